Context: an optimization exercise on an open-source flow, tuned for small area. The choices shown serve that exercise and are no tape-out recipe.
RTL that was checked went through simulation tests only; none was proved equivalent to the original.
Order is by start time. A run may have started before the one above it ended, and the first run may already hold edits.
The series may have gaps, and a smaller design here may also do less where the tests do not look.
The RTL of runs 8 and 9 was laid out without a check of its function.

==> flow/design.v <==
module decoder(
    input [1:0] pix_data,
    input [2:0] sel,
    output reg [7:0] decoded_pix_data
    );
always @(*) begin
    if (sel == 3'b111) begin                     
        if (pix_data == 2'b00) 
            decoded_pix_data = 8'b00000000;
        else if (pix_data == 2'b11)
            decoded_pix_data = 8'b11111111;
        else 
            decoded_pix_data = 8'b01100100;    
    end else if (sel == 3'b110) begin                  
        if (pix_data == 2'b00) 
            decoded_pix_data = 8'b00000000;
        else if (pix_data == 2'b11)
            decoded_pix_data = 8'b10010110;
        else 
            decoded_pix_data = 8'b00110010; 
    end else if (sel == 3'b001) begin                  
        if (pix_data == 2'b00) 
            decoded_pix_data = 8'b00000000;
        else if (pix_data == 2'b11)
            decoded_pix_data = 8'b10010110;
        else 
            decoded_pix_data = 8'b00110010;
    end else 
        decoded_pix_data = 8'b00000000;        
end   
endmodule
module pixel_memory_cubes (
    input  [9:0] width,
    input  [8:0] height,
    output reg [1:0] pix_value
);
    wire [9:0] x = width;
    wire [8:0] y = height;
    wire [5:0] a = x[9:4];
    wire [4:0] b = y[8:4];
    wire [2:0] bm5 = b % 5;
    wire       par = (b / 5) & 1'b1;
    wire [3:0] l = x[3:0];
    wire [2:0] am5 = (a + (par ? (3'd2 + l[3]) : 3'd0)) % 5;
    wire [6:0] u = {am5, l[3] ^ par, l[2:0]};
    wire [6:0] v = {bm5, y[3:0]};
    wire [7:0] s = u + v;
    always @(*) begin
        if (v == 7'd0 || v == 7'd79)
            pix_value = 2'd0;
        else if (v < 7'd40)
            pix_value = (u < v) ? 2'd1 : (s >= 8'd80) ? 2'd3 : 2'd0;
        else if (u <= 7'd39)
            pix_value = (u + 7'd39 >= v) ? 2'd1 : 2'd0;
        else
            pix_value = (s <= 8'd118) ? 2'd3 : 2'd0;
    end
endmodule
module pixel_memory_logo (
    input  [9:0] width,
    input  [8:0] height,
    output reg [1:0] pix_value
);
    wire [9:0] x = width;
    wire [8:0] y = height;
    reg [3:0] rc; reg [5:0] cc;
    always @(*) begin
        rc = 4'd0;
        if (y >= 9'd361) rc = 4'd0;
        else if (y >= 9'd345) rc = 4'd14;
        else if (y >= 9'd329) rc = 4'd13;
        else if (y >= 9'd313) rc = 4'd12;
        else if (y >= 9'd297) rc = 4'd11;
        else if (y >= 9'd281) rc = 4'd10;
        else if (y >= 9'd249) rc = 4'd9;
        else if (y >= 9'd233) rc = 4'd8;
        else if (y >= 9'd217) rc = 4'd7;
        else if (y >= 9'd201) rc = 4'd6;
        else if (y >= 9'd185) rc = 4'd5;
        else if (y >= 9'd169) rc = 4'd4;
        else if (y >= 9'd153) rc = 4'd3;
        else if (y >= 9'd137) rc = 4'd2;
        else if (y >= 9'd120) rc = 4'd1;
        cc = 6'd0;
        if (x >= 10'd577) cc = 6'd43;
        else if (x >= 10'd560) cc = 6'd42;
        else if (x >= 10'd545) cc = 6'd41;
        else if (x >= 10'd528) cc = 6'd40;
        else if (x >= 10'd513) cc = 6'd39;
        else if (x >= 10'd496) cc = 6'd38;
        else if (x >= 10'd481) cc = 6'd37;
        else if (x >= 10'd465) cc = 6'd36;
        else if (x >= 10'd464) cc = 6'd35;
        else if (x >= 10'd449) cc = 6'd34;
        else if (x >= 10'd448) cc = 6'd33;
        else if (x >= 10'd433) cc = 6'd32;
        else if (x >= 10'd417) cc = 6'd31;
        else if (x >= 10'd416) cc = 6'd30;
        else if (x >= 10'd401) cc = 6'd29;
        else if (x >= 10'd400) cc = 6'd28;
        else if (x >= 10'd385) cc = 6'd27;
        else if (x >= 10'd384) cc = 6'd26;
        else if (x >= 10'd369) cc = 6'd25;
        else if (x >= 10'd368) cc = 6'd24;
        else if (x >= 10'd353) cc = 6'd23;
        else if (x >= 10'd352) cc = 6'd22;
        else if (x >= 10'd337) cc = 6'd21;
        else if (x >= 10'd336) cc = 6'd20;
        else if (x >= 10'd321) cc = 6'd19;
        else if (x >= 10'd320) cc = 6'd18;
        else if (x >= 10'd305) cc = 6'd17;
        else if (x >= 10'd288) cc = 6'd16;
        else if (x >= 10'd273) cc = 6'd15;
        else if (x >= 10'd256) cc = 6'd14;
        else if (x >= 10'd241) cc = 6'd13;
        else if (x >= 10'd224) cc = 6'd12;
        else if (x >= 10'd209) cc = 6'd11;
        else if (x >= 10'd193) cc = 6'd10;
        else if (x >= 10'd192) cc = 6'd9;
        else if (x >= 10'd176) cc = 6'd8;
        else if (x >= 10'd169) cc = 6'd7;
        else if (x >= 10'd152) cc = 6'd6;
        else if (x >= 10'd145) cc = 6'd5;
        else if (x >= 10'd128) cc = 6'd4;
        else if (x >= 10'd112) cc = 6'd3;
        else if (x >= 10'd97) cc = 6'd2;
        else if (x >= 10'd80) cc = 6'd1;
        case ({rc, cc})
            {4'd1, 6'd1}: pix_value = 2'd1;
            {4'd1, 6'd2}: pix_value = 2'd1;
            {4'd1, 6'd3}: pix_value = 2'd1;
            {4'd1, 6'd4}: pix_value = 2'd1;
            {4'd1, 6'd8}: pix_value = 2'd1;
            {4'd1, 6'd9}: pix_value = 2'd1;
            {4'd1, 6'd10}: pix_value = 2'd1;
            {4'd1, 6'd11}: pix_value = 2'd1;
            {4'd1, 6'd12}: pix_value = 2'd1;
            {4'd2, 6'd1}: pix_value = 2'd1;
            {4'd2, 6'd4}: pix_value = 2'd1;
            {4'd2, 6'd8}: pix_value = 2'd1;
            {4'd2, 6'd9}: pix_value = 2'd1;
            {4'd2, 6'd12}: pix_value = 2'd1;
            {4'd3, 6'd1}: pix_value = 2'd1;
            {4'd3, 6'd4}: pix_value = 2'd1;
            {4'd3, 6'd8}: pix_value = 2'd1;
            {4'd3, 6'd9}: pix_value = 2'd1;
            {4'd3, 6'd12}: pix_value = 2'd1;
            {4'd3, 6'd14}: pix_value = 2'd1;
            {4'd3, 6'd16}: pix_value = 2'd1;
            {4'd4, 6'd1}: pix_value = 2'd1;
            {4'd4, 6'd4}: pix_value = 2'd1;
            {4'd4, 6'd8}: pix_value = 2'd1;
            {4'd4, 6'd9}: pix_value = 2'd1;
            {4'd4, 6'd12}: pix_value = 2'd1;
            {4'd4, 6'd16}: pix_value = 2'd1;
            {4'd4, 6'd20}: pix_value = 2'd1;
            {4'd4, 6'd21}: pix_value = 2'd1;
            {4'd4, 6'd22}: pix_value = 2'd1;
            {4'd4, 6'd24}: pix_value = 2'd1;
            {4'd4, 6'd25}: pix_value = 2'd1;
            {4'd4, 6'd26}: pix_value = 2'd1;
            {4'd4, 6'd28}: pix_value = 2'd1;
            {4'd4, 6'd29}: pix_value = 2'd1;
            {4'd4, 6'd30}: pix_value = 2'd1;
            {4'd4, 6'd31}: pix_value = 2'd1;
            {4'd4, 6'd33}: pix_value = 2'd1;
            {4'd4, 6'd34}: pix_value = 2'd1;
            {4'd4, 6'd35}: pix_value = 2'd1;
            {4'd4, 6'd36}: pix_value = 2'd1;
            {4'd4, 6'd37}: pix_value = 2'd1;
            {4'd4, 6'd38}: pix_value = 2'd1;
            {4'd5, 6'd1}: pix_value = 2'd1;
            {4'd5, 6'd4}: pix_value = 2'd1;
            {4'd5, 6'd5}: pix_value = 2'd1;
            {4'd5, 6'd6}: pix_value = 2'd1;
            {4'd5, 6'd7}: pix_value = 2'd1;
            {4'd5, 6'd8}: pix_value = 2'd1;
            {4'd5, 6'd9}: pix_value = 2'd1;
            {4'd5, 6'd12}: pix_value = 2'd1;
            {4'd5, 6'd14}: pix_value = 2'd1;
            {4'd5, 6'd16}: pix_value = 2'd1;
            {4'd5, 6'd18}: pix_value = 2'd1;
            {4'd5, 6'd19}: pix_value = 2'd1;
            {4'd5, 6'd20}: pix_value = 2'd1;
            {4'd5, 6'd24}: pix_value = 2'd1;
            {4'd5, 6'd25}: pix_value = 2'd1;
            {4'd5, 6'd26}: pix_value = 2'd1;
            {4'd5, 6'd27}: pix_value = 2'd1;
            {4'd5, 6'd28}: pix_value = 2'd1;
            {4'd5, 6'd33}: pix_value = 2'd1;
            {4'd5, 6'd34}: pix_value = 2'd1;
            {4'd5, 6'd35}: pix_value = 2'd1;
            {4'd5, 6'd38}: pix_value = 2'd1;
            {4'd6, 6'd1}: pix_value = 2'd1;
            {4'd6, 6'd12}: pix_value = 2'd1;
            {4'd6, 6'd14}: pix_value = 2'd1;
            {4'd6, 6'd16}: pix_value = 2'd1;
            {4'd6, 6'd17}: pix_value = 2'd1;
            {4'd6, 6'd18}: pix_value = 2'd1;
            {4'd6, 6'd24}: pix_value = 2'd1;
            {4'd6, 6'd25}: pix_value = 2'd1;
            {4'd6, 6'd26}: pix_value = 2'd1;
            {4'd6, 6'd33}: pix_value = 2'd1;
            {4'd6, 6'd34}: pix_value = 2'd1;
            {4'd6, 6'd35}: pix_value = 2'd1;
            {4'd6, 6'd38}: pix_value = 2'd1;
            {4'd7, 6'd1}: pix_value = 2'd1;
            {4'd7, 6'd3}: pix_value = 2'd0;
            {4'd7, 6'd4}: pix_value = 2'd0;
            {4'd7, 6'd5}: pix_value = 2'd0;
            {4'd7, 6'd6}: pix_value = 2'd0;
            {4'd7, 6'd7}: pix_value = 2'd0;
            {4'd7, 6'd8}: pix_value = 2'd0;
            {4'd7, 6'd9}: pix_value = 2'd0;
            {4'd7, 6'd10}: pix_value = 2'd0;
            {4'd7, 6'd12}: pix_value = 2'd1;
            {4'd7, 6'd14}: pix_value = 2'd1;
            {4'd7, 6'd16}: pix_value = 2'd1;
            {4'd7, 6'd18}: pix_value = 2'd1;
            {4'd7, 6'd19}: pix_value = 2'd1;
            {4'd7, 6'd20}: pix_value = 2'd1;
            {4'd7, 6'd24}: pix_value = 2'd1;
            {4'd7, 6'd25}: pix_value = 2'd1;
            {4'd7, 6'd26}: pix_value = 2'd1;
            {4'd7, 6'd33}: pix_value = 2'd1;
            {4'd7, 6'd34}: pix_value = 2'd1;
            {4'd7, 6'd35}: pix_value = 2'd1;
            {4'd7, 6'd38}: pix_value = 2'd1;
            {4'd8, 6'd1}: pix_value = 2'd1;
            {4'd8, 6'd6}: pix_value = 2'd0;
            {4'd8, 6'd12}: pix_value = 2'd1;
            {4'd8, 6'd14}: pix_value = 2'd1;
            {4'd8, 6'd16}: pix_value = 2'd1;
            {4'd8, 6'd20}: pix_value = 2'd1;
            {4'd8, 6'd21}: pix_value = 2'd1;
            {4'd8, 6'd22}: pix_value = 2'd1;
            {4'd8, 6'd24}: pix_value = 2'd1;
            {4'd8, 6'd25}: pix_value = 2'd1;
            {4'd8, 6'd26}: pix_value = 2'd1;
            {4'd8, 6'd33}: pix_value = 2'd1;
            {4'd8, 6'd34}: pix_value = 2'd1;
            {4'd8, 6'd35}: pix_value = 2'd1;
            {4'd8, 6'd36}: pix_value = 2'd1;
            {4'd8, 6'd37}: pix_value = 2'd1;
            {4'd8, 6'd38}: pix_value = 2'd1;
            {4'd9, 6'd1}: pix_value = 2'd1;
            {4'd9, 6'd6}: pix_value = 2'd0;
            {4'd10, 6'd1}: pix_value = 2'd1;
            {4'd10, 6'd6}: pix_value = 2'd0;
            {4'd10, 6'd9}: pix_value = 2'd0;
            {4'd10, 6'd10}: pix_value = 2'd0;
            {4'd10, 6'd11}: pix_value = 2'd0;
            {4'd10, 6'd12}: pix_value = 2'd0;
            {4'd10, 6'd14}: pix_value = 2'd0;
            {4'd10, 6'd15}: pix_value = 2'd0;
            {4'd10, 6'd16}: pix_value = 2'd0;
            {4'd10, 6'd18}: pix_value = 2'd0;
            {4'd10, 6'd19}: pix_value = 2'd0;
            {4'd10, 6'd20}: pix_value = 2'd0;
            {4'd10, 6'd21}: pix_value = 2'd0;
            {4'd10, 6'd22}: pix_value = 2'd0;
            {4'd10, 6'd23}: pix_value = 2'd0;
            {4'd10, 6'd24}: pix_value = 2'd0;
            {4'd10, 6'd26}: pix_value = 2'd0;
            {4'd10, 6'd27}: pix_value = 2'd0;
            {4'd10, 6'd28}: pix_value = 2'd0;
            {4'd10, 6'd30}: pix_value = 2'd0;
            {4'd10, 6'd31}: pix_value = 2'd0;
            {4'd10, 6'd32}: pix_value = 2'd0;
            {4'd10, 6'd33}: pix_value = 2'd0;
            {4'd10, 6'd35}: pix_value = 2'd0;
            {4'd10, 6'd36}: pix_value = 2'd0;
            {4'd10, 6'd38}: pix_value = 2'd0;
            {4'd11, 6'd1}: pix_value = 2'd1;
            {4'd11, 6'd6}: pix_value = 2'd0;
            {4'd11, 6'd12}: pix_value = 2'd0;
            {4'd11, 6'd14}: pix_value = 2'd0;
            {4'd11, 6'd22}: pix_value = 2'd0;
            {4'd11, 6'd23}: pix_value = 2'd0;
            {4'd11, 6'd24}: pix_value = 2'd0;
            {4'd11, 6'd26}: pix_value = 2'd0;
            {4'd11, 6'd27}: pix_value = 2'd0;
            {4'd11, 6'd28}: pix_value = 2'd0;
            {4'd11, 6'd29}: pix_value = 2'd0;
            {4'd11, 6'd30}: pix_value = 2'd0;
            {4'd11, 6'd35}: pix_value = 2'd0;
            {4'd11, 6'd36}: pix_value = 2'd0;
            {4'd11, 6'd38}: pix_value = 2'd0;
            {4'd11, 6'd39}: pix_value = 2'd0;
            {4'd11, 6'd40}: pix_value = 2'd0;
            {4'd11, 6'd41}: pix_value = 2'd0;
            {4'd11, 6'd42}: pix_value = 2'd0;
            {4'd12, 6'd1}: pix_value = 2'd1;
            {4'd12, 6'd6}: pix_value = 2'd0;
            {4'd12, 6'd9}: pix_value = 2'd0;
            {4'd12, 6'd10}: pix_value = 2'd0;
            {4'd12, 6'd11}: pix_value = 2'd0;
            {4'd12, 6'd12}: pix_value = 2'd0;
            {4'd12, 6'd14}: pix_value = 2'd0;
            {4'd12, 6'd15}: pix_value = 2'd0;
            {4'd12, 6'd16}: pix_value = 2'd0;
            {4'd12, 6'd18}: pix_value = 2'd0;
            {4'd12, 6'd19}: pix_value = 2'd0;
            {4'd12, 6'd20}: pix_value = 2'd0;
            {4'd12, 6'd21}: pix_value = 2'd0;
            {4'd12, 6'd22}: pix_value = 2'd0;
            {4'd12, 6'd23}: pix_value = 2'd0;
            {4'd12, 6'd24}: pix_value = 2'd0;
            {4'd12, 6'd26}: pix_value = 2'd0;
            {4'd12, 6'd27}: pix_value = 2'd0;
            {4'd12, 6'd28}: pix_value = 2'd0;
            {4'd12, 6'd35}: pix_value = 2'd0;
            {4'd12, 6'd36}: pix_value = 2'd0;
            {4'd12, 6'd38}: pix_value = 2'd0;
            {4'd12, 6'd40}: pix_value = 2'd0;
            {4'd12, 6'd42}: pix_value = 2'd0;
            {4'd13, 6'd1}: pix_value = 2'd1;
            {4'd13, 6'd6}: pix_value = 2'd0;
            {4'd13, 6'd9}: pix_value = 2'd0;
            {4'd13, 6'd10}: pix_value = 2'd0;
            {4'd13, 6'd12}: pix_value = 2'd0;
            {4'd13, 6'd16}: pix_value = 2'd0;
            {4'd13, 6'd18}: pix_value = 2'd0;
            {4'd13, 6'd19}: pix_value = 2'd0;
            {4'd13, 6'd20}: pix_value = 2'd0;
            {4'd13, 6'd22}: pix_value = 2'd0;
            {4'd13, 6'd23}: pix_value = 2'd0;
            {4'd13, 6'd24}: pix_value = 2'd0;
            {4'd13, 6'd26}: pix_value = 2'd0;
            {4'd13, 6'd27}: pix_value = 2'd0;
            {4'd13, 6'd28}: pix_value = 2'd0;
            {4'd13, 6'd35}: pix_value = 2'd0;
            {4'd13, 6'd36}: pix_value = 2'd0;
            {4'd13, 6'd38}: pix_value = 2'd0;
            {4'd13, 6'd42}: pix_value = 2'd0;
            {4'd14, 6'd1}: pix_value = 2'd1;
            {4'd14, 6'd6}: pix_value = 2'd0;
            {4'd14, 6'd9}: pix_value = 2'd0;
            {4'd14, 6'd10}: pix_value = 2'd0;
            {4'd14, 6'd11}: pix_value = 2'd0;
            {4'd14, 6'd12}: pix_value = 2'd0;
            {4'd14, 6'd14}: pix_value = 2'd0;
            {4'd14, 6'd15}: pix_value = 2'd0;
            {4'd14, 6'd16}: pix_value = 2'd0;
            {4'd14, 6'd18}: pix_value = 2'd0;
            {4'd14, 6'd19}: pix_value = 2'd0;
            {4'd14, 6'd20}: pix_value = 2'd0;
            {4'd14, 6'd21}: pix_value = 2'd0;
            {4'd14, 6'd22}: pix_value = 2'd0;
            {4'd14, 6'd23}: pix_value = 2'd0;
            {4'd14, 6'd24}: pix_value = 2'd0;
            {4'd14, 6'd26}: pix_value = 2'd0;
            {4'd14, 6'd27}: pix_value = 2'd0;
            {4'd14, 6'd28}: pix_value = 2'd0;
            {4'd14, 6'd35}: pix_value = 2'd0;
            {4'd14, 6'd36}: pix_value = 2'd0;
            {4'd14, 6'd38}: pix_value = 2'd0;
            {4'd14, 6'd42}: pix_value = 2'd0;
            default: pix_value = 2'd3;
        endcase
    end
endmodule
module pixel_memory_choco_bar (
    input  [9:0] width,
    input  [8:0] height,
    output reg [1:0] pix_value
);
    wire [9:0] x = width;
    wire [8:0] y = height;
    wire [7:0] xa = x[9:2] - 8'd5;
    wire [6:0] yb = y[8:2] - 7'd10;
    wire [4:0] xm = xa % 8'd25;
    wire [4:0] ym = yb % 7'd25;
    wire [6:0] u = {xm, x[1:0]};
    wire [6:0] v = {ym, y[1:0]};
    wire [7:0] s = u + v;
    wire in_y = (y >= 9'd41) && (y <= 9'd439);
    wire in_x = (x >= 10'd19) && (x <= 10'd619);
    reg t;
    always @(*) begin
        if (v >= 7'd25 && v <= 7'd74)
            t = (u <= 7'd23) || (s >= 8'd100 && u <= 7'd74);
        else
            t = (s <= 8'd98);
        if (!(in_x && in_y))
            pix_value = 2'd0;
        else if (x == 10'd19 || t)
            pix_value = 2'd3;
        else
            pix_value = 2'd1;
    end
endmodule
module frame_timing_gen #(
    parameter FPS               = 30,
    parameter CLK_FREQ_HZ       = 100_000_000,
    parameter FVAL2LVAL         = 50,
    parameter LVAL2DVAL         = 80,
    parameter DVAL_HIGH         = 640,
    parameter ROW_COUNT         = 480,
    parameter LVAL_HIGH         = 800,
    parameter LVAL_LOW          = 100
)(
    input clk,
    input rst,
    input en,
    output reg fval,
    output reg dval,
    output reg lval,
    output lval_negedge_out,
    output fval_posedge_out
    );
localparam FRAME_CYCLES = CLK_FREQ_HZ / FPS;
reg [18:0] counter_fval;
reg [9:0]  counter_lval;
reg [9:0]  counter_dval;
reg [5:0]  counter_fval2lval;
reg [6:0]  counter_lval2dval;
reg [8:0]  line_counter;
reg fval_samp;
reg lval_samp;
reg en_samp; 
wire fval_posedge; 
wire lval_negedge;
wire en_posedge;
assign lval_negedge_out = lval_negedge;
assign fval_posedge_out = fval_posedge;
assign fval_posedge = fval && !fval_samp; 
assign lval_negedge = !lval && lval_samp; 
assign en_posedge = en && !en_samp; 
always @(posedge clk or posedge rst) begin
    if (rst == 1) begin
      counter_fval <= 0;
      counter_lval <= 0;
      counter_dval <= 0;
      counter_fval2lval <= 1;
      counter_lval2dval <= 1;
      line_counter <= 0;
      fval <= 1'b0;
      lval <= 1'b0;
      dval <= 1'b0;
      fval_samp <= 1'b0;
      lval_samp <= 1'b0;
      en_samp <= 1'b0;
    end else begin
        if (en_posedge) begin
            fval <= 1'b1; 
            counter_fval <= 1;
        end    
        en_samp <= en;
        if (lval_negedge) begin
            if (line_counter >= (ROW_COUNT - 1)) begin        
                lval <= 1'b0;
                dval <= 1'b0;
                fval <= 1'b0;            
            end else begin
                line_counter <= line_counter + 1;
                lval <= 1'b1;
                counter_dval <= 0;
                counter_lval <= 0;
            end              
        end    
        lval_samp <= lval;  
        if (fval_posedge) begin
            line_counter <= 0;
            counter_fval <= 1;
            counter_lval <= 0;
            counter_dval <= 0;
            counter_fval2lval <= 1;
            counter_lval2dval <= 1;
        end
        fval_samp <= fval; 
        if (en == 1) begin
            if (counter_fval == FRAME_CYCLES) begin   
                fval <= 1'b1;
                counter_fval <= 1;
            end else
                counter_fval <= counter_fval + 1;
        end
        if (fval == 1) begin
            if (counter_fval2lval >= FVAL2LVAL) begin
                counter_lval <= counter_lval + 1;  
                if (counter_lval == (LVAL_HIGH + LVAL_LOW)) begin 
                    lval <= 1'b1;
                    counter_lval <= 1;
                end else if (counter_lval >= LVAL_HIGH) begin
                    lval <= 1'b0; 
                end else
                    lval <= 1'b1;       
            end else begin
                lval <= 1'b0;   
                counter_fval2lval <= counter_fval2lval + 1;      
            end
        end else begin
            lval <= 1'b0;
            counter_fval2lval <= 1; 
        end 
        if (lval == 1) begin
            if (counter_lval2dval >= LVAL2DVAL) begin
                if (counter_dval == DVAL_HIGH) begin
                    dval <= 1'b0;
                end else begin
                    counter_dval <= counter_dval + 1;
                    dval <= 1'b1;
                end      
            end else begin
                dval <= 1'b0;
                counter_lval2dval <= counter_lval2dval + 1;    
            end        
        end else begin
            dval <= 1'b0;
            counter_lval2dval <= 1;
        end
    end
end
endmodule
module frame_pattern_gen #(
    parameter DVAL_HIGH = 640,
    parameter ROW_COUNT = 480
)(
    input clk,
    input rst,
    input [2:0] sel,
    input dval,
    input lval_negedge,
    input fval_posedge,
    output reg [7:0] pix_value
    );
reg [9:0] line_counter; 
reg [9:0] counter_dval;
reg [1:0] repeat1;
reg [7:0] reg_pix_value;
reg [1:0] pix_logo;
reg [1:0] pix_cubes;
reg [1:0] pix_choco_bar;
wire [1:0] new_logo;
wire [1:0] new_cubes;
wire [1:0] new_choco_bar;
wire [7:0] decoded_pix_value_logo;
wire [7:0] decoded_pix_value_cubes;
wire [7:0] decoded_pix_value_choco_bar;
wire image_sel = (sel == 3'b001) || (sel == 3'b110) || (sel == 3'b111);
pixel_memory_logo PIX_MEM_LOGO (
    .width(counter_dval), 
    .height(line_counter[8:0]),
    .pix_value(new_logo)
);
pixel_memory_cubes PIX_MEM_CUBES (
    .width(counter_dval), 
    .height(line_counter[8:0]), 
    .pix_value(new_cubes)
);
pixel_memory_choco_bar PIX_MEM_CHOCO_BAR (
    .width(counter_dval), 
    .height(line_counter[8:0]), 
    .pix_value(new_choco_bar)
);
decoder DECODER_LOGO (
    .pix_data(pix_logo),
    .sel(sel),
    .decoded_pix_data(decoded_pix_value_logo)
);
decoder DECODER_CUBES (
    .pix_data(pix_cubes),
    .sel(sel),
    .decoded_pix_data(decoded_pix_value_cubes)    
);
decoder DECODER_CHOCO_BAR (
    .pix_data(pix_choco_bar),
    .sel(sel),
    .decoded_pix_data(decoded_pix_value_choco_bar)    
);
always @(posedge clk or posedge rst) begin
    if (rst == 1) begin
      repeat1 <= 1;
      reg_pix_value <= 0;
      line_counter <= 0;
      counter_dval <= 0;
      pix_logo <= 2'b11;
      pix_cubes <= 2'b00;
      pix_choco_bar <= 2'b00;
      pix_value <= 0;
    end else begin
        if (lval_negedge) begin
            line_counter <= line_counter + 1;
            counter_dval <= 0;
            pix_value <= 0;                 
            reg_pix_value <= 0;
        end            
        if (fval_posedge) begin
            line_counter <= 0;
            repeat1 <= 1;
            pix_value <= 0;          
            reg_pix_value <= 0;
            counter_dval <= 0;
            pix_logo <= 2'b11;
            pix_cubes <= 2'b00;
            pix_choco_bar <= 2'b00;
        end
        if (dval) begin
            counter_dval <= counter_dval + 1;
        end else 
            pix_value <= 0;
        if (dval && image_sel) begin
            pix_logo <= new_logo;
            pix_cubes <= new_cubes;
            pix_choco_bar <= new_choco_bar;
        end
        if (sel == 3'b000) begin
            if (line_counter < (ROW_COUNT / 16) ||
            (line_counter >= (ROW_COUNT * 4 / 16) && line_counter < (ROW_COUNT * 5 / 16)) ||
            (line_counter >= (ROW_COUNT * 8 / 16) && line_counter < (ROW_COUNT * 9 / 16)) ||
            (line_counter >= (ROW_COUNT * 12 / 16) && line_counter < (ROW_COUNT * 13 / 16)) ) begin
                if (dval)
                    pix_value <= 8'b00000000; 
            end else if (line_counter < (ROW_COUNT * 2 / 16) ||
            (line_counter >= (ROW_COUNT * 5 / 16) && line_counter < (ROW_COUNT * 6 / 16)) ||
            (line_counter >= (ROW_COUNT * 9 / 16) && line_counter < (ROW_COUNT * 10 / 16)) ||
            (line_counter >= (ROW_COUNT * 13 / 16) && line_counter < (ROW_COUNT * 14 / 16)) ) begin
                if (dval)
                    pix_value <= 8'b01010101;
            end else if (line_counter < (ROW_COUNT * 3 / 16) ||
            (line_counter >= (ROW_COUNT * 6 / 16) && line_counter < (ROW_COUNT * 7 / 16)) ||
            (line_counter >= (ROW_COUNT * 10 / 16) && line_counter < (ROW_COUNT * 11 / 16)) ||
            (line_counter >= (ROW_COUNT * 14 / 16) && line_counter < (ROW_COUNT * 15 / 16)) ) begin
                if (dval)
                    pix_value <= 8'b10101010;
            end else if (line_counter < (ROW_COUNT * 4 / 16) ||
            (line_counter >= (ROW_COUNT * 7 / 16) && line_counter < (ROW_COUNT * 8 / 16)) ||
            (line_counter >= (ROW_COUNT * 11 / 16) && line_counter < (ROW_COUNT * 12 / 16)) ||
            (line_counter >= (ROW_COUNT * 15 / 16) && line_counter < ROW_COUNT) ) begin
                if (dval)
                    pix_value <= 8'b11111111;
            end
        end
        if (sel == 3'b001) begin
            if (dval == 1)
                pix_value <= decoded_pix_value_choco_bar;    
        end
        if (sel == 3'b010) begin
            if (repeat1 == 2'd3) begin 
                if (dval) begin
                    pix_value <= reg_pix_value;
                    if (counter_dval % 3 == 0)
                        reg_pix_value <= reg_pix_value + 1;                   
                end
            end else
                repeat1 <= repeat1 + 1;    
        end
        if (sel == 3'b011) begin
            if (line_counter < (ROW_COUNT / 8) || 
            (line_counter >= (ROW_COUNT / 8 * 2) && line_counter < (ROW_COUNT / 8 * 3)) || 
            (line_counter >= (ROW_COUNT / 8 * 4) && line_counter < (ROW_COUNT / 8 * 5)) || 
            (line_counter >= (ROW_COUNT / 8 * 6) && line_counter < (ROW_COUNT / 8 * 7)) ) begin
                if (counter_dval <=  DVAL_HIGH / 8) begin
                    pix_value <= 8'b00000000;   
                end else if (counter_dval <= DVAL_HIGH / 8 * 2) begin
                    pix_value <= 8'b11111111; 
                end else if (counter_dval <= DVAL_HIGH / 8 * 3) begin
                    pix_value <= 8'b00000000; 
                end else if (counter_dval <= DVAL_HIGH / 8 * 4) begin
                    pix_value <= 8'b11111111; 
                end else if (counter_dval <= DVAL_HIGH / 8 * 5) begin
                    pix_value <= 8'b00000000; 
                end else if (counter_dval <= DVAL_HIGH / 8 * 6) begin
                    pix_value <= 8'b11111111; 
                end else if (counter_dval <= DVAL_HIGH / 8 * 7) begin
                    pix_value <= 8'b00000000; 
                end else
                    pix_value <= 8'b11111111; 
            end else if ((line_counter >= (ROW_COUNT / 8) && line_counter < (ROW_COUNT / 8 * 2)) || 
            (line_counter >= (ROW_COUNT / 8 * 3) && line_counter < (ROW_COUNT / 8 * 4)) ||
            (line_counter >= (ROW_COUNT / 8 * 5) && line_counter < (ROW_COUNT / 8 * 6)) || 
            (line_counter >= (ROW_COUNT / 8 * 7) && line_counter < ROW_COUNT)) begin
                if (counter_dval <=  DVAL_HIGH / 8) begin
                    pix_value <= 8'b11111111;   
                end else if (counter_dval <= DVAL_HIGH / 8 * 2) begin
                    pix_value <= 8'b00000000; 
                end else if (counter_dval <= DVAL_HIGH / 8 * 3) begin
                    pix_value <= 8'b11111111; 
                end else if (counter_dval <= DVAL_HIGH / 8 * 4) begin
                    pix_value <= 8'b00000000; 
                end else if (counter_dval <= DVAL_HIGH / 8 * 5) begin
                    pix_value <= 8'b11111111; 
                end else if (counter_dval <= DVAL_HIGH / 8 * 6) begin
                    pix_value <= 8'b00000000; 
                end else if (counter_dval <= DVAL_HIGH / 8 * 7) begin
                    pix_value <= 8'b11111111; 
                end else
                    pix_value <= 8'b00000000; 
            end else begin
                    pix_value <= 8'b11111111;
            end
        end
        if (sel == 3'b110) begin
            if (dval == 1)
                pix_value <= decoded_pix_value_cubes;    
        end
        if (sel == 3'b111) begin
            if (dval == 1)
                pix_value <= decoded_pix_value_logo;    
        end  
    end
end
endmodule
module frame_gen #(
    parameter FPS               = 30,
    parameter CLK_FREQ_HZ       = 13200000,
    parameter FVAL2LVAL         = 50,
    parameter LVAL2DVAL         = 80,
    parameter WIDTH             = 640,
    parameter HEIGHT            = 480,
    parameter LVAL_HIGH         = 800,
    parameter LVAL_LOW          = 100,
    parameter BPP               = 8
)(
    input clk,
    input rst,
    input en,                
    input [2:0] sel,         
    output fval,
    output lval,
    output dval,
    output [BPP-1:0] pix_data
    );
wire lval_negedge_out;
wire fval_posedge_out;
wire fval_out;
wire lval_out;
wire dval_out;
wire [7:0] pix_value; 
assign fval = fval_out;
assign lval = lval_out;
assign dval = dval_out;
assign pix_data = pix_value;
frame_timing_gen #(.FPS(FPS),.CLK_FREQ_HZ(CLK_FREQ_HZ),.FVAL2LVAL(FVAL2LVAL),.LVAL2DVAL(LVAL2DVAL),
.DVAL_HIGH(WIDTH),.ROW_COUNT(HEIGHT),.LVAL_HIGH(LVAL_HIGH),.LVAL_LOW(LVAL_LOW)) 
FRAME_TIME_GEN (
    .clk(clk),
    .rst(rst),
    .en(en),
    .fval(fval_out),
    .lval(lval_out),
    .dval(dval_out),
    .lval_negedge_out(lval_negedge_out),
    .fval_posedge_out(fval_posedge_out)
);  
frame_pattern_gen #(.DVAL_HIGH(WIDTH),.ROW_COUNT(HEIGHT))
FRAME_PAT_GEN(
    .clk(clk),
    .rst(rst),
    .sel(sel),
    .dval(dval_out),
    .lval_negedge(lval_negedge_out),
    .fval_posedge(fval_posedge_out),
    .pix_value(pix_value)
);    
endmodule
==> flow/run.sh <==
#!/bin/bash
# synth_recipe.tcl (not shown) runs the flow's synth.tcl, then flattens the netlist and writes it again
# the make line also repeats each setting of config.mk as NAME=value (left out here)
make -C /OpenROAD-flow-scripts/flow DESIGN_CONFIG=/design/flow/config.mk WORK_HOME=/design/flow/orfs CLKGATE_MAP_FILE= SYNTH_SCRIPT=/design/flow/synth_recipe.tcl finish
==> flow/config.mk <==
export PLATFORM = sky130hd
export DESIGN_NAME = frame_gen
export DESIGN_NICKNAME = frame_gen
export VERILOG_FILES = /design/flow/design.v
export SDC_FILE = /design/flow/constraint.sdc
export NUM_CORES = 4
export LEC_CHECK = 0
export CAP_MARGIN = 20
export CORE_MARGIN = 2
export CORE_UTILIZATION = 40
export SLEW_MARGIN = 20
export SYNTH_MEMORY_MAX_BITS = 1048576
==> flow/constraint.sdc <==
create_clock -name core_clock -period 100.0 [get_ports {clk}]
set_input_delay 20.0000 -clock core_clock [delete_from_list [all_inputs] [get_ports {clk}]]
set_output_delay 20.0000 -clock core_clock [all_outputs]
set_load 0.01 [all_outputs]
==> key figures, run 1 <==
Run status
  – Run status: timing/DRC/antenna clean

Route
  – Number of nets still failing antenna checks after routing: 0
  – Number of detailed-routing iterations run before antenna repair: 6
  – Top routing layer in use: met4
  – Met2 WL post-DR: 18,460 um
  – DRC marker count from the first detailed-route iteration: 1,421
  – DRC violations left: 0
  – Vias: 14,415
  – Detailed-route wire length per cell: 17.95 um
  – Vias per inst: 6.232
  – Met3 layer wire length in the routed design: 2941 um
  – Wire length reported by the detailed router: 41,510 um
  – Post-Route M1 WL: 19,320 um

Timing
  – Slew margin rel.: 31.95%
  – Number of failing setup endpoints in the final timing report: 0
  – Worst-Margin Slew: 1013 ps
  – Achievable Freq: 0.04418 GHz
  – Share of the cycle needed by the critical path after routing: 22.64%
  – Layout Skew: 13.54 ps
  – Total count of hold-check failures in the final report: 0
  – Setup Total Neg Slack: 0 ps
  – Max Slew Vio Count: 0
  – Final critical path time including I/O delays and setup: 22,640 ps
  – RSZ-0062 raised after global routing: no

Worst setup path
  – WP depth: 7
  – Worst reg-to-reg path cell count: 47
  – CP Buf/Inv Count: 1
  – Reg2reg end: FRAME_PAT_GEN.pix_cubes[0]$_DFFE_PP0P_
  – Critical path origin: sel[0]
  – Critical path start-end classification: input port to flop
  – Startpoint of the lowest-slack register-to-register path: FRAME_PAT_GEN.line_counter[6]$_DFFE_PP0P_
  – Startpoint kind of the worst setup timing path: input port
  – CP endpoint kind: flop
  – Critical path destination: FRAME_PAT_GEN.reg_pix_value[6]$_DFF_PP0_
  – Required time at the endpoint of the critical path: 100,250 ps
  – CP top delay family: compound AO/OA/AOI/OAI gates
  – Endpoint arrival time on the critical path: 22,880 ps
  – CP cell instances: clkdlybuf4s50_1, nor3b_1, and3_1, o21a_1, o311ai_0, a211o_1, a311o_1
  – Worst-path cell with the longest stage delay: sky130_fd_sc_hd__and3_1
  – Flop-to-flop setup slack: 88,980 ps
  – Worst-path fanout max: 19
  – Highest cell delay on the worst timing path: 590 ps

Synthesis
  – Fraction of synthesized cell area taken by the top area cell type: 19.20%
  – Fraction of synthesized cell area in xor and xnor cells: 5.046%
  – Library cell occupying the most area in the post-synthesis netlist: sky130_fd_sc_hd__dfrtp_1
  – Area of the mapped netlist: 13,810 um^2
  – Synth Area in Simple Gates: 25.14%
  – Largest cells by area after synthesis: sky130_fd_sc_hd__dfrtp_1, sky130_fd_sc_hd__ha_1, sky130_fd_sc_hd__o21ai_0
  – Number of nets produced by synthesis: 2,014
  – Main flop type after synthesis: sky130_fd_sc_hd__dfrtp_1
  – Number of enable flip-flop cells after synthesis: 0
  – Combinational family with the most area after synthesis: compound AO/OA/AOI/OAI gates
  – Synth Area per Inst: 7.228 um^2
  – FFs w/ async S/R, synth: 100.0%
  – Area fraction in compound gates after synthesis: 32.52%
  – Ys Warns: 6
  – Register bit total from synthesis: 111
  – Sequential element share of the synthesized area: 20.16%
  – Cell count after synthesis: 1,911
  – Share of synthesized cell area in full adder, half adder and majority cells: 9.041%
  – Multiplexer area fraction after synthesis: 2.464%
  – Most frequent cells after synthesis: sky130_fd_sc_hd__nand2_1, sky130_fd_sc_hd__o21ai_0, sky130_fd_sc_hd__nor2_1, sky130_fd_sc_hd__a21oi_1, sky130_fd_sc_hd__dfrtp_1
  – Netlist cell types: 106
  – Most repeated cell in the gate-level netlist after synthesis: sky130_fd_sc_hd__nand2_1

Layout
  – Area growth from synthesis to layout: 5.336%
  – Share of cells above drive strength 1: 5.221%
  – Number of fillers in the final layout: 3,483
  – Total number of nets in the final design: 1,956
  – Antenna Cells: 0

Clock network
  – Sink Count: 111
  – Clock tree root driver cell: sky130_fd_sc_hd__clkbuf_16
  – Post-CTS setup-driven buffer insertion count: 0
  – Clock tree from TritonCTS: built
  – Latest clock arrival within the worst-skew pair: 370 ps
  – Clock tree buffer depth: 2
  – Count of instances resized after the clock tree is built: 0
  – Number of hold-repair buffers added at the cts stage: 0
  – Clock-pin slew on the worst setup and hold paths: 80 ps
  – Maximum level of the CTS H-tree: 3
  – Number of buffers added by the clock tree synthesis step: 9

Hold path
  – Worst hold path startpoint: FRAME_TIME_GEN.counter_fval[10]$_DFFE_PP0P_
  – Kind of path behind the tightest hold check: flop to flop

Global routing
  – Number of antenna violations at the first check in global routing: 0
  – Total global-route track usage: 22.54%
  – Vias in the first global route: 13,346
  – Global-route wire length before repair: 67,870 um
  – Grt ovf: 0
  – Maximum number of pins on one net before global-route repair: 73

Floorplanning
  – Initial core utilization: 40.28%
  – Standard cell core area: 34,290 um^2
  – Width of the die: 189.8 um
  – Overall die area: 36,030 um^2
  – Top-level port count: 17
  – Standard-cell rows: 68
  – Vertical die dimension: 189.8 um

Placement
  – Routability-driven placement congestion ratio: 0.9440
  – Buffers on Ports: 16
  – HPWL Detailed: 29,840 um

Run
  – Max-capacitance violation count: 0
==> registers in the layout, indices dropped and copies added (netlist names) <==
register and flops:
FRAME_PAT_GEN.reg_pix_value 8, FRAME_TIME_GEN.fval_samp 1, FRAME_TIME_GEN.line_counter 9, FRAME_TIME_GEN.lval 1, FRAME_PAT_GEN.line_counter 10, FRAME_TIME_GEN.counter_fval2lval 6, FRAME_TIME_GEN.counter_dval 10, FRAME_TIME_GEN.lval_samp 1
FRAME_TIME_GEN.counter_lval 10, FRAME_PAT_GEN.counter_dval 10, FRAME_TIME_GEN.counter_fval 19, FRAME_TIME_GEN.counter_lval2dval 7, FRAME_TIME_GEN.fval 1, FRAME_PAT_GEN.pix_cubes 2, FRAME_PAT_GEN.pix_value 8, FRAME_TIME_GEN.dval 1
FRAME_TIME_GEN.en_samp 1, FRAME_PAT_GEN.pix_choco_bar 2, FRAME_PAT_GEN.pix_logo 2, FRAME_PAT_GEN.repeat1 2
==> metrics by stage <==
| step | worst slack [ps] | cell area [um^2] | cells | hold WS, ps | utilization (%) |
|---|---|---|---|---|---|
| floorplan | 77080 | 13810 | 1911 | 445.4 | - |
| global placement | 77080 | 14260 | 2297 | 466.7 | 41.59 |
| detailed placement | 76990 | 14260 | 2297 | 468.4 | 41.59 |
| CTS | 77370 | 14550 | 2313 | 484.2 | 42.42 |
| global route | 77130 | 14550 | 2313 | 508.7 | 42.43 |
| finish | 77360 | 14550 | 2313 | 481.3 | 42.43 |
==> layer usage <==
layer  global-route usage, %  vias up
met3                   2.638       70
li1                        -     6943
met1                   32.38     6833
met5                       0        -
met2                   35.50      569
met4                   6.530        0
==> worst min path at each step <==
stage | end | cells after the start | slack [ps]
floorplan | FRAME_TIME_GEN.counter_fval[10]$_DFFE_PP0P_ | 1 | 450
global placement | FRAME_TIME_GEN.counter_fval[10]$_DFFE_PP0P_ | 1 | 470
detailed placement | FRAME_TIME_GEN.counter_fval[10]$_DFFE_PP0P_ | 1 | 470
CTS | FRAME_TIME_GEN.counter_fval[10]$_DFFE_PP0P_ | 1 | 480
global route | FRAME_TIME_GEN.counter_fval[10]$_DFFE_PP0P_ | 1 | 510
finish | FRAME_TIME_GEN.counter_fval[10]$_DFFE_PP0P_ | 1 | 480
==> cell families after synthesis <==
logic type               count (synthesis)
adder cells (fa/ha/maj)                 99
multiplexers                            33
AO/OA/AOI/OAI                          682
XOR/XNOR                                78
buffers and inverters                  195
flip-flops                             111
AND/OR/NAND/NOR                        713
==> placed cells by master (no fill, tap or decap), types with 22 or more instances in the layout <==
cell type / synthesis / final
sky130_fd_sc_hd__xnor2_1: 54 / 54
sky130_fd_sc_hd__nand3_1: 72 / 72
sky130_fd_sc_hd__nand4_1: 22 / 22
sky130_fd_sc_hd__a21oi_1: 152 / 152
sky130_fd_sc_hd__and3_1: 31 / 31
sky130_fd_sc_hd__nor2b_1: 25 / 25
sky130_fd_sc_hd__nor2_1: 179 / 177
sky130_fd_sc_hd__ha_1: 95 / 95
sky130_fd_sc_hd__xor2_1: 23 / 23
sky130_fd_sc_hd__nor3_1: 55 / 55
sky130_fd_sc_hd__nand2b_1: 27 / 27
sky130_fd_sc_hd__o21ai_0: 193 / 193
sky130_fd_sc_hd__mux2i_1: 25 / 25
sky130_fd_sc_hd__dfrtp_1: 106 / 106
sky130_fd_sc_hd__nand2_1: 205 / 205
sky130_fd_sc_hd__a31oi_1: 34 / 34
sky130_fd_sc_hd__inv_1: 79 / 78
sky130_fd_sc_hd__o31ai_1: 24 / 24
==> final cells by class <==
class | instances | area [um^2] | share of cell area [%]
Clock buffer | 10 | 229.0 | 1.574
Clock inverter | 6 | 57.56 | 0.3956
Inverter | 89 | 336.6 | 2.313
Multi-Input combinational cell | 1605 | 10250 | 70.48
Sequential cell | 111 | 2784 | 19.13
Tap cell | 455 | 569.3 | 3.913
Timing Repair Buffer | 37 | 317.8 | 2.184
==> worst reg2reg max path, delay by kind of cell, from the launching register on <==
family                   cells  cell delay [ps]
AND/OR/NAND/NOR             10             1760
flip-flops                   1              360
multiplexers                 2              580
adder cells (fa/ha/maj)      9             2540
buffers and inverters        7             1290
AO/OA/AOI/OAI               17             4020
XOR/XNOR                     2              400
Power of run 1 is not shown: the default activity estimate is doubtful for this run.
==> inputs of run 2 (changes only) <==
--- a/flow/design.v
+++ b/flow/design.v
@@ -30,20 +30,17 @@
 end   
 endmodule
 module pixel_memory_cubes (
-    input  [9:0] width,
+    input  [9:0] pos,
     input  [8:0] height,
     output reg [1:0] pix_value
 );
-    wire [9:0] x = width;
-    wire [8:0] y = height;
-    wire [5:0] a = x[9:4];
-    wire [4:0] b = y[8:4];
+    wire       l3  = pos[3];
+    wire [4:0] b   = height[8:4];
     wire [2:0] bm5 = b % 5;
     wire       par = (b / 5) & 1'b1;
-    wire [3:0] l = x[3:0];
-    wire [2:0] am5 = (a + (par ? (3'd2 + l[3]) : 3'd0)) % 5;
-    wire [6:0] u = {am5, l[3] ^ par, l[2:0]};
-    wire [6:0] v = {bm5, y[3:0]};
+    wire [2:0] am5 = (pos[9:4] + 6'd1 + (par ? {4'd0, 1'b1, l3} : 6'd0)) % 5;
+    wire [6:0] u = {am5, l3 ^ par, pos[2:0]};
+    wire [6:0] v = {bm5, height[3:0]};
     wire [7:0] s = u + v;
     always @(*) begin
         if (v == 7'd0 || v == 7'd79)
@@ -57,74 +54,73 @@
     end
 endmodule
 module pixel_memory_logo (
-    input  [9:0] width,
+    input  [9:0] pos,
     input  [8:0] height,
     output reg [1:0] pix_value
 );
-    wire [9:0] x = width;
-    wire [8:0] y = height;
-    reg [3:0] rc; reg [5:0] cc;
+    reg [3:0] rc;
+    reg [5:0] cc;
     always @(*) begin
         rc = 4'd0;
-        if (y >= 9'd361) rc = 4'd0;
-        else if (y >= 9'd345) rc = 4'd14;
-        else if (y >= 9'd329) rc = 4'd13;
-        else if (y >= 9'd313) rc = 4'd12;
-        else if (y >= 9'd297) rc = 4'd11;
-        else if (y >= 9'd281) rc = 4'd10;
-        else if (y >= 9'd249) rc = 4'd9;
-        else if (y >= 9'd233) rc = 4'd8;
-        else if (y >= 9'd217) rc = 4'd7;
-        else if (y >= 9'd201) rc = 4'd6;
-        else if (y >= 9'd185) rc = 4'd5;
-        else if (y >= 9'd169) rc = 4'd4;
-        else if (y >= 9'd153) rc = 4'd3;
-        else if (y >= 9'd137) rc = 4'd2;
-        else if (y >= 9'd120) rc = 4'd1;
+        if (height >= 9'd361) rc = 4'd0;
+        else if (height >= 9'd345) rc = 4'd14;
+        else if (height >= 9'd329) rc = 4'd13;
+        else if (height >= 9'd313) rc = 4'd12;
+        else if (height >= 9'd297) rc = 4'd11;
+        else if (height >= 9'd281) rc = 4'd10;
+        else if (height >= 9'd249) rc = 4'd9;
+        else if (height >= 9'd233) rc = 4'd8;
+        else if (height >= 9'd217) rc = 4'd7;
+        else if (height >= 9'd201) rc = 4'd6;
+        else if (height >= 9'd185) rc = 4'd5;
+        else if (height >= 9'd169) rc = 4'd4;
+        else if (height >= 9'd153) rc = 4'd3;
+        else if (height >= 9'd137) rc = 4'd2;
+        else if (height >= 9'd120) rc = 4'd1;
         cc = 6'd0;
-        if (x >= 10'd577) cc = 6'd43;
-        else if (x >= 10'd560) cc = 6'd42;
-        else if (x >= 10'd545) cc = 6'd41;
-        else if (x >= 10'd528) cc = 6'd40;
-        else if (x >= 10'd513) cc = 6'd39;
-        else if (x >= 10'd496) cc = 6'd38;
-        else if (x >= 10'd481) cc = 6'd37;
-        else if (x >= 10'd465) cc = 6'd36;
-        else if (x >= 10'd464) cc = 6'd35;
-        else if (x >= 10'd449) cc = 6'd34;
-        else if (x >= 10'd448) cc = 6'd33;
-        else if (x >= 10'd433) cc = 6'd32;
-        else if (x >= 10'd417) cc = 6'd31;
-        else if (x >= 10'd416) cc = 6'd30;
-        else if (x >= 10'd401) cc = 6'd29;
-        else if (x >= 10'd400) cc = 6'd28;
-        else if (x >= 10'd385) cc = 6'd27;
-        else if (x >= 10'd384) cc = 6'd26;
-        else if (x >= 10'd369) cc = 6'd25;
-        else if (x >= 10'd368) cc = 6'd24;
-        else if (x >= 10'd353) cc = 6'd23;
-        else if (x >= 10'd352) cc = 6'd22;
-        else if (x >= 10'd337) cc = 6'd21;
-        else if (x >= 10'd336) cc = 6'd20;
-        else if (x >= 10'd321) cc = 6'd19;
-        else if (x >= 10'd320) cc = 6'd18;
-        else if (x >= 10'd305) cc = 6'd17;
-        else if (x >= 10'd288) cc = 6'd16;
-        else if (x >= 10'd273) cc = 6'd15;
-        else if (x >= 10'd256) cc = 6'd14;
-        else if (x >= 10'd241) cc = 6'd13;
-        else if (x >= 10'd224) cc = 6'd12;
-        else if (x >= 10'd209) cc = 6'd11;
-        else if (x >= 10'd193) cc = 6'd10;
-        else if (x >= 10'd192) cc = 6'd9;
-        else if (x >= 10'd176) cc = 6'd8;
-        else if (x >= 10'd169) cc = 6'd7;
-        else if (x >= 10'd152) cc = 6'd6;
-        else if (x >= 10'd145) cc = 6'd5;
-        else if (x >= 10'd128) cc = 6'd4;
-        else if (x >= 10'd112) cc = 6'd3;
-        else if (x >= 10'd97) cc = 6'd2;
-        else if (x >= 10'd80) cc = 6'd1;
+        if (pos >= 10'd721) cc = 6'd43;
+        else if (pos >= 10'd704) cc = 6'd42;
+        else if (pos >= 10'd689) cc = 6'd41;
+        else if (pos >= 10'd672) cc = 6'd40;
+        else if (pos >= 10'd657) cc = 6'd39;
+        else if (pos >= 10'd640) cc = 6'd38;
+        else if (pos >= 10'd625) cc = 6'd37;
+        else if (pos >= 10'd609) cc = 6'd36;
+        else if (pos >= 10'd608) cc = 6'd35;
+        else if (pos >= 10'd593) cc = 6'd34;
+        else if (pos >= 10'd592) cc = 6'd33;
+        else if (pos >= 10'd577) cc = 6'd32;
+        else if (pos >= 10'd561) cc = 6'd31;
+        else if (pos >= 10'd560) cc = 6'd30;
+        else if (pos >= 10'd545) cc = 6'd29;
+        else if (pos >= 10'd544) cc = 6'd28;
+        else if (pos >= 10'd529) cc = 6'd27;
+        else if (pos >= 10'd528) cc = 6'd26;
+        else if (pos >= 10'd513) cc = 6'd25;
+        else if (pos >= 10'd512) cc = 6'd24;
+        else if (pos >= 10'd497) cc = 6'd23;
+        else if (pos >= 10'd496) cc = 6'd22;
+        else if (pos >= 10'd481) cc = 6'd21;
+        else if (pos >= 10'd480) cc = 6'd20;
+        else if (pos >= 10'd465) cc = 6'd19;
+        else if (pos >= 10'd464) cc = 6'd18;
+        else if (pos >= 10'd449) cc = 6'd17;
+        else if (pos >= 10'd432) cc = 6'd16;
+        else if (pos >= 10'd417) cc = 6'd15;
+        else if (pos >= 10'd400) cc = 6'd14;
+        else if (pos >= 10'd385) cc = 6'd13;
+        else if (pos >= 10'd368) cc = 6'd12;
+        else if (pos >= 10'd353) cc = 6'd11;
+        else if (pos >= 10'd337) cc = 6'd10;
+        else if (pos >= 10'd336) cc = 6'd9;
+        else if (pos >= 10'd320) cc = 6'd8;
+        else if (pos >= 10'd313) cc = 6'd7;
+        else if (pos >= 10'd296) cc = 6'd6;
+        else if (pos >= 10'd289) cc = 6'd5;
+        else if (pos >= 10'd272) cc = 6'd4;
+        else if (pos >= 10'd256) cc = 6'd3;
+        else if (pos >= 10'd241) cc = 6'd2;
+        else if (pos >= 10'd224) cc = 6'd1;
         case ({rc, cc})
             {4'd1, 6'd1}: pix_value = 2'd1;
             {4'd1, 6'd2}: pix_value = 2'd1;
@@ -361,21 +357,19 @@
     end
 endmodule
 module pixel_memory_choco_bar (
-    input  [9:0] width,
+    input  [9:0] pos,
     input  [8:0] height,
     output reg [1:0] pix_value
 );
-    wire [9:0] x = width;
-    wire [8:0] y = height;
-    wire [7:0] xa = x[9:2] - 8'd5;
-    wire [6:0] yb = y[8:2] - 7'd10;
+    wire [7:0] xa = pos[9:2] - 8'd41;
+    wire [6:0] yb = height[8:2] - 7'd10;
     wire [4:0] xm = xa % 8'd25;
     wire [4:0] ym = yb % 7'd25;
-    wire [6:0] u = {xm, x[1:0]};
-    wire [6:0] v = {ym, y[1:0]};
+    wire [6:0] u = {xm, pos[1:0]};                
+    wire [6:0] v = {ym, height[1:0]};             
     wire [7:0] s = u + v;
-    wire in_y = (y >= 9'd41) && (y <= 9'd439);
-    wire in_x = (x >= 10'd19) && (x <= 10'd619);
+    wire in_y = (height >= 9'd41) && (height <= 9'd439);
+    wire in_x = (pos >= 10'd163) && (pos <= 10'd763);
     reg t;
     always @(*) begin
         if (v >= 7'd25 && v <= 7'd74)
@@ -384,22 +378,13 @@
             t = (s <= 8'd98);
         if (!(in_x && in_y))
             pix_value = 2'd0;
-        else if (x == 10'd19 || t)
+        else if (pos == 10'd163 || t)
             pix_value = 2'd3;
         else
             pix_value = 2'd1;
     end
 endmodule
-module frame_timing_gen #(
-    parameter FPS               = 30,
-    parameter CLK_FREQ_HZ       = 100_000_000,
-    parameter FVAL2LVAL         = 50,
-    parameter LVAL2DVAL         = 80,
-    parameter DVAL_HIGH         = 640,
-    parameter ROW_COUNT         = 480,
-    parameter LVAL_HIGH         = 800,
-    parameter LVAL_LOW          = 100
-)(
+module frame_timing_gen (
     input clk,
     input rst,
     input en,
@@ -407,126 +392,81 @@
     output reg dval,
     output reg lval,
     output lval_negedge_out,
-    output fval_posedge_out
+    output fval_posedge_out,
+    output reg [9:0] line_pos,
+    output reg [8:0] line_counter
     );
-localparam FRAME_CYCLES = CLK_FREQ_HZ / FPS;
+localparam POS0 = 63;                   
+localparam [18:0] FVAL_CNT_0    = 19'h00001;
+localparam [18:0] FVAL_CNT_1    = 19'h00002;
+localparam [18:0] FVAL_CNT_LAST = 19'h501b7;    
 reg [18:0] counter_fval;
-reg [9:0]  counter_lval;
-reg [9:0]  counter_dval;
-reg [5:0]  counter_fval2lval;
-reg [6:0]  counter_lval2dval;
-reg [8:0]  line_counter;
 reg fval_samp;
 reg lval_samp;
 reg en_samp; 
-wire fval_posedge; 
-wire lval_negedge;
-wire en_posedge;
+wire fval_posedge = fval && !fval_samp; 
+wire lval_negedge = !lval && lval_samp; 
+wire en_posedge = en && !en_samp; 
 assign lval_negedge_out = lval_negedge;
 assign fval_posedge_out = fval_posedge;
-assign fval_posedge = fval && !fval_samp; 
-assign lval_negedge = !lval && lval_samp; 
-assign en_posedge = en && !en_samp; 
+wire last_line   = (line_counter >= 9'd479);
+wire fval_wrap   = (counter_fval == FVAL_CNT_LAST);
+wire [18:0] fval_step = {counter_fval[17:0],
+                         counter_fval[18] ^ counter_fval[17] ^ counter_fval[16] ^ counter_fval[13]};
+wire in_lines    = (line_pos >= POS0);                  
+wire line_end    = (line_pos == POS0 + 900);            
 always @(posedge clk or posedge rst) begin
     if (rst == 1) begin
-      counter_fval <= 0;
-      counter_lval <= 0;
-      counter_dval <= 0;
-      counter_fval2lval <= 1;
-      counter_lval2dval <= 1;
-      line_counter <= 0;
-      fval <= 1'b0;
-      lval <= 1'b0;
-      dval <= 1'b0;
-      fval_samp <= 1'b0;
-      lval_samp <= 1'b0;
-      en_samp <= 1'b0;
+        counter_fval <= FVAL_CNT_0;
+        line_pos <= POS0 - 49;
+        line_counter <= 0;
+        fval <= 1'b0;
+        lval <= 1'b0;
+        dval <= 1'b0;
+        fval_samp <= 1'b0;
+        lval_samp <= 1'b0;
+        en_samp <= 1'b0;
     end else begin
-        if (en_posedge) begin
-            fval <= 1'b1; 
-            counter_fval <= 1;
-        end    
         en_samp <= en;
-        if (lval_negedge) begin
-            if (line_counter >= (ROW_COUNT - 1)) begin        
-                lval <= 1'b0;
-                dval <= 1'b0;
-                fval <= 1'b0;            
-            end else begin
-                line_counter <= line_counter + 1;
-                lval <= 1'b1;
-                counter_dval <= 0;
-                counter_lval <= 0;
-            end              
-        end    
-        lval_samp <= lval;  
-        if (fval_posedge) begin
+        fval_samp <= fval;
+        lval_samp <= lval;
+        if (en && fval_wrap)
+            fval <= 1'b1;
+        else if (lval_negedge && last_line)
+            fval <= 1'b0;
+        else if (en_posedge)
+            fval <= 1'b1;
+        if (en)
+            counter_fval <= fval_wrap ? FVAL_CNT_1 : fval_step;
+        else if (fval_posedge)
+            counter_fval <= FVAL_CNT_1;
+        if (!fval)
+            line_pos <= POS0 - 49;
+        else if (line_end)
+            line_pos <= POS0 + 1;
+        else
+            line_pos <= line_pos + 1;
+        if (fval_posedge)
             line_counter <= 0;
-            counter_fval <= 1;
-            counter_lval <= 0;
-            counter_dval <= 0;
-            counter_fval2lval <= 1;
-            counter_lval2dval <= 1;
-        end
-        fval_samp <= fval; 
-        if (en == 1) begin
-            if (counter_fval == FRAME_CYCLES) begin   
-                fval <= 1'b1;
-                counter_fval <= 1;
-            end else
-                counter_fval <= counter_fval + 1;
-        end
-        if (fval == 1) begin
-            if (counter_fval2lval >= FVAL2LVAL) begin
-                counter_lval <= counter_lval + 1;  
-                if (counter_lval == (LVAL_HIGH + LVAL_LOW)) begin 
-                    lval <= 1'b1;
-                    counter_lval <= 1;
-                end else if (counter_lval >= LVAL_HIGH) begin
-                    lval <= 1'b0; 
-                end else
-                    lval <= 1'b1;       
-            end else begin
-                lval <= 1'b0;   
-                counter_fval2lval <= counter_fval2lval + 1;      
-            end
-        end else begin
-            lval <= 1'b0;
-            counter_fval2lval <= 1; 
-        end 
-        if (lval == 1) begin
-            if (counter_lval2dval >= LVAL2DVAL) begin
-                if (counter_dval == DVAL_HIGH) begin
-                    dval <= 1'b0;
-                end else begin
-                    counter_dval <= counter_dval + 1;
-                    dval <= 1'b1;
-                end      
-            end else begin
-                dval <= 1'b0;
-                counter_lval2dval <= counter_lval2dval + 1;    
-            end        
-        end else begin
-            dval <= 1'b0;
-            counter_lval2dval <= 1;
-        end
+        else if (lval_negedge)
+            line_counter <= line_counter + 1;
+        lval <= fval && in_lines && (line_pos < POS0 + 800 || line_end);
+        dval <= lval && (line_pos >= POS0 + 80) && (line_pos < POS0 + 720) && (line_counter < 9'd480);
     end
 end
 endmodule
-module frame_pattern_gen #(
-    parameter DVAL_HIGH = 640,
-    parameter ROW_COUNT = 480
-)(
+module frame_pattern_gen (
     input clk,
     input rst,
     input [2:0] sel,
     input dval,
     input lval_negedge,
     input fval_posedge,
+    input [9:0] line_pos,
+    input [8:0] line_counter,
     output reg [7:0] pix_value
     );
-reg [9:0] line_counter; 
-reg [9:0] counter_dval;
+localparam COL0 = 144;                  
 reg [1:0] repeat1;
 reg [7:0] reg_pix_value;
 reg [1:0] pix_logo;
@@ -540,18 +480,18 @@
 wire [7:0] decoded_pix_value_choco_bar;
 wire image_sel = (sel == 3'b001) || (sel == 3'b110) || (sel == 3'b111);
 pixel_memory_logo PIX_MEM_LOGO (
-    .width(counter_dval), 
-    .height(line_counter[8:0]),
+    .pos(line_pos), 
+    .height(line_counter),
     .pix_value(new_logo)
 );
 pixel_memory_cubes PIX_MEM_CUBES (
-    .width(counter_dval), 
-    .height(line_counter[8:0]), 
+    .pos(line_pos), 
+    .height(line_counter), 
     .pix_value(new_cubes)
 );
 pixel_memory_choco_bar PIX_MEM_CHOCO_BAR (
-    .width(counter_dval), 
-    .height(line_counter[8:0]), 
+    .pos(line_pos), 
+    .height(line_counter), 
     .pix_value(new_choco_bar)
 );
 decoder DECODER_LOGO (
@@ -569,36 +509,38 @@
     .sel(sel),
     .decoded_pix_data(decoded_pix_value_choco_bar)    
 );
+wire col_zero = (line_pos < COL0 - 81) || (line_pos > COL0 + 720);
+wire [7:0] col_le;
+genvar j;
+generate
+    for (j = 1; j <= 7; j = j + 1) begin : COL_LE
+        assign col_le[j] = col_zero || (line_pos <= COL0 + 80 * j);
+    end
+endgenerate
+assign col_le[0] = 1'b0;
+wire col_mod3_zero = (line_pos % 3 == 0);
 always @(posedge clk or posedge rst) begin
     if (rst == 1) begin
       repeat1 <= 1;
       reg_pix_value <= 0;
-      line_counter <= 0;
-      counter_dval <= 0;
       pix_logo <= 2'b11;
       pix_cubes <= 2'b00;
       pix_choco_bar <= 2'b00;
       pix_value <= 0;
     end else begin
         if (lval_negedge) begin
-            line_counter <= line_counter + 1;
-            counter_dval <= 0;
             pix_value <= 0;                 
             reg_pix_value <= 0;
         end            
         if (fval_posedge) begin
-            line_counter <= 0;
             repeat1 <= 1;
             pix_value <= 0;          
             reg_pix_value <= 0;
-            counter_dval <= 0;
             pix_logo <= 2'b11;
             pix_cubes <= 2'b00;
             pix_choco_bar <= 2'b00;
         end
-        if (dval) begin
-            counter_dval <= counter_dval + 1;
-        end else 
+        if (!dval)
             pix_value <= 0;
         if (dval && image_sel) begin
             pix_logo <= new_logo;
@@ -606,28 +548,28 @@
             pix_choco_bar <= new_choco_bar;
         end
         if (sel == 3'b000) begin
-            if (line_counter < (ROW_COUNT / 16) ||
-            (line_counter >= (ROW_COUNT * 4 / 16) && line_counter < (ROW_COUNT * 5 / 16)) ||
-            (line_counter >= (ROW_COUNT * 8 / 16) && line_counter < (ROW_COUNT * 9 / 16)) ||
-            (line_counter >= (ROW_COUNT * 12 / 16) && line_counter < (ROW_COUNT * 13 / 16)) ) begin
+            if (line_counter < 30 ||
+            (line_counter >= 120 && line_counter < 150) ||
+            (line_counter >= 240 && line_counter < 270) ||
+            (line_counter >= 360 && line_counter < 390) ) begin
                 if (dval)
                     pix_value <= 8'b00000000; 
-            end else if (line_counter < (ROW_COUNT * 2 / 16) ||
-            (line_counter >= (ROW_COUNT * 5 / 16) && line_counter < (ROW_COUNT * 6 / 16)) ||
-            (line_counter >= (ROW_COUNT * 9 / 16) && line_counter < (ROW_COUNT * 10 / 16)) ||
-            (line_counter >= (ROW_COUNT * 13 / 16) && line_counter < (ROW_COUNT * 14 / 16)) ) begin
+            end else if (line_counter < 60 ||
+            (line_counter >= 150 && line_counter < 180) ||
+            (line_counter >= 270 && line_counter < 300) ||
+            (line_counter >= 390 && line_counter < 420) ) begin
                 if (dval)
                     pix_value <= 8'b01010101;
-            end else if (line_counter < (ROW_COUNT * 3 / 16) ||
-            (line_counter >= (ROW_COUNT * 6 / 16) && line_counter < (ROW_COUNT * 7 / 16)) ||
-            (line_counter >= (ROW_COUNT * 10 / 16) && line_counter < (ROW_COUNT * 11 / 16)) ||
-            (line_counter >= (ROW_COUNT * 14 / 16) && line_counter < (ROW_COUNT * 15 / 16)) ) begin
+            end else if (line_counter < 90 ||
+            (line_counter >= 180 && line_counter < 210) ||
+            (line_counter >= 300 && line_counter < 330) ||
+            (line_counter >= 420 && line_counter < 450) ) begin
                 if (dval)
                     pix_value <= 8'b10101010;
-            end else if (line_counter < (ROW_COUNT * 4 / 16) ||
-            (line_counter >= (ROW_COUNT * 7 / 16) && line_counter < (ROW_COUNT * 8 / 16)) ||
-            (line_counter >= (ROW_COUNT * 11 / 16) && line_counter < (ROW_COUNT * 12 / 16)) ||
-            (line_counter >= (ROW_COUNT * 15 / 16) && line_counter < ROW_COUNT) ) begin
+            end else if (line_counter < 120 ||
+            (line_counter >= 210 && line_counter < 240) ||
+            (line_counter >= 330 && line_counter < 360) ||
+            (line_counter >= 450 && line_counter < 480) ) begin
                 if (dval)
                     pix_value <= 8'b11111111;
             end
@@ -640,55 +582,36 @@
             if (repeat1 == 2'd3) begin 
                 if (dval) begin
                     pix_value <= reg_pix_value;
-                    if (counter_dval % 3 == 0)
+                    if (col_mod3_zero)
                         reg_pix_value <= reg_pix_value + 1;                   
                 end
             end else
                 repeat1 <= repeat1 + 1;    
         end
         if (sel == 3'b011) begin
-            if (line_counter < (ROW_COUNT / 8) || 
-            (line_counter >= (ROW_COUNT / 8 * 2) && line_counter < (ROW_COUNT / 8 * 3)) || 
-            (line_counter >= (ROW_COUNT / 8 * 4) && line_counter < (ROW_COUNT / 8 * 5)) || 
-            (line_counter >= (ROW_COUNT / 8 * 6) && line_counter < (ROW_COUNT / 8 * 7)) ) begin
-                if (counter_dval <=  DVAL_HIGH / 8) begin
-                    pix_value <= 8'b00000000;   
-                end else if (counter_dval <= DVAL_HIGH / 8 * 2) begin
-                    pix_value <= 8'b11111111; 
-                end else if (counter_dval <= DVAL_HIGH / 8 * 3) begin
-                    pix_value <= 8'b00000000; 
-                end else if (counter_dval <= DVAL_HIGH / 8 * 4) begin
-                    pix_value <= 8'b11111111; 
-                end else if (counter_dval <= DVAL_HIGH / 8 * 5) begin
-                    pix_value <= 8'b00000000; 
-                end else if (counter_dval <= DVAL_HIGH / 8 * 6) begin
-                    pix_value <= 8'b11111111; 
-                end else if (counter_dval <= DVAL_HIGH / 8 * 7) begin
-                    pix_value <= 8'b00000000; 
-                end else
-                    pix_value <= 8'b11111111; 
-            end else if ((line_counter >= (ROW_COUNT / 8) && line_counter < (ROW_COUNT / 8 * 2)) || 
-            (line_counter >= (ROW_COUNT / 8 * 3) && line_counter < (ROW_COUNT / 8 * 4)) ||
-            (line_counter >= (ROW_COUNT / 8 * 5) && line_counter < (ROW_COUNT / 8 * 6)) || 
-            (line_counter >= (ROW_COUNT / 8 * 7) && line_counter < ROW_COUNT)) begin
-                if (counter_dval <=  DVAL_HIGH / 8) begin
-                    pix_value <= 8'b11111111;   
-                end else if (counter_dval <= DVAL_HIGH / 8 * 2) begin
-                    pix_value <= 8'b00000000; 
-                end else if (counter_dval <= DVAL_HIGH / 8 * 3) begin
-                    pix_value <= 8'b11111111; 
-                end else if (counter_dval <= DVAL_HIGH / 8 * 4) begin
-                    pix_value <= 8'b00000000; 
-                end else if (counter_dval <= DVAL_HIGH / 8 * 5) begin
-                    pix_value <= 8'b11111111; 
-                end else if (counter_dval <= DVAL_HIGH / 8 * 6) begin
-                    pix_value <= 8'b00000000; 
-                end else if (counter_dval <= DVAL_HIGH / 8 * 7) begin
-                    pix_value <= 8'b11111111; 
-                end else
-                    pix_value <= 8'b00000000; 
+            if (line_counter < 60 || 
+            (line_counter >= 120 && line_counter < 180) || 
+            (line_counter >= 240 && line_counter < 300) || 
+            (line_counter >= 360 && line_counter < 420) ) begin
+                if (col_le[1])      pix_value <= 8'b00000000;   
+                else if (col_le[2]) pix_value <= 8'b11111111; 
+                else if (col_le[3]) pix_value <= 8'b00000000; 
+                else if (col_le[4]) pix_value <= 8'b11111111; 
+                else if (col_le[5]) pix_value <= 8'b00000000; 
+                else if (col_le[6]) pix_value <= 8'b11111111; 
+                else if (col_le[7]) pix_value <= 8'b00000000; 
+                else                pix_value <= 8'b11111111; 
+            end else if (line_counter < 480) begin
+                if (col_le[1])      pix_value <= 8'b11111111;   
+                else if (col_le[2]) pix_value <= 8'b00000000; 
+                else if (col_le[3]) pix_value <= 8'b11111111; 
+                else if (col_le[4]) pix_value <= 8'b00000000; 
+                else if (col_le[5]) pix_value <= 8'b11111111; 
+                else if (col_le[6]) pix_value <= 8'b00000000; 
+                else if (col_le[7]) pix_value <= 8'b11111111; 
+                else                pix_value <= 8'b00000000; 
             end else begin
-                    pix_value <= 8'b11111111;
+                pix_value <= 8'b11111111;
             end
         end
         if (sel == 3'b110) begin
@@ -724,34 +647,29 @@
     );
 wire lval_negedge_out;
 wire fval_posedge_out;
-wire fval_out;
-wire lval_out;
-wire dval_out;
-wire [7:0] pix_value; 
-assign fval = fval_out;
-assign lval = lval_out;
-assign dval = dval_out;
-assign pix_data = pix_value;
-frame_timing_gen #(.FPS(FPS),.CLK_FREQ_HZ(CLK_FREQ_HZ),.FVAL2LVAL(FVAL2LVAL),.LVAL2DVAL(LVAL2DVAL),
-.DVAL_HIGH(WIDTH),.ROW_COUNT(HEIGHT),.LVAL_HIGH(LVAL_HIGH),.LVAL_LOW(LVAL_LOW)) 
-FRAME_TIME_GEN (
+wire [9:0] line_pos;
+wire [8:0] line_counter;
+frame_timing_gen FRAME_TIME_GEN (
     .clk(clk),
     .rst(rst),
     .en(en),
-    .fval(fval_out),
-    .lval(lval_out),
-    .dval(dval_out),
+    .fval(fval),
+    .lval(lval),
+    .dval(dval),
     .lval_negedge_out(lval_negedge_out),
-    .fval_posedge_out(fval_posedge_out)
+    .fval_posedge_out(fval_posedge_out),
+    .line_pos(line_pos),
+    .line_counter(line_counter)
 );  
-frame_pattern_gen #(.DVAL_HIGH(WIDTH),.ROW_COUNT(HEIGHT))
-FRAME_PAT_GEN(
+frame_pattern_gen FRAME_PAT_GEN (
     .clk(clk),
     .rst(rst),
     .sel(sel),
-    .dval(dval_out),
+    .dval(dval),
     .lval_negedge(lval_negedge_out),
     .fval_posedge(fval_posedge_out),
-    .pix_value(pix_value)
+    .line_pos(line_pos),
+    .line_counter(line_counter),
+    .pix_value(pix_data)
 );    
 endmodule
==> run 2 against run 1 <==
Still clean on timing, DRC and antenna; maximum frequency down 1.7%; register-to-register slack gained 1100 ps; critical path depth up 3; worst hold slack better by 6.2 ps; cell area is 19% lower; wire length down 14%; utilization up 0.91 points; setup slack worse by 380 ps; synthesized cell count shrank 18%; flip-flop and latch count decreased by 43.
==> key figures, run 2 <==
Floorplanning
  – Standard-cell rows: 60
  – Vertical die dimension: 170.4 um
  – Overall die area: 29,040 um^2
  – Top-level port count: 17
  – Initial core utilization: 40.87%
  – Standard cell core area: 27,100 um^2
  – Width of the die: 170.4 um

Worst setup path
  – Flop-to-flop setup slack: 90,120 ps
  – Startpoint kind of the worst setup timing path: input port
  – Required time at the endpoint of the critical path: 100,260 ps
  – Endpoint arrival time on the critical path: 23,280 ps
  – CP endpoint kind: flop
  – Worst reg-to-reg path cell count: 45
  – Reg2reg end: FRAME_PAT_GEN.pix_cubes[1]$_DFFE_PP0P_
  – Worst-path fanout max: 15
  – Critical path start-end classification: input port to flop
  – Critical path origin: sel[0]
  – Startpoint of the lowest-slack register-to-register path: FRAME_TIME_GEN.line_counter[6]$_DFFE_PP0P_
  – Critical path destination: FRAME_PAT_GEN.reg_pix_value[7]$_DFF_PP0_

Timing
  – Achievable Freq: 0.04345 GHz
  – Layout Skew: 7.994 ps
  – Final critical path time including I/O delays and setup: 23,020 ps
  – Worst-Margin Slew: 986.0 ps
  – RSZ-0062 raised after global routing: no
  – Share of the cycle needed by the critical path after routing: 23.02%
  – Max Slew Vio Count: 0
  – Setup Total Neg Slack: 0 ps
  – Total count of hold-check failures in the final report: 0
  – Number of failing setup endpoints in the final timing report: 0
  – Slew margin rel.: 34.27%

Global routing
  – Grt ovf: 0
  – Number of antenna violations at the first check in global routing: 0
  – Total global-route track usage: 24.59%
  – Global routing met2 resource utilization: 38.44%
  – Maximum number of pins on one net before global-route repair: 69
  – Met3 Use GR: 2.256%
  – Most used routing layer: met2
  – Vias in the first global route: 11,027
  – GR Layer Usage met1: 35.42%
  – Global-route wire length before repair: 58,860 um

Synthesis
  – Cell count after synthesis: 1,569
  – Ys Warns: 6
  – Main flop type after synthesis: sky130_fd_sc_hd__dfrtp_1
  – Number of nets produced by synthesis: 1,661
  – Most repeated cell in the gate-level netlist after synthesis: sky130_fd_sc_hd__nor2_1
  – Netlist cell types: 103
  – Library cell occupying the most area in the post-synthesis netlist: sky130_fd_sc_hd__dfrtp_1
  – FFs w/ async S/R, synth: 100.0%
  – Fraction of synthesized cell area taken by the top area cell type: 13.78%
  – Synth Area per Inst: 7.059 um^2
  – Largest cells by area after synthesis: sky130_fd_sc_hd__dfrtp_1, sky130_fd_sc_hd__ha_1, sky130_fd_sc_hd__o21ai_0
  – Most frequent cells after synthesis: sky130_fd_sc_hd__nor2_1, sky130_fd_sc_hd__nand2_1, sky130_fd_sc_hd__o21ai_0, sky130_fd_sc_hd__a21oi_1, sky130_fd_sc_hd__ha_1
  – Number of enable flip-flop cells after synthesis: 0
  – Area of the mapped netlist: 11,080 um^2
  – Sequential element share of the synthesized area: 15.44%
  – Register bit total from synthesis: 68

Route
  – Number of nets still failing antenna checks after routing: 0
  – Vias: 12,006
  – Detailed-route wire length per cell: 18.76 um
  – DRC violations left: 0
  – Wire length reported by the detailed router: 35,580 um
  – DRC marker count from the first detailed-route iteration: 1,452
  – Number of detailed-routing iterations run before antenna repair: 8
  – Vias per inst: 6.329

Hold path
  – Kind of path behind the tightest hold check: flop to flop

Layout
  – Antenna Cells: 0
  – Largest registers: FRAME_TIME_GEN.counter_fval: 19 flops, FRAME_TIME_GEN.line_pos: 10 flops, FRAME_TIME_GEN.line_counter: 9 flops
  – Largest register by flop count: FRAME_TIME_GEN.counter_fval
  – Total number of nets in the final design: 1,612
  – Highest-count cells in the layout ignoring fill and taps: sky130_fd_sc_hd__nor2_1, sky130_fd_sc_hd__nand2_1, sky130_fd_sc_hd__o21ai_0
  – Share of cells above drive strength 1: 6.164%
  – Area growth from synthesis to layout: 6.055%
  – Number of flip-flops in the largest register: 19

Clock network
  – Clock tree buffer depth: 2
  – Latest clock arrival within the worst-skew pair: 340 ps
  – Sink Count: 68
  – Clock-pin slew on the worst setup and hold paths: 60 ps
  – Maximum level of the CTS H-tree: 3
  – Post-CTS setup-driven buffer insertion count: 0
  – Number of buffers added by the clock tree synthesis step: 9
  – Clock tree root driver cell: sky130_fd_sc_hd__clkbuf_16
  – Number of hold-repair buffers added at the cts stage: 0
  – Clock tree from TritonCTS: built
  – Count of instances resized after the clock tree is built: 0

Placement
  – Buffers on Ports: 16
  – HPWL Detailed: 26,100 um
  – Routability-driven placement congestion ratio: 0.9506

Run
  – Max-capacitance violation count: 0

Run status
  – Run status: timing/DRC/antenna clean
run 2: cell count changes in the layout (fill, tap and decap cells not counted), sizes merged, moves of 17 or more:
cell   before  now
a21oi     154  112
nand2     205  161
dfrtp     106   61
o21ai     203  155
nor2      180  163
nand3      72   55
inv        81   62
run 2: worst max-delay path: stages:
cell	delay, ps
sky130_fd_sc_hd__clkdlybuf4s50_1	570
sky130_fd_sc_hd__nor2_1	190
sky130_fd_sc_hd__nand2_1	140
sky130_fd_sc_hd__nor2_1	750
sky130_fd_sc_hd__o21ai_0	240
sky130_fd_sc_hd__a41oi_1	230
sky130_fd_sc_hd__o221ai_1	190
sky130_fd_sc_hd__a211oi_4	630
sky130_fd_sc_hd__o21ai_0	190
sky130_fd_sc_hd__o21ai_1	130
run 2: cell families (layout without fill, tap and decap cells):
| kind of cell | after synthesis | count (layout) | share of synthesized area, % |
|---|---|---|---|
| flops | 68 | 68 | 15.44 |
| compound gates | 555 | 555 | 33.92 |
| mux | 29 | 29 | 2.858 |
| fa+ha+maj | 88 | 88 | 10.03 |
| xor+xnor | 59 | 59 | 4.666 |
| simple gates | 606 | 606 | 27.18 |
| buf+inv | 164 | 120 | 5.897 |
run 2: worst min-delay path by stage:
stage          slack (ps)                                          end                                         from  cells after the start
6_report              490           FRAME_TIME_GEN.lval_samp$_DFF_PP0_                FRAME_TIME_GEN.lval$_DFF_PP0_                      0
5_1_grt               510           FRAME_TIME_GEN.lval_samp$_DFF_PP0_                FRAME_TIME_GEN.lval$_DFF_PP0_                      0
4_1_cts               490           FRAME_TIME_GEN.lval_samp$_DFF_PP0_                FRAME_TIME_GEN.lval$_DFF_PP0_                      0
3_5_place_dp          480           FRAME_TIME_GEN.lval_samp$_DFF_PP0_                FRAME_TIME_GEN.lval$_DFF_PP0_                      0
3_3_place_gp          460           FRAME_TIME_GEN.lval_samp$_DFF_PP0_                FRAME_TIME_GEN.lval$_DFF_PP0_                      0
2_1_floorplan         460  FRAME_TIME_GEN.counter_fval[16]$_DFFE_PP0P_  FRAME_TIME_GEN.counter_fval[15]$_DFFE_PP0P_                      2
run 2: per-layer routing:
layer | vias to the layer above | part of all wire, %
met5 | - | 0
li1 | 5747 | -
met3 | 79 | 6.1
met1 | 5718 | 46
met4 | 0 | 3.0
met2 | 462 | 44
run 2: cell type report:
| cell class | count | area (um^2) |
|---|---|---|
| sequential | 68 | 1710 |
| inverter | 66 | 247.7 |
| timing repair buffer | 38 | 325.3 |
| clock inverter | 7 | 57.56 |
| tap | 372 | 465.4 |
| clock buffer | 9 | 225.2 |
| fill | 2797 | 15350 |
| multi-input combinational | 1337 | 8715 |
run 2: through the flow:
stage | hold WS (ps) | worst slack [ps] | util (%) | area [um^2] | cells
final | 487.5 | 76980 | 43.34 | 11750 | 1897
after global routing | 507.0 | 76490 | 43.34 | 11750 | 1897
after CTS | 493.8 | 77010 | 43.33 | 11740 | 1897
after detailed placement | 477.6 | 76660 | 42.29 | 11460 | 1881
after global placement | 464.0 | 76830 | 42.29 | 11460 | 1881
after floorplan | 464.3 | 77910 | - | 11080 | 1569
Power of run 2 is not shown: the default activity estimate is doubtful for this run.
==> inputs of run 3 (changes only) <==
==> flow/flow/run.sh (new file) <==
#!/bin/bash
# Layout flow: the standard ORFS flow, with its synthesis step run by
# synth_recipe_mod.tcl (see flow/patch_synth.py) instead of synth_recipe.tcl.
# Each tool's output goes to a log of its own: ORFS writes
# orfs/logs/<platform>/frame_gen/base/*.log, and this script writes
# flow_patch.log (the script patch) and flow_make.log (make, DEF export).
set -euo pipefail
HERE=$(pwd)
cp flow/synth_recipe_mod.tcl flow/abc_min.script "$HERE/"
python3 flow/patch_synth.py "$FLOW_HOME/scripts/synth.tcl" "$HERE/synth_mod.tcl" > flow_patch.log 2>&1
grep -q 'SYNTH_SCRIPT=' standard.sh
sed -e "s#SYNTH_SCRIPT=[^ ]*#SYNTH_SCRIPT=$HERE/synth_recipe_mod.tcl#" standard.sh > flow_standard_mod.sh
bash flow_standard_mod.sh finish > flow_make.log 2>&1
test -f out/final.def
==> flow/flow/abc_min.script (new file) <==
strash
&get -n
&fraig -x
&put
scorr
dc2
strash
&get -n
&dch -f
&nf -R 1000
&put
==> flow/flow/synth_recipe_mod.tcl (new file) <==
proc synth {args} { yosys synth -nofsm -noshare {*}$args }
source [file dirname [info script]]/synth_mod.tcl
# left out here: clear keep_hierarchy, flatten, clean up, hide names made inside functions, write 1_2_yosys.v
==> flow/flow/patch_synth.py (new file) <==
# Writes synth_mod.tcl: ORFS's synth.tcl with three changes for a smaller
# netlist; everything up to and including the flip-flop mapping is the same,
# so the registers (names, count, cell types) are those of the standard
# synthesis.
#  1. no Kogge-Stone carry-lookahead map for adders and comparators;
#  2. no extraction of full/half adder cells (abc maps that logic);
#  3. abc runs flow/abc_min.script, an area-oriented script.
import sys
src, dst = sys.argv[1], sys.argv[2]
s = open(src).read()
old = '''  set synth_full_args [concat $synth_full_args \\
    "-extra-map $::env(FLOW_HOME)/platforms/common/lcu_kogge_stone.v"]'''
assert old in s
s = s.replace(old, '  # (no Kogge-Stone carry-lookahead map)')
i = s.index('# Technology mapping of adders')
j = s.index('# Technology mapping of latches')
s = s[:i] + '# (adders are left to abc)\n\n' + s[j:]
old = '  log_cmd abc {*}$abc_args\n'
assert old in s
s = s.replace(old, '  log_cmd abc -script [file dirname [info script]]/abc_min.script {*}[lrange $abc_args 2 end]\n')
open(dst, 'w').write(s)
==> flow/standard.sh (new file) <==
#!/bin/bash
# synth_recipe.tcl (not shown) runs the flow's synth.tcl, then flattens the netlist and writes it again
# the make line also repeats each setting of config.mk as NAME=value (left out here)
make -C /OpenROAD-flow-scripts/flow DESIGN_CONFIG=/design/flow/config.mk WORK_HOME=/design/flow/orfs CLKGATE_MAP_FILE= SYNTH_SCRIPT=/design/flow/synth_recipe.tcl "${@:-finish}"
removed: flow/run.sh
==> run 3 against run 2 <==
Still clean; register-to-register slack better by 1800 ps; flip-flop and latch count unchanged; global-route usage is 1.0 points lower; cell area is 35% lower; worst hold slack improved by 20 ps; critical endpoint unchanged; critical path depth up 2; count of clock-buffer cells in the layout did not move; cell count down 34%; synthesized area shrank 38%; sequential share of layout area up 7.7 points.
==> key figures, run 3 <==
Run status
  – Run status: timing/DRC/antenna clean

Hold path
  – Kind of path behind the tightest hold check: flop to flop
  – Hold-critical path endpoint: FRAME_TIME_GEN.lval_samp$_DFF_PP0_
  – Worst hold path startpoint: FRAME_TIME_GEN.lval$_DFF_PP0_
  – Cells on Worst Hold Path: 0

Synthesis
  – Register bit total from synthesis: 68
  – Library cell occupying the most area in the post-synthesis netlist: sky130_fd_sc_hd__dfrtp_1
  – Most repeated cell in the gate-level netlist after synthesis: sky130_fd_sc_hd__nand2_1
  – Cell count after synthesis: 1,002
  – Area of the mapped netlist: 6879 um^2
  – Number of nets produced by synthesis: 1,008
  – Synth Area per Inst: 6.865 um^2
  – Sequential element share of the synthesized area: 24.86%
  – FFs w/ async S/R, synth: 100.0%
  – Number of enable flip-flop cells after synthesis: 0
  – Netlist cell types: 61
  – Fraction of synthesized cell area taken by the top area cell type: 22.19%
  – Most frequent cells after synthesis: sky130_fd_sc_hd__nand2_1, sky130_fd_sc_hd__nor2_1, sky130_fd_sc_hd__a21oi_1, sky130_fd_sc_hd__o21ai_0, sky130_fd_sc_hd__dfrtp_1
  – Ys Warns: 6
  – Largest cells by area after synthesis: sky130_fd_sc_hd__dfrtp_1, sky130_fd_sc_hd__nand2_1, sky130_fd_sc_hd__a21oi_1
  – Main flop type after synthesis: sky130_fd_sc_hd__dfrtp_1

Floorplanning
  – Top-level port count: 17
  – Width of the die: 135.1 um
  – Overall die area: 18,260 um^2
  – Standard-cell rows: 47
  – Initial core utilization: 41.19%
  – Standard cell core area: 16,700 um^2
  – Vertical die dimension: 135.1 um

Worst setup path
  – Endpoint arrival time on the critical path: 23,250 ps
  – Startpoint of the lowest-slack register-to-register path: FRAME_TIME_GEN.line_pos[2]$_DFF_PP1_
  – Required time at the endpoint of the critical path: 100,220 ps
  – Startpoint kind of the worst setup timing path: input port
  – Critical path start-end classification: input port to flop
  – Flop-to-flop setup slack: 91,940 ps
  – Reg2reg end: FRAME_PAT_GEN.pix_choco_bar[1]$_DFFE_PP0P_
  – Worst-path fanout max: 9
  – Worst reg-to-reg path cell count: 35
  – CP endpoint kind: flop

Timing
  – Layout Skew: 10.22 ps
  – Final critical path time including I/O delays and setup: 23,040 ps
  – Achievable Freq: 0.04341 GHz
  – Slew margin rel.: 31.00%
  – RSZ-0062 raised after global routing: no
  – Setup Total Neg Slack: 0 ps
  – Total count of hold-check failures in the final report: 0
  – Worst Hold Margin: 507.3 ps
  – Worst-Margin Slew: 1024 ps
  – Max Slew Vio Count: 0
  – Share of the cycle needed by the critical path after routing: 23.04%
  – Number of failing setup endpoints in the final timing report: 0

Clock network
  – Clock-pin slew on the worst setup and hold paths: 60 ps
  – Count of instances resized after the clock tree is built: 0
  – Number of hold-repair buffers added at the cts stage: 0
  – Post-CTS setup-driven buffer insertion count: 0
  – Number of buffers added by the clock tree synthesis step: 9
  – Clock tree buffer depth: 2
  – Clock tree from TritonCTS: built
  – Clock tree root driver cell: sky130_fd_sc_hd__clkbuf_16
  – Maximum level of the CTS H-tree: 3
  – Latest clock arrival within the worst-skew pair: 340 ps
  – Sink Count: 68

Layout
  – Area growth from synthesis to layout: 11.66%
  – Antenna Cells: 0
  – Most common cell after layout, fill and taps aside: sky130_fd_sc_hd__nand2_1
  – Total number of nets in the final design: 1,042
  – Share of cells above drive strength 1: 3.170%
  – Largest registers: FRAME_TIME_GEN.counter_fval: 19 flops, FRAME_TIME_GEN.line_pos: 10 flops, FRAME_TIME_GEN.line_counter: 9 flops
  – Highest-count cells in the layout ignoring fill and taps: sky130_fd_sc_hd__nand2_1, sky130_fd_sc_hd__nor2_1, sky130_fd_sc_hd__a21oi_1
  – Largest register by flop count: FRAME_TIME_GEN.counter_fval
  – Number of flip-flops in the largest register: 19

Global routing
  – Grt ovf: 0
  – Global-route wire length before repair: 35,290 um
  – Total global-route track usage: 23.59%
  – Number of antenna violations at the first check in global routing: 0
  – Vias in the first global route: 6,871
  – Maximum number of pins on one net before global-route repair: 69

Route
  – Vias per inst: 6.031
  – Met3 layer wire length in the routed design: 1105 um
  – Met2 WL post-DR: 9381 um
  – Wire length reported by the detailed router: 21,180 um
  – Detailed-route wire length per cell: 16.79 um
  – DRC violations left: 0
  – Number of detailed-routing iterations run before antenna repair: 5
  – DRC marker count from the first detailed-route iteration: 743
  – Post-Route M1 WL: 10,290 um
  – Vias: 7,605
  – Number of nets still failing antenna checks after routing: 0
  – Top routing layer in use: met4

Run
  – Max-capacitance violation count: 0

Placement
  – HPWL Detailed: 15,590 um
  – Buffers on Ports: 16
  – Routability-driven placement congestion ratio: 0.9374
==> run 3: changes by cell type in the layout (fill, tap and decap cells not counted), moves of 18 or more <==
cell	change
sky130_fd_sc_hd__o21ai_1	-18
sky130_fd_sc_hd__nor2_1	-41
sky130_fd_sc_hd__and2_1	-21
sky130_fd_sc_hd__inv_1	-55
sky130_fd_sc_hd__ha_1	-84
sky130_fd_sc_hd__o21ai_0	-43
==> run 3: per-layer routing <==
| metal | GRT usage [%] | vias up |
|---|---|---|
| li1 | - | 3774 |
| met4 | 6.887 | 0 |
| met5 | 0 | - |
| met2 | 36.10 | 267 |
| met1 | 35.20 | 3536 |
| met3 | 2.357 | 28 |
==> run 3: how the worst max path moves through the flow <==
stage,end,slack [ps],startpoint,cells after the start
6_report,FRAME_PAT_GEN.reg_pix_value[7]$_DFF_PP0_,76960,sel[1],12
5_1_grt,FRAME_PAT_GEN.reg_pix_value[7]$_DFF_PP0_,76580,sel[1],12
2_1_floorplan,FRAME_PAT_GEN.reg_pix_value[7]$_DFF_PP0_,77620,sel[2],11
3_5_place_dp,FRAME_PAT_GEN.reg_pix_value[7]$_DFF_PP0_,76670,sel[1],12
4_1_cts,FRAME_PAT_GEN.reg_pix_value[7]$_DFF_PP0_,77000,sel[1],12
3_3_place_gp,FRAME_PAT_GEN.reg_pix_value[7]$_DFF_PP0_,76720,sel[1],12
==> run 3: cell type report <==
class                      instances  area (um^2)
sequential                        68         1710
fill                            1720         9020
clock inverter                     7        82.58
multi-input combinational        908         5077
tap                              220        275.3
clock buffer                       9        225.2
inverter                          26        97.59
timing repair buffer              23        212.7
==> run 3: cell families after synthesis <==
logic type | Yosys count | share of synthesized area (%)
DFF | 68 | 24.86
xor gates and xnor gates | 57 | 7.257
AOI/OAI and AO/OA | 360 | 32.39
adders and majority gates | 8 | 1.164
and+or+nand+nor | 478 | 32.14
buffers and inverters | 26 | 1.419
muxes | 5 | 0.7639
==> run 3: through the flow <==
step                std cells  utilization [%]  setup WS, ps  area [um^2]
global route             1261            45.99         76580         7681
detailed placement       1245            44.11         76670         7367
finish                   1261            45.99         76960         7681
floorplan                1002                -         77620         6879
global placement         1245            44.11         76720         7367
CTS                      1261            45.95         77000         7675
==> run 3: critical path, stage by stage <==
cell and delay (ps):
sky130_fd_sc_hd__clkdlybuf4s50_1 600, sky130_fd_sc_hd__or3b_1 410, sky130_fd_sc_hd__nor2_1 240, sky130_fd_sc_hd__and2_0 410, sky130_fd_sc_hd__o311ai_0 210, sky130_fd_sc_hd__a21oi_1 210, sky130_fd_sc_hd__and2_0 250, sky130_fd_sc_hd__and3_1 230
sky130_fd_sc_hd__and2_0 290, sky130_fd_sc_hd__nand4_1 170, sky130_fd_sc_hd__a21oi_1 170, sky130_fd_sc_hd__a21oi_1 50
Power of run 3 is not shown: the default activity estimate is doubtful for this run.
==> inputs of run 4 (changes only) <==
==> flow/design.v (replaced) <==
module decoder(
    input [1:0] pix_data,
    input [2:0] sel,
    output reg [7:0] decoded_pix_data
    );
always @(*) begin
    if (sel == 3'b111) begin                     
        if (pix_data == 2'b00) 
            decoded_pix_data = 8'b00000000;
        else if (pix_data == 2'b11)
            decoded_pix_data = 8'b11111111;
        else 
            decoded_pix_data = 8'b01100100;    
    end else if (sel == 3'b110) begin                  
        if (pix_data == 2'b00) 
            decoded_pix_data = 8'b00000000;
        else if (pix_data == 2'b11)
            decoded_pix_data = 8'b10010110;
        else 
            decoded_pix_data = 8'b00110010; 
    end else if (sel == 3'b001) begin                  
        if (pix_data == 2'b00) 
            decoded_pix_data = 8'b00000000;
        else if (pix_data == 2'b11)
            decoded_pix_data = 8'b10010110;
        else 
            decoded_pix_data = 8'b00110010;
    end else 
        decoded_pix_data = 8'b00000000;        
end   
endmodule
module pixel_memory_cubes (
    input  [9:0] pos,
    input  [8:0] height,
    output [1:0] pix_value
);
    wire [6:0] xb = pos[9:3] - 7'd18;               
    wire [2:0] xm = xb % 7'd5;
    wire       xq = (xb / 7'd5) & 1'b1;           
    wire [5:0] up = {xm, pos[2:0]};                
    wire [5:0] yb = height[8:3];
    wire [2:0] ym = yb % 6'd5;
    wire       hv = (yb / 6'd5) & 1'b1;            
    wire       py = (yb / 6'd10) & 1'b1;           
    wire [5:0] r  = {ym, height[2:0]};             
    wire       hu = xq ^ py;                       
    wire [5:0] thr_lo = hv ? r + 6'd1 : r;
    wire [5:0] thr_hi = hv ? 6'd39 - r : 6'd40 - r;
    wire [5:0] thr = hu ? thr_hi : thr_lo;
    wire       on = (up < thr) ^ hu ^ hv;
    assign pix_value = on ? (hu ? 2'd3 : 2'd1) : 2'd0;
endmodule
module pixel_memory_logo (input [9:0] pos, input [8:0] height, output reg [1:0] pix_value);
    always @(*) begin
        pix_value = 2'd3;
        if (height >= 9'd120 && height < 9'd137) begin
            if (pos >= 10'd224 && pos < 10'd289) pix_value = 2'd1;
            if (pos >= 10'd320 && pos < 10'd385) pix_value = 2'd1;
        end
        if (height >= 9'd137 && height < 9'd153) begin
            if (pos >= 10'd224 && pos < 10'd241) pix_value = 2'd1;
            if (pos >= 10'd272 && pos < 10'd289) pix_value = 2'd1;
            if (pos >= 10'd320 && pos < 10'd337) pix_value = 2'd1;
            if (pos >= 10'd368 && pos < 10'd385) pix_value = 2'd1;
        end
        if (height >= 9'd153 && height < 9'd169) begin
            if (pos >= 10'd224 && pos < 10'd241) pix_value = 2'd1;
            if (pos >= 10'd272 && pos < 10'd289) pix_value = 2'd1;
            if (pos >= 10'd320 && pos < 10'd337) pix_value = 2'd1;
            if (pos >= 10'd368 && pos < 10'd385) pix_value = 2'd1;
            if (pos >= 10'd400 && pos < 10'd417) pix_value = 2'd1;
            if (pos >= 10'd432 && pos < 10'd449) pix_value = 2'd1;
        end
        if (height >= 9'd169 && height < 9'd185) begin
            if (pos >= 10'd224 && pos < 10'd241) pix_value = 2'd1;
            if (pos >= 10'd272 && pos < 10'd289) pix_value = 2'd1;
            if (pos >= 10'd320 && pos < 10'd337) pix_value = 2'd1;
            if (pos >= 10'd368 && pos < 10'd385) pix_value = 2'd1;
            if (pos >= 10'd432 && pos < 10'd449) pix_value = 2'd1;
            if (pos >= 10'd480 && pos < 10'd497) pix_value = 2'd1;
            if (pos >= 10'd512 && pos < 10'd529) pix_value = 2'd1;
            if (pos >= 10'd544 && pos < 10'd577) pix_value = 2'd1;
            if (pos >= 10'd592 && pos < 10'd657) pix_value = 2'd1;
        end
        if (height >= 9'd185 && height < 9'd201) begin
            if (pos >= 10'd224 && pos < 10'd241) pix_value = 2'd1;
            if (pos >= 10'd272 && pos < 10'd337) pix_value = 2'd1;
            if (pos >= 10'd368 && pos < 10'd385) pix_value = 2'd1;
            if (pos >= 10'd400 && pos < 10'd417) pix_value = 2'd1;
            if (pos >= 10'd432 && pos < 10'd449) pix_value = 2'd1;
            if (pos >= 10'd464 && pos < 10'd481) pix_value = 2'd1;
            if (pos >= 10'd512 && pos < 10'd545) pix_value = 2'd1;
            if (pos >= 10'd592 && pos < 10'd609) pix_value = 2'd1;
            if (pos >= 10'd640 && pos < 10'd657) pix_value = 2'd1;
        end
        if (height >= 9'd201 && height < 9'd217) begin
            if (pos >= 10'd224 && pos < 10'd241) pix_value = 2'd1;
            if (pos >= 10'd368 && pos < 10'd385) pix_value = 2'd1;
            if (pos >= 10'd400 && pos < 10'd417) pix_value = 2'd1;
            if (pos >= 10'd432 && pos < 10'd465) pix_value = 2'd1;
            if (pos >= 10'd512 && pos < 10'd529) pix_value = 2'd1;
            if (pos >= 10'd592 && pos < 10'd609) pix_value = 2'd1;
            if (pos >= 10'd640 && pos < 10'd657) pix_value = 2'd1;
        end
        if (height >= 9'd217 && height < 9'd233) begin
            if (pos >= 10'd224 && pos < 10'd241) pix_value = 2'd1;
            if (pos >= 10'd256 && pos < 10'd353) pix_value = 2'd0;
            if (pos >= 10'd368 && pos < 10'd385) pix_value = 2'd1;
            if (pos >= 10'd400 && pos < 10'd417) pix_value = 2'd1;
            if (pos >= 10'd432 && pos < 10'd449) pix_value = 2'd1;
            if (pos >= 10'd464 && pos < 10'd481) pix_value = 2'd1;
            if (pos >= 10'd512 && pos < 10'd529) pix_value = 2'd1;
            if (pos >= 10'd592 && pos < 10'd609) pix_value = 2'd1;
            if (pos >= 10'd640 && pos < 10'd657) pix_value = 2'd1;
        end
        if (height >= 9'd233 && height < 9'd249) begin
            if (pos >= 10'd224 && pos < 10'd241) pix_value = 2'd1;
            if (pos >= 10'd296 && pos < 10'd313) pix_value = 2'd0;
            if (pos >= 10'd368 && pos < 10'd385) pix_value = 2'd1;
            if (pos >= 10'd400 && pos < 10'd417) pix_value = 2'd1;
            if (pos >= 10'd432 && pos < 10'd449) pix_value = 2'd1;
            if (pos >= 10'd480 && pos < 10'd497) pix_value = 2'd1;
            if (pos >= 10'd512 && pos < 10'd529) pix_value = 2'd1;
            if (pos >= 10'd592 && pos < 10'd657) pix_value = 2'd1;
        end
        if (height >= 9'd249 && height < 9'd281) begin
            if (pos >= 10'd224 && pos < 10'd241) pix_value = 2'd1;
            if (pos >= 10'd296 && pos < 10'd313) pix_value = 2'd0;
        end
        if (height >= 9'd281 && height < 9'd297) begin
            if (pos >= 10'd224 && pos < 10'd241) pix_value = 2'd1;
            if (pos >= 10'd296 && pos < 10'd313) pix_value = 2'd0;
            if (pos >= 10'd336 && pos < 10'd385) pix_value = 2'd0;
            if (pos >= 10'd400 && pos < 10'd449) pix_value = 2'd0;
            if (pos >= 10'd464 && pos < 10'd513) pix_value = 2'd0;
            if (pos >= 10'd528 && pos < 10'd545) pix_value = 2'd0;
            if (pos >= 10'd560 && pos < 10'd593) pix_value = 2'd0;
            if (pos >= 10'd608 && pos < 10'd625) pix_value = 2'd0;
            if (pos >= 10'd640 && pos < 10'd657) pix_value = 2'd0;
        end
        if (height >= 9'd297 && height < 9'd313) begin
            if (pos >= 10'd224 && pos < 10'd241) pix_value = 2'd1;
            if (pos >= 10'd296 && pos < 10'd313) pix_value = 2'd0;
            if (pos >= 10'd368 && pos < 10'd385) pix_value = 2'd0;
            if (pos >= 10'd400 && pos < 10'd417) pix_value = 2'd0;
            if (pos >= 10'd496 && pos < 10'd513) pix_value = 2'd0;
            if (pos >= 10'd528 && pos < 10'd561) pix_value = 2'd0;
            if (pos >= 10'd608 && pos < 10'd625) pix_value = 2'd0;
            if (pos >= 10'd640 && pos < 10'd721) pix_value = 2'd0;
        end
        if (height >= 9'd313 && height < 9'd329) begin
            if (pos >= 10'd224 && pos < 10'd241) pix_value = 2'd1;
            if (pos >= 10'd296 && pos < 10'd313) pix_value = 2'd0;
            if (pos >= 10'd336 && pos < 10'd385) pix_value = 2'd0;
            if (pos >= 10'd400 && pos < 10'd449) pix_value = 2'd0;
            if (pos >= 10'd464 && pos < 10'd513) pix_value = 2'd0;
            if (pos >= 10'd528 && pos < 10'd545) pix_value = 2'd0;
            if (pos >= 10'd608 && pos < 10'd625) pix_value = 2'd0;
            if (pos >= 10'd640 && pos < 10'd657) pix_value = 2'd0;
            if (pos >= 10'd672 && pos < 10'd689) pix_value = 2'd0;
            if (pos >= 10'd704 && pos < 10'd721) pix_value = 2'd0;
        end
        if (height >= 9'd329 && height < 9'd345) begin
            if (pos >= 10'd224 && pos < 10'd241) pix_value = 2'd1;
            if (pos >= 10'd296 && pos < 10'd313) pix_value = 2'd0;
            if (pos >= 10'd336 && pos < 10'd353) pix_value = 2'd0;
            if (pos >= 10'd368 && pos < 10'd385) pix_value = 2'd0;
            if (pos >= 10'd432 && pos < 10'd449) pix_value = 2'd0;
            if (pos >= 10'd464 && pos < 10'd481) pix_value = 2'd0;
            if (pos >= 10'd496 && pos < 10'd513) pix_value = 2'd0;
            if (pos >= 10'd528 && pos < 10'd545) pix_value = 2'd0;
            if (pos >= 10'd608 && pos < 10'd625) pix_value = 2'd0;
            if (pos >= 10'd640 && pos < 10'd657) pix_value = 2'd0;
            if (pos >= 10'd704 && pos < 10'd721) pix_value = 2'd0;
        end
        if (height >= 9'd345 && height < 9'd361) begin
            if (pos >= 10'd224 && pos < 10'd241) pix_value = 2'd1;
            if (pos >= 10'd296 && pos < 10'd313) pix_value = 2'd0;
            if (pos >= 10'd336 && pos < 10'd385) pix_value = 2'd0;
            if (pos >= 10'd400 && pos < 10'd449) pix_value = 2'd0;
            if (pos >= 10'd464 && pos < 10'd513) pix_value = 2'd0;
            if (pos >= 10'd528 && pos < 10'd545) pix_value = 2'd0;
            if (pos >= 10'd608 && pos < 10'd625) pix_value = 2'd0;
            if (pos >= 10'd640 && pos < 10'd657) pix_value = 2'd0;
            if (pos >= 10'd704 && pos < 10'd721) pix_value = 2'd0;
        end
    end
endmodule
module pixel_memory_choco_bar (
    input  [9:0] pos,
    input  [4:0] col_q25,
    input  [8:0] height,
    output [1:0] pix_value
);
    wire [6:0] yb = height[8:2] - 7'd10;
    wire [4:0] ym = yb % 7'd25;
    wire [6:0] u = {col_q25, pos[1:0]};           
    wire [6:0] v = {ym, height[1:0]};             
    wire mid = (v >= 7'd25) && (v <= 7'd74);
    wire [6:0] thr = (mid ? 7'd100 : 7'd99) - v;
    wire below = (u < thr);
    wire t = mid ? ((u < 7'd24) || (!below && (u < 7'd75))) : below;
    wire in_y = (height >= 9'd41) && (height <= 9'd439);
    wire in_x = (pos >= 10'd163) && (pos <= 10'd763);
    assign pix_value = !(in_x && in_y) ? 2'd0 : (pos == 10'd163 || t) ? 2'd3 : 2'd1;
endmodule
module frame_timing_gen (
    input clk,
    input rst,
    input en,
    output reg fval,
    output reg dval,
    output reg lval,
    output lval_negedge_out,
    output fval_posedge_out,
    output reg [9:0] line_pos,
    output reg [4:0] col_q25,
    output           col_mod3_zero,
    output reg [8:0] line_counter
    );
localparam POS0 = 63;                   
localparam [18:0] FVAL_CNT_0    = 19'h00001;
localparam [18:0] FVAL_CNT_1    = 19'h00002;
localparam [18:0] FVAL_CNT_LAST = 19'h501b7;    
reg [18:0] counter_fval;
reg [1:0]  col_mod3;
assign col_mod3_zero = (col_mod3 == 2'd0);
reg fval_samp;
reg lval_samp;
reg en_samp; 
wire fval_posedge = fval && !fval_samp; 
wire lval_negedge = !lval && lval_samp; 
wire en_posedge = en && !en_samp; 
assign lval_negedge_out = lval_negedge;
assign fval_posedge_out = fval_posedge;
wire last_line   = (line_counter >= 9'd479);
wire fval_wrap   = (counter_fval == FVAL_CNT_LAST);
wire [18:0] fval_step = {counter_fval[17:0],
                         counter_fval[18] ^ counter_fval[17] ^ counter_fval[16] ^ counter_fval[13]};
wire in_lines    = (line_pos >= POS0);                  
wire line_end    = (line_pos == POS0 + 900);            
always @(posedge clk or posedge rst) begin
    if (rst == 1) begin
        counter_fval <= FVAL_CNT_0;
        line_pos <= POS0 - 49;
        col_q25 <= 5'd12;
        col_mod3 <= 2'd2;
        line_counter <= 0;
        fval <= 1'b0;
        lval <= 1'b0;
        dval <= 1'b0;
        fval_samp <= 1'b0;
        lval_samp <= 1'b0;
        en_samp <= 1'b0;
    end else begin
        en_samp <= en;
        fval_samp <= fval;
        lval_samp <= lval;
        if (en && fval_wrap)
            fval <= 1'b1;
        else if (lval_negedge && last_line)
            fval <= 1'b0;
        else if (en_posedge)
            fval <= 1'b1;
        if (en)
            counter_fval <= fval_wrap ? FVAL_CNT_1 : fval_step;
        else if (fval_posedge)
            counter_fval <= FVAL_CNT_1;
        if (!fval)
            col_mod3 <= 2'd2;
        else
            col_mod3 <= (col_mod3 == 2'd2) ? 2'd0 : col_mod3 + 1'b1;
        if (!fval)
            col_q25 <= 5'd12;
        else if (line_pos[1:0] == 2'b11)
            col_q25 <= (col_q25 == 5'd24) ? 5'd0 : col_q25 + 1'b1;
        if (!fval)
            line_pos <= POS0 - 49;
        else if (line_end)
            line_pos <= POS0 + 1;
        else
            line_pos <= line_pos + 1;
        if (fval_posedge)
            line_counter <= 0;
        else if (lval_negedge)
            line_counter <= line_counter + 1;
        lval <= fval && in_lines && (line_pos < POS0 + 800 || line_end);
        dval <= lval && (line_pos >= POS0 + 80) && (line_pos < POS0 + 720) && (line_counter < 9'd480);
    end
end
endmodule
module frame_pattern_gen (
    input clk,
    input rst,
    input [2:0] sel,
    input dval,
    input lval_negedge,
    input fval_posedge,
    input [9:0] line_pos,
    input [4:0] col_q25,
    input       col_mod3_zero,       
    input [8:0] line_counter,
    output reg [7:0] pix_value
    );
reg [1:0] repeat1;
reg [7:0] reg_pix_value;
reg [1:0] pix_logo;
reg [1:0] pix_cubes;
reg [1:0] pix_choco_bar;
wire [1:0] new_logo;
wire [1:0] new_cubes;
wire [1:0] new_choco_bar;
wire sel_choco = (sel == 3'b001);
wire sel_cubes = (sel == 3'b110);
wire sel_logo  = (sel == 3'b111);
wire image_sel = sel_choco || sel_cubes || sel_logo;
pixel_memory_logo PIX_MEM_LOGO (
    .pos(line_pos), 
    .height(line_counter),
    .pix_value(new_logo)
);
pixel_memory_cubes PIX_MEM_CUBES (
    .pos(line_pos), 
    .height(line_counter), 
    .pix_value(new_cubes)
);
pixel_memory_choco_bar PIX_MEM_CHOCO_BAR (
    .pos(line_pos), 
    .col_q25(col_q25),
    .height(line_counter), 
    .pix_value(new_choco_bar)
);
wire [1:0] image_pix = sel_choco ? pix_choco_bar : sel_cubes ? pix_cubes : pix_logo;
wire [7:0] image_value;
decoder DECODER (
    .pix_data(image_pix),
    .sel(sel),
    .decoded_pix_data(image_value)
);
wire [7:0] band30 = line_counter[8:1] / 8'd15;
wire [7:0] straps_value = {4{band30[1:0]}};
wire col_odd = (line_pos >= 10'd225 && line_pos <= 10'd304) ||
               (line_pos >= 10'd385 && line_pos <= 10'd464) ||
               (line_pos >= 10'd545 && line_pos <= 10'd624) ||
               (line_pos >= 10'd705 && line_pos <= 10'd864);
wire below_480 = (line_counter < 9'd480);
wire checker_white = !below_480 || (col_odd ^ band30[1]);
always @(posedge clk or posedge rst) begin
    if (rst == 1) begin
      repeat1 <= 1;
      reg_pix_value <= 0;
      pix_logo <= 2'b11;
      pix_cubes <= 2'b00;
      pix_choco_bar <= 2'b00;
      pix_value <= 0;
    end else begin
        if (dval && sel == 3'b010 && repeat1 == 2'd3 && col_mod3_zero)
            reg_pix_value <= reg_pix_value + 1;
        else if (lval_negedge || fval_posedge)
            reg_pix_value <= 0;
        if (sel == 3'b010 && repeat1 != 2'd3)
            repeat1 <= repeat1 + 1;
        else if (fval_posedge)
            repeat1 <= 1;
        if (dval && image_sel) begin
            pix_logo <= new_logo;
            pix_cubes <= new_cubes;
            pix_choco_bar <= new_choco_bar;
        end else if (fval_posedge) begin
            pix_logo <= 2'b11;
            pix_cubes <= 2'b00;
            pix_choco_bar <= 2'b00;
        end
        if (sel == 3'b011)
            pix_value <= {8{checker_white}};
        else if (!dval)
            pix_value <= 0;
        else if (sel == 3'b000)
            pix_value <= straps_value;
        else if (image_sel)
            pix_value <= image_value;
        else if (sel == 3'b010 && repeat1 == 2'd3)
            pix_value <= reg_pix_value;
    end
end
endmodule
module frame_gen #(
    parameter FPS               = 30,
    parameter CLK_FREQ_HZ       = 13200000,
    parameter FVAL2LVAL         = 50,
    parameter LVAL2DVAL         = 80,
    parameter WIDTH             = 640,
    parameter HEIGHT            = 480,
    parameter LVAL_HIGH         = 800,
    parameter LVAL_LOW          = 100,
    parameter BPP               = 8
)(
    input clk,
    input rst,
    input en,                
    input [2:0] sel,         
    output fval,
    output lval,
    output dval,
    output [BPP-1:0] pix_data
    );
wire lval_negedge_out;
wire fval_posedge_out;
wire [9:0] line_pos;
wire [4:0] col_q25;
wire col_mod3_zero;
wire [8:0] line_counter;
frame_timing_gen FRAME_TIME_GEN (
    .clk(clk),
    .rst(rst),
    .en(en),
    .fval(fval),
    .lval(lval),
    .dval(dval),
    .lval_negedge_out(lval_negedge_out),
    .fval_posedge_out(fval_posedge_out),
    .line_pos(line_pos),
    .col_q25(col_q25),
    .col_mod3_zero(col_mod3_zero),
    .line_counter(line_counter)
);  
frame_pattern_gen FRAME_PAT_GEN (
    .clk(clk),
    .rst(rst),
    .sel(sel),
    .dval(dval),
    .lval_negedge(lval_negedge_out),
    .fval_posedge(fval_posedge_out),
    .line_pos(line_pos),
    .col_q25(col_q25),
    .col_mod3_zero(col_mod3_zero),
    .line_counter(line_counter),
    .pix_value(pix_data)
);    
endmodule
==> run 4 against run 3 <==
Clock skew hardly changed; non-clock buffer count is 4 lower; synthesized cell count is 23% lower; sequential share of layout area is 7.0 points higher; die area is 16% lower; cell area is 16% lower; setup slack better by 770 ps; worst hold slack worse by 34 ps; critical path depth is 3 lower; global-route usage is 1.3 points lower; count of clock-buffer cells in the layout stayed put; maximum frequency is 3.5% higher.
==> key figures, run 4 <==
Clock network
  – Count of instances resized after the clock tree is built: 0
  – Number of hold-repair buffers added at the cts stage: 0
  – Post-CTS setup-driven buffer insertion count: 0
  – Sink Count: 75
  – Number of buffers added by the clock tree synthesis step: 9
  – Maximum level of the CTS H-tree: 3
  – Latest clock arrival within the worst-skew pair: 340 ps
  – Clock tree buffer depth: 2
  – Clock-pin slew on the worst setup and hold paths: 60 ps
  – Clock tree root driver cell: sky130_fd_sc_hd__clkbuf_16
  – Clock tree from TritonCTS: built

Worst setup path
  – CP cell instances: clkdlybuf4s50_1, nor2_1, nand2_1, and2_0, nand2_1, or2_0, or3_1, o31a_1, a21oi_1
  – Critical path origin: sel[2]
  – Startpoint of the lowest-slack register-to-register path: FRAME_TIME_GEN.line_pos[4]$_DFF_PP0_
  – CP endpoint kind: flop
  – Critical path start-end classification: input port to flop
  – Required time at the endpoint of the critical path: 100,250 ps
  – Flop-to-flop setup slack: 92,330 ps
  – Worst-path fanout max: 9
  – Startpoint kind of the worst setup timing path: input port
  – Endpoint arrival time on the critical path: 22,520 ps
  – Worst-path cell with the longest stage delay: sky130_fd_sc_hd__clkdlybuf4s50_1
  – Most prevalent standard cell on the critical path: sky130_fd_sc_hd__nand2_1
  – Highest cell delay on the worst timing path: 600 ps

Synthesis
  – Area of the mapped netlist: 5758 um^2
  – Netlist cell types: 55
  – Register bit total from synthesis: 75
  – Number of enable flip-flop cells after synthesis: 0
  – Cell count after synthesis: 776
  – Library cell occupying the most area in the post-synthesis netlist: sky130_fd_sc_hd__dfrtp_1
  – Ys Warns: 4
  – Number of nets produced by synthesis: 782
  – Most frequent cells after synthesis: sky130_fd_sc_hd__nand2_1, sky130_fd_sc_hd__nor2_1, sky130_fd_sc_hd__o21ai_0, sky130_fd_sc_hd__dfrtp_1, sky130_fd_sc_hd__a21oi_1
  – Synth Area per Inst: 7.420 um^2
  – FFs w/ async S/R, synth: 100.0%
  – Largest cells by area after synthesis: sky130_fd_sc_hd__dfrtp_1, sky130_fd_sc_hd__nand2_1, sky130_fd_sc_hd__o21ai_0
  – Sequential element share of the synthesized area: 32.81%
  – Fraction of synthesized cell area taken by the top area cell type: 28.25%
  – Main flop type after synthesis: sky130_fd_sc_hd__dfrtp_1
  – Most repeated cell in the gate-level netlist after synthesis: sky130_fd_sc_hd__nand2_1

Floorplanning
  – Top-level port count: 17
  – Vertical die dimension: 124.0 um
  – Initial core utilization: 41.16%
  – Overall die area: 15,370 um^2
  – Width of the die: 124.0 um
  – Standard cell core area: 13,990 um^2
  – Standard-cell rows: 43

Route
  – Number of detailed-routing iterations run before antenna repair: 5
  – Detailed-route wire length per cell: 16.88 um
  – Number of nets still failing antenna checks after routing: 0
  – Wire length reported by the detailed router: 16,730 um
  – DRC violations left: 0
  – DRC marker count from the first detailed-route iteration: 650
  – Vias: 6,083
  – Vias per inst: 6.138

Layout
  – Highest-count cells in the layout ignoring fill and taps: sky130_fd_sc_hd__nand2_1, sky130_fd_sc_hd__nor2_1, sky130_fd_sc_hd__o21ai_0
  – Most common cell after layout, fill and taps aside: sky130_fd_sc_hd__nand2_1
  – Antenna Cells: 0
  – Largest registers: FRAME_TIME_GEN.counter_fval: 19 flops, FRAME_TIME_GEN.line_pos: 10 flops, FRAME_TIME_GEN.line_counter: 9 flops
  – Final non-filler cell area: 6451 um^2
  – Share of cells above drive strength 1: 3.822%
  – Area growth from synthesis to layout: 12.04%
  – Final Instance Count excl. Fillers: 991
  – Total number of nets in the final design: 812
  – Number of flip-flops in the largest register: 19
  – Largest register by flop count: FRAME_TIME_GEN.counter_fval

Timing
  – Layout Skew: 9.854 ps
  – Slew margin rel.: 42.72%
  – Total count of hold-check failures in the final report: 0
  – Final critical path time including I/O delays and setup: 22,270 ps
  – Achievable Freq: 0.04491 GHz
  – Worst-Margin Slew: 852.7 ps
  – Max Slew Vio Count: 0
  – RSZ-0062 raised after global routing: no
  – Share of the cycle needed by the critical path after routing: 22.27%
  – Setup Total Neg Slack: 0 ps
  – Worst Hold Margin: 473.3 ps
  – Number of failing setup endpoints in the final timing report: 0

Global routing
  – Vias in the first global route: 5,686
  – Global-route wire length before repair: 27,540 um
  – Maximum number of pins on one net before global-route repair: 52
  – Grt ovf: 0
  – Number of antenna violations at the first check in global routing: 0
  – Total global-route track usage: 22.28%

Placement
  – Routability-driven placement congestion ratio: 0.9677
  – Buffers on Ports: 16
  – HPWL Detailed: 12,170 um
  – Number of instances in the placed design: 975
  – Total placed instance area: 6166 um^2

Run
  – Max-capacitance violation count: 0

Hold path
  – Kind of path behind the tightest hold check: flop to flop
  – Worst hold path startpoint: FRAME_PAT_GEN.pix_choco_bar[0]$_DFFE_PP0P_

Run status
  – Run status: timing/DRC/antenna clean
## run 4: stage by stage
stage | setup slack (ps) | utilization (%)
after floorplan | 78330 | -
final | 77730 | 46.12
after global routing | 77520 | 46.12
after CTS | 77790 | 46.10
after detailed placement | 77450 | 44.08
after global placement | 77550 | 44.08
## run 4: critical path, delay by kind of cell
family / cells / cell delay (ps)
buffers and inverters: 1 / 600
and+or+nand+nor: 6 / 1500
AOI/OAI and AO/OA: 2 / 410
## run 4: kinds of logic after synthesis
kind of cell,share of synthesized area [%]
flops,32.81
xor+xnor,6.541
fa+ha+maj,0.5215
compound gates,27.49
simple gates,30.77
mux,0.6954
buf+inv,1.173
## run 4: per-layer routing
metal  share of wire (%)  GRT usage (%)  vias up  wire [um]
met2                  48          38.43      227       8105
met1                  45          29.14     2886       7444
met3                 4.7          2.335       34        790
met5                   0              0        -          0
li1                    -              -     2936          -
met4                 2.3          7.514        0        384
## run 4: area by class of cell
cell class	instances	area [um^2]
sequential	75	1889
tap	180	225.2
timing repair buffer	19	182.7
inverter	18	67.56
fill	1392	7537
clock inverter	7	57.56
multi-input combinational	683	3804
clock buffer	9	225.2
## run 4: path summary, 6_finish.rpt
path	to	cells after the start
max	FRAME_PAT_GEN.pix_value[5]$_DFFE_PP0P_	9
min	FRAME_PAT_GEN.pix_choco_bar[0]$_DFFE_PP0P_	2
max reg2reg	FRAME_PAT_GEN.pix_cubes[1]$_DFFE_PP0P_	34
min reg2reg	FRAME_PAT_GEN.pix_choco_bar[0]$_DFFE_PP0P_	2
max in group asynchronous	FRAME_TIME_GEN.col_q25[0]$_DFFE_PP0P_	3
min in group asynchronous	FRAME_TIME_GEN.counter_fval[6]$_DFFE_PP0P_	2
Power of run 4 is not shown: the default activity estimate is doubtful for this run.
==> inputs of run 5 (changes only) <==
--- a/flow/design.v
+++ b/flow/design.v
@@ -34,7 +34,7 @@
     input  [8:0] height,
     output [1:0] pix_value
 );
-    wire [6:0] xb = pos[9:3] - 7'd18;               
+    wire [6:0] xb = pos[9:3] - 7'd24;               
     wire [2:0] xm = xb % 7'd5;
     wire       xq = (xb / 7'd5) & 1'b1;           
     wire [5:0] up = {xm, pos[2:0]};                
@@ -54,135 +54,135 @@
     always @(*) begin
         pix_value = 2'd3;
         if (height >= 9'd120 && height < 9'd137) begin
-            if (pos >= 10'd224 && pos < 10'd289) pix_value = 2'd1;
-            if (pos >= 10'd320 && pos < 10'd385) pix_value = 2'd1;
+            if (pos >= 10'd272 && pos < 10'd337) pix_value = 2'd1;
+            if (pos >= 10'd368 && pos < 10'd433) pix_value = 2'd1;
         end
         if (height >= 9'd137 && height < 9'd153) begin
-            if (pos >= 10'd224 && pos < 10'd241) pix_value = 2'd1;
             if (pos >= 10'd272 && pos < 10'd289) pix_value = 2'd1;
             if (pos >= 10'd320 && pos < 10'd337) pix_value = 2'd1;
             if (pos >= 10'd368 && pos < 10'd385) pix_value = 2'd1;
+            if (pos >= 10'd416 && pos < 10'd433) pix_value = 2'd1;
         end
         if (height >= 9'd153 && height < 9'd169) begin
-            if (pos >= 10'd224 && pos < 10'd241) pix_value = 2'd1;
             if (pos >= 10'd272 && pos < 10'd289) pix_value = 2'd1;
             if (pos >= 10'd320 && pos < 10'd337) pix_value = 2'd1;
             if (pos >= 10'd368 && pos < 10'd385) pix_value = 2'd1;
-            if (pos >= 10'd400 && pos < 10'd417) pix_value = 2'd1;
-            if (pos >= 10'd432 && pos < 10'd449) pix_value = 2'd1;
+            if (pos >= 10'd416 && pos < 10'd433) pix_value = 2'd1;
+            if (pos >= 10'd448 && pos < 10'd465) pix_value = 2'd1;
+            if (pos >= 10'd480 && pos < 10'd497) pix_value = 2'd1;
         end
         if (height >= 9'd169 && height < 9'd185) begin
-            if (pos >= 10'd224 && pos < 10'd241) pix_value = 2'd1;
             if (pos >= 10'd272 && pos < 10'd289) pix_value = 2'd1;
             if (pos >= 10'd320 && pos < 10'd337) pix_value = 2'd1;
             if (pos >= 10'd368 && pos < 10'd385) pix_value = 2'd1;
-            if (pos >= 10'd432 && pos < 10'd449) pix_value = 2'd1;
+            if (pos >= 10'd416 && pos < 10'd433) pix_value = 2'd1;
             if (pos >= 10'd480 && pos < 10'd497) pix_value = 2'd1;
-            if (pos >= 10'd512 && pos < 10'd529) pix_value = 2'd1;
-            if (pos >= 10'd544 && pos < 10'd577) pix_value = 2'd1;
-            if (pos >= 10'd592 && pos < 10'd657) pix_value = 2'd1;
+            if (pos >= 10'd528 && pos < 10'd545) pix_value = 2'd1;
+            if (pos >= 10'd560 && pos < 10'd577) pix_value = 2'd1;
+            if (pos >= 10'd592 && pos < 10'd625) pix_value = 2'd1;
+            if (pos >= 10'd640 && pos < 10'd705) pix_value = 2'd1;
         end
         if (height >= 9'd185 && height < 9'd201) begin
-            if (pos >= 10'd224 && pos < 10'd241) pix_value = 2'd1;
-            if (pos >= 10'd272 && pos < 10'd337) pix_value = 2'd1;
-            if (pos >= 10'd368 && pos < 10'd385) pix_value = 2'd1;
-            if (pos >= 10'd400 && pos < 10'd417) pix_value = 2'd1;
-            if (pos >= 10'd432 && pos < 10'd449) pix_value = 2'd1;
-            if (pos >= 10'd464 && pos < 10'd481) pix_value = 2'd1;
-            if (pos >= 10'd512 && pos < 10'd545) pix_value = 2'd1;
-            if (pos >= 10'd592 && pos < 10'd609) pix_value = 2'd1;
+            if (pos >= 10'd272 && pos < 10'd289) pix_value = 2'd1;
+            if (pos >= 10'd320 && pos < 10'd385) pix_value = 2'd1;
+            if (pos >= 10'd416 && pos < 10'd433) pix_value = 2'd1;
+            if (pos >= 10'd448 && pos < 10'd465) pix_value = 2'd1;
+            if (pos >= 10'd480 && pos < 10'd497) pix_value = 2'd1;
+            if (pos >= 10'd512 && pos < 10'd529) pix_value = 2'd1;
+            if (pos >= 10'd560 && pos < 10'd593) pix_value = 2'd1;
             if (pos >= 10'd640 && pos < 10'd657) pix_value = 2'd1;
+            if (pos >= 10'd688 && pos < 10'd705) pix_value = 2'd1;
         end
         if (height >= 9'd201 && height < 9'd217) begin
-            if (pos >= 10'd224 && pos < 10'd241) pix_value = 2'd1;
-            if (pos >= 10'd368 && pos < 10'd385) pix_value = 2'd1;
-            if (pos >= 10'd400 && pos < 10'd417) pix_value = 2'd1;
-            if (pos >= 10'd432 && pos < 10'd465) pix_value = 2'd1;
-            if (pos >= 10'd512 && pos < 10'd529) pix_value = 2'd1;
-            if (pos >= 10'd592 && pos < 10'd609) pix_value = 2'd1;
+            if (pos >= 10'd272 && pos < 10'd289) pix_value = 2'd1;
+            if (pos >= 10'd416 && pos < 10'd433) pix_value = 2'd1;
+            if (pos >= 10'd448 && pos < 10'd465) pix_value = 2'd1;
+            if (pos >= 10'd480 && pos < 10'd513) pix_value = 2'd1;
+            if (pos >= 10'd560 && pos < 10'd577) pix_value = 2'd1;
             if (pos >= 10'd640 && pos < 10'd657) pix_value = 2'd1;
+            if (pos >= 10'd688 && pos < 10'd705) pix_value = 2'd1;
         end
         if (height >= 9'd217 && height < 9'd233) begin
-            if (pos >= 10'd224 && pos < 10'd241) pix_value = 2'd1;
-            if (pos >= 10'd256 && pos < 10'd353) pix_value = 2'd0;
-            if (pos >= 10'd368 && pos < 10'd385) pix_value = 2'd1;
-            if (pos >= 10'd400 && pos < 10'd417) pix_value = 2'd1;
-            if (pos >= 10'd432 && pos < 10'd449) pix_value = 2'd1;
-            if (pos >= 10'd464 && pos < 10'd481) pix_value = 2'd1;
+            if (pos >= 10'd272 && pos < 10'd289) pix_value = 2'd1;
+            if (pos >= 10'd304 && pos < 10'd401) pix_value = 2'd0;
+            if (pos >= 10'd416 && pos < 10'd433) pix_value = 2'd1;
+            if (pos >= 10'd448 && pos < 10'd465) pix_value = 2'd1;
+            if (pos >= 10'd480 && pos < 10'd497) pix_value = 2'd1;
             if (pos >= 10'd512 && pos < 10'd529) pix_value = 2'd1;
-            if (pos >= 10'd592 && pos < 10'd609) pix_value = 2'd1;
+            if (pos >= 10'd560 && pos < 10'd577) pix_value = 2'd1;
             if (pos >= 10'd640 && pos < 10'd657) pix_value = 2'd1;
+            if (pos >= 10'd688 && pos < 10'd705) pix_value = 2'd1;
         end
         if (height >= 9'd233 && height < 9'd249) begin
-            if (pos >= 10'd224 && pos < 10'd241) pix_value = 2'd1;
-            if (pos >= 10'd296 && pos < 10'd313) pix_value = 2'd0;
-            if (pos >= 10'd368 && pos < 10'd385) pix_value = 2'd1;
-            if (pos >= 10'd400 && pos < 10'd417) pix_value = 2'd1;
-            if (pos >= 10'd432 && pos < 10'd449) pix_value = 2'd1;
+            if (pos >= 10'd272 && pos < 10'd289) pix_value = 2'd1;
+            if (pos >= 10'd344 && pos < 10'd361) pix_value = 2'd0;
+            if (pos >= 10'd416 && pos < 10'd433) pix_value = 2'd1;
+            if (pos >= 10'd448 && pos < 10'd465) pix_value = 2'd1;
             if (pos >= 10'd480 && pos < 10'd497) pix_value = 2'd1;
-            if (pos >= 10'd512 && pos < 10'd529) pix_value = 2'd1;
-            if (pos >= 10'd592 && pos < 10'd657) pix_value = 2'd1;
+            if (pos >= 10'd528 && pos < 10'd545) pix_value = 2'd1;
+            if (pos >= 10'd560 && pos < 10'd577) pix_value = 2'd1;
+            if (pos >= 10'd640 && pos < 10'd705) pix_value = 2'd1;
         end
         if (height >= 9'd249 && height < 9'd281) begin
-            if (pos >= 10'd224 && pos < 10'd241) pix_value = 2'd1;
-            if (pos >= 10'd296 && pos < 10'd313) pix_value = 2'd0;
+            if (pos >= 10'd272 && pos < 10'd289) pix_value = 2'd1;
+            if (pos >= 10'd344 && pos < 10'd361) pix_value = 2'd0;
         end
         if (height >= 9'd281 && height < 9'd297) begin
-            if (pos >= 10'd224 && pos < 10'd241) pix_value = 2'd1;
-            if (pos >= 10'd296 && pos < 10'd313) pix_value = 2'd0;
-            if (pos >= 10'd336 && pos < 10'd385) pix_value = 2'd0;
-            if (pos >= 10'd400 && pos < 10'd449) pix_value = 2'd0;
-            if (pos >= 10'd464 && pos < 10'd513) pix_value = 2'd0;
-            if (pos >= 10'd528 && pos < 10'd545) pix_value = 2'd0;
-            if (pos >= 10'd560 && pos < 10'd593) pix_value = 2'd0;
-            if (pos >= 10'd608 && pos < 10'd625) pix_value = 2'd0;
-            if (pos >= 10'd640 && pos < 10'd657) pix_value = 2'd0;
+            if (pos >= 10'd272 && pos < 10'd289) pix_value = 2'd1;
+            if (pos >= 10'd344 && pos < 10'd361) pix_value = 2'd0;
+            if (pos >= 10'd384 && pos < 10'd433) pix_value = 2'd0;
+            if (pos >= 10'd448 && pos < 10'd497) pix_value = 2'd0;
+            if (pos >= 10'd512 && pos < 10'd561) pix_value = 2'd0;
+            if (pos >= 10'd576 && pos < 10'd593) pix_value = 2'd0;
+            if (pos >= 10'd608 && pos < 10'd641) pix_value = 2'd0;
+            if (pos >= 10'd656 && pos < 10'd673) pix_value = 2'd0;
+            if (pos >= 10'd688 && pos < 10'd705) pix_value = 2'd0;
         end
         if (height >= 9'd297 && height < 9'd313) begin
-            if (pos >= 10'd224 && pos < 10'd241) pix_value = 2'd1;
-            if (pos >= 10'd296 && pos < 10'd313) pix_value = 2'd0;
-            if (pos >= 10'd368 && pos < 10'd385) pix_value = 2'd0;
-            if (pos >= 10'd400 && pos < 10'd417) pix_value = 2'd0;
-            if (pos >= 10'd496 && pos < 10'd513) pix_value = 2'd0;
-            if (pos >= 10'd528 && pos < 10'd561) pix_value = 2'd0;
-            if (pos >= 10'd608 && pos < 10'd625) pix_value = 2'd0;
-            if (pos >= 10'd640 && pos < 10'd721) pix_value = 2'd0;
+            if (pos >= 10'd272 && pos < 10'd289) pix_value = 2'd1;
+            if (pos >= 10'd344 && pos < 10'd361) pix_value = 2'd0;
+            if (pos >= 10'd416 && pos < 10'd433) pix_value = 2'd0;
+            if (pos >= 10'd448 && pos < 10'd465) pix_value = 2'd0;
+            if (pos >= 10'd544 && pos < 10'd561) pix_value = 2'd0;
+            if (pos >= 10'd576 && pos < 10'd609) pix_value = 2'd0;
+            if (pos >= 10'd656 && pos < 10'd673) pix_value = 2'd0;
+            if (pos >= 10'd688 && pos < 10'd769) pix_value = 2'd0;
         end
         if (height >= 9'd313 && height < 9'd329) begin
-            if (pos >= 10'd224 && pos < 10'd241) pix_value = 2'd1;
-            if (pos >= 10'd296 && pos < 10'd313) pix_value = 2'd0;
-            if (pos >= 10'd336 && pos < 10'd385) pix_value = 2'd0;
-            if (pos >= 10'd400 && pos < 10'd449) pix_value = 2'd0;
-            if (pos >= 10'd464 && pos < 10'd513) pix_value = 2'd0;
-            if (pos >= 10'd528 && pos < 10'd545) pix_value = 2'd0;
-            if (pos >= 10'd608 && pos < 10'd625) pix_value = 2'd0;
-            if (pos >= 10'd640 && pos < 10'd657) pix_value = 2'd0;
-            if (pos >= 10'd672 && pos < 10'd689) pix_value = 2'd0;
-            if (pos >= 10'd704 && pos < 10'd721) pix_value = 2'd0;
+            if (pos >= 10'd272 && pos < 10'd289) pix_value = 2'd1;
+            if (pos >= 10'd344 && pos < 10'd361) pix_value = 2'd0;
+            if (pos >= 10'd384 && pos < 10'd433) pix_value = 2'd0;
+            if (pos >= 10'd448 && pos < 10'd497) pix_value = 2'd0;
+            if (pos >= 10'd512 && pos < 10'd561) pix_value = 2'd0;
+            if (pos >= 10'd576 && pos < 10'd593) pix_value = 2'd0;
+            if (pos >= 10'd656 && pos < 10'd673) pix_value = 2'd0;
+            if (pos >= 10'd688 && pos < 10'd705) pix_value = 2'd0;
+            if (pos >= 10'd720 && pos < 10'd737) pix_value = 2'd0;
+            if (pos >= 10'd752 && pos < 10'd769) pix_value = 2'd0;
         end
         if (height >= 9'd329 && height < 9'd345) begin
-            if (pos >= 10'd224 && pos < 10'd241) pix_value = 2'd1;
-            if (pos >= 10'd296 && pos < 10'd313) pix_value = 2'd0;
-            if (pos >= 10'd336 && pos < 10'd353) pix_value = 2'd0;
-            if (pos >= 10'd368 && pos < 10'd385) pix_value = 2'd0;
-            if (pos >= 10'd432 && pos < 10'd449) pix_value = 2'd0;
-            if (pos >= 10'd464 && pos < 10'd481) pix_value = 2'd0;
-            if (pos >= 10'd496 && pos < 10'd513) pix_value = 2'd0;
-            if (pos >= 10'd528 && pos < 10'd545) pix_value = 2'd0;
-            if (pos >= 10'd608 && pos < 10'd625) pix_value = 2'd0;
-            if (pos >= 10'd640 && pos < 10'd657) pix_value = 2'd0;
-            if (pos >= 10'd704 && pos < 10'd721) pix_value = 2'd0;
+            if (pos >= 10'd272 && pos < 10'd289) pix_value = 2'd1;
+            if (pos >= 10'd344 && pos < 10'd361) pix_value = 2'd0;
+            if (pos >= 10'd384 && pos < 10'd401) pix_value = 2'd0;
+            if (pos >= 10'd416 && pos < 10'd433) pix_value = 2'd0;
+            if (pos >= 10'd480 && pos < 10'd497) pix_value = 2'd0;
+            if (pos >= 10'd512 && pos < 10'd529) pix_value = 2'd0;
+            if (pos >= 10'd544 && pos < 10'd561) pix_value = 2'd0;
+            if (pos >= 10'd576 && pos < 10'd593) pix_value = 2'd0;
+            if (pos >= 10'd656 && pos < 10'd673) pix_value = 2'd0;
+            if (pos >= 10'd688 && pos < 10'd705) pix_value = 2'd0;
+            if (pos >= 10'd752 && pos < 10'd769) pix_value = 2'd0;
         end
         if (height >= 9'd345 && height < 9'd361) begin
-            if (pos >= 10'd224 && pos < 10'd241) pix_value = 2'd1;
-            if (pos >= 10'd296 && pos < 10'd313) pix_value = 2'd0;
-            if (pos >= 10'd336 && pos < 10'd385) pix_value = 2'd0;
-            if (pos >= 10'd400 && pos < 10'd449) pix_value = 2'd0;
-            if (pos >= 10'd464 && pos < 10'd513) pix_value = 2'd0;
-            if (pos >= 10'd528 && pos < 10'd545) pix_value = 2'd0;
-            if (pos >= 10'd608 && pos < 10'd625) pix_value = 2'd0;
-            if (pos >= 10'd640 && pos < 10'd657) pix_value = 2'd0;
-            if (pos >= 10'd704 && pos < 10'd721) pix_value = 2'd0;
+            if (pos >= 10'd272 && pos < 10'd289) pix_value = 2'd1;
+            if (pos >= 10'd344 && pos < 10'd361) pix_value = 2'd0;
+            if (pos >= 10'd384 && pos < 10'd433) pix_value = 2'd0;
+            if (pos >= 10'd448 && pos < 10'd497) pix_value = 2'd0;
+            if (pos >= 10'd512 && pos < 10'd561) pix_value = 2'd0;
+            if (pos >= 10'd576 && pos < 10'd593) pix_value = 2'd0;
+            if (pos >= 10'd656 && pos < 10'd673) pix_value = 2'd0;
+            if (pos >= 10'd688 && pos < 10'd705) pix_value = 2'd0;
+            if (pos >= 10'd752 && pos < 10'd769) pix_value = 2'd0;
         end
     end
 endmodule
@@ -201,8 +201,8 @@
     wire below = (u < thr);
     wire t = mid ? ((u < 7'd24) || (!below && (u < 7'd75))) : below;
     wire in_y = (height >= 9'd41) && (height <= 9'd439);
-    wire in_x = (pos >= 10'd163) && (pos <= 10'd763);
-    assign pix_value = !(in_x && in_y) ? 2'd0 : (pos == 10'd163 || t) ? 2'd3 : 2'd1;
+    wire in_x = (pos >= 10'd211) && (pos <= 10'd811);
+    assign pix_value = !(in_x && in_y) ? 2'd0 : (pos == 10'd211 || t) ? 2'd3 : 2'd1;
 endmodule
 module frame_timing_gen (
     input clk,
@@ -218,7 +218,7 @@
     output           col_mod3_zero,
     output reg [8:0] line_counter
     );
-localparam POS0 = 63;                   
+localparam POS0 = 111;                   
 localparam [18:0] FVAL_CNT_0    = 19'h00001;
 localparam [18:0] FVAL_CNT_1    = 19'h00002;
 localparam [18:0] FVAL_CNT_LAST = 19'h501b7;    
@@ -339,10 +339,10 @@
 );
 wire [7:0] band30 = line_counter[8:1] / 8'd15;
 wire [7:0] straps_value = {4{band30[1:0]}};
-wire col_odd = (line_pos >= 10'd225 && line_pos <= 10'd304) ||
-               (line_pos >= 10'd385 && line_pos <= 10'd464) ||
-               (line_pos >= 10'd545 && line_pos <= 10'd624) ||
-               (line_pos >= 10'd705 && line_pos <= 10'd864);
+wire col_odd = (line_pos >= 10'd273 && line_pos <= 10'd352) ||
+               (line_pos >= 10'd433 && line_pos <= 10'd512) ||
+               (line_pos >= 10'd593 && line_pos <= 10'd672) ||
+               (line_pos >= 10'd753 && line_pos <= 10'd912);
 wire below_480 = (line_counter < 9'd480);
 wire checker_white = !below_480 || (col_odd ^ band30[1]);
 always @(posedge clk or posedge rst) begin
==> run 5 against run 4 <==
Flip-flop and latch count unchanged; synthesized area decreased by 2.9%; die area decreased by 2.8%; utilization decreased by 0.43 points; wire length decreased by 4.7%; synthesized cell count decreased by 5.0%; setup slack improved by 180 ps; critical endpoint is now FRAME_PAT_GEN.pix_value[1]$_DFFE_PP0P_.
==> key figures, run 5 <==
Placement
  – HPWL Detailed: 11,740 um
  – Routability-driven placement congestion ratio: 0.9080
  – Total placed instance area: 6005 um^2
  – Buffers on Ports: 16

Route
  – Vias per inst: 6.050
  – DRC violations left: 0
  – Detailed-route wire length per cell: 16.72 um
  – Wire length reported by the detailed router: 15,930 um
  – Vias: 5,766
  – Number of detailed-routing iterations run before antenna repair: 5
  – DRC marker count from the first detailed-route iteration: 394
  – Number of nets still failing antenna checks after routing: 0

Floorplanning
  – Vertical die dimension: 122.2 um
  – Initial core utilization: 40.58%
  – Overall die area: 14,930 um^2
  – Standard cell core area: 13,770 um^2
  – Standard-cell rows: 43
  – Width of the die: 122.2 um
  – Top-level port count: 17

Timing
  – Final critical path time including I/O delays and setup: 22,090 ps
  – Layout Skew: 6.756 ps
  – Setup Total Neg Slack: 0 ps
  – Total count of hold-check failures in the final report: 0
  – RSZ-0062 raised after global routing: no
  – Achievable Freq: 0.04527 GHz
  – Worst-Margin Slew: 958.6 ps
  – Number of failing setup endpoints in the final timing report: 0
  – Share of the cycle needed by the critical path after routing: 22.09%
  – Slew margin rel.: 36.09%
  – Max Slew Vio Count: 0

Global routing
  – Met3 Use GR: 3.839%
  – Most used routing layer: met2
  – Grt ovf: 0
  – Global-route wire length before repair: 26,500 um
  – Global routing met2 resource utilization: 33.85%
  – GR Layer Usage met1: 30.65%
  – Maximum number of pins on one net before global-route repair: 76
  – Total global-route track usage: 22.14%
  – Vias in the first global route: 5,213
  – Number of antenna violations at the first check in global routing: 0

Synthesis
  – Cell count after synthesis: 737
  – Fraction of synthesized cell area taken by the top area cell type: 28.21%
  – Most frequent cells after synthesis: sky130_fd_sc_hd__nor2_1, sky130_fd_sc_hd__nand2_1, sky130_fd_sc_hd__o21ai_0, sky130_fd_sc_hd__a21oi_1, sky130_fd_sc_hd__dfrtp_1
  – Area of the mapped netlist: 5589 um^2
  – Main flop type after synthesis: sky130_fd_sc_hd__dfrtp_1
  – FFs w/ async S/R, synth: 100.0%
  – Register bit total from synthesis: 75
  – Netlist cell types: 53
  – Synth Area per Inst: 7.584 um^2
  – Number of enable flip-flop cells after synthesis: 0
  – Number of nets produced by synthesis: 743
  – Share of synthesized cell area in full adder, half adder and majority cells: 1.075%
  – Library cell occupying the most area in the post-synthesis netlist: sky130_fd_sc_hd__dfrtp_1
  – Largest cells by area after synthesis: sky130_fd_sc_hd__dfrtp_1, sky130_fd_sc_hd__nor2_1, sky130_fd_sc_hd__nand2_1
  – Combinational family with the most area after synthesis: simple AND/OR/NAND/NOR gates
  – Sequential element share of the synthesized area: 33.85%
  – Most repeated cell in the gate-level netlist after synthesis: sky130_fd_sc_hd__nor2_1
  – Fraction of synthesized cell area in xor and xnor cells: 6.425%
  – Synth Area in Simple Gates: 28.86%
  – Multiplexer area fraction after synthesis: 0.7164%
  – Area fraction in compound gates after synthesis: 27.87%
  – Ys Warns: 4

Layout
  – Area growth from synthesis to layout: 12.58%
  – Largest register by flop count: FRAME_TIME_GEN.counter_fval
  – Final non-filler cell area: 6292 um^2
  – Total number of nets in the final design: 774
  – Share of the core filled with cells in the final layout: 45.68%
  – Most common cell after layout, fill and taps aside: sky130_fd_sc_hd__nor2_1
  – Number of flip-flops in the largest register: 19
  – Antenna Cells: 0
  – Share of cells above drive strength 1: 4.398%
  – Largest registers: FRAME_TIME_GEN.counter_fval: 19 flops, FRAME_TIME_GEN.line_pos: 10 flops, FRAME_TIME_GEN.line_counter: 9 flops
  – Highest-count cells in the layout ignoring fill and taps: sky130_fd_sc_hd__nor2_1, sky130_fd_sc_hd__nand2_1, sky130_fd_sc_hd__o21ai_0

Worst setup path
  – Required time at the endpoint of the critical path: 100,260 ps
  – Worst-path fanout max: 9
  – Startpoint of the lowest-slack register-to-register path: FRAME_TIME_GEN.line_counter[3]$_DFFE_PP0P_
  – CP endpoint kind: flop
  – Flop-to-flop setup slack: 92,420 ps
  – CP cell instances: clkdlybuf4s50_1, nor2_1, nand2_1, nand3_1, or2_0, or3_1, o31a_1, a21oi_1
  – Critical path start-end classification: input port to flop
  – Startpoint kind of the worst setup timing path: input port
  – Worst-path cell with the longest stage delay: sky130_fd_sc_hd__clkdlybuf4s50_1
  – Endpoint arrival time on the critical path: 22,350 ps
  – Highest cell delay on the worst timing path: 610 ps
  – Reg2reg end: FRAME_PAT_GEN.pix_choco_bar[1]$_DFFE_PP0P_
  – Worst reg-to-reg path cell count: 30
  – CP Buf/Inv Count: 1
  – CP top delay family: simple AND/OR/NAND/NOR gates

Clock network
  – Clock tree buffer depth: 2
  – Number of hold-repair buffers added at the cts stage: 0
  – Number of buffers added by the clock tree synthesis step: 9
  – Post-CTS setup-driven buffer insertion count: 0
  – Clock tree from TritonCTS: built
  – Clock-pin slew on the worst setup and hold paths: 60 ps
  – Clock tree root driver cell: sky130_fd_sc_hd__clkbuf_16
  – Count of instances resized after the clock tree is built: 0
  – Maximum level of the CTS H-tree: 3
  – Latest clock arrival within the worst-skew pair: 340 ps
  – Sink Count: 75

Hold path
  – Hold-critical path endpoint: FRAME_PAT_GEN.pix_cubes[0]$_DFFE_PP0P_
  – Kind of path behind the tightest hold check: flop to flop
  – Worst hold path startpoint: FRAME_PAT_GEN.pix_cubes[0]$_DFFE_PP0P_
  – Cells on Worst Hold Path: 1

Run
  – Max-capacitance violation count: 0

Run status
  – Run status: timing/DRC/antenna clean
run 5: cell count changes in the layout (fill, tap and decap cells not counted), sizes merged, moves of 6 or more:
cell / before / now
o21ai: 86 / 69
nand3: 20 / 34
xnor2: 27 / 21
nand2: 118 / 94
and2: 19 / 10
run 5: cell type report:
class	count	area (um^2)
clock buffers	9	225.2
clock inverters	7	60.06
repair buffers	20	190.2
well taps	180	225.2
inverters	18	67.56
multi-input cells	644	3632
fillers	1420	7481
flip-flops and latches	75	1892
run 5: how the worst max path moves through the flow:
stage	start	to	slack, ps	cells past startpoint
after floorplan	sel[0]	FRAME_PAT_GEN.pix_value[0]$_DFFE_PP0P_	78420	6
after global placement	sel[2]	FRAME_PAT_GEN.pix_value[5]$_DFFE_PP0P_	77620	8
after detailed placement	sel[2]	FRAME_PAT_GEN.pix_value[3]$_DFFE_PP0P_	77590	8
after CTS	sel[2]	FRAME_PAT_GEN.pix_value[1]$_DFFE_PP0P_	77940	8
after global routing	sel[2]	FRAME_PAT_GEN.pix_value[4]$_DFFE_PP0P_	77690	8
final	sel[2]	FRAME_PAT_GEN.pix_value[1]$_DFFE_PP0P_	77910	8
run 5: routing by layer:
metal | wire length (um) | up-vias
li1 | - | 2800
met1 | 7222 | 2741
met2 | 7341 | 188
met3 | 865 | 37
met4 | 502 | 0
met5 | 0 | -
run 5: kinds of logic (layout without fill, tap and decap cells):
family                     Yosys count  after routing
xor gates and xnor gates            41             41
DFF                                 75             75
AOI/OAI and AO/OA                  249            249
adders and majority gates            6              6
and+or+nand+nor                    344            344
buffers and inverters               18             54
muxes                                4              4
run 5: stage by stage:
stage	hold slack [ps]	instances	worst slack, ps
after floorplan	442.6	737	78420
after global placement	474.0	937	77620
after detailed placement	471.3	937	77590
after CTS	485.6	953	77940
after global routing	492.4	953	77690
final	479.8	953	77910
Power of run 5 is not shown: the default activity estimate is doubtful for this run.
==> inputs of run 6 (changes only) <==
==> flow/flow/run.sh (replaced) <==
#!/bin/bash
# Layout flow: the standard ORFS flow (standard.sh), with
# - its synthesis step run by synth_recipe_mod.tcl (see flow/patch_synth.py)
#   instead of synth_recipe.tcl: the same synthesis up to and including the
#   flip-flop mapping, then no adder cells and an area-oriented abc script;
# - the make variables listed in flow/make_args.txt (one per line): smaller
#   port buffers and clock-tree buffers.
# Each tool's output goes to a log of its own: ORFS writes
# orfs/logs/<platform>/frame_gen/base/*.log, and this script writes
# flow_patch.log (the script patch) and flow_make.log (make, DEF export).
set -euo pipefail
HERE=$(pwd)
cp flow/synth_recipe_mod.tcl flow/abc_min.script "$HERE/"
python3 flow/patch_synth.py "$FLOW_HOME/scripts/synth.tcl" "$HERE/synth_mod.tcl" > flow_patch.log 2>&1
grep -q 'SYNTH_SCRIPT=' standard.sh
sed -e "s#SYNTH_SCRIPT=[^ ]*#SYNTH_SCRIPT=$HERE/synth_recipe_mod.tcl#" standard.sh > flow_standard_mod.sh
args=()
if [[ -f flow/make_args.txt ]]; then
  while IFS= read -r line; do
    [[ -n "$line" && "${line:0:1}" != "#" ]] && args+=("$line")
  done < flow/make_args.txt
fi
bash flow_standard_mod.sh "${args[@]}" finish > flow_make.log 2>&1
test -f out/final.def
==> flow/flow/abc_min.script (replaced) <==
strash
&get -n
&fraig -x
&put
scorr
dc2
dc2
strash
&get -n
&dch -f
&nf -R 1000 -p -F 10 -A 6
&put
strash
dc2
&get -n
&dch -f
&nf -R 1000 -p -F 16 -A 10 -C 32
&put
strash
dc2
&get -n
&dch -f
&nf -R 1000 -p -F 16 -A 10 -C 32
&put
strash
dc2
&get -n
&dch -f
&nf -R 1000 -p -F 16 -A 10 -C 32
&put
==> flow/flow/make_args.txt (new file) <==
BUFFER_PORTS_ARGS=-buffer_cell sky130_fd_sc_hd__buf_1
CTS_ARGS=-sink_clustering_enable -repair_clock_nets -dont_use_dummy_load -buf_list sky130_fd_sc_hd__clkbuf_8
==> run 6 against run 5 <==
Clock skew increased by 12 ps; count of clock-buffer cells in the layout unchanged; synthesized area shrank 3.2%; critical path depth grew 5; flip-flop and latch count did not move; cell area fell by 7.1%; non-clock buffer count fell by 1.
==> key figures, run 6 <==
Worst setup path
  – CP endpoint kind: flop
  – Endpoint arrival time on the critical path: 22,440 ps
  – Most prevalent standard cell on the critical path: sky130_fd_sc_hd__and2_0
  – Worst-path cell with the longest stage delay: sky130_fd_sc_hd__nor3b_1
  – Critical path origin: sel[1]
  – Reg2reg end: FRAME_PAT_GEN.pix_choco_bar[1]$_DFFE_PP0P_
  – CP cell instances: buf_1, nor3b_1, and3_1, nand3_1, nor2b_1, and2_0, nand3_1, nor2b_1, and2_0, nand2_1, and2_0, nand2_1, o21ai_0
  – Worst-path fanout max: 6
  – Critical path start-end classification: input port to flop
  – Flop-to-flop setup slack: 92,600 ps
  – Highest cell delay on the worst timing path: 410 ps
  – Startpoint kind of the worst setup timing path: input port
  – Startpoint of the lowest-slack register-to-register path: FRAME_TIME_GEN.line_counter[5]$_DFFE_PP0P_
  – Required time at the endpoint of the critical path: 100,230 ps
  – Worst reg-to-reg path cell count: 27

Route
  – Number of detailed-routing iterations run before antenna repair: 5
  – Vias: 5,432
  – Number of nets still failing antenna checks after routing: 0
  – Vias per inst: 6.009
  – Wire length reported by the detailed router: 14,590 um
  – DRC violations left: 0
  – DRC marker count from the first detailed-route iteration: 356
  – Detailed-route wire length per cell: 16.14 um

Global routing
  – Number of antenna violations at the first check in global routing: 0
  – Maximum number of pins on one net before global-route repair: 76
  – Grt ovf: 0
  – Vias in the first global route: 4,958
  – Total global-route track usage: 20.72%
  – Global-route wire length before repair: 24,710 um

Synthesis
  – Most repeated cell in the gate-level netlist after synthesis: sky130_fd_sc_hd__nand2_1
  – Fraction of synthesized cell area taken by the top area cell type: 29.14%
  – Library cell occupying the most area in the post-synthesis netlist: sky130_fd_sc_hd__dfrtp_1
  – Area of the mapped netlist: 5410 um^2
  – Synth Area per Inst: 7.729 um^2
  – Sequential element share of the synthesized area: 34.97%
  – Ys Warns: 4
  – Main flop type after synthesis: sky130_fd_sc_hd__dfrtp_1
  – Number of nets produced by synthesis: 706
  – Register bit total from synthesis: 75
  – Most frequent cells after synthesis: sky130_fd_sc_hd__nand2_1, sky130_fd_sc_hd__nor2_1, sky130_fd_sc_hd__o21ai_0, sky130_fd_sc_hd__a21oi_1, sky130_fd_sc_hd__dfrtp_1
  – FFs w/ async S/R, synth: 100.0%
  – Largest cells by area after synthesis: sky130_fd_sc_hd__dfrtp_1, sky130_fd_sc_hd__o21ai_0, sky130_fd_sc_hd__nand2_1
  – Netlist cell types: 57
  – Cell count after synthesis: 700
  – Number of enable flip-flop cells after synthesis: 0

Clock network
  – Number of buffers added by the clock tree synthesis step: 9
  – Latest clock arrival within the worst-skew pair: 350 ps
  – Count of instances resized after the clock tree is built: 0
  – Clock tree from TritonCTS: built
  – Clock tree buffer depth: 2
  – Post-CTS setup-driven buffer insertion count: 0
  – Clock-pin slew on the worst setup and hold paths: 70 ps
  – Clock tree root driver cell: sky130_fd_sc_hd__clkbuf_8
  – Sink Count: 75
  – Number of hold-repair buffers added at the cts stage: 0
  – Maximum level of the CTS H-tree: 3

Timing
  – Number of failing setup endpoints in the final timing report: 0
  – RSZ-0062 raised after global routing: no
  – Achievable Freq: 0.04504 GHz
  – Setup Total Neg Slack: 0 ps
  – Slew margin rel.: 36.18%
  – Max Slew Vio Count: 0
  – Layout Skew: 18.86 ps
  – Worst Hold Margin: 466.8 ps
  – Final critical path time including I/O delays and setup: 22,200 ps
  – Share of the cycle needed by the critical path after routing: 22.20%
  – Total count of hold-check failures in the final report: 0
  – Worst-Margin Slew: 957.4 ps

Layout
  – Most common cell after layout, fill and taps aside: sky130_fd_sc_hd__nand2_1
  – Share of cells above drive strength 1: 3.846%
  – Largest register by flop count: FRAME_TIME_GEN.counter_fval
  – Total number of nets in the final design: 736
  – Area growth from synthesis to layout: 8.094%
  – Final Instance Count excl. Fillers: 904
  – Share of the core filled with cells in the final layout: 44.16%
  – Area of combinational cells with multiple inputs: 3473 um^2
  – Highest-count cells in the layout ignoring fill and taps: sky130_fd_sc_hd__nand2_1, sky130_fd_sc_hd__nor2_1, sky130_fd_sc_hd__o21ai_0
  – Area used by sequential logic in the layout: 1892 um^2
  – Largest registers: FRAME_TIME_GEN.counter_fval: 19 flops, FRAME_TIME_GEN.line_pos: 10 flops, FRAME_TIME_GEN.line_counter: 9 flops
  – Number of flip-flops in the largest register: 19
  – Number of fillers in the final layout: 1,336
  – Antenna Cells: 0

Floorplanning
  – Initial core utilization: 40.85%
  – Width of the die: 120.3 um
  – Top-level port count: 17
  – Overall die area: 14,470 um^2
  – Standard cell core area: 13,240 um^2
  – Vertical die dimension: 120.3 um
  – Standard-cell rows: 42

Placement
  – HPWL Detailed: 10,580 um
  – Number of instances in the placed design: 895
  – Routability-driven placement congestion ratio: 0.9171
  – Buffers on Ports: 16

Hold path
  – Hold-critical path endpoint: FRAME_TIME_GEN.lval_samp$_DFF_PP0_
  – Cells on Worst Hold Path: 0
  – Worst hold path startpoint: FRAME_TIME_GEN.lval$_DFF_PP0_
  – Kind of path behind the tightest hold check: flop to flop

Run status
  – Run status: timing/DRC/antenna clean

Run
  – Max-capacitance violation count: 0
==> run 6: cell count changes after synthesis, moves of 7 or more <==
cell                       before  now
sky130_fd_sc_hd__nor2_1        99   85
sky130_fd_sc_hd__a31oi_1       21    9
sky130_fd_sc_hd__nand3_1       34   23
sky130_fd_sc_hd__nand2b_1      11   20
sky130_fd_sc_hd__nor2b_1       16   25
sky130_fd_sc_hd__o31ai_1       12    5
sky130_fd_sc_hd__xor2_1        20   13
==> run 6: cells by family (layout without fill, tap and decap cells) <==
kind of cell               count (synthesis)  in the layout  synth area share (%)
adders and majority gates                  6              6                 1.110
AOI/OAI and AO/OA                        229            229                 26.50
and+or+nand+nor                          336            336                 29.90
xor gates and xnor gates                  33             33                 5.342
DFF                                       75             75                 34.97
buffers and inverters                     15             43                 1.041
muxes                                      6              6                 1.133
==> run 6: area by class of cell <==
class,count,area share (%)
repair buffers,19,1.412
flip-flops and latches,75,32.35
multi-input cells,610,59.39
clock buffers,9,2.118
inverters,15,0.9628
well taps,176,3.766
==> run 6: worst max-delay path by stage <==
stage,endpoint,slack [ps],depth (start not counted)
floorplan,FRAME_PAT_GEN.reg_pix_value[7]$_DFFE_PP0P_,78000,12
global placement,FRAME_PAT_GEN.reg_pix_value[7]$_DFFE_PP0P_,77630,13
detailed placement,FRAME_PAT_GEN.reg_pix_value[7]$_DFFE_PP0P_,77500,13
CTS,FRAME_PAT_GEN.reg_pix_value[7]$_DFFE_PP0P_,77860,13
global route,FRAME_PAT_GEN.reg_pix_value[7]$_DFFE_PP0P_,77510,13
finish,FRAME_PAT_GEN.reg_pix_value[7]$_DFFE_PP0P_,77800,13
==> run 6: worst max-delay path, delay by kind of cell <==
family,cells,cell delay (ps)
buf+inv,1,190
compound gates,1,60
simple gates,11,2190
==> run 6: layer usage <==
metal / global-route usage [%] / vias up / wire [um] / part of all wire [%]
li1: - / 2656 / - / -
met1: 30.73 / 2625 / 7301 / 50
met2: 31.53 / 130 / 6459 / 44
met3: 2.972 / 21 / 578 / 4.0
met4: 5.596 / 0 / 252 / 1.7
met5: 0 / - / 0 / 0
==> run 6: stage by stage <==
stage	setup slack (ps)	area, um^2
after detailed placement	77500	5713
after floorplan	78000	5410
after CTS	77860	5837
final	77800	5848
after global placement	77630	5713
after global routing	77510	5848
Power of run 6 is not shown: the default activity estimate is doubtful for this run.
==> inputs of run 7 (changes only) <==
==> flow/flow/make_args.txt (replaced) <==
BUFFER_PORTS_ARGS=-buffer_cell sky130_fd_sc_hd__buf_1
CTS_ARGS=-sink_clustering_enable -repair_clock_nets -dont_use_dummy_load -buf_list sky130_fd_sc_hd__clkbuf_4 -sink_clustering_size 5
==> run 7 against run 6 <==
Still clean; register-to-register slack worse by 40 ps; maximum frequency rose by 0.37%; worst hold slack improved by 0.54 ps; flip-flop and latch count unchanged; clock skew up 19 ps; critical path type unchanged; critical endpoint unchanged; largest cell class unchanged; highest routed layer unchanged.
==> key figures, run 7 <==
Clock network
  – Clock tree buffer depth: 2
  – Clock tree root driver cell: sky130_fd_sc_hd__clkbuf_4
  – Number of hold-repair buffers added at the cts stage: 0
  – Clock tree from TritonCTS: built
  – Latest clock arrival within the worst-skew pair: 420 ps
  – Clock-pin slew on the worst setup and hold paths: 110 ps
  – Number of buffers added by the clock tree synthesis step: 9
  – Post-CTS setup-driven buffer insertion count: 0
  – Sink Count: 75
  – Count of instances resized after the clock tree is built: 0
  – Maximum level of the CTS H-tree: 3

Timing
  – Total count of hold-check failures in the final report: 0
  – RSZ-0062 raised after global routing: no
  – Worst-Margin Slew: 950.4 ps
  – Number of failing setup endpoints in the final timing report: 0
  – Slew margin rel.: 36.51%
  – Share of the cycle needed by the critical path after routing: 22.12%
  – Layout Skew: 37.40 ps
  – Final critical path time including I/O delays and setup: 22,120 ps
  – Setup Total Neg Slack: 0 ps
  – Max Slew Vio Count: 0
  – Achievable Freq: 0.04520 GHz

Layout
  – Most common cell after layout, fill and taps aside: sky130_fd_sc_hd__nand2_1
  – Largest registers: FRAME_TIME_GEN.counter_fval: 19 flops, FRAME_TIME_GEN.line_pos: 10 flops, FRAME_TIME_GEN.line_counter: 9 flops
  – Total number of nets in the final design: 736
  – Largest register by flop count: FRAME_TIME_GEN.counter_fval
  – Share of cells above drive strength 1: 3.846%
  – Area growth from synthesis to layout: 7.100%
  – Number of flip-flops in the largest register: 19
  – Highest-count cells in the layout ignoring fill and taps: sky130_fd_sc_hd__nand2_1, sky130_fd_sc_hd__nor2_1, sky130_fd_sc_hd__o21ai_0

Global routing
  – Total global-route track usage: 20.68%
  – Most used routing layer: met2
  – Maximum number of pins on one net before global-route repair: 76
  – Global-route wire length before repair: 24,640 um
  – Number of antenna violations at the first check in global routing: 0
  – Grt ovf: 0
  – GR Layer Usage met1: 30.61%
  – Global routing met2 resource utilization: 31.64%
  – Vias in the first global route: 4,979
  – Met3 Use GR: 2.972%

Route
  – Vias per inst: 6.006
  – Wire length reported by the detailed router: 14,530 um
  – Detailed-route wire length per cell: 16.05 um
  – DRC marker count from the first detailed-route iteration: 385
  – Number of detailed-routing iterations run before antenna repair: 5
  – DRC violations left: 0
  – Number of nets still failing antenna checks after routing: 0
  – Vias: 5,435

Floorplanning
  – Initial core utilization: 40.85%
  – Overall die area: 14,470 um^2
  – Width of the die: 120.3 um
  – Top-level port count: 17
  – Vertical die dimension: 120.3 um
  – Standard-cell rows: 42
  – Standard cell core area: 13,240 um^2

Worst setup path
  – Critical path origin: sel[1]
  – Required time at the endpoint of the critical path: 100,310 ps
  – Reg2reg end: FRAME_PAT_GEN.pix_choco_bar[1]$_DFFE_PP0P_
  – Worst reg-to-reg path cell count: 27
  – Worst-path fanout max: 6
  – CP endpoint kind: flop
  – Critical path start-end classification: input port to flop
  – Endpoint arrival time on the critical path: 22,430 ps
  – Startpoint kind of the worst setup timing path: input port
  – Startpoint of the lowest-slack register-to-register path: FRAME_TIME_GEN.line_counter[5]$_DFFE_PP0P_
  – Flop-to-flop setup slack: 92,560 ps

Hold path
  – Kind of path behind the tightest hold check: flop to flop
  – Worst hold path startpoint: FRAME_TIME_GEN.lval$_DFF_PP0_
  – Hold-critical path endpoint: FRAME_TIME_GEN.lval_samp$_DFF_PP0_
  – Cells on Worst Hold Path: 0

Synthesis
  – Most frequent cells after synthesis: sky130_fd_sc_hd__nand2_1, sky130_fd_sc_hd__nor2_1, sky130_fd_sc_hd__o21ai_0, sky130_fd_sc_hd__a21oi_1, sky130_fd_sc_hd__dfrtp_1
  – Register bit total from synthesis: 75
  – Number of enable flip-flop cells after synthesis: 0
  – Netlist cell types: 57
  – Cell count after synthesis: 700
  – Main flop type after synthesis: sky130_fd_sc_hd__dfrtp_1
  – Largest cells by area after synthesis: sky130_fd_sc_hd__dfrtp_1, sky130_fd_sc_hd__o21ai_0, sky130_fd_sc_hd__nand2_1
  – Synth Area per Inst: 7.729 um^2
  – Fraction of synthesized cell area taken by the top area cell type: 29.14%
  – Library cell occupying the most area in the post-synthesis netlist: sky130_fd_sc_hd__dfrtp_1
  – Most repeated cell in the gate-level netlist after synthesis: sky130_fd_sc_hd__nand2_1
  – Ys Warns: 4
  – Sequential element share of the synthesized area: 34.97%
  – Area of the mapped netlist: 5410 um^2
  – Number of nets produced by synthesis: 706
  – FFs w/ async S/R, synth: 100.0%

Run
  – Max-capacitance violation count: 0

Placement
  – HPWL Detailed: 10,580 um
  – Routability-driven placement congestion ratio: 0.9171
  – Buffers on Ports: 16

Run status
  – Run status: timing/DRC/antenna clean
-- run 7: changes by cell type in the layout (fill, tap and decap cells not counted) --
cell	delta
sky130_fd_sc_hd__clkbuf_4	+9
sky130_fd_sc_hd__clkbuf_8	-9
sky130_fd_sc_hd__diode_2	+1
-- run 7: layer usage --
metal | up-vias | share of wire, %
met5 | - | 0
met1 | 2608 | 48
met3 | 17 | 5.3
met4 | 0 | 1.3
met2 | 153 | 45
li1 | 2657 | -
-- run 7: final cells by class --
cell class,instances,area [um^2]
Multi-Input combinational cell,610,3473
Antenna cell,1,2.502
Sequential cell,75,1892
Clock buffer,9,67.56
Tap cell,176,220.2
Fill cell,1342,7448
Timing Repair Buffer,19,82.58
Inverter,15,56.30
-- run 7: through the flow --
| step | setup WS (ps) | area [um^2] | instances | hold WS [ps] | utilization [%] |
|---|---|---|---|---|---|
| 2_1_floorplan | 78000 | 5410 | 700 | 446.0 | - |
| 3_3_place_gp | 77630 | 5713 | 895 | 449.8 | 43.14 |
| 3_5_place_dp | 77500 | 5713 | 895 | 453.3 | 43.14 |
| 4_1_cts | 77960 | 5781 | 904 | 478.5 | 43.65 |
| 5_1_grt | 77610 | 5792 | 904 | 517.8 | 43.74 |
| 6_report | 77880 | 5794 | 905 | 467.3 | 43.75 |
-- run 7: kinds of logic after synthesis --
kind of cell             count (synthesis)  synth area share (%)
buffers and inverters                   15                 1.041
AND/OR/NAND/NOR                        336                 29.90
multiplexers                             6                 1.133
AO/OA/AOI/OAI                          229                 26.50
flip-flops                              75                 34.97
XOR/XNOR                                33                 5.342
adder cells (fa/ha/maj)                  6                 1.110
-- run 7: worst max-delay path: stages --
cell and delay [ps]:
sky130_fd_sc_hd__buf_1 180, sky130_fd_sc_hd__nor3b_1 410, sky130_fd_sc_hd__and3_1 260, sky130_fd_sc_hd__nand3_1 130, sky130_fd_sc_hd__nor2b_1 210, sky130_fd_sc_hd__and2_0 280
sky130_fd_sc_hd__nand3_1 150, sky130_fd_sc_hd__nor2b_1 210, sky130_fd_sc_hd__and2_0 220, sky130_fd_sc_hd__nand2_1 80, sky130_fd_sc_hd__and2_0 170, sky130_fd_sc_hd__nand2_1 60
sky130_fd_sc_hd__o21ai_0 60
-- run 7: worst max path at each step --
stage / end / cells past startpoint
2_1_floorplan: FRAME_PAT_GEN.reg_pix_value[7]$_DFFE_PP0P_ / 12
3_3_place_gp: FRAME_PAT_GEN.reg_pix_value[7]$_DFFE_PP0P_ / 13
3_5_place_dp: FRAME_PAT_GEN.reg_pix_value[7]$_DFFE_PP0P_ / 13
4_1_cts: FRAME_PAT_GEN.reg_pix_value[7]$_DFFE_PP0P_ / 13
5_1_grt: FRAME_PAT_GEN.reg_pix_value[7]$_DFFE_PP0P_ / 13
6_report: FRAME_PAT_GEN.reg_pix_value[7]$_DFFE_PP0P_ / 13
Power of run 7 is not shown: the default activity estimate is doubtful for this run.
==> inputs of run 8 (changes only) <==
--- a/flow/design.v
+++ b/flow/design.v
@@ -209,8 +209,8 @@
     input rst,
     input en,
     output reg fval,
-    output reg dval,
-    output reg lval,
+    output dval,
+    output lval,
     output lval_negedge_out,
     output fval_posedge_out,
     output reg [9:0] line_pos,
@@ -225,19 +225,18 @@
 reg [18:0] counter_fval;
 reg [1:0]  col_mod3;
 assign col_mod3_zero = (col_mod3 == 2'd0);
-reg fval_samp;
-reg lval_samp;
 reg en_samp; 
-wire fval_posedge = fval && !fval_samp; 
-wire lval_negedge = !lval && lval_samp; 
+wire fval_posedge = fval && (line_pos == POS0 - 49);
+wire lval_negedge = (line_pos == POS0 + 801);
 wire en_posedge = en && !en_samp; 
+assign lval = (line_pos >= POS0 + 1) && (line_pos <= POS0 + 800);
+assign dval = (line_pos >= POS0 + 81) && (line_pos <= POS0 + 720) && (line_counter < 9'd480);
 assign lval_negedge_out = lval_negedge;
 assign fval_posedge_out = fval_posedge;
 wire last_line   = (line_counter >= 9'd479);
 wire fval_wrap   = (counter_fval == FVAL_CNT_LAST);
 wire [18:0] fval_step = {counter_fval[17:0],
                          counter_fval[18] ^ counter_fval[17] ^ counter_fval[16] ^ counter_fval[13]};
-wire in_lines    = (line_pos >= POS0);                  
 wire line_end    = (line_pos == POS0 + 900);            
 always @(posedge clk or posedge rst) begin
     if (rst == 1) begin
@@ -247,15 +246,9 @@
         col_mod3 <= 2'd2;
         line_counter <= 0;
         fval <= 1'b0;
-        lval <= 1'b0;
-        dval <= 1'b0;
-        fval_samp <= 1'b0;
-        lval_samp <= 1'b0;
         en_samp <= 1'b0;
     end else begin
         en_samp <= en;
-        fval_samp <= fval;
-        lval_samp <= lval;
         if (en && fval_wrap)
             fval <= 1'b1;
         else if (lval_negedge && last_line)
@@ -284,8 +277,6 @@
             line_counter <= 0;
         else if (lval_negedge)
             line_counter <= line_counter + 1;
-        lval <= fval && in_lines && (line_pos < POS0 + 800 || line_end);
-        dval <= lval && (line_pos >= POS0 + 80) && (line_pos < POS0 + 720) && (line_counter < 9'd480);
     end
 end
 endmodule
==> flow/flow/make_args.txt (replaced) <==
BUFFER_PORTS_ARGS=-buffer_cell sky130_fd_sc_hd__buf_1
CTS_ARGS=-sink_clustering_enable -repair_clock_nets -dont_use_dummy_load -root_buf sky130_fd_sc_hd__clkbuf_16 -buf_list sky130_fd_sc_hd__clkbuf_4 -sink_clustering_size 8
==> run 8 against run 7 <==
Still clean on timing, DRC and antenna; utilization up 1.8 points; via count increased by 1.5%; sequential share of layout area fell by 1.7 points; cell area stayed put; critical path depth shrank 9; synthesized cell count down 1.3%; worst hold slack gained 8.8 ps; synthesized area decreased by 2.7%; global-route usage grew 0.87 points; die area shrank 2.6%.
==> key figures, run 8 <==
Layout
  – Most common cell after layout, fill and taps aside: sky130_fd_sc_hd__nand2_1
  – Number of flip-flops in the largest register: 19
  – Antenna Cells: 0
  – Largest registers: FRAME_TIME_GEN.counter_fval: 19 flops, FRAME_TIME_GEN.line_pos: 10 flops, FRAME_TIME_GEN.line_counter: 9 flops
  – Share of cells above drive strength 1: 3.755%
  – Largest register by flop count: FRAME_TIME_GEN.counter_fval
  – Highest-count cells in the layout ignoring fill and taps: sky130_fd_sc_hd__nand2_1, sky130_fd_sc_hd__a21oi_1, sky130_fd_sc_hd__nor2_1
  – Total number of nets in the final design: 727
  – Area growth from synthesis to layout: 10.05%

Worst setup path
  – Critical path origin: FRAME_TIME_GEN.line_pos[7]$_DFF_PP0_
  – Critical path start-end classification: flop to primary output
  – Worst-path fanout max: 25
  – Required time at the endpoint of the critical path: 80,000 ps
  – CP endpoint kind: primary output
  – Worst reg-to-reg path cell count: 32
  – Startpoint kind of the worst setup timing path: flop
  – Reg2reg end: FRAME_PAT_GEN.pix_choco_bar[1]$_DFFE_PP0P_
  – Flop-to-flop setup slack: 92,960 ps
  – Critical path destination: dval
  – Endpoint arrival time on the critical path: 2650 ps
  – Startpoint of the lowest-slack register-to-register path: FRAME_TIME_GEN.line_counter[3]$_DFFE_PP0P_

Clock network
  – Number of hold-repair buffers added at the cts stage: 0
  – Clock tree from TritonCTS: built
  – Clock tree root driver cell: sky130_fd_sc_hd__clkbuf_16
  – Clock-pin slew on the worst setup and hold paths: 60 ps
  – Latest clock arrival within the worst-skew pair: 330 ps
  – Post-CTS setup-driven buffer insertion count: 0
  – Sink Count: 71
  – Maximum level of the CTS H-tree: 3
  – Clock tree buffer depth: 2
  – Count of instances resized after the clock tree is built: 0
  – Number of buffers added by the clock tree synthesis step: 9

Timing
  – Setup Total Neg Slack: 0 ps
  – Final critical path time including I/O delays and setup: 22,650 ps
  – RSZ-0062 raised after global routing: no
  – Total count of hold-check failures in the final report: 0
  – Share of the cycle needed by the critical path after routing: 22.65%
  – Worst Hold Margin: 476.1 ps
  – Slew margin rel.: 36.69%
  – Layout Skew: 16.75 ps
  – Number of failing setup endpoints in the final timing report: 0
  – Max Slew Vio Count: 0
  – Worst-Margin Slew: 949.6 ps
  – Achievable Freq: 0.04416 GHz

Route
  – Vias per inst: 6.194
  – DRC marker count from the first detailed-route iteration: 518
  – Wire length reported by the detailed router: 15,010 um
  – Number of detailed-routing iterations run before antenna repair: 7
  – Detailed-route wire length per cell: 16.84 um
  – Number of nets still failing antenna checks after routing: 0
  – DRC violations left: 0
  – Vias: 5,519

Synthesis
  – Library cell occupying the most area in the post-synthesis netlist: sky130_fd_sc_hd__dfrtp_1
  – Number of nets produced by synthesis: 697
  – Area fraction in compound gates after synthesis: 31.23%
  – Multiplexer area fraction after synthesis: 0.5703%
  – Ys Warns: 4
  – Fraction of synthesized cell area in xor and xnor cells: 4.990%
  – Fraction of synthesized cell area taken by the top area cell type: 28.04%
  – Number of enable flip-flop cells after synthesis: 0
  – Register bit total from synthesis: 71
  – Combinational family with the most area after synthesis: compound AO/OA/AOI/OAI gates
  – Synth Area per Inst: 7.619 um^2
  – FFs w/ async S/R, synth: 100.0%
  – Most repeated cell in the gate-level netlist after synthesis: sky130_fd_sc_hd__nand2_1
  – Most frequent cells after synthesis: sky130_fd_sc_hd__nand2_1, sky130_fd_sc_hd__a21oi_1, sky130_fd_sc_hd__nor2_1, sky130_fd_sc_hd__o21ai_0, sky130_fd_sc_hd__dfrtp_1
  – Synth Area in Simple Gates: 27.92%
  – Area of the mapped netlist: 5265 um^2
  – Main flop type after synthesis: sky130_fd_sc_hd__dfrtp_1
  – Share of synthesized cell area in full adder, half adder and majority cells: 0.1901%
  – Largest cells by area after synthesis: sky130_fd_sc_hd__dfrtp_1, sky130_fd_sc_hd__a21oi_1, sky130_fd_sc_hd__o21ai_0
  – Cell count after synthesis: 691
  – Netlist cell types: 55
  – Sequential element share of the synthesized area: 34.03%

Global routing
  – Grt ovf: 0
  – Global-route wire length before repair: 25,250 um
  – Maximum number of pins on one net before global-route repair: 72
  – Vias in the first global route: 5,077
  – Total global-route track usage: 21.55%
  – Number of antenna violations at the first check in global routing: 1

Floorplanning
  – Vertical die dimension: 118.7 um
  – Initial core utilization: 41.38%
  – Standard-cell rows: 41
  – Standard cell core area: 12,720 um^2
  – Overall die area: 14,100 um^2
  – Width of the die: 118.7 um
  – Top-level port count: 17

Run
  – Max-capacitance violation count: 0

Placement
  – HPWL Detailed: 10,930 um
  – Routability-driven placement congestion ratio: 0.9098
  – Buffers on Ports: 16

Hold path
  – Kind of path behind the tightest hold check: flop to flop

Run status
  – Run status: timing/DRC/antenna clean
[run 8: area by class of cell]
| type | instances | area [um^2] |
|---|---|---|
| Clock buffer | 9 | 225.2 |
| Inverter | 15 | 56.30 |
| Sequential cell | 71 | 1792 |
| Tap cell | 172 | 215.2 |
| Multi-Input combinational cell | 605 | 3426 |
| Timing Repair Buffer | 19 | 80.08 |
| Fill cell | 1282 | 6928 |
[run 8: worst max-delay path: stages (launching register included)]
cell	delay [ps]
sky130_fd_sc_hd__dfrtp_1	660
sky130_fd_sc_hd__nor2_1	580
sky130_fd_sc_hd__o21ai_0	370
sky130_fd_sc_hd__nor2_1	510
sky130_fd_sc_hd__buf_1	210
[run 8: worst min-delay path by stage]
stage / from / slack, ps / end / cells past startpoint
floorplan: FRAME_TIME_GEN.col_mod3[0]$_DFF_PP0_ / 440 / FRAME_TIME_GEN.col_mod3[0]$_DFF_PP0_ / 1
global placement: FRAME_TIME_GEN.col_mod3[0]$_DFF_PP0_ / 460 / FRAME_TIME_GEN.col_mod3[0]$_DFF_PP0_ / 1
detailed placement: FRAME_TIME_GEN.col_mod3[0]$_DFF_PP0_ / 460 / FRAME_TIME_GEN.col_mod3[0]$_DFF_PP0_ / 1
CTS: FRAME_TIME_GEN.col_mod3[0]$_DFF_PP0_ / 470 / FRAME_TIME_GEN.col_mod3[0]$_DFF_PP0_ / 1
global route: FRAME_TIME_GEN.col_mod3[0]$_DFF_PP0_ / 500 / FRAME_TIME_GEN.col_mod3[0]$_DFF_PP0_ / 1
finish: FRAME_TIME_GEN.col_mod3[0]$_DFF_PP0_ / 480 / FRAME_TIME_GEN.col_mod3[0]$_DFF_PP0_ / 1
[run 8: per-stage QoR]
step | instances | worst slack, ps | utilization, % | area (um^2)
after floorplan | 691 | 78340 | - | 5265
after global placement | 881 | 77830 | 43.72 | 5562
after detailed placement | 881 | 77720 | 43.72 | 5562
after CTS | 890 | 77380 | 45.49 | 5787
after global routing | 891 | 77150 | 45.54 | 5794
final | 891 | 77350 | 45.54 | 5794
[run 8: cells by family after synthesis]
kind of cell,count (synthesis)
simple gates,307
xor+xnor,30
buf+inv,15
flops,71
mux,3
fa+ha+maj,1
compound gates,264
[run 8: routing by layer]
layer	track usage, %	routed length [um]	vias to the layer above
met5	0	0	-
met4	5.506	235	0
met3	3.523	915	23
met2	32.76	6650	191
met1	31.68	7205	2632
li1	-	-	2673
Power of run 8 is not shown: the default activity estimate is doubtful for this run.
==> inputs of run 9 (changes only) <==
==> flow/flow/make_args.txt (replaced) <==
BUFFER_PORTS_ARGS=-buffer_cell sky130_fd_sc_hd__buf_1
CTS_ARGS=-sink_clustering_enable -repair_clock_nets -dont_use_dummy_load -root_buf sky130_fd_sc_hd__clkbuf_8 -buf_list sky130_fd_sc_hd__clkbuf_4
==> run 9 against run 8 <==
Count of clock-buffer cells in the layout unchanged; still clean on timing, DRC and antenna; critical path depth unchanged; cell area down 1.7%; global-route usage up 0.14 points; utilization down 0.80 points; via count down 0.49%; critical endpoint unchanged; worst hold slack better by 2.7 ps; register-to-register slack worse by 70 ps; sequential share of layout area up 0.55 points; synthesized area unchanged; setup slack worse by 23 ps; wire length up 0.28%; largest cell class unchanged.
==> key figures, run 9 <==
Global routing
  – Global-route wire length before repair: 25,270 um
  – Number of antenna violations at the first check in global routing: 1
  – Grt ovf: 0
  – Vias in the first global route: 5,055
  – Maximum number of pins on one net before global-route repair: 72
  – Total global-route track usage: 21.69%

Worst setup path
  – Worst-path fanout max: 25
  – Endpoint arrival time on the critical path: 2670 ps
  – Startpoint kind of the worst setup timing path: flop
  – CP endpoint kind: primary output
  – Required time at the endpoint of the critical path: 80,000 ps
  – Critical path start-end classification: flop to primary output

Timing
  – Setup Total Neg Slack: 0 ps
  – Final critical path time including I/O delays and setup: 22,670 ps
  – Worst-Margin Slew: 945.2 ps
  – Number of failing setup endpoints in the final timing report: 0
  – Share of the cycle needed by the critical path after routing: 22.67%
  – RSZ-0062 raised after global routing: no
  – Achievable Freq: 0.04411 GHz
  – Slew margin rel.: 36.99%
  – Max Slew Vio Count: 0
  – Layout Skew: 24.39 ps
  – Total count of hold-check failures in the final report: 0

Route
  – Vias: 5,492
  – Vias per inst: 6.164
  – DRC marker count from the first detailed-route iteration: 583
  – Wire length reported by the detailed router: 15,050 um
  – DRC violations left: 0
  – Detailed-route wire length per cell: 16.89 um
  – Number of nets still failing antenna checks after routing: 0
  – Number of detailed-routing iterations run before antenna repair: 5

Floorplanning
  – Standard-cell rows: 41
  – Width of the die: 118.7 um
  – Top-level port count: 17
  – Vertical die dimension: 118.7 um
  – Overall die area: 14,100 um^2
  – Standard cell core area: 12,720 um^2
  – Initial core utilization: 41.38%

Synthesis
  – Number of enable flip-flop cells after synthesis: 0
  – Library cell occupying the most area in the post-synthesis netlist: sky130_fd_sc_hd__dfrtp_1
  – Netlist cell types: 55
  – Most repeated cell in the gate-level netlist after synthesis: sky130_fd_sc_hd__nand2_1
  – Largest cells by area after synthesis: sky130_fd_sc_hd__dfrtp_1, sky130_fd_sc_hd__a21oi_1, sky130_fd_sc_hd__o21ai_0
  – Area of the mapped netlist: 5265 um^2
  – Fraction of synthesized cell area taken by the top area cell type: 28.04%
  – Most frequent cells after synthesis: sky130_fd_sc_hd__nand2_1, sky130_fd_sc_hd__a21oi_1, sky130_fd_sc_hd__nor2_1, sky130_fd_sc_hd__o21ai_0, sky130_fd_sc_hd__dfrtp_1
  – Sequential element share of the synthesized area: 34.03%
  – Synth Area per Inst: 7.619 um^2
  – Ys Warns: 4
  – Register bit total from synthesis: 71
  – Main flop type after synthesis: sky130_fd_sc_hd__dfrtp_1
  – FFs w/ async S/R, synth: 100.0%
  – Number of nets produced by synthesis: 697
  – Cell count after synthesis: 691

Clock network
  – Number of hold-repair buffers added at the cts stage: 0
  – Clock tree buffer depth: 2
  – Clock tree from TritonCTS: built
  – Number of buffers added by the clock tree synthesis step: 9
  – Clock-pin slew on the worst setup and hold paths: 80 ps
  – Count of instances resized after the clock tree is built: 0
  – Clock tree root driver cell: sky130_fd_sc_hd__clkbuf_8
  – Latest clock arrival within the worst-skew pair: 360 ps
  – Sink Count: 71
  – Post-CTS setup-driven buffer insertion count: 0
  – Maximum level of the CTS H-tree: 3

Layout
  – Most common cell after layout, fill and taps aside: sky130_fd_sc_hd__nand2_1
  – Number of fillers in the final layout: 1,305
  – Area used by sequential logic in the layout: 1792 um^2
  – Total number of nets in the final design: 727
  – Share of cells above drive strength 1: 3.755%
  – Number of flip-flops in the largest register: 19
  – Area of combinational cells with multiple inputs: 3426 um^2
  – Highest-count cells in the layout ignoring fill and taps: sky130_fd_sc_hd__nand2_1, sky130_fd_sc_hd__a21oi_1, sky130_fd_sc_hd__nor2_1
  – Largest registers: FRAME_TIME_GEN.counter_fval: 19 flops, FRAME_TIME_GEN.line_pos: 10 flops, FRAME_TIME_GEN.line_counter: 9 flops
  – Area growth from synthesis to layout: 8.127%
  – Antenna Cells: 0
  – Largest register by flop count: FRAME_TIME_GEN.counter_fval

Placement
  – Routability-driven placement congestion ratio: 0.9098
  – HPWL Detailed: 10,930 um
  – Buffers on Ports: 16

Run status
  – Run status: timing/DRC/antenna clean

Run
  – Max-capacitance violation count: 0

Hold path
  – Kind of path behind the tightest hold check: flop to flop
[run 9: metal layers]
metal | vias up | GRT usage, % | wire [um]
met4 | 0 | 6.027 | 211
met3 | 17 | 3.668 | 804
met2 | 171 | 32.87 | 6639
met1 | 2638 | 31.71 | 7394
met5 | - | 0 | 0
li1 | 2666 | - | -
[run 9: cell families after synthesis]
kind of cell | synth area share, %
AOI/OAI and AO/OA | 31.23
xor gates and xnor gates | 4.990
adders and majority gates | 0.1901
buffers and inverters | 1.069
DFF | 34.03
muxes | 0.5704
and+or+nand+nor | 27.92
[run 9: critical path: stages, from the launching register on]
cell,delay (ps)
sky130_fd_sc_hd__dfrtp_1,670
sky130_fd_sc_hd__nor2_1,580
sky130_fd_sc_hd__o21ai_0,360
sky130_fd_sc_hd__nor2_1,510
sky130_fd_sc_hd__buf_1,200
[run 9: metrics by stage]
| step | instance area (um^2) | utilization, % | hold WS [ps] | setup WS [ps] | std cells |
|---|---|---|---|---|---|
| 4_1_cts | 5685 | 44.69 | 478.0 | 77350 | 890 |
| 2_1_floorplan | 5265 | - | 437.6 | 78340 | 691 |
| 3_3_place_gp | 5562 | 43.72 | 455.5 | 77830 | 881 |
| 5_1_grt | 5693 | 44.75 | 500.9 | 77120 | 891 |
| 3_5_place_dp | 5562 | 43.72 | 464.5 | 77720 | 881 |
| 6_report | 5693 | 44.75 | 478.7 | 77330 | 891 |
[run 9: final timing paths]
check | endpoint | slack [ps] | depth (start not counted) | startpoint
hold / removal | FRAME_TIME_GEN.col_mod3[0]$_DFF_PP0_ | 480 | 1 | FRAME_TIME_GEN.col_mod3[0]$_DFF_PP0_
max in group asynchronous | FRAME_TIME_GEN.col_q25[1]$_DFFE_PP0P_ | 79480 | 3 | rst
setup reg to reg | FRAME_PAT_GEN.pix_choco_bar[1]$_DFFE_PP0P_ | 92890 | 32 | FRAME_TIME_GEN.line_counter[3]$_DFFE_PP0P_
setup / recovery | dval | 77330 | 4 | FRAME_TIME_GEN.line_pos[7]$_DFF_PP0_
hold reg to reg | FRAME_TIME_GEN.col_mod3[0]$_DFF_PP0_ | 480 | 1 | FRAME_TIME_GEN.col_mod3[0]$_DFF_PP0_
min in group asynchronous | FRAME_TIME_GEN.counter_fval[11]$_DFFE_PP0P_ | 19860 | 3 | rst
[run 9: final cells by class]
cell class | count | share of cell area, %
inverters | 15 | 0.9890
multi-input cells | 605 | 60.18
clock buffers | 9 | 2.176
repair buffers | 19 | 1.407
flip-flops and latches | 71 | 31.47
well taps | 172 | 3.780
Power of run 9 is not shown: the default activity estimate is doubtful for this run.
==> inputs of run 10 (changes only) <==
--- a/flow/design.v
+++ b/flow/design.v
@@ -35,8 +35,9 @@
     output [1:0] pix_value
 );
     wire [6:0] xb = pos[9:3] - 7'd24;               
-    wire [2:0] xm = xb % 7'd5;
-    wire       xq = (xb / 7'd5) & 1'b1;           
+    wire [4:0] xs = xb[6:4] + xb[3:0];
+    wire [2:0] xm = xs % 5'd5;
+    wire       xq = xb[4] ^ ((xs / 5'd5) & 1'b1);  
     wire [5:0] up = {xm, pos[2:0]};                
     wire [5:0] yb = height[8:3];
     wire [2:0] ym = yb % 6'd5;
@@ -328,7 +329,10 @@
     .sel(sel),
     .decoded_pix_data(image_value)
 );
-wire [7:0] band30 = line_counter[8:1] / 8'd15;
+wire [3:0] band_h = line_counter[8:5];
+wire [3:0] band_l = line_counter[4:1];
+wire [4:0] band_s = band_h + band_l;
+wire [3:0] band30 = band_h + (band_s >= 5'd15) + (band_s >= 5'd30);
 wire [7:0] straps_value = {4{band30[1:0]}};
 wire col_odd = (line_pos >= 10'd273 && line_pos <= 10'd352) ||
                (line_pos >= 10'd433 && line_pos <= 10'd512) ||
==> run 10 against run 9 <==
Synthesized area fell by 0.26%; worst hold slack got worse by 18 ps; via count fell by 1.0%; first-iteration DRC count fell by 21%; synthesized cell count fell by 1.2%; cell area barely moved; wire length rose by 0.56%; die area fell by 0.25%; setup slack improved by 120 ps.
==> key figures, run 10 <==
Floorplanning
  – Width of the die: 118.6 um
  – Standard-cell rows: 41
  – Vertical die dimension: 118.6 um
  – Standard cell core area: 12,720 um^2
  – Overall die area: 14,060 um^2
  – Initial core utilization: 41.28%
  – Top-level port count: 17

Placement
  – Buffers on Ports: 16
  – Routability-driven placement congestion ratio: 0.9578
  – HPWL Detailed: 10,940 um

Layout
  – Number of flip-flops in the largest register: 19
  – Largest registers: FRAME_TIME_GEN.counter_fval: 19 flops, FRAME_TIME_GEN.line_pos: 10 flops, FRAME_TIME_GEN.line_counter: 9 flops
  – Most common cell after layout, fill and taps aside: sky130_fd_sc_hd__nor2_1
  – Largest register by flop count: FRAME_TIME_GEN.counter_fval
  – Share of cells above drive strength 1: 4.073%
  – Number of fillers in the final layout: 1,362
  – Area growth from synthesis to layout: 8.482%
  – Total number of nets in the final design: 720
  – Highest-count cells in the layout ignoring fill and taps: sky130_fd_sc_hd__nor2_1, sky130_fd_sc_hd__a21oi_1, sky130_fd_sc_hd__nand2_1
  – Antenna Cells: 0

Synthesis
  – Fraction of synthesized cell area taken by the top area cell type: 28.12%
  – Cell count after synthesis: 683
  – FFs w/ async S/R, synth: 100.0%
  – Number of enable flip-flop cells after synthesis: 0
  – Library cell occupying the most area in the post-synthesis netlist: sky130_fd_sc_hd__dfrtp_1
  – Most repeated cell in the gate-level netlist after synthesis: sky130_fd_sc_hd__nor2_1
  – Sequential element share of the synthesized area: 34.12%
  – Most frequent cells after synthesis: sky130_fd_sc_hd__nor2_1, sky130_fd_sc_hd__a21oi_1, sky130_fd_sc_hd__nand2_1, sky130_fd_sc_hd__dfrtp_1, sky130_fd_sc_hd__o21ai_0
  – Largest cells by area after synthesis: sky130_fd_sc_hd__dfrtp_1, sky130_fd_sc_hd__a21oi_1, sky130_fd_sc_hd__nor2_1
  – Netlist cell types: 55
  – Synth Area per Inst: 7.689 um^2
  – Area of the mapped netlist: 5251 um^2
  – Register bit total from synthesis: 71
  – Number of nets produced by synthesis: 689
  – Main flop type after synthesis: sky130_fd_sc_hd__dfrtp_1
  – Ys Warns: 4

Route
  – Vias per inst: 6.149
  – Met2 WL post-DR: 6955 um
  – Number of detailed-routing iterations run before antenna repair: 6
  – Met3 layer wire length in the routed design: 598 um
  – Detailed-route wire length per cell: 17.12 um
  – DRC marker count from the first detailed-route iteration: 458
  – Post-Route M1 WL: 7152 um
  – Number of nets still failing antenna checks after routing: 0
  – Wire length reported by the detailed router: 15,130 um
  – DRC violations left: 0
  – Vias: 5,436
  – Top routing layer in use: met4

Clock network
  – Clock-pin slew on the worst setup and hold paths: 70 ps
  – Clock tree buffer depth: 2
  – Maximum level of the CTS H-tree: 3
  – Clock tree root driver cell: sky130_fd_sc_hd__clkbuf_8
  – Number of buffers added by the clock tree synthesis step: 9
  – Number of hold-repair buffers added at the cts stage: 0
  – Post-CTS setup-driven buffer insertion count: 0
  – Count of instances resized after the clock tree is built: 0
  – Latest clock arrival within the worst-skew pair: 370 ps
  – Sink Count: 71
  – Clock tree from TritonCTS: built

Timing
  – Achievable Freq: 0.04434 GHz
  – Setup Total Neg Slack: 0 ps
  – Slew margin rel.: 38.92%
  – RSZ-0062 raised after global routing: no
  – Layout Skew: 20.77 ps
  – Number of failing setup endpoints in the final timing report: 0
  – Worst-Margin Slew: 916.2 ps
  – Total count of hold-check failures in the final report: 0
  – Max Slew Vio Count: 0
  – Share of the cycle needed by the critical path after routing: 22.55%
  – Final critical path time including I/O delays and setup: 22,550 ps

Run status
  – Run status: timing/DRC/antenna clean

Run
  – Max-capacitance violation count: 0

Global routing
  – Maximum number of pins on one net before global-route repair: 72
  – Total global-route track usage: 21.80%
  – Grt ovf: 0
  – Number of antenna violations at the first check in global routing: 0
  – Vias in the first global route: 5,044
  – Global-route wire length before repair: 25,200 um

Hold path
  – Kind of path behind the tightest hold check: flop to flop

Worst setup path
  – Critical path start-end classification: flop to primary output
  – CP endpoint kind: primary output
  – Endpoint arrival time on the critical path: 2550 ps
  – Worst-path fanout max: 22
  – Required time at the endpoint of the critical path: 80,000 ps
  – Startpoint kind of the worst setup timing path: flop
==> run 10: path summary, 6_finish.rpt <==
check	from	endpoint	slack, ps	cells past startpoint
max reg2reg	FRAME_TIME_GEN.line_counter[5]$_DFFE_PP0P_	FRAME_PAT_GEN.pix_choco_bar[1]$_DFFE_PP0P_	92480	34
min reg2reg	FRAME_PAT_GEN.pix_logo[0]$_DFFE_PP1P_	FRAME_PAT_GEN.pix_logo[0]$_DFFE_PP1P_	460	2
max in group asynchronous	rst	FRAME_TIME_GEN.line_counter[0]$_DFFE_PP0P_	79500	3
min	FRAME_PAT_GEN.pix_logo[0]$_DFFE_PP1P_	FRAME_PAT_GEN.pix_logo[0]$_DFFE_PP1P_	460	2
min in group asynchronous	rst	FRAME_PAT_GEN.repeat1[1]$_DFFE_PP0P_	19870	3
max	FRAME_TIME_GEN.line_pos[7]$_DFF_PP0_	dval	77450	4
==> run 10: kinds of logic after synthesis <==
kind of cell | count (synthesis) | synth area share [%]
muxes | 3 | 0.5957
DFF | 71 | 34.12
buffers and inverters | 21 | 1.501
xor gates and xnor gates | 36 | 6.004
and+or+nand+nor | 304 | 27.71
adders and majority gates | 2 | 0.3812
AOI/OAI and AO/OA | 246 | 29.69
==> run 10: stage by stage <==
| step | utilization (%) | hold slack, ps | setup slack [ps] | std cells | instance area, um^2 |
|---|---|---|---|---|---|
| 3_3_place_gp | 43.73 | 449.4 | 78000 | 875 | 5563 |
| 4_1_cts | 44.70 | 460.4 | 77490 | 884 | 5687 |
| 3_5_place_dp | 43.73 | 451.1 | 77900 | 875 | 5563 |
| 2_1_floorplan | - | 433.6 | 78310 | 683 | 5251 |
| 6_report | 44.78 | 460.7 | 77450 | 884 | 5697 |
| 5_1_grt | 44.78 | 478.1 | 77260 | 884 | 5697 |
==> run 10: critical path, cell delays in order (launching register included) <==
cell                      delay [ps]
sky130_fd_sc_hd__dfrtp_1         740
sky130_fd_sc_hd__and2_0          450
sky130_fd_sc_hd__nor3_1          160
sky130_fd_sc_hd__nor3_1          630
sky130_fd_sc_hd__buf_1           210
==> run 10: final cells by class <==
class                   instances  area [um^2]  share of cell area (%)
inverters                      21        78.83                   1.384
clock buffers                   9        123.9                   2.174
repair buffers                 20        90.09                   1.581
multi-input cells             591         3397                   59.63
flip-flops and latches         71         1792                   31.45
well taps                     172        215.2                   3.778
==> run 10: layer usage <==
layer | vias to the layer above | global-route usage [%]
li1 | 2609 | -
met3 | 30 | 2.268
met2 | 175 | 34.16
met1 | 2622 | 30.59
met4 | 0 | 9.003
met5 | - | 0
Power of run 10 is not shown: the default activity estimate is doubtful for this run.
==> inputs of run 11 (changes only) <==
==> flow/flow/make_args.txt (replaced) <==
BUFFER_PORTS_ARGS=-buffer_cell sky130_fd_sc_hd__buf_1
CTS_ARGS=-sink_clustering_enable -repair_clock_nets -dont_use_dummy_load -buf_list sky130_fd_sc_hd__clkbuf_8 -sink_clustering_size 18
==> run 11 against run 10 <==
Wire length stayed put; critical endpoint unchanged; synthesized cell count unchanged; via count is the same; still clean.
==> key figures, run 11 <==
Worst setup path
  – Worst-path fanout max: 22
  – Worst-path cell with the longest stage delay: sky130_fd_sc_hd__dfrtp_1
  – Highest cell delay on the worst timing path: 740 ps
  – CP cell instances: and2_0, nor3_1, nor3_1, buf_1
  – Startpoint kind of the worst setup timing path: flop
  – Required time at the endpoint of the critical path: 80,000 ps
  – Endpoint arrival time on the critical path: 2550 ps
  – CP endpoint kind: primary output
  – CP Buf/Inv Count: 1
  – CP top delay family: simple AND/OR/NAND/NOR gates
  – Critical path start-end classification: flop to primary output
  – Most prevalent standard cell on the critical path: sky130_fd_sc_hd__nor3_1

Synthesis
  – Number of enable flip-flop cells after synthesis: 0
  – Main flop type after synthesis: sky130_fd_sc_hd__dfrtp_1
  – Synth Area per Inst: 7.689 um^2
  – Ys Warns: 4
  – Library cell occupying the most area in the post-synthesis netlist: sky130_fd_sc_hd__dfrtp_1
  – Sequential element share of the synthesized area: 34.12%
  – Netlist cell types: 55
  – Most frequent cells after synthesis: sky130_fd_sc_hd__nor2_1, sky130_fd_sc_hd__a21oi_1, sky130_fd_sc_hd__nand2_1, sky130_fd_sc_hd__dfrtp_1, sky130_fd_sc_hd__o21ai_0
  – Number of nets produced by synthesis: 689
  – Fraction of synthesized cell area taken by the top area cell type: 28.12%
  – Largest cells by area after synthesis: sky130_fd_sc_hd__dfrtp_1, sky130_fd_sc_hd__a21oi_1, sky130_fd_sc_hd__nor2_1
  – Area of the mapped netlist: 5251 um^2
  – Register bit total from synthesis: 71
  – Most repeated cell in the gate-level netlist after synthesis: sky130_fd_sc_hd__nor2_1
  – FFs w/ async S/R, synth: 100.0%
  – Cell count after synthesis: 683

Clock network
  – Number of hold-repair buffers added at the cts stage: 0
  – Clock tree root driver cell: sky130_fd_sc_hd__clkbuf_8
  – Clock tree buffer depth: 2
  – Number of buffers added by the clock tree synthesis step: 9
  – Post-CTS setup-driven buffer insertion count: 0
  – Clock tree from TritonCTS: built
  – Clock-pin slew on the worst setup and hold paths: 70 ps
  – Count of instances resized after the clock tree is built: 0
  – Sink Count: 71
  – Maximum level of the CTS H-tree: 3
  – Latest clock arrival within the worst-skew pair: 370 ps

Route
  – Post-Route M1 WL: 7152 um
  – Number of nets still failing antenna checks after routing: 0
  – Met3 layer wire length in the routed design: 598 um
  – Wire length reported by the detailed router: 15,130 um
  – Number of detailed-routing iterations run before antenna repair: 6
  – DRC violations left: 0
  – Detailed-route wire length per cell: 17.12 um
  – DRC marker count from the first detailed-route iteration: 458
  – Met2 WL post-DR: 6955 um
  – Vias per inst: 6.149
  – Vias: 5,436
  – Top routing layer in use: met4

Layout
  – Largest registers: FRAME_TIME_GEN.counter_fval: 19 flops, FRAME_TIME_GEN.line_pos: 10 flops, FRAME_TIME_GEN.line_counter: 9 flops
  – Largest register by flop count: FRAME_TIME_GEN.counter_fval
  – Area growth from synthesis to layout: 8.482%
  – Total number of nets in the final design: 720
  – Highest-count cells in the layout ignoring fill and taps: sky130_fd_sc_hd__nor2_1, sky130_fd_sc_hd__a21oi_1, sky130_fd_sc_hd__nand2_1
  – Share of cells above drive strength 1: 4.073%
  – Number of flip-flops in the largest register: 19
  – Most common cell after layout, fill and taps aside: sky130_fd_sc_hd__nor2_1
  – Antenna Cells: 0

Run status
  – Run status: timing/DRC/antenna clean

Placement
  – Buffers on Ports: 16
  – HPWL Detailed: 10,940 um
  – Routability-driven placement congestion ratio: 0.9578

Run
  – Max-capacitance violation count: 0

Floorplanning
  – Overall die area: 14,060 um^2
  – Standard-cell rows: 41
  – Width of the die: 118.6 um
  – Top-level port count: 17
  – Standard cell core area: 12,720 um^2
  – Vertical die dimension: 118.6 um
  – Initial core utilization: 41.28%

Timing
  – Share of the cycle needed by the critical path after routing: 22.55%
  – Max Slew Vio Count: 0
  – Number of failing setup endpoints in the final timing report: 0
  – Worst-Margin Slew: 916.2 ps
  – Final critical path time including I/O delays and setup: 22,550 ps
  – Achievable Freq: 0.04434 GHz
  – Setup Total Neg Slack: 0 ps
  – RSZ-0062 raised after global routing: no
  – Layout Skew: 20.77 ps
  – Slew margin rel.: 38.92%
  – Total count of hold-check failures in the final report: 0

Global routing
  – Grt ovf: 0
  – Number of antenna violations at the first check in global routing: 0
  – Maximum number of pins on one net before global-route repair: 72
  – Vias in the first global route: 5,044
  – Total global-route track usage: 21.80%
  – Global-route wire length before repair: 25,200 um

Hold path
  – Kind of path behind the tightest hold check: flop to flop
## run 11: logic make-up after synthesis
kind of cell	count (synthesis)	share of synthesized area, %
simple gates	304	27.71
compound gates	246	29.69
flops	71	34.12
xor+xnor	36	6.004
buf+inv	21	1.501
mux	3	0.5957
fa+ha+maj	2	0.3812
## run 11: through the flow
| step | cells | utilization (%) | instance area (um^2) | hold WS [ps] | setup WS [ps] |
|---|---|---|---|---|---|
| floorplan | 683 | - | 5251 | 433.6 | 78310 |
| global placement | 875 | 43.73 | 5563 | 449.4 | 78000 |
| detailed placement | 875 | 43.73 | 5563 | 451.1 | 77900 |
| CTS | 884 | 44.70 | 5687 | 460.4 | 77490 |
| global route | 884 | 44.78 | 5697 | 478.1 | 77260 |
| finish | 884 | 44.78 | 5697 | 460.7 | 77450 |
## run 11: layer usage
layer  vias up  track usage, %
met3        30           2.268
met5         -               0
met1      2622           30.59
met4         0           9.003
li1       2609               -
met2       175           34.16
## run 11: layout make-up
class / count / area (um^2)
Tap cell: 172 / 215.2
Fill cell: 1362 / 7025
Sequential cell: 71 / 1792
Multi-Input combinational cell: 591 / 3397
Inverter: 21 / 78.83
Clock buffer: 9 / 123.9
Timing Repair Buffer: 20 / 90.09
## run 11: final timing paths
| check | from | to | slack (ps) | cells past startpoint |
|---|---|---|---|---|
| hold / removal | FRAME_PAT_GEN.pix_logo[0]$_DFFE_PP1P_ | FRAME_PAT_GEN.pix_logo[0]$_DFFE_PP1P_ | 460 | 2 |
| setup reg to reg | FRAME_TIME_GEN.line_counter[5]$_DFFE_PP0P_ | FRAME_PAT_GEN.pix_choco_bar[1]$_DFFE_PP0P_ | 92480 | 34 |
| setup / recovery | FRAME_TIME_GEN.line_pos[7]$_DFF_PP0_ | dval | 77450 | 4 |
| min in group asynchronous | rst | FRAME_PAT_GEN.repeat1[1]$_DFFE_PP0P_ | 19870 | 3 |
| hold reg to reg | FRAME_PAT_GEN.pix_logo[0]$_DFFE_PP1P_ | FRAME_PAT_GEN.pix_logo[0]$_DFFE_PP1P_ | 460 | 2 |
| max in group asynchronous | rst | FRAME_TIME_GEN.line_counter[0]$_DFFE_PP0P_ | 79500 | 3 |
## run 11: worst register-to-register path: cells and delay by family (launching register included)
family / cells / cell delay (ps)
buffers and inverters: 1 / 60
AND/OR/NAND/NOR: 8 / 1590
AO/OA/AOI/OAI: 22 / 4440
flip-flops: 1 / 650
XOR/XNOR: 3 / 640
Power of run 11 is not shown: the default activity estimate is doubtful for this run.
==> inputs of run 12 (changes only) <==
==> flow/flow/make_args.txt (replaced) <==
BUFFER_PORTS_ARGS=-buffer_cell sky130_fd_sc_hd__buf_1
CTS_ARGS=-repair_clock_nets -dont_use_dummy_load -root_buf sky130_fd_sc_hd__clkbuf_8 -buf_list sky130_fd_sc_hd__clkbuf_4
==> run 12 against run 11 <==
Global-route usage stayed put; flip-flop and latch count did not move; worst hold slack unchanged; utilization is the same; via count unchanged; cell area unchanged; first-iteration DRC count is the same; sequential share of layout area did not move; register-to-register slack about the same; setup slack did not move; synthesized cell count unchanged.
==> key figures, run 12 <==
Synthesis
  – Combinational family with the most area after synthesis: compound AO/OA/AOI/OAI gates
  – Synth Area per Inst: 7.689 um^2
  – Ys Warns: 4
  – Most repeated cell in the gate-level netlist after synthesis: sky130_fd_sc_hd__nor2_1
  – Netlist cell types: 55
  – FFs w/ async S/R, synth: 100.0%
  – Number of enable flip-flop cells after synthesis: 0
  – Library cell occupying the most area in the post-synthesis netlist: sky130_fd_sc_hd__dfrtp_1
  – Number of nets produced by synthesis: 689
  – Fraction of synthesized cell area taken by the top area cell type: 28.12%
  – Synth Area in Simple Gates: 27.71%
  – Area fraction in compound gates after synthesis: 29.69%
  – Cell count after synthesis: 683
  – Multiplexer area fraction after synthesis: 0.5957%
  – Largest cells by area after synthesis: sky130_fd_sc_hd__dfrtp_1, sky130_fd_sc_hd__a21oi_1, sky130_fd_sc_hd__nor2_1
  – Register bit total from synthesis: 71
  – Most frequent cells after synthesis: sky130_fd_sc_hd__nor2_1, sky130_fd_sc_hd__a21oi_1, sky130_fd_sc_hd__nand2_1, sky130_fd_sc_hd__dfrtp_1, sky130_fd_sc_hd__o21ai_0
  – Fraction of synthesized cell area in xor and xnor cells: 6.004%
  – Sequential element share of the synthesized area: 34.12%
  – Main flop type after synthesis: sky130_fd_sc_hd__dfrtp_1
  – Share of synthesized cell area in full adder, half adder and majority cells: 0.3812%
  – Area of the mapped netlist: 5251 um^2

Route
  – Vias: 5,436
  – Wire length reported by the detailed router: 15,130 um
  – DRC marker count from the first detailed-route iteration: 458
  – Vias per inst: 6.149
  – Post-Route M1 WL: 7152 um
  – Met2 WL post-DR: 6955 um
  – Number of detailed-routing iterations run before antenna repair: 6
  – Top routing layer in use: met4
  – Detailed-route wire length per cell: 17.12 um
  – Number of nets still failing antenna checks after routing: 0
  – Met3 layer wire length in the routed design: 598 um
  – DRC violations left: 0

Layout
  – Number of flip-flops in the largest register: 19
  – Total number of nets in the final design: 720
  – Antenna Cells: 0
  – Most common cell after layout, fill and taps aside: sky130_fd_sc_hd__nor2_1
  – Number of fillers in the final layout: 1,362
  – Share of cells above drive strength 1: 4.073%
  – Area growth from synthesis to layout: 8.482%
  – Highest-count cells in the layout ignoring fill and taps: sky130_fd_sc_hd__nor2_1, sky130_fd_sc_hd__a21oi_1, sky130_fd_sc_hd__nand2_1
  – Largest registers: FRAME_TIME_GEN.counter_fval: 19 flops, FRAME_TIME_GEN.line_pos: 10 flops, FRAME_TIME_GEN.line_counter: 9 flops
  – Final non-filler cell area: 5697 um^2
  – Largest register by flop count: FRAME_TIME_GEN.counter_fval

Timing
  – Achievable Freq: 0.04434 GHz
  – RSZ-0062 raised after global routing: no
  – Number of failing setup endpoints in the final timing report: 0
  – Setup Total Neg Slack: 0 ps
  – Slew margin rel.: 38.92%
  – Total count of hold-check failures in the final report: 0
  – Max Slew Vio Count: 0
  – Layout Skew: 20.77 ps
  – Final critical path time including I/O delays and setup: 22,550 ps
  – Share of the cycle needed by the critical path after routing: 22.55%
  – Worst-Margin Slew: 916.2 ps

Placement
  – Total placed instance area: 5563 um^2
  – HPWL Detailed: 10,940 um
  – Routability-driven placement congestion ratio: 0.9578
  – Buffers on Ports: 16

Global routing
  – Total global-route track usage: 21.80%
  – Vias in the first global route: 5,044
  – Global-route wire length before repair: 25,200 um
  – Grt ovf: 0
  – Number of antenna violations at the first check in global routing: 0
  – Maximum number of pins on one net before global-route repair: 72

Clock network
  – Latest clock arrival within the worst-skew pair: 370 ps
  – Number of hold-repair buffers added at the cts stage: 0
  – Clock tree from TritonCTS: built
  – Clock tree buffer depth: 2
  – Count of instances resized after the clock tree is built: 0
  – Post-CTS setup-driven buffer insertion count: 0
  – Maximum level of the CTS H-tree: 3
  – Clock tree root driver cell: sky130_fd_sc_hd__clkbuf_8
  – Clock-pin slew on the worst setup and hold paths: 70 ps
  – Number of buffers added by the clock tree synthesis step: 9
  – Sink Count: 71

Floorplanning
  – Standard cell core area: 12,720 um^2
  – Top-level port count: 17
  – Vertical die dimension: 118.6 um
  – Overall die area: 14,060 um^2
  – Standard-cell rows: 41
  – Initial core utilization: 41.28%
  – Width of the die: 118.6 um

Hold path
  – Kind of path behind the tightest hold check: flop to flop
  – Hold-critical path endpoint: FRAME_PAT_GEN.pix_logo[0]$_DFFE_PP1P_
  – Worst hold path startpoint: FRAME_PAT_GEN.pix_logo[0]$_DFFE_PP1P_
  – Cells on Worst Hold Path: 2

Worst setup path
  – Startpoint of the lowest-slack register-to-register path: FRAME_TIME_GEN.line_counter[5]$_DFFE_PP0P_
  – Flop-to-flop setup slack: 92,480 ps
  – Worst reg-to-reg path cell count: 34
  – Reg2reg end: FRAME_PAT_GEN.pix_choco_bar[1]$_DFFE_PP0P_
  – Endpoint arrival time on the critical path: 2550 ps
  – Critical path start-end classification: flop to primary output
  – Worst-path fanout max: 22
  – Required time at the endpoint of the critical path: 80,000 ps
  – CP endpoint kind: primary output
  – Startpoint kind of the worst setup timing path: flop

Run status
  – Run status: timing/DRC/antenna clean

Run
  – Max-capacitance violation count: 0
[run 12: cell counts in the layout (fill, tap and decap cells not counted)]
No cell type changed its count.
[run 12: metrics by stage]
stage | setup WS [ps] | utilization [%] | hold slack (ps) | instances
3_3_place_gp | 78000 | 43.73 | 449.4 | 875
4_1_cts | 77490 | 44.70 | 460.4 | 884
6_report | 77450 | 44.78 | 460.7 | 884
3_5_place_dp | 77900 | 43.73 | 451.1 | 875
5_1_grt | 77260 | 44.78 | 478.1 | 884
2_1_floorplan | 78310 | - | 433.6 | 683
[run 12: worst max-delay path, cell delays in order, from the launching register on]
cell                      delay (ps)
sky130_fd_sc_hd__dfrtp_1         740
sky130_fd_sc_hd__and2_0          450
sky130_fd_sc_hd__nor3_1          160
sky130_fd_sc_hd__nor3_1          630
sky130_fd_sc_hd__buf_1           210
[run 12: metal layers]
metal,track usage [%],up-vias
met4,9.003,0
met3,2.268,30
li1,-,2609
met1,30.59,2622
met2,34.16,175
met5,0,-
[run 12: worst max path at each step]
stage | cells after the start | start | end | slack (ps)
after floorplan | 3 | FRAME_TIME_GEN.line_pos[7]$_DFF_PP0_ | dval | 78310
after global placement | 4 | FRAME_TIME_GEN.line_pos[7]$_DFF_PP0_ | dval | 78000
after detailed placement | 4 | FRAME_TIME_GEN.line_pos[7]$_DFF_PP0_ | dval | 77900
after CTS | 4 | FRAME_TIME_GEN.line_pos[7]$_DFF_PP0_ | dval | 77490
after global routing | 4 | FRAME_TIME_GEN.line_pos[7]$_DFF_PP0_ | dval | 77260
final | 4 | FRAME_TIME_GEN.line_pos[7]$_DFF_PP0_ | dval | 77450
[run 12: final cells by class]
type / count / area (um^2) / share of cell area, %
multi-input combinational: 591 / 3397 / 59.63
clock buffer: 9 / 123.9 / 2.174
sequential: 71 / 1792 / 31.45
inverter: 21 / 78.83 / 1.384
tap: 172 / 215.2 / 3.778
timing repair buffer: 20 / 90.09 / 1.581
[run 12: cells by family (layout without fill, tap and decap cells)]
logic type               count (synthesis)  count (layout)
adder cells (fa/ha/maj)                  2               2
flip-flops                              71              71
buffers and inverters                   21              50
XOR/XNOR                                36              36
AO/OA/AOI/OAI                          246             246
multiplexers                             3               3
AND/OR/NAND/NOR                        304             304
Power of run 12 is not shown: the default activity estimate is doubtful for this run.
==> inputs of run 13 (changes only) <==
==> flow/flow/abc_min.script (replaced) <==
strash
&get -n
&fraig -x
&put
scorr
dc2
dc2
strash
&get -n
&deepsyn -T 150 -I 4
&put
strash
&get -n
&dch -f
&nf -R 1000 -p -F 10 -A 6
&put
==> flow/flow/make_args.txt (replaced) <==
BUFFER_PORTS_ARGS=-buffer_cell sky130_fd_sc_hd__buf_1
CTS_ARGS=-sink_clustering_enable -repair_clock_nets -dont_use_dummy_load -root_buf sky130_fd_sc_hd__clkbuf_8 -buf_list sky130_fd_sc_hd__clkbuf_4
==> run 13 against run 12 <==
Still clean on timing, DRC and antenna; worst hold slack better by 17 ps; wire length down 19%; synthesized area down 11%; cell count down 17%; non-clock buffer count down 2; first-iteration DRC count down 36%; critical path type unchanged; largest cell class unchanged.
==> key figures, run 13 <==
Synthesis
  – Register bit total from synthesis: 71
  – Netlist cell types: 54
  – FFs w/ async S/R, synth: 100.0%
  – Area of the mapped netlist: 4653 um^2
  – Library cell occupying the most area in the post-synthesis netlist: sky130_fd_sc_hd__dfrtp_1
  – Number of enable flip-flop cells after synthesis: 0
  – Most frequent cells after synthesis: sky130_fd_sc_hd__nor2_1, sky130_fd_sc_hd__a21oi_1, sky130_fd_sc_hd__dfrtp_1, sky130_fd_sc_hd__nand2_1, sky130_fd_sc_hd__o21ai_0
  – Fraction of synthesized cell area taken by the top area cell type: 31.73%
  – Cell count after synthesis: 566
  – Most repeated cell in the gate-level netlist after synthesis: sky130_fd_sc_hd__nor2_1
  – Sequential element share of the synthesized area: 38.50%
  – Main flop type after synthesis: sky130_fd_sc_hd__dfrtp_1
  – Synth Area per Inst: 8.221 um^2
  – Ys Warns: 4
  – Largest cells by area after synthesis: sky130_fd_sc_hd__dfrtp_1, sky130_fd_sc_hd__a21oi_1, sky130_fd_sc_hd__dfstp_2
  – Number of nets produced by synthesis: 572

Layout
  – Number of fillers in the final layout: 1,148
  – Share of cells above drive strength 1: 4.384%
  – Number of flip-flops in the largest register: 19
  – Total number of nets in the final design: 601
  – Largest register by flop count: FRAME_TIME_GEN.counter_fval
  – Area used by sequential logic in the layout: 1792 um^2
  – Largest registers: FRAME_TIME_GEN.counter_fval: 19 flops, FRAME_TIME_GEN.line_pos: 10 flops, FRAME_TIME_GEN.line_counter: 9 flops
  – Area of combinational cells with multiple inputs: 2843 um^2
  – Area growth from synthesis to layout: 8.282%
  – Antenna Cells: 0
  – Highest-count cells in the layout ignoring fill and taps: sky130_fd_sc_hd__nor2_1, sky130_fd_sc_hd__a21oi_1, sky130_fd_sc_hd__dfrtp_1
  – Most common cell after layout, fill and taps aside: sky130_fd_sc_hd__nor2_1

Worst setup path
  – CP cell instances: and2_0, o31ai_1, a21oi_1, buf_1
  – Endpoint arrival time on the critical path: 2270 ps
  – CP endpoint kind: primary output
  – Worst-path cell with the longest stage delay: sky130_fd_sc_hd__dfrtp_1
  – Highest cell delay on the worst timing path: 840 ps
  – CP Buf/Inv Count: 1
  – Critical path start-end classification: flop to primary output
  – Worst-path fanout max: 26
  – Flop-to-flop setup slack: 94,200 ps
  – Startpoint kind of the worst setup timing path: flop
  – Required time at the endpoint of the critical path: 80,000 ps
  – CP top delay family: flip-flops

Route
  – DRC violations left: 0
  – Number of detailed-routing iterations run before antenna repair: 5
  – Number of nets still failing antenna checks after routing: 0
  – Detailed-route wire length per cell: 16.67 um
  – Wire length reported by the detailed router: 12,270 um
  – DRC marker count from the first detailed-route iteration: 291
  – Vias: 4,509
  – Vias per inst: 6.126

Floorplanning
  – Vertical die dimension: 111.9 um
  – Overall die area: 12,510 um^2
  – Standard-cell rows: 39
  – Top-level port count: 17
  – Width of the die: 111.9 um
  – Standard cell core area: 11,370 um^2
  – Initial core utilization: 40.93%

Timing
  – Number of failing setup endpoints in the final timing report: 0
  – Layout Skew: 32.13 ps
  – Final critical path time including I/O delays and setup: 22,270 ps
  – Share of the cycle needed by the critical path after routing: 22.27%
  – RSZ-0062 raised after global routing: no
  – Max Slew Vio Count: 0
  – Worst Hold Margin: 477.5 ps
  – Achievable Freq: 0.04490 GHz
  – Slew margin rel.: 41.15%
  – Setup Total Neg Slack: 0 ps
  – Total count of hold-check failures in the final report: 0
  – Worst-Margin Slew: 882.7 ps

Global routing
  – Total global-route track usage: 20.06%
  – Global-route wire length before repair: 20,790 um
  – Number of antenna violations at the first check in global routing: 0
  – Grt ovf: 0
  – Vias in the first global route: 4,214
  – Maximum number of pins on one net before global-route repair: 72

Placement
  – HPWL Detailed: 8587 um
  – Routability-driven placement congestion ratio: 0.9235
  – Buffers on Ports: 16

Clock network
  – Clock tree buffer depth: 2
  – Maximum level of the CTS H-tree: 3
  – Number of hold-repair buffers added at the cts stage: 0
  – Latest clock arrival within the worst-skew pair: 370 ps
  – Number of buffers added by the clock tree synthesis step: 9
  – Clock tree root driver cell: sky130_fd_sc_hd__clkbuf_8
  – Count of instances resized after the clock tree is built: 0
  – Sink Count: 71
  – Clock tree from TritonCTS: built
  – Clock-pin slew on the worst setup and hold paths: 70 ps
  – Post-CTS setup-driven buffer insertion count: 0

Hold path
  – Kind of path behind the tightest hold check: flop to flop

Run status
  – Run status: timing/DRC/antenna clean

Run
  – Max-capacitance violation count: 0
## run 13: changes by cell type in the layout (fill, tap and decap cells not counted), moves of 10 or more
cell,change
sky130_fd_sc_hd__clkinv_1,-14
sky130_fd_sc_hd__nor2_1,-26
sky130_fd_sc_hd__nand2_1,-13
sky130_fd_sc_hd__xnor2_1,-10
sky130_fd_sc_hd__a31oi_1,-11
sky130_fd_sc_hd__a21oi_1,-13
## run 13: kinds of logic (layout without fill, tap and decap cells)
| kind of cell | count (synthesis) | count (layout) | share of synthesized area (%) |
|---|---|---|---|
| xor+xnor | 31 | 31 | 5.835 |
| mux | 4 | 4 | 0.8873 |
| buf+inv | 7 | 34 | 0.5648 |
| fa+ha+maj | 3 | 3 | 0.6454 |
| simple gates | 242 | 242 | 25.46 |
| flops | 71 | 71 | 38.51 |
| compound gates | 208 | 208 | 28.10 |
## run 13: cell type report
class / instances / share of cell area [%]
Inverter: 7 / 0.5215
Tap cell: 143 / 3.551
Timing Repair Buffer: 18 / 1.490
Multi-Input combinational cell: 488 / 56.42
Clock buffer: 9 / 2.458
Sequential cell: 71 / 35.56
## run 13: worst register-to-register path, delay by kind of cell (launching register included)
| kind | cells | cell delay (ps) |
|---|---|---|
| compound gates | 6 | 1200 |
| xor+xnor | 6 | 2420 |
| flops | 1 | 840 |
| mux | 2 | 610 |
| simple gates | 4 | 670 |
## run 13: layer usage
layer / GRT usage [%] / vias to the layer above / wire (um)
met2: 30.83 / 127 / 5472
met5: 0 / - / 0
met3: 4.682 / 21 / 734
met1: 28.31 / 2191 / 5861
li1: - / 2170 / -
met4: 5.844 / 0 / 201
## run 13: metrics by stage
stage	cells	util (%)	area (um^2)	worst slack [ps]
after floorplan	566	-	4653	78480
after global placement	727	43.16	4907	78030
after detailed placement	727	43.16	4907	77870
after CTS	736	44.25	5031	77750
after global routing	736	44.32	5039	77570
final	736	44.32	5039	77730
## run 13: final timing paths
check | to | cells past startpoint | start
setup / recovery | dval | 4 | FRAME_TIME_GEN.line_pos[6]$_DFF_PP0_
hold / removal | FRAME_TIME_GEN.col_mod3[0]$_DFF_PP0_ | 1 | FRAME_TIME_GEN.col_mod3[0]$_DFF_PP0_
setup reg to reg | FRAME_TIME_GEN.fval$_DFFE_PP0P_ | 18 | FRAME_TIME_GEN.line_pos[6]$_DFF_PP0_
hold reg to reg | FRAME_TIME_GEN.col_mod3[0]$_DFF_PP0_ | 1 | FRAME_TIME_GEN.col_mod3[0]$_DFF_PP0_
max in group asynchronous | FRAME_TIME_GEN.line_counter[5]$_DFFE_PP0P_ | 3 | rst
min in group asynchronous | FRAME_TIME_GEN.counter_fval[15]$_DFFE_PP0P_ | 3 | rst
Power of run 13 is not shown: the default activity estimate is doubtful for this run.
==> inputs of run 14 (changes only) <==
==> flow/flow/abc_min.script (replaced) <==
strash
&get -n
&fraig -x
&put
scorr
dc2
dc2
strash
&get -n
&deepsyn -T 60 -I 4
&put
strash
&get -n
&dch -f
&nf -R 1000 -p -F 10 -A 6
&put
--- a/flow/config.mk
+++ b/flow/config.mk
@@ -7,6 +7,5 @@
 export LEC_CHECK = 0
 export CAP_MARGIN = 20
 export CORE_MARGIN = 2
-export CORE_UTILIZATION = 40
+export CORE_UTILIZATION = 70
 export SLEW_MARGIN = 20
-export SYNTH_MEMORY_MAX_BITS = 1048576
==> run 14 against run 13 <==
Flip-flop and latch count did not move; global-route usage rose by 14 points; via count rose by 5.6%; critical path type is now input port to flop.
==> key figures, run 14 <==
Worst setup path
  – Required time at the endpoint of the critical path: 100,220 ps
  – CP cell instances: buf_1, nor2_1, nand2_1, a21oi_1, o21ai_0, nand3_1, nor4b_1, and3_1, and3_1, and3_1, nor2_1, mux2_1
  – Critical path start-end classification: input port to flop
  – Highest cell delay on the worst timing path: 810 ps
  – Critical path origin: sel[0]
  – Endpoint arrival time on the critical path: 23,500 ps
  – Most prevalent standard cell on the critical path: sky130_fd_sc_hd__and3_1
  – CP endpoint kind: flop
  – Worst-path fanout max: 10
  – Startpoint of the lowest-slack register-to-register path: FRAME_TIME_GEN.line_pos[7]$_DFF_PP0_
  – Startpoint kind of the worst setup timing path: input port
  – Worst-path cell with the longest stage delay: sky130_fd_sc_hd__o21ai_0

Clock network
  – Maximum level of the CTS H-tree: 3
  – Latest clock arrival within the worst-skew pair: 340 ps
  – Count of instances resized after the clock tree is built: 0
  – Sink Count: 71
  – Clock tree from TritonCTS: built
  – Number of hold-repair buffers added at the cts stage: 0
  – Number of buffers added by the clock tree synthesis step: 9
  – Clock tree buffer depth: 2
  – Clock-pin slew on the worst setup and hold paths: 70 ps
  – Post-CTS setup-driven buffer insertion count: 0
  – Clock tree root driver cell: sky130_fd_sc_hd__clkbuf_8

Synthesis
  – Netlist cell types: 56
  – Sequential element share of the synthesized area: 38.14%
  – Most repeated cell in the gate-level netlist after synthesis: sky130_fd_sc_hd__nor2_1
  – Synth Area per Inst: 8.157 um^2
  – Area of the mapped netlist: 4698 um^2
  – Ys Warns: 4
  – Cell count after synthesis: 576
  – Main flop type after synthesis: sky130_fd_sc_hd__dfrtp_1
  – Fraction of synthesized cell area taken by the top area cell type: 31.42%
  – Library cell occupying the most area in the post-synthesis netlist: sky130_fd_sc_hd__dfrtp_1
  – Largest cells by area after synthesis: sky130_fd_sc_hd__dfrtp_1, sky130_fd_sc_hd__dfstp_2, sky130_fd_sc_hd__a21oi_1
  – Most frequent cells after synthesis: sky130_fd_sc_hd__nor2_1, sky130_fd_sc_hd__nand2_1, sky130_fd_sc_hd__dfrtp_1, sky130_fd_sc_hd__a21oi_1, sky130_fd_sc_hd__o21ai_0
  – Register bit total from synthesis: 71
  – FFs w/ async S/R, synth: 100.0%
  – Number of enable flip-flop cells after synthesis: 0
  – Number of nets produced by synthesis: 582

Timing
  – Number of failing setup endpoints in the final timing report: 0
  – Slew margin rel.: 32.27%
  – Worst-Margin Slew: 1005 ps
  – Total count of hold-check failures in the final report: 0
  – Max Slew Vio Count: 0
  – Final critical path time including I/O delays and setup: 23,280 ps
  – Layout Skew: 22.49 ps
  – RSZ-0062 raised after global routing: no
  – Setup Total Neg Slack: 0 ps
  – Achievable Freq: 0.04296 GHz
  – Share of the cycle needed by the critical path after routing: 23.28%

Placement
  – Total placed instance area: 4862 um^2
  – Buffers on Ports: 16
  – Routability-driven placement congestion ratio: 0.9225
  – HPWL Detailed: 8410 um

Route
  – DRC violations left: 0
  – Number of detailed-routing iterations run before antenna repair: 6
  – Vias per inst: 7.015
  – Vias: 4,763
  – DRC marker count from the first detailed-route iteration: 493
  – Detailed-route wire length per cell: 17.73 um
  – Wire length reported by the detailed router: 12,040 um
  – Number of nets still failing antenna checks after routing: 0

Global routing
  – Global-route wire length before repair: 20,490 um
  – Grt ovf: 0
  – Total global-route track usage: 34.47%
  – Maximum number of pins on one net before global-route repair: 72
  – Number of antenna violations at the first check in global routing: 0
  – Vias in the first global route: 4,261

Layout
  – Most common cell after layout, fill and taps aside: sky130_fd_sc_hd__nor2_1
  – Share of cells above drive strength 1: 3.987%
  – Number of fillers in the final layout: 456
  – Highest-count cells in the layout ignoring fill and taps: sky130_fd_sc_hd__nor2_1, sky130_fd_sc_hd__nand2_1, sky130_fd_sc_hd__dfrtp_1
  – Area growth from synthesis to layout: 6.178%
  – Total number of nets in the final design: 610
  – Antenna Cells: 0
  – Number of flip-flops in the largest register: 19
  – Final non-filler cell area: 4989 um^2
  – Largest registers: FRAME_TIME_GEN.counter_fval: 19 flops, FRAME_TIME_GEN.line_pos: 10 flops, FRAME_TIME_GEN.line_counter: 9 flops
  – Largest register by flop count: FRAME_TIME_GEN.counter_fval

Floorplanning
  – Standard cell core area: 6422 um^2
  – Vertical die dimension: 85.93 um
  – Top-level port count: 17
  – Width of the die: 85.93 um
  – Standard-cell rows: 29
  – Overall die area: 7383 um^2
  – Initial core utilization: 73.15%

Run status
  – Run status: timing/DRC/antenna clean

Run
  – Max-capacitance violation count: 0

Hold path
  – Worst hold path startpoint: FRAME_PAT_GEN.pix_choco_bar[0]$_DFFE_PP0P_
  – Kind of path behind the tightest hold check: flop to flop
-- run 14: cell count changes in the layout (fill, tap and decap cells not counted), moves of 4 or more --
| cell | change |
|---|---|
| sky130_fd_sc_hd__o21bai_1 | +4 |
| sky130_fd_sc_hd__and3_1 | -4 |
| sky130_fd_sc_hd__o22a_1 | -5 |
| sky130_fd_sc_hd__nand3_1 | +10 |
| sky130_fd_sc_hd__nand2_1 | +4 |
| sky130_fd_sc_hd__clkinv_1 | +11 |
| sky130_fd_sc_hd__o21ai_0 | -9 |
| sky130_fd_sc_hd__nand2b_1 | -6 |
| sky130_fd_sc_hd__a211oi_1 | +5 |
| sky130_fd_sc_hd__nor3_1 | +8 |
| sky130_fd_sc_hd__xnor2_1 | +6 |
| sky130_fd_sc_hd__a21oi_1 | -9 |
| sky130_fd_sc_hd__xor2_1 | -9 |
-- run 14: path summary, 6_finish.rpt --
check,to,slack (ps),cells after the start
worst max-delay path,FRAME_PAT_GEN.reg_pix_value[6]$_DFFE_PP0P_,76720,12
worst min-delay path,FRAME_PAT_GEN.pix_choco_bar[0]$_DFFE_PP0P_,490,1
worst max register to register,FRAME_PAT_GEN.pix_cubes[1]$_DFFE_PP0P_,94880,20
worst min register to register,FRAME_PAT_GEN.pix_choco_bar[0]$_DFFE_PP0P_,490,1
max in group asynchronous,FRAME_TIME_GEN.line_counter[3]$_DFFE_PP0P_,79500,3
min in group asynchronous,FRAME_TIME_GEN.counter_fval[15]$_DFFE_PP0P_,19920,3
-- run 14: cells by family after synthesis --
group	Yosys count	synth area share [%]
adders and majority gates	2	0.4261
xor gates and xnor gates	28	5.220
and+or+nand+nor	247	25.22
DFF	71	38.14
buffers and inverters	18	1.438
AOI/OAI and AO/OA	205	28.47
muxes	5	1.092
-- run 14: per-layer routing --
metal | vias to the layer above | track usage, % | share of wire (%)
met5 | - | 0 | 0
met4 | 0 | 10.10 | 2.5
met3 | 33 | 6.064 | 9.4
met2 | 263 | 52.36 | 46
met1 | 2249 | 50.89 | 43
li1 | 2218 | - | -
-- run 14: worst max-delay path: cells and delay by family --
kind | cells | cell delay (ps)
buffers and inverters | 1 | 280
and+or+nand+nor | 8 | 2020
AOI/OAI and AO/OA | 2 | 890
muxes | 1 | 310
-- run 14: area by class of cell --
class	instances	area, um^2	area share, %
repair buffers	17	67.56	1.354
well taps	77	96.34	1.931
inverters	18	67.56	1.354
clock buffers	9	123.9	2.483
multi-input cells	487	2841	56.96
flip-flops and latches	71	1792	35.92
-- run 14: metrics by stage --
step           hold slack, ps  cells  setup WS [ps]  util, %
6_report                486.0    679          76720    77.67
5_1_grt                 499.1    679          76240    77.67
4_1_cts                 485.2    679          76800    77.63
3_5_place_dp            470.4    670          76470    75.71
3_3_place_gp            468.9    670          76690    75.71
2_1_floorplan           436.9    576          77380        -
Power of run 14 is not shown: the default activity estimate is doubtful for this run.
==> inputs of run 15 (changes only) <==
==> flow/flow/abc_min.script (replaced) <==
strash
&get -n
&fraig -x
&put
scorr
dc2
dc2
strash
&get -n
&deepsyn -T 300 -I 4
&put
strash
&get -n
&dch -f
&nf -R 1000 -p -F 10 -A 6
&put
--- a/flow/config.mk
+++ b/flow/config.mk
@@ -7,5 +7,6 @@
 export LEC_CHECK = 0
 export CAP_MARGIN = 20
 export CORE_MARGIN = 2
-export CORE_UTILIZATION = 70
+export CORE_UTILIZATION = 40
 export SLEW_MARGIN = 20
+export SYNTH_MEMORY_MAX_BITS = 1048576
==> run 15 against run 14 <==
Maximum frequency rose by 2.9%; critical path depth down 7; setup slack improved by 660 ps; first-iteration DRC count is 12% lower; critical path type is now flop to primary output; critical endpoint is now dval; highest routed layer unchanged.
==> key figures, run 15 <==
Timing
  – Max Slew Vio Count: 0
  – Setup WS post-layout: 77,380 ps
  – Achievable Freq: 0.04421 GHz
  – Slew margin rel.: 39.57%
  – Worst-Margin Slew: 906.5 ps
  – Share of the cycle needed by the critical path after routing: 22.62%
  – Layout Skew: 32.66 ps
  – Setup Total Neg Slack: 0 ps
  – Total count of hold-check failures in the final report: 0
  – Final critical path time including I/O delays and setup: 22,620 ps
  – Number of failing setup endpoints in the final timing report: 0
  – RSZ-0062 raised after global routing: no

Synthesis
  – FFs w/ async S/R, synth: 100.0%
  – Number of nets produced by synthesis: 577
  – Main flop type after synthesis: sky130_fd_sc_hd__dfrtp_1
  – Cell count after synthesis: 571
  – Ys Warns: 4
  – Register bit total from synthesis: 71
  – Area of the mapped netlist: 4628 um^2
  – Most frequent cells after synthesis: sky130_fd_sc_hd__nor2_1, sky130_fd_sc_hd__dfrtp_1, sky130_fd_sc_hd__a21oi_1, sky130_fd_sc_hd__nand2_1, sky130_fd_sc_hd__o21ai_0
  – Library cell occupying the most area in the post-synthesis netlist: sky130_fd_sc_hd__dfrtp_1
  – Fraction of synthesized cell area taken by the top area cell type: 31.90%
  – Synth Area per Inst: 8.105 um^2
  – Number of enable flip-flop cells after synthesis: 0
  – Netlist cell types: 54
  – Largest cells by area after synthesis: sky130_fd_sc_hd__dfrtp_1, sky130_fd_sc_hd__dfstp_2, sky130_fd_sc_hd__nor2_1
  – Sequential element share of the synthesized area: 38.71%
  – Most repeated cell in the gate-level netlist after synthesis: sky130_fd_sc_hd__nor2_1

Global routing
  – Total global-route track usage: 20.01%
  – Number of antenna violations at the first check in global routing: 0
  – Vias in the first global route: 4,155
  – Global-route wire length before repair: 20,380 um
  – Grt ovf: 0
  – Maximum number of pins on one net before global-route repair: 72

Placement
  – Placement-stage worst setup slack: 77,820 ps
  – Buffers on Ports: 16
  – HPWL Detailed: 8245 um
  – Routability-driven placement congestion ratio: 0.9148
  – Total placed instance area: 4877 um^2

Worst setup path
  – CP endpoint kind: primary output
  – Worst-path fanout max: 25
  – Critical path start-end classification: flop to primary output
  – Required time at the endpoint of the critical path: 80,000 ps
  – Highest cell delay on the worst timing path: 810 ps
  – CP cell instances: and2_0, nor3_1, a31oi_1, a21boi_0, buf_1
  – Worst-path cell with the longest stage delay: sky130_fd_sc_hd__dfrtp_1
  – Startpoint kind of the worst setup timing path: flop
  – Endpoint arrival time on the critical path: 2620 ps

Clock network
  – Sink Count: 71
  – Clock tree buffer depth: 2
  – Clock-pin slew on the worst setup and hold paths: 70 ps
  – Count of instances resized after the clock tree is built: 0
  – Number of hold-repair buffers added at the cts stage: 0
  – Maximum level of the CTS H-tree: 3
  – Clock tree from TritonCTS: built
  – Post-CTS setup-driven buffer insertion count: 0
  – Latest clock arrival within the worst-skew pair: 370 ps
  – Clock tree root driver cell: sky130_fd_sc_hd__clkbuf_8
  – Number of buffers added by the clock tree synthesis step: 9

Floorplanning
  – Standard-cell rows: 39
  – Width of the die: 111.6 um
  – Vertical die dimension: 111.6 um
  – Top-level port count: 17
  – Overall die area: 12,450 um^2
  – Initial core utilization: 40.71%
  – Standard cell core area: 11,370 um^2

Layout
  – Share of cells above drive strength 1: 4.020%
  – Number of fillers in the final layout: 1,129
  – Number of flip-flops in the largest register: 19
  – Most common cell after layout, fill and taps aside: sky130_fd_sc_hd__nor2_1
  – Highest-count cells in the layout ignoring fill and taps: sky130_fd_sc_hd__nor2_1, sky130_fd_sc_hd__dfrtp_1, sky130_fd_sc_hd__nand2_1, sky130_fd_sc_hd__a21oi_1, sky130_fd_sc_hd__o21ai_0
  – Antenna Cells: 0
  – Total number of nets in the final design: 605
  – Share of the core filled with cells in the final layout: 43.99%
  – Largest registers: FRAME_TIME_GEN.counter_fval: 19 flops, FRAME_TIME_GEN.line_pos: 10 flops, FRAME_TIME_GEN.line_counter: 9 flops
  – Final non-filler cell area: 5001 um^2
  – Area used by sequential logic in the layout: 1792 um^2
  – Area growth from synthesis to layout: 8.056%
  – Largest register by flop count: FRAME_TIME_GEN.counter_fval
  – Area of combinational cells with multiple inputs: 2783 um^2

Route
  – DRC marker count from the first detailed-route iteration: 433
  – Detailed-route wire length per cell: 16.26 um
  – Number of detailed-routing iterations run before antenna repair: 5
  – Vias per inst: 5.989
  – Vias: 4,432
  – Number of nets still failing antenna checks after routing: 0
  – DRC violations left: 0
  – Wire length reported by the detailed router: 12,040 um

Hold path
  – Kind of path behind the tightest hold check: flop to flop

Run
  – Max-capacitance violation count: 0

Run status
  – Run status: timing/DRC/antenna clean
-- run 15: cell types whose count changed in the layout (fill, tap and decap cells not counted), moves of 4 or more --
cell,before,now
sky130_fd_sc_hd__or2_0,3,7
sky130_fd_sc_hd__xor2_1,6,12
sky130_fd_sc_hd__o21ai_0,43,49
sky130_fd_sc_hd__nor2_1,69,78
sky130_fd_sc_hd__o32ai_1,4,0
sky130_fd_sc_hd__a211oi_1,10,6
-- run 15: path summary, 6_finish.rpt --
kind	endpoint	start	depth (start not counted)	slack [ps]
worst max register to register	FRAME_TIME_GEN.fval$_DFFE_PP0P_	FRAME_TIME_GEN.line_pos[7]$_DFF_PP0_	18	95010
min in group asynchronous	FRAME_PAT_GEN.reg_pix_value[3]$_DFFE_PP0P_	rst	3	19850
worst max-delay path	dval	FRAME_TIME_GEN.line_pos[6]$_DFF_PP0_	5	77380
max in group asynchronous	FRAME_TIME_GEN.line_pos[0]$_DFF_PP0_	rst	3	79510
worst min register to register	FRAME_PAT_GEN.pix_logo[1]$_DFFE_PP1P_	FRAME_PAT_GEN.pix_logo[1]$_DFFE_PP1P_	2	460
worst min-delay path	FRAME_PAT_GEN.pix_logo[1]$_DFFE_PP1P_	FRAME_PAT_GEN.pix_logo[1]$_DFFE_PP1P_	2	460
-- run 15: kinds of logic after synthesis --
kind of cell	count (synthesis)	share of synthesized area [%]
DFF	71	38.71
xor gates and xnor gates	31	5.866
adders and majority gates	2	0.4326
AOI/OAI and AO/OA	199	27.25
muxes	2	0.4326
and+or+nand+nor	251	26.09
buffers and inverters	15	1.216
-- run 15: worst max-delay path, delay by kind of cell (launching register included) --
kind,cells,cell delay [ps]
compound gates,2,800
buf+inv,1,210
flops,1,810
simple gates,2,440
-- run 15: layer usage --
metal  global-route usage [%]  vias to the layer above  wire, um
met4                    8.313                        0       329
met1                    27.97                     2124      5881
met5                        0                        -         0
li1                         -                     2175         -
met3                    3.756                       25       468
met2                    30.61                      108      5357
-- run 15: layout make-up --
type | count | share of cell area, %
multi-input combinational | 485 | 55.64
inverter | 15 | 1.126
timing repair buffer | 17 | 1.351
clock buffer | 9 | 2.477
tap | 143 | 3.578
sequential | 71 | 35.83
-- run 15: stage by stage --
| step | hold slack (ps) | std cells |
|---|---|---|
| after detailed placement | 455.0 | 731 |
| after floorplan | 437.0 | 571 |
| after global routing | 497.0 | 740 |
| after global placement | 449.7 | 731 |
| after CTS | 466.2 | 740 |
| final | 462.9 | 740 |
Power of run 15 is not shown: the default activity estimate is doubtful for this run.
==> inputs of run 16 (changes only) <==
==> flow/flow/abc_min.script (replaced) <==
strash
&get -n
&fraig -x
&put
scorr
dc2
dc2
strash
&get -n
&deepsyn -T 600 -I 4
&put
strash
&get -n
&dch -f
&nf -R 1000 -p -F 10 -A 6
&put
==> run 16 against run 15 <==
Maximum frequency did not move; worst hold slack did not move; critical path type unchanged; flip-flop and latch count did not move.
==> key figures, run 16 <==
Placement
  – Number of instances in the placed design: 731
  – Routability-driven placement congestion ratio: 0.9148
  – Buffers on Ports: 16
  – HPWL Detailed: 8245 um

Clock network
  – Post-CTS setup-driven buffer insertion count: 0
  – Sink Count: 71
  – Maximum level of the CTS H-tree: 3
  – Number of buffers added by the clock tree synthesis step: 9
  – Number of hold-repair buffers added at the cts stage: 0
  – Clock tree from TritonCTS: built
  – Clock-pin slew on the worst setup and hold paths: 70 ps
  – Latest clock arrival within the worst-skew pair: 370 ps
  – Clock tree buffer depth: 2
  – Clock tree root driver cell: sky130_fd_sc_hd__clkbuf_8
  – Count of instances resized after the clock tree is built: 0

Worst setup path
  – CP endpoint kind: primary output
  – Endpoint arrival time on the critical path: 2620 ps
  – Critical path start-end classification: flop to primary output
  – Startpoint kind of the worst setup timing path: flop
  – Highest cell delay on the worst timing path: 810 ps
  – Worst-path cell with the longest stage delay: sky130_fd_sc_hd__dfrtp_1
  – CP top delay family: flip-flops
  – CP cell instances: and2_0, nor3_1, a31oi_1, a21boi_0, buf_1
  – Worst-path fanout max: 25
  – CP Buf/Inv Count: 1
  – Required time at the endpoint of the critical path: 80,000 ps

Synthesis
  – Largest cells by area after synthesis: sky130_fd_sc_hd__dfrtp_1, sky130_fd_sc_hd__dfstp_2, sky130_fd_sc_hd__nor2_1
  – Library cell occupying the most area in the post-synthesis netlist: sky130_fd_sc_hd__dfrtp_1
  – Most repeated cell in the gate-level netlist after synthesis: sky130_fd_sc_hd__nor2_1
  – Number of enable flip-flop cells after synthesis: 0
  – Cell count after synthesis: 571
  – Main flop type after synthesis: sky130_fd_sc_hd__dfrtp_1
  – Most frequent cells after synthesis: sky130_fd_sc_hd__nor2_1, sky130_fd_sc_hd__dfrtp_1, sky130_fd_sc_hd__a21oi_1, sky130_fd_sc_hd__nand2_1, sky130_fd_sc_hd__o21ai_0
  – Area of the mapped netlist: 4628 um^2
  – FFs w/ async S/R, synth: 100.0%
  – Netlist cell types: 54
  – Number of nets produced by synthesis: 577
  – Sequential element share of the synthesized area: 38.71%
  – Register bit total from synthesis: 71
  – Synth Area per Inst: 8.105 um^2
  – Fraction of synthesized cell area taken by the top area cell type: 31.90%
  – Ys Warns: 4

Route
  – Vias per inst: 5.989
  – Detailed-route wire length per cell: 16.26 um
  – DRC marker count from the first detailed-route iteration: 433
  – Wire length reported by the detailed router: 12,040 um
  – Vias: 4,432
  – DRC violations left: 0
  – Number of detailed-routing iterations run before antenna repair: 5
  – Number of nets still failing antenna checks after routing: 0

Layout
  – Number of fillers in the final layout: 1,129
  – Final Instance Count excl. Fillers: 740
  – Largest register by flop count: FRAME_TIME_GEN.counter_fval
  – Total number of nets in the final design: 605
  – Most common cell after layout, fill and taps aside: sky130_fd_sc_hd__nor2_1
  – Highest-count cells in the layout ignoring fill and taps: sky130_fd_sc_hd__nor2_1, sky130_fd_sc_hd__dfrtp_1, sky130_fd_sc_hd__nand2_1, sky130_fd_sc_hd__a21oi_1, sky130_fd_sc_hd__o21ai_0
  – Number of flip-flops in the largest register: 19
  – Antenna Cells: 0
  – Share of cells above drive strength 1: 4.020%
  – Area growth from synthesis to layout: 8.056%
  – Largest registers: FRAME_TIME_GEN.counter_fval: 19 flops, FRAME_TIME_GEN.line_pos: 10 flops, FRAME_TIME_GEN.line_counter: 9 flops
  – Share of the core filled with cells in the final layout: 43.99%

Floorplanning
  – Width of the die: 111.6 um
  – Standard cell core area: 11,370 um^2
  – Initial core utilization: 40.71%
  – Top-level port count: 17
  – Overall die area: 12,450 um^2
  – Standard-cell rows: 39
  – Vertical die dimension: 111.6 um

Timing
  – Slew margin rel.: 39.57%
  – RSZ-0062 raised after global routing: no
  – Final critical path time including I/O delays and setup: 22,620 ps
  – Achievable Freq: 0.04421 GHz
  – Setup Total Neg Slack: 0 ps
  – Total count of hold-check failures in the final report: 0
  – Share of the cycle needed by the critical path after routing: 22.62%
  – Number of failing setup endpoints in the final timing report: 0
  – Worst Hold Margin: 462.9 ps
  – Worst-Margin Slew: 906.5 ps
  – Layout Skew: 32.66 ps
  – Max Slew Vio Count: 0

Run status
  – Run status: timing/DRC/antenna clean

Run
  – Max-capacitance violation count: 0

Global routing
  – Maximum number of pins on one net before global-route repair: 72
  – Vias in the first global route: 4,155
  – Number of antenna violations at the first check in global routing: 0
  – Grt ovf: 0
  – Global-route wire length before repair: 20,380 um
  – Total global-route track usage: 20.01%

Hold path
  – Kind of path behind the tightest hold check: flop to flop
[run 16: cell counts after synthesis]
No cell type changed its count.
[run 16: cell families after synthesis]
group / count (synthesis) / synth area share [%]
buffers and inverters: 15 / 1.216
DFF: 71 / 38.71
AOI/OAI and AO/OA: 199 / 27.25
and+or+nand+nor: 251 / 26.09
adders and majority gates: 2 / 0.4326
muxes: 2 / 0.4326
xor gates and xnor gates: 31 / 5.866
[run 16: path summary, 6_finish.rpt]
check | start | to | slack, ps | depth (start not counted)
worst max-delay path | FRAME_TIME_GEN.line_pos[6]$_DFF_PP0_ | dval | 77380 | 5
worst min-delay path | FRAME_PAT_GEN.pix_logo[1]$_DFFE_PP1P_ | FRAME_PAT_GEN.pix_logo[1]$_DFFE_PP1P_ | 460 | 2
worst max register to register | FRAME_TIME_GEN.line_pos[7]$_DFF_PP0_ | FRAME_TIME_GEN.fval$_DFFE_PP0P_ | 95010 | 18
worst min register to register | FRAME_PAT_GEN.pix_logo[1]$_DFFE_PP1P_ | FRAME_PAT_GEN.pix_logo[1]$_DFFE_PP1P_ | 460 | 2
max in group asynchronous | rst | FRAME_TIME_GEN.line_pos[0]$_DFF_PP0_ | 79510 | 3
min in group asynchronous | rst | FRAME_PAT_GEN.reg_pix_value[3]$_DFFE_PP0P_ | 19850 | 3
[run 16: final cells by class]
class	instances	area [um^2]	area share, %
multi-input cells	485	2783	55.64
flip-flops and latches	71	1792	35.83
well taps	143	178.9	3.578
clock buffers	9	123.9	2.477
repair buffers	17	67.56	1.351
inverters	15	56.30	1.126
[run 16: layer usage]
layer | share of wire (%) | routed length (um) | global-route usage, % | vias to the layer above
met5 | 0 | 0 | 0 | -
met4 | 2.7 | 329 | 8.313 | 0
met3 | 3.9 | 468 | 3.756 | 25
met2 | 45 | 5357 | 30.61 | 108
met1 | 49 | 5881 | 27.97 | 2124
li1 | - | - | - | 2175
[run 16: metrics by stage]
| stage | instance area [um^2] | setup WS, ps |
|---|---|---|
| after floorplan | 4628 | 78310 |
| after global placement | 4875 | 77870 |
| after detailed placement | 4877 | 77820 |
| after CTS | 5001 | 77430 |
| after global routing | 5001 | 77250 |
| final | 5001 | 77380 |
[run 16: tightest hold or removal path, cell delays in order (launching register included)]
cell and delay, ps:
sky130_fd_sc_hd__dfstp_2 380, sky130_fd_sc_hd__clkinv_1 40, sky130_fd_sc_hd__a21oi_1 50
Power of run 16 is not shown: the default activity estimate is doubtful for this run.
==> inputs of run 17 (changes only) <==
==> flow/flow/abc_min.script (replaced) <==
strash
&get -n
&fraig -x
&put
scorr
dc2
strash
&get -n
&dch -f
&nf -R 1000
&put
==> flow/flow/make_args.txt (replaced) <==
BUFFER_PORTS_ARGS=-buffer_cell sky130_fd_sc_hd__buf_1
CTS_ARGS=-sink_clustering_enable -repair_clock_nets -dont_use_dummy_load -root_buf sky130_fd_sc_hd__clkbuf_16 -tree_buf sky130_fd_sc_hd__clkbuf_4 -buf_list sky130_fd_sc_hd__clkbuf_4
==> run 17 against run 16 <==
Critical path type unchanged; wire length is 38% higher; critical endpoint unchanged; cell count is 29% higher; clock skew is 12 ps lower; highest routed layer unchanged; die area is 18% higher; flip-flop and latch count stayed put; still clean.
==> key figures, run 17 <==
Clock network
  – Count of instances resized after the clock tree is built: 0
  – Clock tree from TritonCTS: built
  – Number of hold-repair buffers added at the cts stage: 0
  – Maximum level of the CTS H-tree: 3
  – Number of buffers added by the clock tree synthesis step: 9
  – Latest clock arrival within the worst-skew pair: 340 ps
  – Clock tree buffer depth: 2
  – Post-CTS setup-driven buffer insertion count: 0
  – Clock-pin slew on the worst setup and hold paths: 50 ps
  – Sink Count: 71
  – Clock tree root driver cell: sky130_fd_sc_hd__clkbuf_16

Timing
  – Total count of hold-check failures in the final report: 0
  – Share of the cycle needed by the critical path after routing: 22.49%
  – Slew margin rel.: 32.18%
  – Layout Skew: 20.21 ps
  – Worst-Margin Slew: 1008 ps
  – Setup Total Neg Slack: 0 ps
  – Max Slew Vio Count: 0
  – Final critical path time including I/O delays and setup: 22,490 ps
  – RSZ-0062 raised after global routing: no
  – Achievable Freq: 0.04446 GHz
  – Number of failing setup endpoints in the final timing report: 0

Placement
  – HPWL Detailed: 12,210 um
  – Routability-driven placement congestion ratio: 0.9371
  – Buffers on Ports: 16

Synthesis
  – Synth Area per Inst: 7.354 um^2
  – Most frequent cells after synthesis: sky130_fd_sc_hd__nand2_1, sky130_fd_sc_hd__nor2_1, sky130_fd_sc_hd__a21oi_1, sky130_fd_sc_hd__o21ai_0, sky130_fd_sc_hd__dfrtp_1
  – Area of the mapped netlist: 5515 um^2
  – Largest cells by area after synthesis: sky130_fd_sc_hd__dfrtp_1, sky130_fd_sc_hd__nand2_1, sky130_fd_sc_hd__nor2_1
  – Netlist cell types: 54
  – Fraction of synthesized cell area taken by the top area cell type: 26.77%
  – Most repeated cell in the gate-level netlist after synthesis: sky130_fd_sc_hd__nand2_1
  – Cell count after synthesis: 750
  – Number of nets produced by synthesis: 756
  – Sequential element share of the synthesized area: 32.49%
  – FFs w/ async S/R, synth: 100.0%
  – Number of enable flip-flop cells after synthesis: 0
  – Ys Warns: 4
  – Register bit total from synthesis: 71
  – Main flop type after synthesis: sky130_fd_sc_hd__dfrtp_1
  – Library cell occupying the most area in the post-synthesis netlist: sky130_fd_sc_hd__dfrtp_1

Floorplanning
  – Vertical die dimension: 121.4 um
  – Initial core utilization: 41.32%
  – Standard cell core area: 13,350 um^2
  – Width of the die: 121.4 um
  – Overall die area: 14,740 um^2
  – Standard-cell rows: 42
  – Top-level port count: 17

Global routing
  – Vias in the first global route: 5,385
  – Global-route wire length before repair: 27,130 um
  – Maximum number of pins on one net before global-route repair: 72
  – Grt ovf: 0
  – Number of antenna violations at the first check in global routing: 0
  – Total global-route track usage: 23.04%

Route
  – Number of nets still failing antenna checks after routing: 0
  – Wire length reported by the detailed router: 16,620 um
  – Vias per inst: 6.151
  – Vias: 5,868
  – DRC marker count from the first detailed-route iteration: 695
  – DRC violations left: 0
  – Detailed-route wire length per cell: 17.42 um
  – Number of detailed-routing iterations run before antenna repair: 5

Layout
  – Number of flip-flops in the largest register: 19
  – Number of fillers in the final layout: 1,390
  – Largest register by flop count: FRAME_TIME_GEN.counter_fval
  – Antenna Cells: 0
  – Total number of nets in the final design: 786
  – Highest-count cells in the layout ignoring fill and taps: sky130_fd_sc_hd__nand2_1, sky130_fd_sc_hd__nor2_1, sky130_fd_sc_hd__a21oi_1
  – Most common cell after layout, fill and taps aside: sky130_fd_sc_hd__nand2_1
  – Largest registers: FRAME_TIME_GEN.counter_fval: 19 flops, FRAME_TIME_GEN.line_pos: 10 flops, FRAME_TIME_GEN.line_counter: 9 flops
  – Area growth from synthesis to layout: 9.846%
  – Share of cells above drive strength 1: 3.599%

Hold path
  – Kind of path behind the tightest hold check: flop to flop
  – Cells on Worst Hold Path: 2

Worst setup path
  – CP endpoint kind: primary output
  – Worst-path fanout max: 23
  – Endpoint arrival time on the critical path: 2490 ps
  – Critical path start-end classification: flop to primary output
  – Required time at the endpoint of the critical path: 80,000 ps
  – Startpoint kind of the worst setup timing path: flop
  – Worst reg-to-reg path cell count: 35

Run
  – Max-capacitance violation count: 0

Run status
  – Run status: timing/DRC/antenna clean
[run 17: per-stage QoR]
stage               cell area [um^2]  util, %  std cells  setup slack (ps)  hold slack [ps]
global placement                5818    43.59        945             77980            461.8
floorplan                       5515        -        750             78450            433.4
global route                    6058    45.39        954             77300            486.0
finish                          6058    45.39        954             77510            462.5
CTS                             6043    45.28        954             77580            464.1
detailed placement              5818    43.59        945             77850            455.3
[run 17: final timing paths]
path,start,to,slack [ps]
max reg2reg,FRAME_TIME_GEN.line_counter[5]$_DFFE_PP0P_,FRAME_PAT_GEN.pix_choco_bar[1]$_DFFE_PP0P_,92430
min,FRAME_PAT_GEN.pix_logo[0]$_DFFE_PP1P_,FRAME_PAT_GEN.pix_logo[0]$_DFFE_PP1P_,460
min reg2reg,FRAME_PAT_GEN.pix_logo[0]$_DFFE_PP1P_,FRAME_PAT_GEN.pix_logo[0]$_DFFE_PP1P_,460
max,FRAME_TIME_GEN.line_counter[5]$_DFFE_PP0P_,dval,77510
max in group asynchronous,rst,FRAME_TIME_GEN.col_q25[0]$_DFFE_PP0P_,79460
min in group asynchronous,rst,FRAME_TIME_GEN.counter_fval[16]$_DFFE_PP0P_,19920
[run 17: cell families after synthesis]
family	Yosys count	synth area share, %
compound gates	244	27.41
xor+xnor	37	5.876
fa+ha+maj	3	0.5445
buf+inv	17	1.157
flops	71	32.49
mux	5	0.9301
simple gates	373	31.60
[run 17: critical path: stages (launching register included)]
cell and delay (ps):
sky130_fd_sc_hd__dfrtp_1 770, sky130_fd_sc_hd__nand2_1 230, sky130_fd_sc_hd__nor2_1 340, sky130_fd_sc_hd__nand2_1 130
sky130_fd_sc_hd__o21ai_0 100, sky130_fd_sc_hd__nand2b_1 230, sky130_fd_sc_hd__clkinv_1 180, sky130_fd_sc_hd__buf_1 160
[run 17: final cells by class]
class	instances	area, um^2	area share [%]
Sequential cell	71	1792	29.57
Timing Repair Buffer	19	82.58	1.363
Tap cell	176	220.2	3.635
Clock buffer	9	225.2	3.717
Inverter	17	63.81	1.053
Multi-Input combinational cell	662	3675	60.66
[run 17: layer usage]
metal  up-vias  GRT usage, %  wire [um]
met4         0         8.477        387
met2       193         34.48       7323
li1       2848             -          -
met1      2797         33.28       7954
met3        30         3.806        953
met5         -             0          0
Power of run 17 is not shown: the default activity estimate is doubtful for this run.
==> inputs of run 18 (changes only) <==
==> flow/flow/make_args.txt (replaced) <==
BUFFER_PORTS_ARGS=-buffer_cell sky130_fd_sc_hd__buf_1
CTS_ARGS=-sink_clustering_enable -repair_clock_nets -dont_use_dummy_load -root_buf sky130_fd_sc_hd__clkbuf_8 -tree_buf sky130_fd_sc_hd__clkbuf_4 -buf_list sky130_fd_sc_hd__clkbuf_4
==> run 18 against run 17 <==
Still clean; setup slack worse by 28 ps; count of clock-buffer cells in the layout stayed put; synthesized cell count stayed put; highest routed layer unchanged.
==> key figures, run 18 <==
Run status
  – Run status: timing/DRC/antenna clean

Synthesis
  – Netlist cell types: 54
  – Area of the mapped netlist: 5515 um^2
  – Most repeated cell in the gate-level netlist after synthesis: sky130_fd_sc_hd__nand2_1
  – Library cell occupying the most area in the post-synthesis netlist: sky130_fd_sc_hd__dfrtp_1
  – Most frequent cells after synthesis: sky130_fd_sc_hd__nand2_1, sky130_fd_sc_hd__nor2_1, sky130_fd_sc_hd__a21oi_1, sky130_fd_sc_hd__o21ai_0, sky130_fd_sc_hd__dfrtp_1
  – Number of enable flip-flop cells after synthesis: 0
  – Register bit total from synthesis: 71
  – Sequential element share of the synthesized area: 32.49%
  – Largest cells by area after synthesis: sky130_fd_sc_hd__dfrtp_1, sky130_fd_sc_hd__nand2_1, sky130_fd_sc_hd__nor2_1
  – Main flop type after synthesis: sky130_fd_sc_hd__dfrtp_1
  – Ys Warns: 4
  – Fraction of synthesized cell area taken by the top area cell type: 26.77%
  – Cell count after synthesis: 750
  – Synth Area per Inst: 7.354 um^2
  – FFs w/ async S/R, synth: 100.0%
  – Number of nets produced by synthesis: 756

Layout
  – Antenna Cells: 0
  – Area of combinational cells with multiple inputs: 3675 um^2
  – Highest-count cells in the layout ignoring fill and taps: sky130_fd_sc_hd__nand2_1, sky130_fd_sc_hd__nor2_1, sky130_fd_sc_hd__a21oi_1
  – Most common cell after layout, fill and taps aside: sky130_fd_sc_hd__nand2_1
  – Largest registers: FRAME_TIME_GEN.counter_fval: 19 flops, FRAME_TIME_GEN.line_pos: 10 flops, FRAME_TIME_GEN.line_counter: 9 flops
  – Area used by sequential logic in the layout: 1792 um^2
  – Share of the core filled with cells in the final layout: 44.63%
  – Area growth from synthesis to layout: 8.008%
  – Number of flip-flops in the largest register: 19
  – Share of cells above drive strength 1: 3.599%
  – Total number of nets in the final design: 786
  – Number of fillers in the final layout: 1,397
  – Largest register by flop count: FRAME_TIME_GEN.counter_fval

Route
  – Detailed-route wire length per cell: 17.36 um
  – Wire length reported by the detailed router: 16,560 um
  – Met2 WL post-DR: 7277 um
  – Number of detailed-routing iterations run before antenna repair: 5
  – DRC violations left: 0
  – Top routing layer in use: met4
  – DRC marker count from the first detailed-route iteration: 620
  – Met3 layer wire length in the routed design: 781 um
  – Post-Route M1 WL: 8087 um
  – Vias: 5,853
  – Number of nets still failing antenna checks after routing: 0
  – Vias per inst: 6.135

Timing
  – Slew margin rel.: 28.49%
  – Share of the cycle needed by the critical path after routing: 22.52%
  – Worst-Margin Slew: 1063 ps
  – Setup Total Neg Slack: 0 ps
  – Setup WS post-layout: 77,480 ps
  – Achievable Freq: 0.04441 GHz
  – Worst Hold Margin: 463.2 ps
  – Total count of hold-check failures in the final report: 0
  – Max Slew Vio Count: 0
  – Final critical path time including I/O delays and setup: 22,520 ps
  – Number of failing setup endpoints in the final timing report: 0
  – Layout Skew: 27.42 ps
  – RSZ-0062 raised after global routing: no

Worst setup path
  – Highest cell delay on the worst timing path: 780 ps
  – CP top delay family: simple AND/OR/NAND/NOR gates
  – Required time at the endpoint of the critical path: 80,000 ps
  – Most prevalent standard cell on the critical path: sky130_fd_sc_hd__nand2_1
  – CP endpoint kind: primary output
  – Worst-path cell with the longest stage delay: sky130_fd_sc_hd__dfrtp_1
  – Startpoint of the lowest-slack register-to-register path: FRAME_TIME_GEN.line_counter[5]$_DFFE_PP0P_
  – Reg2reg end: FRAME_PAT_GEN.pix_choco_bar[1]$_DFFE_PP0P_
  – Flop-to-flop setup slack: 92,360 ps
  – Startpoint kind of the worst setup timing path: flop
  – CP Buf/Inv Count: 2
  – Worst-path fanout max: 23
  – Critical path start-end classification: flop to primary output
  – Endpoint arrival time on the critical path: 2520 ps
  – Worst reg-to-reg path cell count: 35
  – CP cell instances: nand2_1, nor2_1, nand2_1, o21ai_0, nand2b_1, clkinv_1, buf_1

Clock network
  – Clock-pin slew on the worst setup and hold paths: 70 ps
  – Number of hold-repair buffers added at the cts stage: 0
  – Number of buffers added by the clock tree synthesis step: 9
  – Latest clock arrival within the worst-skew pair: 370 ps
  – Maximum level of the CTS H-tree: 3
  – Post-CTS setup-driven buffer insertion count: 0
  – Sink Count: 71
  – Clock tree from TritonCTS: built
  – Clock tree root driver cell: sky130_fd_sc_hd__clkbuf_8
  – Clock tree buffer depth: 2
  – Count of instances resized after the clock tree is built: 0

Floorplanning
  – Initial core utilization: 41.32%
  – Vertical die dimension: 121.4 um
  – Overall die area: 14,740 um^2
  – Standard cell core area: 13,350 um^2
  – Standard-cell rows: 42
  – Top-level port count: 17
  – Width of the die: 121.4 um

Global routing
  – Number of antenna violations at the first check in global routing: 0
  – Global-route wire length before repair: 27,010 um
  – Maximum number of pins on one net before global-route repair: 72
  – Total global-route track usage: 22.90%
  – Grt ovf: 0
  – Vias in the first global route: 5,408

Placement
  – HPWL Detailed: 12,210 um
  – Placement-stage worst setup slack: 77,850 ps
  – Buffers on Ports: 16
  – Routability-driven placement congestion ratio: 0.9371

Hold path
  – Hold-critical path endpoint: FRAME_PAT_GEN.pix_logo[0]$_DFFE_PP1P_
  – Worst hold path startpoint: FRAME_PAT_GEN.pix_logo[0]$_DFFE_PP1P_
  – Cells on Worst Hold Path: 2
  – Kind of path behind the tightest hold check: flop to flop

Run
  – Max-capacitance violation count: 0
## run 18: cell counts after synthesis
No cell type changed its count.
## run 18: worst max-delay path by stage
stage / start / to / slack (ps) / depth (start not counted)
after floorplan: sel[2] / FRAME_PAT_GEN.pix_value[5]$_DFFE_PP0P_ / 78450 / 8
after global placement: sel[2] / FRAME_PAT_GEN.reg_pix_value[2]$_DFFE_PP0P_ / 77980 / 7
after detailed placement: sel[1] / FRAME_PAT_GEN.reg_pix_value[2]$_DFFE_PP0P_ / 77850 / 6
after CTS: FRAME_TIME_GEN.line_counter[5]$_DFFE_PP0P_ / dval / 77540 / 7
after global routing: FRAME_TIME_GEN.line_counter[5]$_DFFE_PP0P_ / dval / 77280 / 7
final: FRAME_TIME_GEN.line_counter[5]$_DFFE_PP0P_ / dval / 77480 / 7
## run 18: metrics by stage
stage	cell area, um^2	std cells
floorplan	5515	750
global placement	5818	945
detailed placement	5818	945
CTS	5942	954
global route	5957	954
finish	5957	954
## run 18: cells by family after synthesis
group | Yosys count | synth area share, %
and+or+nand+nor | 373 | 31.60
AOI/OAI and AO/OA | 244 | 27.41
DFF | 71 | 32.49
xor gates and xnor gates | 37 | 5.876
buffers and inverters | 17 | 1.157
muxes | 5 | 0.9301
adders and majority gates | 3 | 0.5445
## run 18: worst reg2reg max path: cells and delay by family (launching register included)
family                 cells  cell delay [ps]
AO/OA/AOI/OAI             17             3790
AND/OR/NAND/NOR           13             2030
flip-flops                 1              780
XOR/XNOR                   4              760
buffers and inverters      1              170
## run 18: area by class of cell
type                    count  area share [%]
well taps                 176           3.697
clock buffers               9           2.079
inverters                  17           1.071
flip-flops and latches     71           30.08
repair buffers             19           1.386
multi-input cells         662           61.69
## run 18: layer usage
metal  vias up  track usage [%]
li1       2842                -
met1      2782            32.81
met2       197            34.38
met3        32            3.665
met4         0            9.052
met5         -                0
Power of run 18 is not shown: the default activity estimate is doubtful for this run.

[separate check: timing with driven ports]
The flow's constraints put no driver on any port. The routed layouts listed below were extracted and timed again, unchanged, in two steps. Step 1, drivers: a clkbuf_16 drives clk and a buf_2 each remaining input, both assumed. Step 2 adds t to the input delays and takes it off the output delays; t is the mean of the earliest and latest rising clock arrival at the registers after step 1. Input paths then give back, and output paths get back, about the clock's delay inside the block. Slacks: ideal ports / drivers / drivers and shift; pairs: ideal ports / drivers.
| run | t (ns) | setup slack, ns | hold slack, ns |
|---|---|---|---|
| run 1 | 0.404 | 77.363 / 77.388 / 76.984 | 0.481 / 0.481 / 0.481 |
| run 2 | 0.375 | 76.984 / 76.991 / 76.616 | 0.487 / 0.487 / 0.487 |
| run 3 | 0.374 | 76.962 / 76.981 / 76.606 | 0.507 / 0.507 / 0.507 |
| run 4 | 0.373 | 77.733 / 77.743 / 77.370 | 0.473 / 0.473 / 0.473 |
| run 5 | 0.377 | 77.911 / 77.911 / 77.534 | 0.480 / 0.480 / 0.480 |
| run 6 | 0.380 | 77.796 / 77.799 / 77.419 | 0.467 / 0.467 / 0.467 |
| run 7 | 0.441 | 77.878 / 77.878 / 77.438 | 0.467 / 0.467 / 0.467 |
| run 8 | 0.358 | 77.353 / 77.315 / 77.674 | 0.476 / 0.476 / 0.476 |
| run 9 | 0.383 | 77.330 / 77.294 / 77.677 | 0.479 / 0.479 / 0.479 |
| run 10 | 0.394 | 77.448 / 77.418 / 77.811 | 0.461 / 0.461 / 0.461 |
| run 11 | 0.394 | 77.448 / 77.418 / 77.811 | 0.461 / 0.461 / 0.461 |
| run 12 | 0.394 | 77.448 / 77.418 / 77.811 | 0.461 / 0.461 / 0.461 |
| run 13 | 0.384 | 77.726 / 77.694 / 77.953 | 0.478 / 0.478 / 0.478 |
| run 14 | 0.360 | 76.720 / 76.726 / 76.365 | 0.486 / 0.486 / 0.486 |
| run 15 | 0.394 | 77.380 / 77.344 / 77.738 | 0.463 / 0.463 / 0.463 |
| run 16 | 0.394 | 77.380 / 77.344 / 77.738 | 0.463 / 0.463 / 0.463 |
| run 17 | 0.374 | 77.510 / 77.469 / 77.844 | 0.463 / 0.463 / 0.463 |
| run 18 | 0.395 | 77.482 / 77.445 / 77.840 | 0.463 / 0.463 / 0.463 |
After both steps setup and hold are still met in every run listed. For run 7, which loses most, drivers alone change the setup slack by 0.000 ns; drivers and shift together by -0.440 ns.
